Background: an optimization exercise with open tools, aiming at small area. Do not read the settings as production practice.
The RTL was checked by simulation tests, not by an equivalence proof against the original design.
The runs stand in the order in which they began. Some may have run side by side, so a run need not build on the results above it, and the first need not be the original design.
Some runs may be left out. An edit can pass the tests and still lose a function that they never use.
In runs 4 to 11 the design's own scripts or RTL, not TritonCTS, make the clock network.
The clock input has no modelled driver; a real chip could not lean on it and would need a root buffer or a full tree.
Power figures rest on the tool's default switching activity, not on a simulated workload.

File: constraint.sdc
create_clock -name core_clock -period 30.0 [get_ports {CLK}]
set_input_delay 6.0000 -clock core_clock [delete_from_list [all_inputs] [get_ports {CLK}]]
set_output_delay 6.0000 -clock core_clock [all_outputs]
set_load 0.01 [all_outputs]
File: design.v
module SevenSegment(x, f);
	input [3:0]x;
	output reg [6:0]f;
	always @(x)
	begin
		case(x)
			4'b0000: f = ~(7'b1111110);
			4'b0001: f = ~(7'b0110000);
			4'b0010: f = ~(7'b1101101);
			4'b0011: f = ~(7'b1111001);
			4'b0100: f = ~(7'b0110011);
			4'b0101: f = ~(7'b1011011);
			4'b0110: f = ~(7'b1011111);
			4'b0111: f = ~(7'b1110000);
			4'b1000: f = ~(7'b1111111);
			4'b1001: f = ~(7'b1111011);
			4'b1010: f = ~(7'b1110111);
			4'b1011: f = ~(7'b0011111);
			4'b1100: f = ~(7'b1001110);
			4'b1101: f = ~(7'b0111101);
			4'b1110: f = ~(7'b1001111);
			4'b1111: f = ~(7'b1000111);
		endcase
	end
endmodule
module BCD_decoder(input [13:0]number,
						 output [6:0]HEXOUT_0, output [6:0]HEXOUT_1, output [6:0]HEXOUT_2, output [6:0]HEXOUT_3);
	reg [3:0]digit_0;
	reg [3:0]digit_1;
	reg [3:0]digit_2;
	reg [3:0]digit_3;
	always@(number)
	begin
		digit_3 = number / 1000;
		digit_2 = (number / 100) % 10;
		digit_1 = (number / 10) % 10;
		digit_0 = number % 10;
	end
	SevenSegment HEX0(digit_0[3:0],HEXOUT_0[6:0]);
	SevenSegment HEX1(digit_1[3:0],HEXOUT_1[6:0]);
	SevenSegment HEX2(digit_2[3:0],HEXOUT_2[6:0]);
	SevenSegment HEX3(digit_3[3:0],HEXOUT_3[6:0]);
endmodule
module BCD_counter(input clock, input rst, input tick, input start, input reset, output  reg [13:0]count);
	always@(posedge clock)
	begin
		if(rst == 1)
			count <= 0;
		else if(tick == 1)
		begin
			if(reset == 1)
				count <= 0;
			else if(start == 1)
				count <= (count + 1) % 9999;
		end
	end
endmodule
module Clock_divider(input CLK, input rst, output div_CLK, output tick);
	parameter n = 1000;
	integer clock_count;
	reg new_clock;
	always@(posedge CLK)
	begin
		if(rst)
		begin
			clock_count <= 0;
			new_clock <= 1'b0;
		end
		else if(clock_count < (n/2))
			clock_count <= clock_count + 1;
		else
		begin
			new_clock <= ~new_clock;
			clock_count <= 0;
		end
	end
	assign div_CLK = new_clock;
	assign tick = ~(clock_count < (n/2)) & ~new_clock;
endmodule
module LFSR(input CLK, input rst, input tick, output reg [7:0]number);
	parameter start_state = 8'b01101010;
	always@(posedge CLK)
	begin
		if(rst)
			number <= start_state;
		else if(tick)
		begin
			number <= {number[3] ^ number[5] ^ number[7] ^ number[0], number[7:1]};
		end
	end
endmodule
module go_buffs(input clock, input rst, input step,
					 output reg [7:0]HEX0, output reg [7:0]HEX1, output reg [7:0]HEX2, output reg [7:0]HEX3, output reg [7:0]HEX4, output reg [7:0]HEX5);
	parameter g_HEX = ~(8'b01011111);
	parameter O_HEX = ~(8'b01111110);
	parameter space_HEX = ~(8'b00000000);
	parameter b_HEX = ~(8'b00011111);
	parameter u_HEX = ~(8'b00011100);
	parameter f_HEX = ~(8'b01000111);
	parameter s_HEX = ~(8'b01011011);
	integer state;
	integer next_state;
	always@(*)
		next_state = (state + 1) % 9;
	always@(posedge clock)
	begin
		if(rst)
		begin
			HEX5 <= g_HEX;
			HEX4 <= O_HEX;
			HEX3 <= space_HEX;
			HEX2 <= b_HEX;
			HEX1 <= u_HEX;
			HEX0 <= f_HEX;
			state <= 0;
		end
		else if(step)
		begin
			state <= next_state;
			HEX5 <= HEX4;
			HEX4 <= HEX3;
			HEX3 <= HEX2;
			HEX2 <= HEX1;
			HEX1 <= HEX0;
			case(next_state)
				0: HEX0 <= f_HEX;
				1: HEX0 <= f_HEX;
				2: HEX0 <= s_HEX;
				3: HEX0 <= space_HEX;
				4: HEX0 <= g_HEX;
				5: HEX0 <= O_HEX;
				6: HEX0 <= space_HEX;
				7: HEX0 <= b_HEX;
				8: HEX0 <= u_HEX;
			endcase
		end
	end
endmodule
module MUX(input [4*n-1:0]x, input[1:0]s, output reg [n-1:0]f);
	parameter n = 4;
	always@(x,s)
	begin
		case(s)
			2'b00: f = x[n-1:0];
			2'b01: f = x[2*n-1:n];
			2'b10: f = x[3*n-1:2*n];
			2'b11: f = x[4*n-1:3*n];
		endcase
	end
endmodule
module Project_2( input [1:0]KEY,
						input [9:0]SW,input CLK,input RST,
						output [9:0]LED,
						output [7:0]HEXOUT_0, output [7:0]HEXOUT_1, output [7:0]HEXOUT_2, output [7:0]HEXOUT_3, output [7:0]HEXOUT_4, output [7:0]HEXOUT_5);
	reg [1:0]state;
	parameter ready_state = 2'b00;	 
	parameter delay_state = 2'b01;	 
	parameter timing_state = 2'b10;	 
	parameter finish_state = 2'b11;	 
	parameter ready_HEX0 = ~(8'b00111011);	 
	parameter ready_HEX1 = ~(8'b00111101);	 
	parameter ready_HEX2 = ~(8'b01110111);	 
	parameter ready_HEX3 = ~(8'b01001111);	 
	parameter ready_HEX4 = ~(8'b01000110);	 
	parameter ready_HEX5 = ~(8'b00000000);	 
	parameter ready_all = {ready_HEX5, ready_HEX4, ready_HEX3, ready_HEX2, ready_HEX1, ready_HEX0};
	parameter delay_HEX0 = ~(8'b00111011);	 
	parameter delay_HEX1 = ~(8'b01110111);	 
	parameter delay_HEX2 = ~(8'b00110000);	 
	parameter delay_HEX3 = ~(8'b01001111);	 
	parameter delay_HEX4 = ~(8'b00111101);	 
	parameter delay_HEX5 = ~(8'b00000000);	 
	parameter delay_all = {delay_HEX5, delay_HEX4, delay_HEX3, delay_HEX2, delay_HEX1, delay_HEX0};
	wire clock_1k;
	wire tick_1k;
	Clock_divider clock_division(CLK, RST, clock_1k, tick_1k);
	defparam clock_division.n = 8;	 
	wire clock_5;
	wire tick_5;
	Clock_divider clock_division2(CLK, RST, clock_5, tick_5);
	defparam clock_division2.n = 1998;	 
	wire [8:0]delay;
	reg [8:0]current_delay;
	assign delay[8] = 1'b0;
	LFSR random(CLK, RST, tick_1k, delay[7:0]);
	wire [7:0]react_HEX0;
	wire [7:0]react_HEX1;
	wire [7:0]react_HEX2;
	wire [7:0]react_HEX3;
	wire [47:0]react_all;
	assign react_all[47:0] = {8'b11111111, 8'b11111111, react_HEX3[7:0], react_HEX2[7:0], react_HEX1[7:0], react_HEX0[7:0]};
	assign react_HEX0[7] = 1;
	assign react_HEX1[7] = 1;
	assign react_HEX2[7] = 1;
	assign react_HEX3[7] = 0;
	wire go;
	wire reset;
	assign go = state[1] & ~state[0];
	assign reset = ~state[1] & ~state[0];
	wire [13:0]reaction_count;
	BCD_counter reaction_counter(CLK, RST, tick_1k, go, reset, reaction_count[13:0]);
	BCD_decoder reaction_HEX_block(reaction_count[13:0], react_HEX0[6:0], react_HEX1[6:0], react_HEX2[6:0], react_HEX3[6:0]);
	wire [7:0]high_HEX0;
	wire [7:0]high_HEX1;
	wire [7:0]high_HEX2;
	wire [7:0]high_HEX3;
	assign high_HEX0[7] = 1;
	assign high_HEX1[7] = 1;
	assign high_HEX2[7] = 1;
	assign high_HEX3[7] = 0;
	wire [47:0]high_all;
	assign high_all[47:0] = {8'b11111111, 8'b11111111, high_HEX3[7:0], high_HEX2[7:0], high_HEX1[7:0], high_HEX0[7:0]};
	reg [13:0]high_score_count;
	BCD_decoder high_score_HEX_block(high_score_count[13:0], high_HEX0[6:0], high_HEX1[6:0], high_HEX2[6:0], high_HEX3[6:0]);
	always@(posedge CLK)
	begin
		if(RST)
			high_score_count[13:0] <= 14'b11111111111111;
		else if((state == finish_state) && (reaction_count < high_score_count))
		begin
			high_score_count[13:0] <= reaction_count[13:0];
		end
	end
	reg [1:0]button_state;
	reg key0_last;
	always@(posedge CLK)
	begin
		if(RST)
		begin
			button_state <= 2'b00;
			key0_last <= 1'b1;
		end
		else
		begin
			key0_last <= KEY[0];
			if(~KEY[1])
			begin
				button_state <= 2'b00;
			end
			else if(key0_last & ~KEY[0])
			begin
				button_state <= (button_state + 1) % 3;
			end
		end
	end
	integer delay_count;
	reg delay_flag;
	always@(posedge CLK)
	begin
		if(RST)
		begin
			state <= ready_state;
			delay_count <= 0;
			delay_flag <= 1'b0;
		end
		else if(tick_1k)
		case(button_state)
			2'b00: state <= ready_state;
			2'b01:
			begin
				if((delay_count < ((delay << 1) + 500)) && (delay_flag == 0))
				begin
					state <= delay_state;
					delay_count <= delay_count + 1;
				end
				else
				begin
					state <= timing_state;
					delay_flag <= 1;
					delay_count <= 0;
				end
			end
			2'b10:
			begin
				state <= finish_state;
				delay_flag <= 0;
			end
		endcase
	end
	genvar i;
	generate
		for(i=0; i<10; i=i+1) begin: LED_assignment
			assign LED[i] = state[1];
		end
	endgenerate
	wire [7:0]buff_HEX0;
	wire [7:0]buff_HEX1;
	wire [7:0]buff_HEX2;
	wire [7:0]buff_HEX3;
	wire [7:0]buff_HEX4;
	wire [7:0]buff_HEX5;
	wire [47:0]buff_all;
	assign buff_all[47:0] = {buff_HEX5[7:0],buff_HEX4[7:0],buff_HEX3[7:0],buff_HEX2[7:0],buff_HEX1[7:0],buff_HEX0[7:0]};
	reg buff_gate_last;
	always@(posedge CLK)
	begin
		if(RST)
			buff_gate_last <= 1'b0;
		else
			buff_gate_last <= clock_5 & state[1];
	end
	go_buffs buff_block(CLK, RST, clock_5 & state[1] & ~buff_gate_last, buff_HEX0[7:0], buff_HEX1[7:0], buff_HEX2[7:0], buff_HEX3[7:0], buff_HEX4[7:0], buff_HEX5[7:0]);
	wire [47:0]reaction_total;
	MUX react_HEX_MUX({react_all[47:0],buff_all[47:0],buff_all[47:0],ready_all[47:0]}, state[1:0], reaction_total[47:0]);
	defparam react_HEX_MUX.n = 48;
	MUX final_HEX_MUX({reaction_total[47:0], high_all[47:0], reaction_total[47:0], reaction_total[47:0]}, {SW[9:8] & ~state[1:0]},
		{HEXOUT_5[7:0], HEXOUT_4[7:0], HEXOUT_3[7:0], HEXOUT_2[7:0], HEXOUT_1[7:0], HEXOUT_0[7:0]});
	defparam final_HEX_MUX.n = 48;
endmodule
File: config.mk
export PLATFORM = sky130hd
export DESIGN_NAME = Project_2
export DESIGN_NICKNAME = Project_2
export VERILOG_FILES = /design/flow/design.v
export SDC_FILE = /design/flow/constraint.sdc
export NUM_CORES = 4
export LEC_CHECK = 0
export CAP_MARGIN = 20
export CORE_MARGIN = 2
export CORE_UTILIZATION = 40
export SLEW_MARGIN = 20
File: run.sh
#!/bin/bash
# synth_recipe.tcl (not shown) runs the flow's synth.tcl, then flattens the netlist and writes it again
# the make line also repeats each setting of config.mk as NAME=value (left out here)
make -C /OpenROAD-flow-scripts/flow DESIGN_CONFIG=/design/flow/config.mk WORK_HOME=/design/flow/orfs CLKGATE_MAP_FILE= SYNTH_SCRIPT=/design/flow/synth_recipe.tcl finish
==> notes.md, run 1 <==
----------------------------------------------------
[Finish]
  Antenna diode instance count ... 0
  Count of filler cells inserted in the layout ... 7,323
  Most frequent standard cell in the layout excluding fill and tap cells ... sky130_fd_sc_hd__nor2_1
  Post-route design area ... 30,120 um2
  Final Net Count ... ~4,100
  Area delta synth->final ... 7.411%
  Commonest non-fill, non-tap cells in the layout ... sky130_fd_sc_hd__nor2_1, sky130_fd_sc_hd__nand2_1, sky130_fd_sc_hd__a21oi_1, sky130_fd_sc_hd__o21ai_0, sky130_fd_sc_hd__xnor2_1
  Fraction of final layout cells sized beyond drive strength 1 ... about 6.3%

[Die]
  Total number of placement rows ... 97
  Die area ... 72,240 um2
  X dimension of the die ... around 270 um
  Chip Height ... approximately 270 um
  Starting utilization of the core area ... roughly two fifths
  Area of the core ... 69,660 um2
  I/O pin count ... between 70 and 80

[Clocking]
  Deepest clock path buffer count ... 3
  Clock tree root driver cell ... sky130_fd_sc_hd__clkbuf_16
  Htree depth ... 1
  Total number of clock tree sinks ... between 200 and 250
  Hold-fix buffers at CTS ... 0
  Clock-pin slew reported for the worst setup and hold paths after clock tree synthesis ... ~0.060 ns
  Post-CTS Setup Repair Bufs ... 0
  Clock buffers created by TritonCTS ... 26
  CTS tree ... done
  Resized Gates After CTS ... 0
  Worst skew pair latency ... 0.54 ns

[Worst setup path]
  Critical register-to-register path startpoint ... buff_block.state[0]
  Critical Path Most Common Cell ... sky130_fd_sc_hd__nor2_1
  Element type at the critical path end ... primary output
  Required time of the critical path ... 24.00 ns
  Type of element launching the critical path ... flop
  Critical-path top delay cell ... sky130_fd_sc_hd__dfxtp_1
  Peak fanout along the critical path ... 19
  Critical Setup Path Class ... reg -> out
  Crit. Startpoint ... reaction_counter.count[12]
  Crit-path max cell delay ... roughly 0.75 ns
  Worst EP arrival ... 17.19 ns

[Timing]
  Final TNS setup ... 0 ns
  Worst Max-Slew Pin Slew ... 1.141 ns
  RSZ-0062 raised after global routing ... false
  Final hold viol count ... 0
  Final Setup Violations ... 0
  Fmax achieved ... between 0.04 and 0.05 GHz
  Relative slew slack ... 23.94%
  Final period demand of the worst path ... around 23 ns
  Max-slew violation total from the final report ... 0
  Largest clock skew in the final design ... 0.01046 ns
  Period utilization ... between 70 and 80%

[Hold path]
  Hold crit path type ... reg -> reg
  Critical hold path startpoint ... clock_division2.clock_count[0]

[Logic synthesis]
  Sequential cell area fraction in the yosys report ... between 10% and 20%
  Top area cells in the synthesized netlist ... sky130_fd_sc_hd__dfxtp_1, sky130_fd_sc_hd__xnor2_1, sky130_fd_sc_hd__nor2_1, sky130_fd_sc_hd__nand2_1, sky130_fd_sc_hd__ha_1
  Post-synth EDFFs ... 0
  Area share of the largest cell type after synthesis ... ~15%
  Cell Area, Synth ... 28,040 um2
  Distinct cell type count after synthesis ... about 140
  Cells after Synth ... 4,096
  Flip-flop cell with the highest count after synthesis ... sky130_fd_sc_hd__dfxtp_1
  Count of synthesis-stage warnings from yosys ... 9
  Average instance area after synthesis ... a little under 7 um2
  Area leader, netlist ... sky130_fd_sc_hd__dfxtp_1
  Register bit count reported by yosys ... about 210
  Async S/R FF share, synth ... 0%

[Drt]
  Remaining DRCs ... 0
  Number of detailed-route iterations in the first pass ... 7
  Post-Route WL ... about 80,000 um
  Number of routed nets with antenna violations ... 0
  Post-DR vias/cell ... between 5 and 6
  DR vias ... 29,040
  Detail-routed net length per standard cell ... around 16 um
  Violation count after the first detailed-route iteration ... around 2,100

[Place]
  Routability congestion estimate from global placement ... around 0.9
  Number of buffers inserted by port buffering ... 58
  Post-detailed-placement half-perimeter wirelength ... slightly below 60,000 um
  Cell Area, Placed ... between 20,000 and 30,000 um2

[Run]
  Max_cap viols ... 0

[Global routing]
  First-pass GRT wire length ... 129,800 um
  Total congestion overflow after global routing ... 0
  Maximum number of pins on one net before global-route repair ... 55
  Number of antenna violations at the first check in global routing ... 0
  Number of global-route vias before repair ... 25,500
  GRT Resource Usage Total ... between 20% and 30%

[Outcome]
  Result of the run ... no timing/DRC/antenna violations

----------------------------------------------------
cells by family after synthesis:
| group | share of synthesized area [%] |
|---|---|
| buffers and inverters | 5.577 |
| adders and majority gates | 6.229 |
| xor gates and xnor gates | 10.94 |
| other | 0.01337 |
| DFF | 14.92 |
| AOI/OAI and AO/OA | 30.16 |
| muxes | 3.507 |
| and+or+nand+nor | 28.66 |
flip-flops by register name, indices dropped and copies added, names as in the netlist, 8 cells and up:
name                         count
clock_division2.clock_count     32
high_score_count                14
random.number                    8
buff_block.state                32
delay_count                     32
reaction_counter.count          14
clock_division.clock_count      32
metal layers:
metal | vias to the layer above | wire [um] | global-route usage, %
met2 | 666 | 35690 | 34.44
met4 | 0 | 1834 | 5.210
met3 | 94 | 3686 | 2.155
met5 | - | 0 | 0
met1 | 13560 | 38860 | 29.66
li1 | 14720 | - | -
synth_stat cells, types with 22 or more instances:
cell                       count
sky130_fd_sc_hd__nor2_1      516
sky130_fd_sc_hd__nand2_1     489
sky130_fd_sc_hd__a21oi_1     302
sky130_fd_sc_hd__o21ai_0     250
sky130_fd_sc_hd__xnor2_1     228
sky130_fd_sc_hd__dfxtp_1     209
sky130_fd_sc_hd__clkbuf_1    173
sky130_fd_sc_hd__nand3_1     151
sky130_fd_sc_hd__inv_1       132
sky130_fd_sc_hd__ha_1        126
sky130_fd_sc_hd__xor2_1      114
sky130_fd_sc_hd__nor3_1      102
sky130_fd_sc_hd__a31oi_1      64
sky130_fd_sc_hd__a211oi_1     59
sky130_fd_sc_hd__mux2i_1      59
sky130_fd_sc_hd__and3_1       54
sky130_fd_sc_hd__o211ai_1     54
sky130_fd_sc_hd__nand4_1      51
sky130_fd_sc_hd__o22ai_1      51
sky130_fd_sc_hd__a22oi_1      45
sky130_fd_sc_hd__and2_1       43
sky130_fd_sc_hd__nand2b_1     43
sky130_fd_sc_hd__nor4_1       40
sky130_fd_sc_hd__nor2b_1      38
sky130_fd_sc_hd__a21o_1       36
sky130_fd_sc_hd__o21ai_1      31
sky130_fd_sc_hd__or3_1        31
sky130_fd_sc_hd__o31ai_1      26
sky130_fd_sc_hd__buf_4        24
sky130_fd_sc_hd__o21a_1       24
sky130_fd_sc_hd__or2_2        22
final timing paths:
kind	end	slack (ns)	depth (start not counted)
worst min register to register	clock_division2.clock_count[0]	0.44	1
worst max register to register	buff_block.HEX0[5]	8.00	76
worst min-delay path	clock_division2.clock_count[0]	0.44	1
worst max-delay path	HEXOUT_1[6]	6.81	68
area by class of cell:
| cell class | count | area (um2) | area share, % |
|---|---|---|---|
| sequential | 209 | 4184 | 13.89 |
| timing repair buffer | 103 | 920.9 | 3.057 |
| clock inverter | 14 | 192.7 | 0.6397 |
| clock buffer | 34 | 721.9 | 2.397 |
| inverter | 147 | 551.8 | 1.832 |
| tap | 940 | 1176 | 3.905 |
| multi-input combinational | 3511 | 22370 | 74.28 |
critical path, delay by kind of cell (launching register included):
| family | cells | cell delay (ns) |
|---|---|---|
| DFF | 1 | 0.75 |
| muxes | 2 | 0.37 |
| AOI/OAI and AO/OA | 24 | 5.69 |
| and+or+nand+nor | 25 | 5.50 |
| adders and majority gates | 3 | 0.85 |
| buffers and inverters | 10 | 2.22 |
| xor gates and xnor gates | 4 | 1.25 |
metrics by stage:
step                      utilization (%)  std cells  setup slack, ns  hold WS [ns]
after detailed placement            41.86       4909            7.137        0.4402
after floorplan                         -       4100            9.606        0.4176
after global routing                43.24       4958            5.044        0.4614
after global placement              41.85       4908            7.274        0.4345
final                               43.24       4958            6.812        0.4448
after CTS                           43.17       4957            6.502        0.4484
Power of run 1 is not shown: the default activity estimate is doubtful for this run.
==> inputs of run 2 (changes only) <==
==> design.v (replaced) <==
module Project_2( input [1:0]KEY,
						input [9:0]SW,input CLK,input RST,
						output [9:0]LED,
						output [7:0]HEXOUT_0, output [7:0]HEXOUT_1, output [7:0]HEXOUT_2, output [7:0]HEXOUT_3, output [7:0]HEXOUT_4, output [7:0]HEXOUT_5);
	function [3:0] bcd_inc(input [3:0] d, input ci);
		bcd_inc = {d[3] ^ (ci & (d[3] ? d[0] : d[2] & d[1] & d[0])),
		           d[2] ^ (ci & d[1] & d[0]),
		           d[1] ^ (ci & d[0] & ~d[3]),
		           d[0] ^ ci};
	endfunction
	reg [3:0] c1;
	wire tick = c1[2] & ~c1[1] & ~c1[0];
	wire wrap = c1[3] & c1[0];
	always @(posedge CLK)
		c1 <= RST ? 4'd0 : bcd_inc(c1, 1'b1);
	reg [6:0] m;
	reg clock_5;
	wire m_end = m[6] & m[5] & m[1] & m[0];	 
	wire [7:0] mc;	 
	assign mc[0] = wrap & ~m_end;
	genvar gi;
	generate for (gi = 0; gi < 7; gi = gi + 1) begin : mcarry
		assign mc[gi+1] = mc[gi] & m[gi];
	end endgenerate
	always @(posedge CLK) begin
		m <= (RST | (wrap & m_end)) ? 7'd0 : m ^ mc[6:0];
		clock_5 <= ~RST & (clock_5 ^ (wrap & m_end));
	end
	reg [7:0] lfsr;
	always @(posedge CLK)
		if (RST) lfsr <= 8'b01101010;
		else if (tick) lfsr <= {lfsr[3] ^ lfsr[5] ^ lfsr[7] ^ lfsr[0], lfsr[7:1]};
	reg [1:0] button_state;
	reg key0_last;
	wire press = key0_last & ~KEY[0];
	always @(posedge CLK) begin
		key0_last <= RST | KEY[0];
		if (RST | ~KEY[1])
			button_state <= 2'b00;
		else if (press)
			button_state <= {button_state[0], ~button_state[1] & ~button_state[0]};
	end
	reg [1:0] state;
	reg [9:0] dcnt;		 
	reg delay_flag;
	wire [8:0] lt;
	assign lt[0] = 1'b0;
	generate for (gi = 0; gi < 8; gi = gi + 1) begin : cmp
		assign lt[gi+1] = (~dcnt[gi+1] & lfsr[gi]) | (~(dcnt[gi+1] ^ lfsr[gi]) & lt[gi]);
	end endgenerate
	wire in_delay = (~dcnt[9] | lt[8]) & ~delay_flag;
	wire [10:0] dc;
	assign dc[0] = 1'b1;
	generate for (gi = 0; gi < 10; gi = gi + 1) begin : dcarry
		assign dc[gi+1] = dc[gi] & dcnt[gi];
	end endgenerate
	always @(posedge CLK)
		if (RST) begin
			state <= 2'b00;
			dcnt <= 10'd12;
			delay_flag <= 1'b0;
		end else if (tick)
			case (button_state)
				2'b00: state <= 2'b00;
				2'b01:
					if (in_delay) begin
						state <= 2'b01;
						dcnt <= dcnt ^ dc[9:0];
					end else begin
						state <= 2'b10;
						delay_flag <= 1'b1;
						dcnt <= 10'd12;
					end
				default: begin	 
					state <= 2'b11;
					delay_flag <= 1'b0;
				end
			endcase
	reg [3:0] r3, r2, r1, r0;
	wire r_last = r3[3] & r3[0] & r2[3] & r2[0] & r1[3] & r1[0] & r0[3] & ~r0[0];	 
	wire r_go = tick & state[1] & ~state[0];
	wire r_clr = tick & ((~state[1] & ~state[0]) | (state[1] & ~state[0] & r_last));
	wire rc1 = r_go & r0[3] & r0[0];
	wire rc2 = rc1 & r1[3] & r1[0];
	wire rc3 = rc2 & r2[3] & r2[0];
	always @(posedge CLK)
		if (r_clr) begin
			r3 <= 4'd0; r2 <= 4'd0; r1 <= 4'd0; r0 <= 4'd0;
		end else begin
			r0 <= bcd_inc(r0, r_go);
			r1 <= bcd_inc(r1, rc1);
			r2 <= bcd_inc(r2, rc2);
			r3 <= bcd_inc(r3, rc3);
		end
	reg h_max;
	reg [3:0] h3, h2, h1, h0;
	wire [15:0] rv = {r3, r2, r1, r0};
	wire [15:0] hv = {h3, h2, h1, h0};
	wire [16:0] hlt;	 
	assign hlt[0] = 1'b0;
	generate for (gi = 0; gi < 16; gi = gi + 1) begin : hcmp
		assign hlt[gi+1] = (~rv[gi] & hv[gi]) | (~(rv[gi] ^ hv[gi]) & hlt[gi]);
	end endgenerate
	always @(posedge CLK)
		if (RST) begin
			h_max <= 1'b1;
			h3 <= 4'd0; h2 <= 4'd3; h1 <= 4'd8; h0 <= 4'd3;	 
		end else if (state[1] & state[0] & (h_max | hlt[16])) begin
			h_max <= 1'b0;
			h3 <= r3; h2 <= r2; h1 <= r1; h0 <= r0;
		end
	reg buff_gate_last;
	wire buff_gate = clock_5 & state[1];
	always @(posedge CLK)
		buff_gate_last <= buff_gate;
	reg [3:0] bpos;		 
	wire bstep = buff_gate & ~buff_gate_last;
	always @(posedge CLK)
		if (RST | (bstep & bpos[3])) bpos <= 4'd0;
		else if (bstep) bpos <= {bpos[2] & bpos[1] & bpos[0], bpos[2] ^ (bpos[1] & bpos[0]), bpos[1] ^ bpos[0], ~bpos[0]};
	assign LED = {10{state[1]}};
	function [6:0] buff_lit(input [3:0] p);
		reg [8:0] o;
		begin
			o = 9'd1 << p;
			buff_lit = {o[0] | o[1] | o[5] | o[6] | o[7],		 
			            o[1],					 
			            o[0] | o[1] | o[3] | o[4] | o[7],		 
			            o[0] | o[1] | o[3] | o[4] | o[7],		 
			            o[0] | o[1] | o[3] | o[4] | o[5] | o[6],	 
			            o[0] | o[1] | o[3] | o[5] | o[6] | o[7],	 
			            o[0] | o[3] | o[5] | o[6] | o[7]};		 
		end
	endfunction
	function [3:0] add9(input [3:0] a, input [3:0] k);	 
		add9 = (a + k >= 9) ? a + k - 4'd9 : a + k;
	endfunction
	function [6:0] seg_lit(input [3:0] x);
		reg A, B, C, D;
		begin
			{A, B, C, D} = x;
			seg_lit = {A | C | (B & D) | (~B & ~D),
			           ~B | (~C & ~D) | (C & D),
			           B | ~C | D,
			           A | (~B & ~D) | (C & ~D) | (B & ~C & D) | (~B & C),
			           (~B & ~D) | (C & ~D),
			           A | (~C & ~D) | (B & ~C) | (B & ~D),
			           A | (B & ~C) | (~B & C) | (C & ~D)};
		end
	endfunction
	wire show_high = ~state[1] & SW[9] & (~SW[8] | state[0]);
	wire show_num = show_high | (state[1] & state[0]);
	wire ready = ~state[1] & ~state[0];
	wire [15:0] digits = show_high ? hv : rv;
	wire [27:0] num_lit = {seg_lit(digits[15:12]), seg_lit(digits[11:8]), seg_lit(digits[7:4]), seg_lit(digits[3:0])};
	wire [41:0] buff_l = {buff_lit(bpos), buff_lit(add9(bpos, 4'd1)), buff_lit(add9(bpos, 4'd2)),
	                      buff_lit(add9(bpos, 4'd3)), buff_lit(add9(bpos, 4'd4)), buff_lit(add9(bpos, 4'd5))};
	wire [41:0] ready_l = {7'b0000000, 7'b1000110, 7'b1001111, 7'b1110111, 7'b0111101, 7'b0111011};
	wire [41:0] lit = show_num ? {14'd0, num_lit} : ready ? ready_l : buff_l;
	assign HEXOUT_5 = {1'b1, ~lit[41:35]};
	assign HEXOUT_4 = {1'b1, ~lit[34:28]};
	assign HEXOUT_3 = {~show_num, ~lit[27:21]};
	assign HEXOUT_2 = {1'b1, ~lit[20:14]};
	assign HEXOUT_1 = {1'b1, ~lit[13:7]};
	assign HEXOUT_0 = {1'b1, ~lit[6:0]};
endmodule
==> run 2 against run 1 <==
Still clean on timing, DRC and antenna. Synthesized cell count fell by 80%. Register-to-register slack improved by 19 ns. Wire length fell by 79%. Clock skew barely moved. Largest cell class unchanged.
==> notes.md, run 2 <==
----------------------------------------------------
[Clocking]
  Clock-pin slew reported for the worst setup and hold paths after clock tree synthesis ... roughly 0.06 ns
  Post-CTS Setup Repair Bufs ... 0
  Clock tree root driver cell ... sky130_fd_sc_hd__clkbuf_16
  Clock buffers created by TritonCTS ... 9
  Htree depth ... 3
  Deepest clock path buffer count ... 2
  Worst skew pair latency ... ~0.34 ns
  Resized Gates After CTS ... 0
  Hold-fix buffers at CTS ... 0
  CTS tree ... done
  Total number of clock tree sinks ... between 70 and 80

[Power]
  Maximum vdd drop ... 28.08 uV
  Tot Pwr ... 0.2743 mW
  Lkg Pwr ... 2.932 nW
  Power per Cell Area ... between 30 and 40 nW/um2

[Place]
  Routability congestion estimate from global placement ... 0.8628
  Number of buffers inserted by port buffering ... 58
  Cell Area, Placed ... about 7000 um2
  Post-detailed-placement half-perimeter wirelength ... roughly 12,000 um
  Dpl cells ... about 1,100

[Logic synthesis]
  Top area cells in the synthesized netlist ... sky130_fd_sc_hd__dfxtp_1, sky130_fd_sc_hd__ha_1, sky130_fd_sc_hd__mux2i_1, sky130_fd_sc_hd__nor2_1, sky130_fd_sc_hd__xnor2_1
  Count of synthesis-stage warnings from yosys ... 1
  Register bit count reported by yosys ... between 70 and 80
  Cells after Synth ... 830
  Average instance area after synthesis ... between 7 and 8 um2
  Area leader, netlist ... sky130_fd_sc_hd__dfxtp_1
  Distinct cell type count after synthesis ... 80
  Post-synth EDFFs ... 0
  Async S/R FF share, synth ... 0%
  Flip-flop cell with the highest count after synthesis ... sky130_fd_sc_hd__dfxtp_1
  Most used standard cell by instance count after synthesis ... sky130_fd_sc_hd__nor2_1
  Commonest cells in the synthesized netlist ... sky130_fd_sc_hd__nor2_1, sky130_fd_sc_hd__dfxtp_1, sky130_fd_sc_hd__nand2_1
  Area share of the largest cell type after synthesis ... approximately 23%
  Sequential cell area fraction in the yosys report ... 23.11%
  Cell Area, Synth ... 6411 um2

[Worst setup path]
  Peak fanout along the critical path ... 21
  Element type at the critical path end ... primary output
  R2R Setup Slk ... approximately 27 ns
  Critical register-to-register path startpoint ... r0[1]
  Critical Setup Path Class ... in -> out
  Required time of the critical path ... ~24 ns
  Worst R2R Path Depth ... 10
  Type of element launching the critical path ... primary input
  Worst EP arrival ... ~10 ns
  Crit Reg-Reg Endpoint ... h1[1]

[Finish]
  Largest registers ... dcnt x10, lfsr x8, m x7
  Fraction of final layout cells sized beyond drive strength 1 ... under 10%
  Max FFs per register ... 10
  Commonest non-fill, non-tap cells in the layout ... sky130_fd_sc_hd__nor2_1, sky130_fd_sc_hd__dfxtp_1, sky130_fd_sc_hd__nand2_1, sky130_fd_sc_hd__ha_1, sky130_fd_sc_hd__clkdlybuf4s50_1
  Non-filler cells in the finished layout ... ~1,100
  Post-route design area ... approximately 7300 um2
  Largest reg by FF count ... dcnt
  Most frequent standard cell in the layout excluding fill and tap cells ... sky130_fd_sc_hd__nor2_1
  Final Net Count ... between 900 and 1,000
  Antenna diode instance count ... 0
  Post-layout util ... ~46%
  Area delta synth->final ... 14.09%

[Timing]
  Period utilization ... between 50% and 60%
  Final hold viol count ... 0
  Final TNS setup ... 0 ns
  Max-slew violation total from the final report ... 0
  Worst Max-Slew Pin Slew ... just over 1 ns
  Fmax achieved ... ~0.063 GHz
  Largest clock skew in the final design ... between 0.01 and 0.015 ns
  RSZ-0062 raised after global routing ... false
  Final Setup Violations ... 0
  Final period demand of the worst path ... ~16 ns
  Relative slew slack ... around 31%

[Drt]
  Violation count after the first detailed-route iteration ... 461
  Remaining DRCs ... 0
  Post-DR vias/cell ... ~5.4
  Max Used Layer ... met4
  Number of routed nets with antenna violations ... 0
  Number of detailed-route iterations in the first pass ... 5
  Post-Route WL ... ~16,000 um
  Met3 wire len ... between 700 and 800 um
  M1 WL ... approximately 8100 um
  Detail-routed net length per standard cell ... roughly 15 um
  Met2 Wirelength ... about 7300 um
  DR vias ... between 5,000 and 6,000

[Hold path]
  Hold crit path type ... reg -> reg
  Hold Path Sink ... h_max
  Critical hold path startpoint ... h_max
  Worst hold stages ... 1

[Global routing]
  Number of antenna violations at the first check in global routing ... 0
  Number of global-route vias before repair ... ~5,300
  Total congestion overflow after global routing ... 0
  Maximum number of pins on one net before global-route repair ... 66
  GRT Resource Usage Total ... between 15 and 20%
  First-pass GRT wire length ... ~27,000 um

[Die]
  Chip Height ... around 130 um
  Die area ... 17,060 um2
  Area of the core ... roughly 16,000 um2
  Starting utilization of the core area ... 40.65%
  X dimension of the die ... 130.6 um
  I/O pin count ... roughly 70
  Total number of placement rows ... 46

[Run]
  Max_cap viols ... 0

[Outcome]
  Result of the run ... no timing/DRC/antenna violations

----------------------------------------------------
==> run 2: kinds of logic (layout without fill, tap and decap cells) <==
logic type	after synthesis	count (layout)	share of synthesized area, %
buffers and inverters	97	120	7.143
and+or+nand+nor	298	298	22.93
AOI/OAI and AO/OA	220	220	22.76
adders and majority gates	59	59	11.44
other	1	5	0.05849
DFF	74	74	23.11
muxes	38	38	6.069
xor gates and xnor gates	43	43	6.499
==> run 2: final cells by class <==
class                   count  area (um2)
clock buffers              10       229.0
clock inverters             6       65.06
fillers                  1647        8456
inverters                  39       146.4
multi-input cells         663        4494
flip-flops and latches     74        1481
well taps                 216       270.3
repair buffers             65       628.1
==> run 2: how the worst max path moves through the flow <==
stage,slack [ns],endpoint,cells past startpoint,from
after CTS,14.01,HEXOUT_1[3],9,SW[8]
after floorplan,16.57,HEXOUT_2[2],8,SW[8]
after detailed placement,14.03,HEXOUT_1[3],9,SW[8]
after global placement,14.03,HEXOUT_1[3],9,SW[8]
final,14.02,HEXOUT_1[3],9,SW[8]
after global routing,13.75,HEXOUT_1[3],9,SW[8]
==> run 2: metrics by stage <==
| step | setup slack [ns] | hold slack, ns |
|---|---|---|
| final | 14.02 | 0.4605 |
| after global routing | 13.75 | 0.4920 |
| after CTS | 14.01 | 0.4616 |
| after detailed placement | 14.03 | 0.4477 |
| after global placement | 14.03 | 0.4425 |
| after floorplan | 16.57 | 0.4279 |
==> run 2: where the power goes <==
| part | internal [mW] | leakage, nW | switching (mW) | total (mW) |
|---|---|---|---|---|
| clock network | 0.0645 | 0.143 | 0.0428 | 0.107 |
| logic | 0.0278 | 2.19 | 0.0314 | 0.0592 |
| registers | 0.103 | 0.599 | 0.00525 | 0.108 |
| total | 0.195 | 2.93 | 0.0795 | 0.274 |
==> run 2: layer usage <==
| metal | GRT usage, % | up-vias |
|---|---|---|
| met1 | 27.01 | 2693 |
| li1 | - | 2994 |
| met2 | 30.58 | 127 |
| met5 | 0 | - |
| met3 | 3.705 | 18 |
| met4 | 6.258 | 0 |
==> run 2: worst max-delay path, stage by stage <==
cell                              delay, ns
sky130_fd_sc_hd__clkdlybuf4s50_1       0.40
sky130_fd_sc_hd__nand2b_1              0.08
sky130_fd_sc_hd__nand3b_2              0.51
sky130_fd_sc_hd__nand2_1               0.73
sky130_fd_sc_hd__clkinv_1              0.55
sky130_fd_sc_hd__nand2_1               0.71
sky130_fd_sc_hd__a21oi_1               0.14
sky130_fd_sc_hd__or2_2                 0.36
sky130_fd_sc_hd__clkdlybuf4s50_1       0.48
==> inputs of run 3 (changes only) <==
==> flow/run.sh (new file) <==
#!/bin/bash
# Own layout flow: the standard layout with
#  - the standard flow's synthesis script, except that abc maps with flow/abc.script and
#    the full-adder extraction is skipped (ADDER_MAP_FILE empty),
#  - port buffers of the smallest buffer cell.
# Each tool's output goes to the logs ORFS writes under orfs/logs; make's own
# output goes to flow_make.log here.
set -euo pipefail
W=$(pwd)
# flow/abc_proc.tcl is sourced right after synth_recipe.tcl's first line
{ head -n 1 synth_recipe.tcl; echo "source $W/flow/abc_proc.tcl"; tail -n +2 synth_recipe.tcl; } > own_synth.tcl
bash standard.sh "SYNTH_SCRIPT=$W/own_synth.tcl" "ADDER_MAP_FILE=" \
  "BUFFER_PORTS_ARGS=-buffer_cell sky130_fd_sc_hd__buf_1" \
  finish > flow_make.log 2>&1
==> flow/abc.script (new file) <==
strash
dc2
strash
&get -n
&dch -f
&nf -R 1000
&put
topo
==> flow/abc_proc.tcl (new file) <==
# abc runs flow/abc.script instead of the script ORFS picks
set ::own_abc_script [file join [file dirname [file normalize [info script]]] abc.script]
proc abc {args} {
  set i [lsearch -exact $args -script]
  if {$i >= 0} { lset args [expr {$i + 1}] $::own_abc_script }
  yosys abc {*}$args
}
==> standard.sh (new file) <==
#!/bin/bash
# synth_recipe.tcl (not shown) runs the flow's synth.tcl, then flattens the netlist and writes it again
# the make line also repeats each setting of config.mk as NAME=value (left out here)
make -C /OpenROAD-flow-scripts/flow DESIGN_CONFIG=/design/flow/config.mk WORK_HOME=/design/flow/orfs CLKGATE_MAP_FILE= SYNTH_SCRIPT=/design/flow/synth_recipe.tcl "${@:-finish}"
removed: run.sh
==> run 3 against run 2 <==
Core utilization decreased by 0.60 points. Non-clock buffer count shrank 3. Combinational power is 79% lower. Wire length is 35% lower. Clock skew decreased by 0.0027 ns. Die area decreased by 35%. Final area is 37% lower. Sequential share of layout area up 12 points. Cell count decreased by 29%. Sequential cell count unchanged. Largest cell class unchanged. Largest power group unchanged.
==> notes.md, run 3 <==
----------------------------------------------------
[Outcome]
  Result of the run ... no timing/DRC/antenna violations

[Finish]
  Antenna diode instance count ... 0
  Max FFs per register ... 10
  Largest registers ... dcnt x10, lfsr x8, m x7
  Commonest non-fill, non-tap cells in the layout ... sky130_fd_sc_hd__nor2_1, sky130_fd_sc_hd__dfxtp_1, sky130_fd_sc_hd__buf_1, sky130_fd_sc_hd__nand2_1, sky130_fd_sc_hd__a21oi_1
  Area delta synth->final ... 12.66%
  Most frequent standard cell in the layout excluding fill and tap cells ... sky130_fd_sc_hd__nor2_1
  Count of filler cells inserted in the layout ... 1,073
  Final Net Count ... around 640
  Post-route design area ... approximately 4600 um2
  Fraction of final layout cells sized beyond drive strength 1 ... 3.349%
  Largest reg by FF count ... dcnt

[Logic synthesis]
  Most used standard cell by instance count after synthesis ... sky130_fd_sc_hd__nor2_1
  Commonest cells in the synthesized netlist ... sky130_fd_sc_hd__nor2_1, sky130_fd_sc_hd__dfxtp_1, sky130_fd_sc_hd__a21oi_1, sky130_fd_sc_hd__nand2_1, sky130_fd_sc_hd__o21ai_0
  Sequential cell area fraction in the yosys report ... between 30 and 40%
  Async S/R FF share, synth ... 0%
  Area leader, netlist ... sky130_fd_sc_hd__dfxtp_1
  Cells after Synth ... roughly 560
  Register bit count reported by yosys ... 74
  Flip-flop cell with the highest count after synthesis ... sky130_fd_sc_hd__dfxtp_1
  Top area cells in the synthesized netlist ... sky130_fd_sc_hd__dfxtp_1, sky130_fd_sc_hd__nor2_1, sky130_fd_sc_hd__a21oi_1, sky130_fd_sc_hd__o21ai_0, sky130_fd_sc_hd__nand2_1
  Distinct cell type count after synthesis ... 44
  Cell Area, Synth ... just over 4000 um2
  Count of synthesis-stage warnings from yosys ... 1
  Average instance area after synthesis ... 7.331 um2
  Post-synth EDFFs ... 0
  Area share of the largest cell type after synthesis ... around 36%

[Drt]
  Number of routed nets with antenna violations ... 0
  Detail-routed net length per standard cell ... ~14 um
  Number of detailed-route iterations in the first pass ... 6
  Post-DR vias/cell ... approximately 5.5
  Violation count after the first detailed-route iteration ... approximately 210
  Post-Route WL ... ~11,000 um
  DR vias ... roughly 4,200
  Remaining DRCs ... 0

[Worst setup path]
  Critical Path Most Common Cell ... sky130_fd_sc_hd__buf_1
  Type of element launching the critical path ... primary input
  Element type at the critical path end ... primary output
  Worst path depth ... 11
  Critical Setup Path Class ... in -> out
  Crit. Startpoint ... SW[8]
  Sequence of cells on the critical path ... buf_1, nand2b_1, nand3b_1, buf_4, nand2_1, clkinv_1, o21ai_0, nor2_1, nand4_1, nand3_1, buf_1
  Required time of the critical path ... approximately 24 ns
  Number of buffers and inverters on the critical path ... 4
  Critical register-to-register path startpoint ... r0[0]
  R2R Setup Slk ... ~26 ns
  Largest delay share family, worst path ... simple AND/OR/NAND/NOR gates
  Crit Reg-Reg Endpoint ... h1[1]
  Endpoint of the worst setup timing path ... HEXOUT_0[0]
  Peak fanout along the critical path ... 33
  Worst EP arrival ... about 8.4 ns
  Critical-path top delay cell ... sky130_fd_sc_hd__nand2_1
  Worst R2R Path Depth ... 19
  Crit-path max cell delay ... roughly 0.49 ns

[Timing]
  RSZ-0062 raised after global routing ... false
  Relative slew slack ... between 50 and 60%
  Final TNS setup ... 0 ns
  Worst Max-Slew Pin Slew ... about 0.73 ns
  Largest clock skew in the final design ... roughly 0.0075 ns
  Final Setup Violations ... 0
  Period utilization ... 47.99%
  Final period demand of the worst path ... 14.40 ns
  Max-slew violation total from the final report ... 0
  Final hold viol count ... 0
  Fmax achieved ... 0.06946 GHz
  Smallest hold slack ... approximately 0.44 ns

[Clocking]
  Hold-fix buffers at CTS ... 0
  Total number of clock tree sinks ... 74
  Clock-pin slew reported for the worst setup and hold paths after clock tree synthesis ... ~0.09 ns
  Worst skew pair latency ... between 0.3 and 0.4 ns
  Clock buffers created by TritonCTS ... 9
  Resized Gates After CTS ... 0
  Post-CTS Setup Repair Bufs ... 0
  Deepest clock path buffer count ... 2
  CTS tree ... done
  Clock tree root driver cell ... sky130_fd_sc_hd__clkbuf_8
  Htree depth ... 3

[Die]
  Area of the core ... 10,140 um2
  Chip Height ... 105.5 um
  Starting utilization of the core area ... just over 40%
  I/O pin count ... ~70
  X dimension of the die ... approximately 110 um
  Total number of placement rows ... 37
  Die area ... about 11,000 um2

[Place]
  Cell Area, Placed ... approximately 4400 um2
  Routability congestion estimate from global placement ... between 0.9 and 1
  Number of buffers inserted by port buffering ... between 50 and 60
  Post-detailed-placement half-perimeter wirelength ... just under 8000 um

[Global routing]
  First-pass GRT wire length ... approximately 18,000 um
  GRT Resource Usage Total ... between 10% and 20%
  Number of global-route vias before repair ... around 3,800
  Total congestion overflow after global routing ... 0
  Maximum number of pins on one net before global-route repair ... 34
  Number of antenna violations at the first check in global routing ... 0

[Power]
  Switching power of the nets ... ~0.052 mW
  Lkg Pwr ... about 1.6 nW
  Power per Cell Area ... about 42 nW/um2
  Maximum vdd drop ... between 20 and 30 uV
  Cell internal pwr ... 0.1432 mW
  Gate power share ... roughly 6.4%
  Sequential group share of total power ... 51.4%
  Tot Pwr ... roughly 0.19 mW
  Proportion of power drawn by the clock network ... between 40 and 50%
  Fraction of power spent switching nets ... between 20% and 30%

[Run]
  Max_cap viols ... 0

[Hold path]
  Hold crit path type ... reg -> reg

----------------------------------------------------
[run 3: cell types whose count changed after synthesis, sizes merged, moves of 17 or more]
cell | before | now
clkinv | 3 | 28
clkbuf | 27 | 0
inv | 36 | 0
mux2i | 34 | 10
xnor2 | 37 | 6
ha | 57 | 0
nand2 | 70 | 53
nand2b | 33 | 8
[run 3: per-stage QoR]
| stage | util [%] | std cells | setup WS [ns] |
|---|---|---|---|
| after floorplan | - | 566 | 15.42 |
| after global placement | 43.60 | 746 | 15.63 |
| after detailed placement | 43.60 | 746 | 15.63 |
| after CTS | 45.66 | 762 | 15.62 |
| after global routing | 45.79 | 763 | 15.33 |
| final | 45.79 | 763 | 15.60 |
[run 3: worst reg2reg max path, delay by kind of cell, from the launching register on]
family	cells	cell delay, ns
muxes	1	0.26
DFF	1	0.37
AOI/OAI and AO/OA	11	1.37
adders and majority gates	3	1.07
and+or+nand+nor	4	0.93
[run 3: final cells by class]
type                            instances  area [um2]  area share, %
Multi-Input combinational cell        447        2429          52.32
Inverter                               28       105.1          2.264
Clock inverter                          7       85.08          1.833
Tap cell                              136       170.2          3.666
Sequential cell                        74        1481          31.91
Timing Repair Buffer                   62       247.7          5.337
Clock buffer                            9       123.9          2.668
[run 3: cell families after synthesis]
kind of cell,Yosys count,share of synthesized area (%)
AND/OR/NAND/NOR,248,27.73
AO/OA/AOI/OAI,168,24.57
flip-flops,74,35.96
buffers and inverters,45,5.648
XOR/XNOR,10,2.126
multiplexers,10,2.429
adder cells (fa/ha/maj),6,1.458
other,1,0.09101
[run 3: routing by layer]
metal  GRT usage (%)  vias up  part of all wire, %  wire length [um]
met4           6.203        0                  1.6               173
met5               0        -                    0                 0
met1           23.93     1938                   46              4903
met2           33.09      113                   47              5060
li1                -     2133                    -                 -
met3           4.020       15                  5.4               577
[run 3: how the worst min path moves through the flow]
| stage | startpoint | cells after the start | end | slack (ns) |
|---|---|---|---|---|
| after CTS | h_max | 2 | h_max | 0.45 |
| after floorplan | h_max | 2 | h_max | 0.42 |
| after global routing | h_max | 2 | h_max | 0.46 |
| final | h_max | 2 | h_max | 0.44 |
| after global placement | h_max | 2 | h_max | 0.43 |
| after detailed placement | h_max | 2 | h_max | 0.43 |
[run 3: power groups by stage]
stage	combinational (mW)	sequential, mW	clock (mW)
2_1_floorplan	0.00871	0.102	0
6_report	0.0125	0.100	0.0823
4_1_cts	0.0125	0.100	0.0847
3_5_place_dp	0.0124	0.102	0
5_1_grt	0.0140	0.100	0.0891
3_3_place_gp	0.0122	0.102	0
==> inputs of run 4 (changes only) <==
==> flow/run.sh (replaced) <==
#!/bin/bash
# Own layout flow: the standard layout (standard.sh), with
#  - the standard flow's synthesis script, except that abc maps with flow/abc.script and
#    the full-adder extraction is skipped (ADDER_MAP_FILE empty),
#  - port buffers of the smallest buffer cell,
#  - a clock tree built by flow/cts.tcl in place of the CTS step: a root
#    buffer and four leaf buffers, each for a group of nearby flip-flops.
# Logs: make's output in flow_place.log and flow_finish.log, the clock tree
# step's in flow_cts.log, and each ORFS step's in orfs/logs.
set -euo pipefail
W=$(pwd)
# flow/abc_proc.tcl is sourced right after synth_recipe.tcl's first line
{ head -n 1 synth_recipe.tcl; echo "source $W/flow/abc_proc.tcl"; tail -n +2 synth_recipe.tcl; } > own_synth.tcl
VARS=("SYNTH_SCRIPT=$W/own_synth.tcl" "ADDER_MAP_FILE="
  "BUFFER_PORTS_ARGS=-buffer_cell sky130_fd_sc_hd__buf_1"
  "CORE_UTILIZATION=70" "PLACE_DENSITY=0.8")
bash standard.sh "${VARS[@]}" place > flow_place.log 2>&1
R=$W/orfs/results/$FLOW_PLATFORM/Project_2/base
LIB=$FLOW_HOME/platforms/$FLOW_PLATFORM/lib/sky130_fd_sc_hd__tt_025C_1v80.lib \
PLATFORM_DIR=$FLOW_HOME/platforms/$FLOW_PLATFORM \
CTS_IN=$R/3_place.odb CTS_SDC_IN=$R/3_place.sdc CTS_OUT=$R/4_1_cts.odb \
CTS_GROUPS=4 CTS_LEAF_BUF=sky130_fd_sc_hd__clkbuf_8 CTS_ROOT_BUF=sky130_fd_sc_hd__clkbuf_4 \
  openroad -no_init -exit $W/flow/cts.tcl > flow_cts.log 2>&1
sleep 1
cp $R/4_1_cts.odb $R/4_cts.odb
sleep 1
cp $R/3_place.sdc $R/4_cts.sdc
bash standard.sh "${VARS[@]}" finish > flow_finish.log 2>&1
==> flow/cts.tcl (new file) <==
# Clock tree for a small design: CLK drives a root clock buffer, which drives a
# few leaf buffers, each for one group of nearby flip-flops, placed at the middle
# of its group; then the placement is legalised.
# Reads $::env(CTS_IN) (odb) and $::env(CTS_SDC_IN); writes $::env(CTS_OUT).
read_liberty $::env(LIB)
read_db $::env(CTS_IN)
read_sdc $::env(CTS_SDC_IN)
source $::env(PLATFORM_DIR)/setRC.tcl
set db [ord::get_db]
set block [ord::get_db_block]
set clk_net [$block findNet CLK]
set leaf_master [$db findMaster $::env(CTS_LEAF_BUF)]
set ngroups $::env(CTS_GROUPS)

# clock sinks and their positions
set sinks {}
foreach it [$clk_net getITerms] {
  set inst [$it getInst]
  lassign [$inst getLocation] x y
  lappend sinks [list $it $x $y]
}
puts "clock sinks: [llength $sinks]"

# split the sinks into ngroups groups: k-means on their positions, started from
# strips sorted by x
set sorted [lsort -real -index 1 $sinks]
set n [llength $sorted]
set cents {}
for {set g 0} {$g < $ngroups} {incr g} {
  set lo [expr {$g * $n / $ngroups}]
  set hi [expr {($g + 1) * $n / $ngroups - 1}]
  set sx 0; set sy 0
  foreach s [lrange $sorted $lo $hi] { set sx [expr {$sx + [lindex $s 1]}]; set sy [expr {$sy + [lindex $s 2]}] }
  set k [expr {$hi - $lo + 1}]
  lappend cents [list [expr {$sx / $k}] [expr {$sy / $k}]]
}
# k-means with groups of at most cap sinks: each round, sinks pick their
# nearest centroid that still has room, the closest sink-centroid pairs first
set cap [expr {($n + $ngroups - 1) / $ngroups}]
for {set iter 0} {$iter < 30} {incr iter} {
  set pairs {}
  set si 0
  foreach s $sinks {
    for {set g 0} {$g < $ngroups} {incr g} {
      lassign [lindex $cents $g] cx cy
      lappend pairs [list [expr {abs([lindex $s 1] - $cx) + abs([lindex $s 2] - $cy)}] $si $g]
    }
    incr si
  }
  set pairs [lsort -real -index 0 $pairs]
  set groups {}
  set room {}
  for {set g 0} {$g < $ngroups} {incr g} { lappend groups {}; lappend room $cap }
  set done {}
  foreach p $pairs {
    lassign $p d si g
    if {[dict exists $done $si] || [lindex $room $g] <= 0} continue
    dict set done $si 1
    lset room $g [expr {[lindex $room $g] - 1}]
    lset groups $g [concat [lindex $groups $g] [list [lindex $sinks $si]]]
  }
  set cents {}
  foreach grp $groups {
    set sx 0; set sy 0
    foreach s $grp { set sx [expr {$sx + [lindex $s 1]}]; set sy [expr {$sy + [lindex $s 2]}] }
    set k [expr {max(1, [llength $grp])}]
    lappend cents [list [expr {$sx / $k}] [expr {$sy / $k}]]
  }
}
set groups [lsearch -all -inline -not -exact $groups {}]
foreach grp $groups { puts "group of [llength $grp]" }

proc centroid {items} {
  set sx 0; set sy 0
  foreach s $items { set sx [expr {$sx + [lindex $s 1]}]; set sy [expr {$sy + [lindex $s 2]}] }
  set k [llength $items]
  return [list [expr {int($sx / $k)}] [expr {int($sy / $k)}]]
}

proc add_buf {block master name in_net out_name x y} {
  set inst [odb::dbInst_create $block $master $name]
  set out [odb::dbNet_create $block $out_name]
  $out setSigType CLOCK
  [$inst findITerm A] connect $in_net
  [$inst findITerm X] connect $out
  $inst setLocation $x $y
  $inst setPlacementStatus PLACED
  return $out
}

if {$ngroups == 1} {
  lassign [centroid $sinks] cx cy
  foreach s $sinks { [lindex $s 0] disconnect }
  set out [add_buf $block $leaf_master clkbuf_leaf_0 $clk_net clknet_leaf_0 $cx $cy]
  foreach s $sinks { [lindex $s 0] connect $out }
} else {
  set root_master [$db findMaster $::env(CTS_ROOT_BUF)]
  lassign [centroid $sinks] cx cy
  foreach s $sinks { [lindex $s 0] disconnect }
  set root [add_buf $block $root_master clkbuf_root $clk_net clknet_root $cx $cy]
  set g 0
  foreach grp $groups {
    lassign [centroid $grp] gx gy
    set out [add_buf $block $leaf_master clkbuf_leaf_$g $root clknet_leaf_$g $gx $gy]
    foreach s $grp { [lindex $s 0] connect $out }
    incr g
  }
}
detailed_placement
check_placement
set_propagated_clock [all_clocks]
estimate_parasitics -placement
report_clock_skew
set w 0
foreach p [get_pins -hierarchical */CLK] { set s [get_property $p slew_max]; if {$s > $w} {set w $s} }
puts "max clock pin slew $w"
report_worst_slack -min
report_worst_slack -max
write_db $::env(CTS_OUT)
==> run 4 against run 3 <==
Critical endpoint is now HEXOUT_3[6]. Worst hold slack improved by 0.016 ns. Via count increased by 2.2%. Sequential power about the same. Largest cell class unchanged. Total power decreased by 21%.
==> notes.md, run 4 <==
----------------------------------------------------
[Timing]
  Final period demand of the worst path ... between 10 and 15 ns
  Largest clock skew in the final design ... around 0.012 ns
  Relative slew slack ... 26.66%
  Period utilization ... 49.66%
  Final hold viol count ... 0
  Smallest hold slack ... around 0.46 ns
  Fmax achieved ... 0.06712 GHz
  RSZ-0062 raised after global routing ... false
  Final Setup Violations ... 0
  Worst Max-Slew Pin Slew ... approximately 1.1 ns
  Final Worst Setup Slack ... between 15 and 20 ns
  Final TNS setup ... 0 ns
  Max-slew violation total from the final report ... 0

[Finish]
  Largest registers ... dcnt x10, lfsr x8, m x7
  Largest reg by FF count ... dcnt
  Antenna diode instance count ... 0
  Count of filler cells inserted in the layout ... around 420
  Commonest non-fill, non-tap cells in the layout ... sky130_fd_sc_hd__nor2_1, sky130_fd_sc_hd__dfxtp_1, sky130_fd_sc_hd__buf_1, sky130_fd_sc_hd__nand2_1, sky130_fd_sc_hd__a21oi_1
  Area delta synth->final ... 6.802%
  Max FFs per register ... 10
  Fraction of final layout cells sized beyond drive strength 1 ... under 10%
  Final Net Count ... ~630
  Most frequent standard cell in the layout excluding fill and tap cells ... sky130_fd_sc_hd__nor2_1
  Non-filler cells in the finished layout ... 687

[Run]
  Max_cap viols ... 0

[Drt]
  DR vias ... 4,290
  Number of detailed-route iterations in the first pass ... 5
  Violation count after the first detailed-route iteration ... 364
  Detail-routed net length per standard cell ... ~15 um
  Post-Route WL ... between 10,000 and 15,000 um
  Post-DR vias/cell ... 6.245
  Number of routed nets with antenna violations ... 0
  Remaining DRCs ... 0

[Worst setup path]
  Number of buffers and inverters on the critical path ... 3
  Required time of the critical path ... roughly 24 ns
  Critical Path Most Common Cell ... sky130_fd_sc_hd__nand2_1
  Worst path depth ... 12
  Critical-path top delay cell ... sky130_fd_sc_hd__nor2_1
  Crit-path max cell delay ... 0.79 ns
  Critical Setup Path Class ... in -> out
  Peak fanout along the critical path ... 33
  R2R Setup Slk ... roughly 26 ns
  Worst EP arrival ... a little under 9 ns
  Sequence of cells on the critical path ... buf_1, nand2b_1, nand3b_1, buf_4, nand2_1, nor2_1, nand2_1, or3_1, a21oi_1, nand2_1, o31ai_1, buf_1
  Critical register-to-register path startpoint ... r0[0]
  Type of element launching the critical path ... primary input
  Worst R2R Path Depth ... 20
  Crit Reg-Reg Endpoint ... h1[2]
  Element type at the critical path end ... primary output
  Largest delay share family, worst path ... simple AND/OR/NAND/NOR gates

[Die]
  Die area ... 6516 um2
  Total number of placement rows ... 27
  Area of the core ... 5608 um2
  Starting utilization of the core area ... approximately 73%
  I/O pin count ... just over 70
  Chip Height ... roughly 81 um
  X dimension of the die ... a little over 80 um

[Power]
  Lkg Pwr ... 1.562 nW
  Maximum vdd drop ... 47.25 uV
  Power per Cell Area ... about 35 nW/um2

[Logic synthesis]
  Area leader, netlist ... sky130_fd_sc_hd__dfxtp_1
  Post-synth EDFFs ... 0
  Async S/R FF share, synth ... 0%
  Most used standard cell by instance count after synthesis ... sky130_fd_sc_hd__nor2_1
  Distinct cell type count after synthesis ... 44
  Flip-flop cell with the highest count after synthesis ... sky130_fd_sc_hd__dfxtp_1
  Average instance area after synthesis ... roughly 7.3 um2
  Sequential cell area fraction in the yosys report ... between 30% and 40%
  Register bit count reported by yosys ... 74
  Top area cells in the synthesized netlist ... sky130_fd_sc_hd__dfxtp_1, sky130_fd_sc_hd__nor2_1, sky130_fd_sc_hd__a21oi_1, sky130_fd_sc_hd__o21ai_0, sky130_fd_sc_hd__nand2_1
  Commonest cells in the synthesized netlist ... sky130_fd_sc_hd__nor2_1, sky130_fd_sc_hd__dfxtp_1, sky130_fd_sc_hd__a21oi_1, sky130_fd_sc_hd__nand2_1, sky130_fd_sc_hd__o21ai_0
  Count of synthesis-stage warnings from yosys ... 1
  Cell Area, Synth ... just over 4000 um2
  Area share of the largest cell type after synthesis ... between 30% and 40%
  Cells after Synth ... around 560

[Clocking]
  Worst skew pair latency ... between 0.3 and 0.4 ns
  Clock-pin slew reported for the worst setup and hold paths after clock tree synthesis ... 0.10 ns

[Hold path]
  Worst hold stages ... 2
  Critical hold path startpoint ... h_max
  Hold Path Sink ... h_max
  Hold crit path type ... reg -> reg

[Global routing]
  Total congestion overflow after global routing ... 0
  Maximum number of pins on one net before global-route repair ... 34
  Number of global-route vias before repair ... roughly 3,900
  GRT Resource Usage Total ... around a third
  First-pass GRT wire length ... ~17,000 um
  Number of antenna violations at the first check in global routing ... 0

[Place]
  Number of buffers inserted by port buffering ... between 50 and 60
  Setup slack after placement ... 15.21 ns
  Dpl cells ... 682
  Routability congestion estimate from global placement ... 0.9741
  Post-detailed-placement half-perimeter wirelength ... between 7000 and 8000 um

[Outcome]
  Result of the run ... no timing/DRC/antenna violations

----------------------------------------------------
[run 4: cell counts after synthesis]
No cell type changed its count.
[run 4: through the flow]
step / util, % / area, um2 / power, mW
floorplan: - / 4135 / 0.1109
global placement: 77.35 / 4338 / 0.1142
detailed placement: 77.35 / 4338 / 0.1147
global route: 78.47 / 4400 / 0.1595
finish: 78.47 / 4400 / 0.1543
[run 4: cells by family (layout without fill, tap and decap cells)]
group	count (synthesis)	count (layout)	synth area share, %
xor gates and xnor gates	10	10	2.126
and+or+nand+nor	248	248	27.73
AOI/OAI and AO/OA	168	168	24.57
muxes	10	10	2.429
other	1	5	0.09101
adders and majority gates	6	6	1.458
buffers and inverters	45	94	5.648
DFF	74	74	35.96
[run 4: worst reg2reg max path, delay by kind of cell (launching register included)]
kind / cells / cell delay [ns]
compound gates: 11 / 1.35
fa+ha+maj: 3 / 1.09
buf+inv: 1 / 0.35
flops: 1 / 0.37
mux: 1 / 0.23
simple gates: 4 / 0.99
[run 4: final cells by class]
cell class	count	area, um2	area share [%]
multi-input cells	447	2421	55.02
flip-flops and latches	74	1481	33.67
repair buffers	61	240.2	5.459
inverters	28	105.1	2.388
well taps	72	90.09	2.047
plain buffers	5	62.56	1.422
[run 4: where the power goes]
part	internal, mW	switching [mW]
combinational	0.00387	0.00869
sequential	0.0992	0.00106
clock	0.0137	0.0277
total	0.117	0.0375
[run 4: layer usage]
| layer | vias up | wire length, um | track usage (%) |
|---|---|---|---|
| li1 | 2109 | - | - |
| met1 | 2014 | 4267 | 37.54 |
| met2 | 159 | 5415 | 62.58 |
| met3 | 8 | 711 | 2.921 |
| met4 | 0 | 111 | 5.932 |
| met5 | - | 0 | 0 |
[run 4: worst max path at each step]
stage / start / end
finish: SW[8] / HEXOUT_3[6]
global route: SW[8] / HEXOUT_3[6]
detailed placement: SW[8] / HEXOUT_3[2]
global placement: SW[8] / HEXOUT_3[2]
floorplan: SW[8] / HEXOUT_3[2]
==> inputs of run 5 (changes only) <==
--- a/design.v
+++ b/design.v
@@ -92,7 +92,6 @@
 			r2 <= bcd_inc(r2, rc2);
 			r3 <= bcd_inc(r3, rc3);
 		end
-	reg h_max;
 	reg [3:0] h3, h2, h1, h0;
 	wire [15:0] rv = {r3, r2, r1, r0};
 	wire [15:0] hv = {h3, h2, h1, h0};
@@ -103,10 +102,8 @@
 	end endgenerate
 	always @(posedge CLK)
 		if (RST) begin
-			h_max <= 1'b1;
-			h3 <= 4'd0; h2 <= 4'd3; h1 <= 4'd8; h0 <= 4'd3;	 
-		end else if (state[1] & state[0] & (h_max | hlt[16])) begin
-			h_max <= 1'b0;
+			h3 <= 4'd12; h2 <= 4'd3; h1 <= 4'd8; h0 <= 4'd3;
+		end else if (state[1] & state[0] & hlt[16]) begin
 			h3 <= r3; h2 <= r2; h1 <= r1; h0 <= r0;
 		end
 	reg buff_gate_last;
@@ -116,36 +113,18 @@
 	reg [3:0] bpos;		 
 	wire bstep = buff_gate & ~buff_gate_last;
 	always @(posedge CLK)
-		if (RST | (bstep & bpos[3])) bpos <= 4'd0;
+		if (RST | (bstep & bpos[3])) bpos <= 4'd0;	 
 		else if (bstep) bpos <= {bpos[2] & bpos[1] & bpos[0], bpos[2] ^ (bpos[1] & bpos[0]), bpos[1] ^ bpos[0], ~bpos[0]};
 	assign LED = {10{state[1]}};
-	function [6:0] buff_lit(input [3:0] p);
-		reg [8:0] o;
+	localparam [335:0] BUFF_M = 336'he3029b9b7bebe971014d4d3d7574b800a6a69ebabadc80d3d3cfdd5d6e406969676e2e3720b4b4b3b797;
+	localparam [41:0] BUFF_8 = 42'b000000010111111111110000000000111110011100;
+	localparam [55:0] SEG_M = 56'hed9ffb6d45717c;
+	localparam [6:0] SEG_0 = 7'h7E, SEG_8 = 7'h7F, SEG_9 = 7'h7B;
+	function [6:0] seg_lit(input [3:0] x);
+		integer k;
 		begin
-			o = 9'd1 << p;
-			buff_lit = {o[0] | o[1] | o[5] | o[6] | o[7],		 
-			            o[1],					 
-			            o[0] | o[1] | o[3] | o[4] | o[7],		 
-			            o[0] | o[1] | o[3] | o[4] | o[7],		 
-			            o[0] | o[1] | o[3] | o[4] | o[5] | o[6],	 
-			            o[0] | o[1] | o[3] | o[5] | o[6] | o[7],	 
-			            o[0] | o[3] | o[5] | o[6] | o[7]};		 
-		end
-	endfunction
-	function [3:0] add9(input [3:0] a, input [3:0] k);	 
-		add9 = (a + k >= 9) ? a + k - 4'd9 : a + k;
-	endfunction
-	function [6:0] seg_lit(input [3:0] x);
-		reg A, B, C, D;
-		begin
-			{A, B, C, D} = x;
-			seg_lit = {A | C | (B & D) | (~B & ~D),
-			           ~B | (~C & ~D) | (C & D),
-			           B | ~C | D,
-			           A | (~B & ~D) | (C & ~D) | (B & ~C & D) | (~B & C),
-			           (~B & ~D) | (C & ~D),
-			           A | (~C & ~D) | (B & ~C) | (B & ~D),
-			           A | (B & ~C) | (~B & C) | (C & ~D)};
+			for (k = 0; k < 7; k = k + 1)
+				seg_lit[k] = x[3] ? (x[2] ? SEG_0[k] : x[0] ? SEG_9[k] : SEG_8[k]) : SEG_M[k*8 + x[2:0]];
 		end
 	endfunction
 	wire show_high = ~state[1] & SW[9] & (~SW[8] | state[0]);
@@ -153,8 +132,10 @@
 	wire ready = ~state[1] & ~state[0];
 	wire [15:0] digits = show_high ? hv : rv;
 	wire [27:0] num_lit = {seg_lit(digits[15:12]), seg_lit(digits[11:8]), seg_lit(digits[7:4]), seg_lit(digits[3:0])};
-	wire [41:0] buff_l = {buff_lit(bpos), buff_lit(add9(bpos, 4'd1)), buff_lit(add9(bpos, 4'd2)),
-	                      buff_lit(add9(bpos, 4'd3)), buff_lit(add9(bpos, 4'd4)), buff_lit(add9(bpos, 4'd5))};
+	wire [41:0] buff_l;
+	generate for (gi = 0; gi < 42; gi = gi + 1) begin : buffdec
+		assign buff_l[gi] = bpos[3] ? BUFF_8[gi] : BUFF_M[gi*8 + bpos[2:0]];
+	end endgenerate
 	wire [41:0] ready_l = {7'b0000000, 7'b1000110, 7'b1001111, 7'b1110111, 7'b0111101, 7'b0111011};
 	wire [41:0] lit = show_num ? {14'd0, num_lit} : ready ? ready_l : buff_l;
 	assign HEXOUT_5 = {1'b1, ~lit[41:35]};
--- a/flow/run.sh
+++ b/flow/run.sh
@@ -1,10 +1,10 @@
 #!/bin/bash
 # Own layout flow: the standard layout (standard.sh), with
-#  - the standard flow's synthesis script, except that abc maps with flow/abc.script and
+#  - the standard flow's synthesis script, except that abc maps with flow/abc.script (deepsyn, then dch and nf) and
 #    the full-adder extraction is skipped (ADDER_MAP_FILE empty),
 #  - port buffers of the smallest buffer cell,
 #  - a clock tree built by flow/cts.tcl in place of the CTS step: a root
-#    buffer and four leaf buffers, each for a group of nearby flip-flops.
+#    buffer and eight leaf buffers, each for a group of nearby flip-flops.
 # Logs: make's output in flow_place.log and flow_finish.log, the clock tree
 # step's in flow_cts.log, and each ORFS step's in orfs/logs.
 set -euo pipefail
@@ -19,7 +19,7 @@
 LIB=$FLOW_HOME/platforms/$FLOW_PLATFORM/lib/sky130_fd_sc_hd__tt_025C_1v80.lib \
 PLATFORM_DIR=$FLOW_HOME/platforms/$FLOW_PLATFORM \
 CTS_IN=$R/3_place.odb CTS_SDC_IN=$R/3_place.sdc CTS_OUT=$R/4_1_cts.odb \
-CTS_GROUPS=4 CTS_LEAF_BUF=sky130_fd_sc_hd__clkbuf_8 CTS_ROOT_BUF=sky130_fd_sc_hd__clkbuf_4 \
+CTS_GROUPS=8 CTS_LEAF_BUF=sky130_fd_sc_hd__clkbuf_4 CTS_ROOT_BUF=sky130_fd_sc_hd__clkbuf_2 \
   openroad -no_init -exit $W/flow/cts.tcl > flow_cts.log 2>&1
 sleep 1
 cp $R/4_1_cts.odb $R/4_cts.odb
==> flow/abc.script (replaced) <==
strash
&get -n
&deepsyn -T 60
&put
dc2
strash
&get -n
&dch -f
&nf -R 1000
&put
topo
==> run 5 against run 4 <==
Combinational power grew 130%. Synthesized area shrank 7.3%. Global-route usage down 3.9 points. Sequential cell count down 1. Sequential share of layout area rose by 1.9 points. First-iteration DRC count fell by 19%. Critical path type unchanged. Cell count shrank 8.4%.
==> notes.md, run 5 <==
----------------------------------------------------
[Global routing]
  First-pass GRT wire length ... 14,480 um
  Maximum number of pins on one net before global-route repair ... 31
  Number of global-route vias before repair ... between 3,000 and 4,000
  Number of antenna violations at the first check in global routing ... 0
  GRT Resource Usage Total ... about 28%
  Total congestion overflow after global routing ... 0

[Finish]
  Area delta synth->final ... 7.735%
  Commonest non-fill, non-tap cells in the layout ... sky130_fd_sc_hd__dfxtp_1, sky130_fd_sc_hd__buf_1, sky130_fd_sc_hd__a21oi_1, sky130_fd_sc_hd__nor2_1, sky130_fd_sc_hd__nand2_1
  Largest registers ... dcnt x10, lfsr x8, m x7
  Fraction of final layout cells sized beyond drive strength 1 ... 2.326%
  Antenna diode instance count ... 0
  Post-layout util ... between 70% and 80%
  Count of filler cells inserted in the layout ... ~390
  Final Net Count ... 575
  Largest reg by FF count ... dcnt
  Max FFs per register ... 10
  Most frequent standard cell in the layout excluding fill and tap cells ... sky130_fd_sc_hd__dfxtp_1

[Power]
  Switching power of the nets ... ~0.050 mW
  Fraction of power spent switching nets ... 28.72%
  Power per Cell Area ... roughly 42 nW/um2
  Cell internal pwr ... between 0.1 and 0.15 mW
  Lkg Pwr ... between 1.5 and 2 nW
  Proportion of power drawn by the clock network ... between 20 and 25%
  Gate power share ... between 10% and 20%
  Maximum vdd drop ... 38.73 uV
  Sequential group share of total power ... approximately three fifths

[Timing]
  Max-slew violation total from the final report ... 0
  Period utilization ... roughly 52%
  Final Setup Violations ... 0
  Final period demand of the worst path ... 15.52 ns
  Final Worst Setup Slack ... ~14 ns
  Final hold viol count ... 0
  Final TNS setup ... 0 ns
  RSZ-0062 raised after global routing ... false
  Fmax achieved ... between 0.06 and 0.07 GHz
  Worst Max-Slew Pin Slew ... 1.086 ns
  Largest clock skew in the final design ... between 0.02 and 0.025 ns
  Relative slew slack ... a little over a quarter

[Place]
  Number of buffers inserted by port buffering ... 58
  Post-detailed-placement half-perimeter wirelength ... around 6400 um
  Routability congestion estimate from global placement ... approximately 0.96
  Setup slack after placement ... ~14 ns

[Clocking]
  Worst skew pair latency ... approximately 0.48 ns
  Clock-pin slew reported for the worst setup and hold paths after clock tree synthesis ... approximately 0.09 ns

[Drt]
  Post-Route WL ... roughly 8600 um
  Violation count after the first detailed-route iteration ... around 300
  Number of routed nets with antenna violations ... 0
  Remaining DRCs ... 0
  Post-DR vias/cell ... 5.882
  Number of detailed-route iterations in the first pass ... 7
  Detail-routed net length per standard cell ... between 10 and 15 um
  DR vias ... 3,700

[Die]
  Area of the core ... slightly above 5000 um2
  X dimension of the die ... ~78 um
  I/O pin count ... 72
  Total number of placement rows ... 26
  Chip Height ... between 70 and 80 um
  Die area ... a little over 6000 um2
  Starting utilization of the core area ... ~74%

[Logic synthesis]
  Register bit count reported by yosys ... 73
  Flip-flop cell with the highest count after synthesis ... sky130_fd_sc_hd__dfxtp_1
  Async S/R FF share, synth ... 0%
  Top area cells in the synthesized netlist ... sky130_fd_sc_hd__dfxtp_1, sky130_fd_sc_hd__a21oi_1, sky130_fd_sc_hd__nor2_1, sky130_fd_sc_hd__nand2_1, sky130_fd_sc_hd__clkinv_1
  Average instance area after synthesis ... 7.620 um2
  Area share of the largest cell type after synthesis ... 38.28%
  Count of synthesis-stage warnings from yosys ... 1
  Cells after Synth ... approximately 500
  Post-synth EDFFs ... 0
  Sequential cell area fraction in the yosys report ... approximately two fifths
  Cell Area, Synth ... 3817 um2
  Most used standard cell by instance count after synthesis ... sky130_fd_sc_hd__dfxtp_1
  Area leader, netlist ... sky130_fd_sc_hd__dfxtp_1
  Distinct cell type count after synthesis ... 45
  Commonest cells in the synthesized netlist ... sky130_fd_sc_hd__dfxtp_1, sky130_fd_sc_hd__a21oi_1, sky130_fd_sc_hd__nor2_1

[Hold path]
  Hold crit path type ... reg -> reg

[Worst setup path]
  Type of element launching the critical path ... primary input
  Required time of the critical path ... about 24 ns
  Element type at the critical path end ... primary output
  Critical Setup Path Class ... in -> out
  Peak fanout along the critical path ... 13
  Worst EP arrival ... ~9.5 ns

[Outcome]
  Result of the run ... no timing/DRC/antenna violations

[Run]
  Max_cap viols ... 0

----------------------------------------------------
==> run 5: cell types whose count changed after synthesis, sizes merged, moves of 9 or more <==
cell    previous run  this run
clkinv            28        42
o21ai             48        25
a22o               1        10
nor2              90        52
==> run 5: through the flow <==
| step | cells | area, um2 | hold slack, ns | power [mW] |
|---|---|---|---|---|
| final | 629 | 4113 | 0.4724 | 0.1745 |
| after global routing | 629 | 4113 | 0.4756 | 0.1842 |
| after detailed placement | 618 | 4025 | 0.4523 | 0.1361 |
| after global placement | 618 | 4025 | 0.4446 | 0.1351 |
| after floorplan | 505 | 3832 | 0.4304 | 0.1280 |
==> run 5: power groups by stage <==
stage	Combinational (mW)	Clock [mW]	Sequential [mW]
5_1_grt	0.0335	0.0448	0.106
6_report	0.0294	0.0399	0.105
3_5_place_dp	0.0288	0	0.107
3_3_place_gp	0.0281	0	0.107
2_1_floorplan	0.0222	0	0.106
==> run 5: layer usage <==
metal  GRT usage (%)  part of all wire [%]  up-vias
li1                -                     -     1899
met1           36.89                    45     1649
met2           50.43                    48      136
met3           1.977                   5.9       16
met4           4.821                   1.9        0
met5               0                     0        -
==> run 5: final timing paths <==
kind | cells past startpoint | end | from | slack [ns]
min | 2 | h0[0] | h0[0] | 0.47
min reg2reg | 2 | h0[0] | h0[0] | 0.47
max reg2reg | 18 | h2[0] | r0[0] | 25.79
max | 19 | HEXOUT_2[0] | SW[9] | 14.48
==> run 5: kinds of logic after synthesis <==
logic type | share of synthesized area (%)
AOI/OAI and AO/OA | 24.91
buffers and inverters | 7.473
and+or+nand+nor | 25.07
other | 0.09823
xor gates and xnor gates | 2.065
muxes | 0.7867
adders and majority gates | 1.311
DFF | 38.28
==> run 5: area by class of cell <==
type	count	area, um2	area share (%)
multi-input cells	373	2086	50.71
flip-flops and latches	73	1461	35.53
repair buffers	62	255.2	6.206
inverters	42	157.7	3.833
well taps	70	87.58	2.130
plain buffers	9	65.06	1.582
==> run 5: worst max-delay path: stages <==
cell,delay (ns)
sky130_fd_sc_hd__buf_1,0.11
sky130_fd_sc_hd__clkinv_1,0.05
sky130_fd_sc_hd__o21ai_0,0.10
sky130_fd_sc_hd__nand3b_1,0.42
sky130_fd_sc_hd__nand2_1,0.38
sky130_fd_sc_hd__clkinv_1,0.18
sky130_fd_sc_hd__o21ai_0,0.15
sky130_fd_sc_hd__nor2_1,0.37
sky130_fd_sc_hd__nand2_1,0.17
sky130_fd_sc_hd__a21oi_1,0.29
sky130_fd_sc_hd__nor2_1,0.13
sky130_fd_sc_hd__nand2_1,0.11
sky130_fd_sc_hd__nand2_1,0.11
sky130_fd_sc_hd__nand2b_1,0.17
sky130_fd_sc_hd__nand2_1,0.09
sky130_fd_sc_hd__o21ai_0,0.25
sky130_fd_sc_hd__o21ai_0,0.18
sky130_fd_sc_hd__nand2_1,0.11
sky130_fd_sc_hd__buf_1,0.15
==> inputs of run 6 (changes only) <==
--- a/design.v
+++ b/design.v
@@ -79,7 +79,7 @@
 	reg [3:0] r3, r2, r1, r0;
 	wire r_last = r3[3] & r3[0] & r2[3] & r2[0] & r1[3] & r1[0] & r0[3] & ~r0[0];	 
 	wire r_go = tick & state[1] & ~state[0];
-	wire r_clr = tick & ((~state[1] & ~state[0]) | (state[1] & ~state[0] & r_last));
+	wire r_clr = (~state[1] & ~state[0]) | (r_go & r_last);
 	wire rc1 = r_go & r0[3] & r0[0];
 	wire rc2 = rc1 & r1[3] & r1[0];
 	wire rc3 = rc2 & r2[3] & r2[0];
@@ -130,7 +130,7 @@
 	wire show_high = ~state[1] & SW[9] & (~SW[8] | state[0]);
 	wire show_num = show_high | (state[1] & state[0]);
 	wire ready = ~state[1] & ~state[0];
-	wire [15:0] digits = show_high ? hv : rv;
+	wire [15:0] digits = state[1] ? rv : hv;
 	wire [27:0] num_lit = {seg_lit(digits[15:12]), seg_lit(digits[11:8]), seg_lit(digits[7:4]), seg_lit(digits[3:0])};
 	wire [41:0] buff_l;
 	generate for (gi = 0; gi < 42; gi = gi + 1) begin : buffdec
--- a/flow/run.sh
+++ b/flow/run.sh
@@ -1,6 +1,6 @@
 #!/bin/bash
 # Own layout flow: the standard layout (standard.sh), with
-#  - the standard flow's synthesis script, except that abc maps with flow/abc.script (deepsyn, then dch and nf) and
+#  - the standard flow's synthesis script, except that abc maps with flow/abc.script (deepsyn, then dch and amap) and
 #    the full-adder extraction is skipped (ADDER_MAP_FILE empty),
 #  - port buffers of the smallest buffer cell,
 #  - a clock tree built by flow/cts.tcl in place of the CTS step: a root
==> flow/abc.script (replaced) <==
strash
&get -n
&deepsyn -T 90
&put
strash
dch -f
amap
topo
==> run 6 against run 5 <==
Still clean on timing, DRC and antenna. Total power fell by 7.1%. Die area down 1.4%. Via count grew 5.8%. Worst setup slack worse by 0.24 ns. Core utilization shrank 1.0 points. Critical endpoint is now HEXOUT_2[5]. Largest power group unchanged.
==> notes.md, run 6 <==
----------------------------------------------------
[Drt]
  Post-Route WL ... 9133 um
  Number of detailed-route iterations in the first pass ... 6
  Number of routed nets with antenna violations ... 0
  Post-DR vias/cell ... 6.051
  Detail-routed net length per standard cell ... between 10 and 15 um
  Violation count after the first detailed-route iteration ... roughly 290
  DR vias ... 3,915
  Remaining DRCs ... 0

[Worst setup path]
  Critical Setup Path Class ... in -> out
  Element type at the critical path end ... primary output
  Crit. Startpoint ... SW[8]
  Required time of the critical path ... 24.00 ns
  Worst R2R Path Depth ... 23
  Type of element launching the critical path ... primary input
  Critical register-to-register path startpoint ... r0[3]
  Worst EP arrival ... 9.76 ns
  Peak fanout along the critical path ... 10

[Timing]
  Worst Max-Slew Pin Slew ... about 1 ns
  Max-slew violation total from the final report ... 0
  RSZ-0062 raised after global routing ... false
  Largest clock skew in the final design ... between 0.02 and 0.03 ns
  Fmax achieved ... about 0.063 GHz
  Final TNS setup ... 0 ns
  Final hold viol count ... 0
  Relative slew slack ... about a third
  Period utilization ... a little over half
  Final Setup Violations ... 0
  Final period demand of the worst path ... between 15 and 20 ns

[Global routing]
  Number of antenna violations at the first check in global routing ... 0
  Total congestion overflow after global routing ... 0
  Maximum number of pins on one net before global-route repair ... 32
  First-pass GRT wire length ... between 15,000 and 20,000 um
  Number of global-route vias before repair ... 3,573
  GRT Resource Usage Total ... roughly 30%

[Die]
  Starting utilization of the core area ... 73.20%
  Chip Height ... 77.32 um
  Total number of placement rows ... 26
  X dimension of the die ... slightly below 80 um
  Area of the core ... around 5100 um2
  Die area ... between 5000 and 6000 um2
  I/O pin count ... between 70 and 80

[Run]
  Max_cap viols ... 0

[Logic synthesis]
  Async S/R FF share, synth ... 0%
  Sequential cell area fraction in the yosys report ... 38.84%
  Flip-flop cell with the highest count after synthesis ... sky130_fd_sc_hd__dfxtp_1
  Cell Area, Synth ... between 3000 and 4000 um2
  Area leader, netlist ... sky130_fd_sc_hd__dfxtp_1
  Post-synth EDFFs ... 0
  Count of synthesis-stage warnings from yosys ... 1
  Commonest cells in the synthesized netlist ... sky130_fd_sc_hd__nor2_1, sky130_fd_sc_hd__clkinv_1, sky130_fd_sc_hd__dfxtp_1
  Distinct cell type count after synthesis ... 38
  Average instance area after synthesis ... a little over 7 um2
  Cells after Synth ... between 500 and 600
  Most used standard cell by instance count after synthesis ... sky130_fd_sc_hd__nor2_1
  Register bit count reported by yosys ... 73
  Top area cells in the synthesized netlist ... sky130_fd_sc_hd__dfxtp_1, sky130_fd_sc_hd__nor2_1, sky130_fd_sc_hd__clkinv_1, sky130_fd_sc_hd__o22ai_1, sky130_fd_sc_hd__o21ai_0
  Area share of the largest cell type after synthesis ... just under 40%

[Outcome]
  Result of the run ... no timing/DRC/antenna violations

[Power]
  Maximum vdd drop ... roughly 36 uV
  Lkg Pwr ... approximately 1.3 nW
  Power per Cell Area ... 40.20 nW/um2
  Switching power of the nets ... roughly 0.044 mW
  Sequential group share of total power ... approximately three fifths
  Gate power share ... a little over an eighth
  Fraction of power spent switching nets ... roughly 27%
  Proportion of power drawn by the clock network ... 25.3%
  Cell internal pwr ... 0.1178 mW

[Finish]
  Antenna diode instance count ... 0
  Max FFs per register ... 10
  Largest reg by FF count ... dcnt
  Fraction of final layout cells sized beyond drive strength 1 ... ~1.9%
  Largest registers ... dcnt x10, lfsr x8, m x7
  Most frequent standard cell in the layout excluding fill and tap cells ... sky130_fd_sc_hd__nor2_1
  Area delta synth->final ... 7.250%
  Final Net Count ... 593
  Non-filler cells in the finished layout ... 647
  Commonest non-fill, non-tap cells in the layout ... sky130_fd_sc_hd__nor2_1, sky130_fd_sc_hd__clkinv_1, sky130_fd_sc_hd__dfxtp_1, sky130_fd_sc_hd__buf_1, sky130_fd_sc_hd__o21ai_0

[Place]
  Routability congestion estimate from global placement ... 0.9514
  Dpl cells ... between 600 and 700
  Post-detailed-placement half-perimeter wirelength ... just under 7000 um
  Number of buffers inserted by port buffering ... 58

[Clocking]
  Clock-pin slew reported for the worst setup and hold paths after clock tree synthesis ... roughly 0.1 ns
  Worst skew pair latency ... just under 0.5 ns

[Hold path]
  Critical hold path startpoint ... clock_5
  Hold crit path type ... reg -> reg
  Worst hold stages ... 2

----------------------------------------------------
run 6: cell count changes after synthesis, moves of 10 or more:
cell and delta:
sky130_fd_sc_hd__a21oi_1 -35, sky130_fd_sc_hd__nand2b_1 -10, sky130_fd_sc_hd__o21ai_0 +12, sky130_fd_sc_hd__and3_1 -16
sky130_fd_sc_hd__nor2_1 +51, sky130_fd_sc_hd__o22ai_1 +27, sky130_fd_sc_hd__clkinv_1 +37, sky130_fd_sc_hd__a22o_1 -10
sky130_fd_sc_hd__nand2_1 -21
run 6: cell families after synthesis:
| group | after synthesis | share of synthesized area (%) |
|---|---|---|
| simple gates | 202 | 23.88 |
| compound gates | 149 | 25.91 |
| buf+inv | 96 | 11.27 |
| flops | 73 | 38.84 |
| other cells | 1 | 0.09967 |
run 6: path summary, 6_finish.rpt:
check | end | slack [ns]
setup / recovery | HEXOUT_2[5] | 14.24
hold / removal | buff_gate_last | 0.47
setup reg to reg | h1[1] | 25.90
hold reg to reg | buff_gate_last | 0.47
run 6: final cells by class:
cell class / instances / area (um2)
well taps: 70 / 87.58
repair buffers: 60 / 232.7
fillers: 412 / 1105
flip-flops and latches: 73 / 1461
plain buffers: 9 / 65.06
inverters: 79 / 296.5
multi-input cells: 356 / 1892
run 6: worst max-delay path, stage by stage:
cell and delay (ns):
sky130_fd_sc_hd__buf_1 0.08, sky130_fd_sc_hd__o21ai_0 0.07, sky130_fd_sc_hd__o21ai_0 0.07, sky130_fd_sc_hd__buf_4 0.19, sky130_fd_sc_hd__clkinv_1 0.25, sky130_fd_sc_hd__nor2_1 0.25, sky130_fd_sc_hd__nand2_1 0.25, sky130_fd_sc_hd__clkinv_1 0.14
sky130_fd_sc_hd__o21ai_0 0.30, sky130_fd_sc_hd__nor2_1 0.19, sky130_fd_sc_hd__nor2_1 0.07, sky130_fd_sc_hd__o21ai_0 0.43, sky130_fd_sc_hd__nor2_1 0.07, sky130_fd_sc_hd__o21ai_0 0.22, sky130_fd_sc_hd__nor2b_1 0.42, sky130_fd_sc_hd__nor2_1 0.08
sky130_fd_sc_hd__nor2_1 0.26, sky130_fd_sc_hd__o311ai_0 0.21, sky130_fd_sc_hd__buf_1 0.20
run 6: layer usage:
metal  track usage, %  part of all wire (%)  up-vias
met4            11.79                   2.6        0
li1                 -                     -     1940
met3            2.824                   6.4       21
met5                0                     0        -
met1            37.67                    42     1795
met2            53.22                    49      159
run 6: power groups by stage:
stage | Sequential (mW) | Clock [mW] | Combinational (mW)
finish | 0.0997 | 0.0411 | 0.0214
global route | 0.100 | 0.0456 | 0.0233
detailed placement | 0.102 | 0 | 0.0208
global placement | 0.102 | 0 | 0.0203
floorplan | 0.102 | 0 | 0.0146
run 6: through the flow:
stage / hold WS, ns / power (mW) / worst slack [ns] / instance area (um2) / util, %
6_report: 0.4682 / 0.1622 / 14.24 / 4035 / 78.51
3_5_place_dp: 0.4506 / 0.1228 / 14.40 / 3970 / 77.24
2_1_floorplan: 0.4268 / 0.1162 / 14.61 / 3777 / -
5_1_grt: 0.4855 / 0.1689 / 13.82 / 4035 / 78.51
3_3_place_gp: 0.4385 / 0.1222 / 14.51 / 3970 / 77.24
==> inputs of run 7 (changes only) <==
--- a/flow/run.sh
+++ b/flow/run.sh
@@ -1,6 +1,6 @@
 #!/bin/bash
 # Own layout flow: the standard layout (standard.sh), with
-#  - the standard flow's synthesis script, except that abc maps with flow/abc.script (deepsyn, then dch and amap) and
+#  - the standard flow's synthesis script, except that abc maps with flow/abc.script (deepsyn, then dch and amap), keeping the best of four seeds, and
 #    the full-adder extraction is skipped (ADDER_MAP_FILE empty),
 #  - port buffers of the smallest buffer cell,
 #  - a clock tree built by flow/cts.tcl in place of the CTS step: a root
==> flow/abc.script (replaced) <==
strash
&get -n
&deepsyn -T 45 -S @SEED@
&put
strash
dch -f
amap
topo
==> flow/abc_proc.tcl (replaced) <==
# abc maps with flow/abc.script instead of the script ORFS picks. The script is
# run once per seed in ::own_abc_seeds (its @SEED@ replaced by the seed), each
# time from the same design, and the run with the smallest cell area is kept.
set ::own_flow_dir [file dirname [file normalize [info script]]]
set ::own_abc_seeds {0 1 2 3}
proc own_area {} {
  set lib [lindex $::env(LIB_FILES) 0]
  set s [tee -q -s result.string stat -liberty $lib]
  if {[regexp {Chip area for module[^:]*:\s*([0-9.]+)} $s -> a]} { return $a }
  return 1e30
}
proc abc {args} {
  set i [lsearch -exact $args -script]
  if {$i < 0} { yosys abc {*}$args; return }
  set tmpl [read [open [file join $::own_flow_dir abc.script]]]
  yosys design -save own_abc_pre
  set best 1e30
  set best_seed -1
  foreach seed $::own_abc_seeds {
    yosys design -load own_abc_pre
    set f [file join $::env(OBJECTS_DIR) own_abc_$seed.script]
    set fh [open $f w]
    puts $fh [string map [list @SEED@ $seed] $tmpl]
    close $fh
    lset args [expr {$i + 1}] $f
    yosys abc {*}$args
    set a [own_area]
    puts "own abc seed $seed: area $a"
    if {$a < $best} { set best $a; set best_seed $seed; yosys design -save own_abc_best }
  }
  puts "own abc: kept seed $best_seed, area $best"
  yosys design -load own_abc_best
}
==> run 7 against run 6 <==
Fmax decreased by 0.75%. Critical path depth rose by 2. Sequential cell count is the same. First-iteration DRC count rose by 3.1%. Synthesized cell count fell by 1.7%. Register-to-register slack improved by 0.46 ns. Wire length is 3.6% lower. Sequential share of layout area grew 0.43 points. Worst hold slack got worse by 0.026 ns. Synthesized area decreased by 1.3%. Combinational power decreased by 13%.
==> notes.md, run 7 <==
----------------------------------------------------
[Finish]
  Count of filler cells inserted in the layout ... 411
  Max FFs per register ... 10
  Fraction of final layout cells sized beyond drive strength 1 ... 1.937%
  Post-route design area ... 3988 um2
  Largest registers ... dcnt x10, lfsr x8, m x7
  Area delta synth->final ... 7.342%
  Final Net Count ... about 600
  Antenna diode instance count ... 0
  Largest reg by FF count ... dcnt
  Most frequent standard cell in the layout excluding fill and tap cells ... sky130_fd_sc_hd__nor2_1
  Commonest non-fill, non-tap cells in the layout ... sky130_fd_sc_hd__nor2_1, sky130_fd_sc_hd__clkinv_1, sky130_fd_sc_hd__dfxtp_1, sky130_fd_sc_hd__buf_1, sky130_fd_sc_hd__o21ai_0

[Global routing]
  First-pass GRT wire length ... ~15,000 um
  Total congestion overflow after global routing ... 0
  GRT busiest layer ... met2
  Met1 Track Usage GR ... 37.34%
  Number of global-route vias before repair ... roughly 3,500
  Global-route track usage on met3 ... under 10%
  Met2 track demand over resource in global routing ... 52.37%
  Maximum number of pins on one net before global-route repair ... 35
  GRT Resource Usage Total ... just under 30%
  Number of antenna violations at the first check in global routing ... 0

[Hold path]
  Hold crit path type ... reg -> reg

[Drt]
  Remaining DRCs ... 0
  Violation count after the first detailed-route iteration ... 303
  Number of detailed-route iterations in the first pass ... 6
  Number of routed nets with antenna violations ... 0
  Post-Route WL ... between 8000 and 9000 um
  DR vias ... just under 4,000
  Post-DR vias/cell ... 6.052
  Detail-routed net length per standard cell ... approximately 14 um

[Place]
  Cell Area, Placed ... around 3900 um2
  Number of buffers inserted by port buffering ... 58
  Post-detailed-placement half-perimeter wirelength ... about 6800 um
  Routability congestion estimate from global placement ... approximately 1

[Logic synthesis]
  Flip-flop cell with the highest count after synthesis ... sky130_fd_sc_hd__dfxtp_1
  Area leader, netlist ... sky130_fd_sc_hd__dfxtp_1
  Distinct cell type count after synthesis ... 38
  Register bit count reported by yosys ... 73
  Area share of the largest cell type after synthesis ... 39.34%
  Sequential cell area fraction in the yosys report ... roughly two fifths
  Commonest cells in the synthesized netlist ... sky130_fd_sc_hd__nor2_1, sky130_fd_sc_hd__clkinv_1, sky130_fd_sc_hd__dfxtp_1
  Most used standard cell by instance count after synthesis ... sky130_fd_sc_hd__nor2_1
  Top area cells in the synthesized netlist ... sky130_fd_sc_hd__dfxtp_1, sky130_fd_sc_hd__nor2_1, sky130_fd_sc_hd__clkinv_1, sky130_fd_sc_hd__o22ai_1, sky130_fd_sc_hd__o21ai_0
  Async S/R FF share, synth ... 0%
  Cells after Synth ... between 500 and 600
  Post-synth EDFFs ... 0
  Cell Area, Synth ... 3715 um2
  Count of synthesis-stage warnings from yosys ... 1
  Average instance area after synthesis ... 7.255 um2

[Worst setup path]
  Peak fanout along the critical path ... 14
  Element type at the critical path end ... primary output
  Worst EP arrival ... between 9 and 10 ns
  Required time of the critical path ... 24.00 ns
  Critical Setup Path Class ... in -> out
  Type of element launching the critical path ... primary input

[Timing]
  Fmax achieved ... between 0.06 and 0.07 GHz
  Period utilization ... a little over half
  Final period demand of the worst path ... roughly 16 ns
  Worst Max-Slew Pin Slew ... between 1 and 1.5 ns
  RSZ-0062 raised after global routing ... false
  Final Setup Violations ... 0
  Largest clock skew in the final design ... 0.02711 ns
  Relative slew slack ... a little under a third
  Max-slew violation total from the final report ... 0
  Final hold viol count ... 0
  Final TNS setup ... 0 ns

[Clocking]
  Clock-pin slew reported for the worst setup and hold paths after clock tree synthesis ... about 0.090 ns
  Worst skew pair latency ... about 0.46 ns

[Die]
  Total number of placement rows ... 26
  Chip Height ... between 70 and 80 um
  Die area ... between 5000 and 6000 um2
  X dimension of the die ... ~77 um
  Area of the core ... 5107 um2
  I/O pin count ... 72
  Starting utilization of the core area ... 72.73%

[Power]
  Tot Pwr ... between 0.15 and 0.2 mW
  Lkg Pwr ... around 1.3 nW
  Maximum vdd drop ... ~39 uV
  Power per Cell Area ... roughly 40 nW/um2

[Run]
  Max_cap viols ... 0

[Outcome]
  Result of the run ... no timing/DRC/antenna violations

----------------------------------------------------
==> run 7: stage by stage <==
stage               setup WS (ns)  cells  utilization, %  hold slack, ns
finish                      14.12    638           78.07          0.4417
global route                13.60    638           78.07          0.4622
detailed placement          14.27    629           76.80          0.4506
global placement            14.32    629           76.80          0.4363
floorplan                   14.01    516               -          0.4268
==> run 7: path summary, 6_finish.rpt <==
check | startpoint | end | slack (ns) | cells past startpoint
worst min-delay path | clock_5 | buff_gate_last | 0.44 | 2
worst max register to register | r0[3] | h2[2] | 26.36 | 16
worst max-delay path | SW[8] | HEXOUT_1[0] | 14.12 | 21
worst min register to register | clock_5 | buff_gate_last | 0.44 | 2
==> run 7: metal layers <==
| layer | wire [um] | vias to the layer above |
|---|---|---|
| li1 | - | 1916 |
| met1 | 3812 | 1782 |
| met2 | 4292 | 153 |
| met3 | 600 | 10 |
| met4 | 101 | 0 |
| met5 | 0 | - |
==> run 7: cell type report <==
type / count / area [um2] / area share, %
repair buffers: 60 / 232.7 / 5.836
flip-flops and latches: 73 / 1461 / 36.65
plain buffers: 9 / 65.06 / 1.632
multi-input cells: 347 / 1844 / 46.25
inverters: 79 / 296.5 / 7.436
well taps: 70 / 87.58 / 2.196
==> run 7: worst max-delay path: stages <==
cell	delay (ns)
sky130_fd_sc_hd__buf_1	0.07
sky130_fd_sc_hd__o21ai_0	0.06
sky130_fd_sc_hd__o21ai_0	0.07
sky130_fd_sc_hd__buf_4	0.23
sky130_fd_sc_hd__o21ai_0	0.28
sky130_fd_sc_hd__nor2_1	0.23
sky130_fd_sc_hd__clkinv_1	0.11
sky130_fd_sc_hd__nor2_1	0.37
sky130_fd_sc_hd__nor2_1	0.13
sky130_fd_sc_hd__nor3_1	0.48
sky130_fd_sc_hd__nor2_1	0.17
sky130_fd_sc_hd__nor2_1	0.28
sky130_fd_sc_hd__a21oi_1	0.15
sky130_fd_sc_hd__nor2_1	0.20
sky130_fd_sc_hd__nor2_1	0.08
sky130_fd_sc_hd__nor3_1	0.30
sky130_fd_sc_hd__clkinv_1	0.13
sky130_fd_sc_hd__nand2_1	0.09
sky130_fd_sc_hd__nor3_1	0.07
sky130_fd_sc_hd__a211oi_1	0.19
sky130_fd_sc_hd__buf_1	0.18
==> run 7: power breakdown <==
part	leakage (nW)	internal [mW]	switching [mW]
clock network	0.0410	0.0131	0.0273
registers	0.590	0.0981	0.00137
logic	0.675	0.00575	0.0129
total	1.31	0.117	0.0416
==> run 7: kinds of logic after synthesis <==
kind of cell / synth area share, %
AND/OR/NAND/NOR: 21.99
flip-flops: 39.34
buffers and inverters: 11.42
AO/OA/AOI/OAI: 27.15
other: 0.1009
==> inputs of run 8 (changes only) <==
--- a/design.v
+++ b/design.v
@@ -79,7 +79,7 @@
 	reg [3:0] r3, r2, r1, r0;
 	wire r_last = r3[3] & r3[0] & r2[3] & r2[0] & r1[3] & r1[0] & r0[3] & ~r0[0];	 
 	wire r_go = tick & state[1] & ~state[0];
-	wire r_clr = (~state[1] & ~state[0]) | (r_go & r_last);
+	wire r_clr = RST | (~state[1] & ~state[0]) | (r_go & r_last);
 	wire rc1 = r_go & r0[3] & r0[0];
 	wire rc2 = rc1 & r1[3] & r1[0];
 	wire rc3 = rc2 & r2[3] & r2[0];
@@ -109,7 +109,7 @@
 	reg buff_gate_last;
 	wire buff_gate = clock_5 & state[1];
 	always @(posedge CLK)
-		buff_gate_last <= buff_gate;
+		buff_gate_last <= ~RST & buff_gate;
 	reg [3:0] bpos;		 
 	wire bstep = buff_gate & ~buff_gate_last;
 	always @(posedge CLK)
@@ -124,20 +124,29 @@
 		integer k;
 		begin
 			for (k = 0; k < 7; k = k + 1)
-				seg_lit[k] = x[3] ? (x[2] ? SEG_0[k] : x[0] ? SEG_9[k] : SEG_8[k]) : SEG_M[k*8 + x[2:0]];
+				seg_lit[k] = x[3] ? (x[0] ? SEG_9[k] : SEG_8[k]) : SEG_M[k*8 + x[2:0]];
+		end
+	endfunction
+	function [6:0] seg_lit3(input [3:0] x);
+		integer k;
+		begin
+			for (k = 0; k < 7; k = k + 1)
+				seg_lit3[k] = x[3] ? (x[2] ? SEG_0[k] : x[0] ? SEG_9[k] : SEG_8[k]) : SEG_M[k*8 + x[2:0]];
 		end
 	endfunction
 	wire show_high = ~state[1] & SW[9] & (~SW[8] | state[0]);
 	wire show_num = show_high | (state[1] & state[0]);
 	wire ready = ~state[1] & ~state[0];
 	wire [15:0] digits = state[1] ? rv : hv;
-	wire [27:0] num_lit = {seg_lit(digits[15:12]), seg_lit(digits[11:8]), seg_lit(digits[7:4]), seg_lit(digits[3:0])};
-	wire [41:0] buff_l;
-	generate for (gi = 0; gi < 42; gi = gi + 1) begin : buffdec
-		assign buff_l[gi] = bpos[3] ? BUFF_8[gi] : BUFF_M[gi*8 + bpos[2:0]];
+	wire [27:0] num_lit = {seg_lit3(digits[15:12]), seg_lit(digits[11:8]), seg_lit(digits[7:4]), seg_lit(digits[3:0])};
+	localparam [41:0] READY_L = {7'b0000000, 7'b1000110, 7'b1001111, 7'b1110111, 7'b0111101, 7'b0111011};
+	wire tp3 = bpos[3] | ready;
+	wire tp0 = bpos[0] | ready;
+	wire [41:0] text_l;
+	generate for (gi = 0; gi < 42; gi = gi + 1) begin : textdec
+		assign text_l[gi] = tp3 ? (tp0 ? READY_L[gi] : BUFF_8[gi]) : BUFF_M[gi*8 + bpos[2:0]];
 	end endgenerate
-	wire [41:0] ready_l = {7'b0000000, 7'b1000110, 7'b1001111, 7'b1110111, 7'b0111101, 7'b0111011};
-	wire [41:0] lit = show_num ? {14'd0, num_lit} : ready ? ready_l : buff_l;
+	wire [41:0] lit = show_num ? {14'd0, num_lit} : text_l;
 	assign HEXOUT_5 = {1'b1, ~lit[41:35]};
 	assign HEXOUT_4 = {1'b1, ~lit[34:28]};
 	assign HEXOUT_3 = {~show_num, ~lit[27:21]};
--- a/flow/run.sh
+++ b/flow/run.sh
@@ -1,6 +1,6 @@
 #!/bin/bash
 # Own layout flow: the standard layout (standard.sh), with
-#  - the standard flow's synthesis script, except that abc maps with flow/abc.script (deepsyn, then dch and amap), keeping the best of four seeds, and
+#  - the standard flow's synthesis script, except that abc maps with flow/abc.script (deepsyn, then dch and amap), keeping the best of eight seeds, and
 #    the full-adder extraction is skipped (ADDER_MAP_FILE empty),
 #  - port buffers of the smallest buffer cell,
 #  - a clock tree built by flow/cts.tcl in place of the CTS step: a root
--- a/flow/abc_proc.tcl
+++ b/flow/abc_proc.tcl
@@ -2,7 +2,7 @@
 # run once per seed in ::own_abc_seeds (its @SEED@ replaced by the seed), each
 # time from the same design, and the run with the smallest cell area is kept.
 set ::own_flow_dir [file dirname [file normalize [info script]]]
-set ::own_abc_seeds {0 1 2 3}
+set ::own_abc_seeds {0 1 2 3 4 5 6 7}
 proc own_area {} {
   set lib [lindex $::env(LIB_FILES) 0]
   set s [tee -q -s result.string stat -liberty $lib]
==> run 8 against run 7 <==
Die area shrank 0.26%. First-iteration DRC count is 26% higher. Cell count decreased by 0.16%. Global-route usage rose by 0.087 points. Final area is 0.25% lower. Clock power increased by 3%. Synthesized cell count is 0.20% lower. Sequential cell count stayed put.
==> notes.md, run 8 <==
----------------------------------------------------
[Clocking]
  Worst skew pair latency ... between 0.4 and 0.5 ns
  Clock-pin slew reported for the worst setup and hold paths after clock tree synthesis ... approximately 0.10 ns

[Logic synthesis]
  Register bit count reported by yosys ... 73
  Flip-flop cell with the highest count after synthesis ... sky130_fd_sc_hd__dfxtp_1
  Area share of the largest cell type after synthesis ... about 40%
  Top area cells in the synthesized netlist ... sky130_fd_sc_hd__dfxtp_1, sky130_fd_sc_hd__nor2_1, sky130_fd_sc_hd__clkinv_1, sky130_fd_sc_hd__o22ai_1, sky130_fd_sc_hd__nor3_1
  Post-synth EDFFs ... 0
  Most used standard cell by instance count after synthesis ... sky130_fd_sc_hd__nor2_1
  Cells after Synth ... 511
  Cell Area, Synth ... 3705 um2
  Distinct cell type count after synthesis ... 35
  Async S/R FF share, synth ... 0%
  Count of synthesis-stage warnings from yosys ... 1
  Sequential cell area fraction in the yosys report ... between 30% and 40%
  Commonest cells in the synthesized netlist ... sky130_fd_sc_hd__nor2_1, sky130_fd_sc_hd__clkinv_1, sky130_fd_sc_hd__dfxtp_1
  Average instance area after synthesis ... 7.250 um2
  Area leader, netlist ... sky130_fd_sc_hd__dfxtp_1

[Finish]
  Most frequent standard cell in the layout excluding fill and tap cells ... sky130_fd_sc_hd__nor2_1
  Count of filler cells inserted in the layout ... 410
  Largest registers ... dcnt x10, lfsr x8, m x7
  Commonest non-fill, non-tap cells in the layout ... sky130_fd_sc_hd__nor2_1, sky130_fd_sc_hd__clkinv_1, sky130_fd_sc_hd__dfxtp_1, sky130_fd_sc_hd__buf_1
  Post-route design area ... between 3000 and 4000 um2
  Area delta synth->final ... 7.362%
  Antenna diode instance count ... 0
  Final Net Count ... 583
  Largest reg by FF count ... dcnt
  Fraction of final layout cells sized beyond drive strength 1 ... just under 2%
  Max FFs per register ... 10

[Die]
  Area of the core ... 5107 um2
  Chip Height ... 76.75 um
  Die area ... 5891 um2
  Starting utilization of the core area ... 72.54%
  I/O pin count ... 72
  X dimension of the die ... between 70 and 80 um
  Total number of placement rows ... 26

[Timing]
  Final period demand of the worst path ... ~15 ns
  Relative slew slack ... about a third
  Largest clock skew in the final design ... ~0.030 ns
  Period utilization ... between 40% and 50%
  RSZ-0062 raised after global routing ... false
  Smallest hold slack ... around 0.47 ns
  Fmax achieved ... 0.06788 GHz
  Final hold viol count ... 0
  Final Worst Setup Slack ... between 15 and 20 ns
  Max-slew violation total from the final report ... 0
  Final TNS setup ... 0 ns
  Worst Max-Slew Pin Slew ... just under 1 ns
  Final Setup Violations ... 0

[Worst setup path]
  Type of element launching the critical path ... primary input
  Critical register-to-register path startpoint ... r0[2]
  Worst R2R Path Depth ... 19
  R2R Setup Slk ... 26.32 ns
  Required time of the critical path ... 24.00 ns
  Element type at the critical path end ... primary output
  Worst EP arrival ... between 8 and 9 ns
  Crit Reg-Reg Endpoint ... h0[0]
  Peak fanout along the critical path ... 13
  Critical Setup Path Class ... in -> out

[Drt]
  Number of detailed-route iterations in the first pass ... 7
  Post-DR vias/cell ... a little under 6
  DR vias ... approximately 3,800
  Remaining DRCs ... 0
  Post-Route WL ... roughly 8600 um
  Detail-routed net length per standard cell ... roughly 14 um
  Violation count after the first detailed-route iteration ... roughly 380
  Number of routed nets with antenna violations ... 0

[Hold path]
  Hold crit path type ... reg -> reg
  Worst hold stages ... 2
  Hold Path Sink ... buff_gate_last
  Critical hold path startpoint ... clock_5

[Power]
  Tot Pwr ... roughly 0.15 mW
  Power per Cell Area ... 38.79 nW/um2
  Maximum vdd drop ... between 30 and 40 uV
  Lkg Pwr ... roughly 1.3 nW

[Run]
  Max_cap viols ... 0

[Global routing]
  Total congestion overflow after global routing ... 0
  Number of global-route vias before repair ... between 3,000 and 4,000
  Number of antenna violations at the first check in global routing ... 0
  GRT Resource Usage Total ... 29.02%
  First-pass GRT wire length ... 14,810 um
  Maximum number of pins on one net before global-route repair ... 31

[Place]
  Routability congestion estimate from global placement ... 1.003
  Number of buffers inserted by port buffering ... between 50 and 60
  Setup slack after placement ... between 15 and 20 ns
  Cell Area, Placed ... around 4000 um2
  Post-detailed-placement half-perimeter wirelength ... 6467 um

[Outcome]
  Result of the run ... no timing/DRC/antenna violations

----------------------------------------------------
## run 8: changes by cell type in the layout (fill, tap and decap cells not counted), sizes merged, moves of 3 or more
cell    previous run  this run
and3               4         7
nor3              33        36
o32ai              0         3
or3                1         6
nand2             29        36
a22oi              1         4
o221ai            10         1
nor2             104        85
## run 8: final cells by class
cell class	count	area (um2)	area share, %
repair buffers	60	232.7	5.851
multi-input cells	344	1827	45.93
plain buffers	9	65.06	1.636
inverters	81	304.0	7.644
well taps	70	87.58	2.202
flip-flops and latches	73	1461	36.74
## run 8: worst max-delay path by stage
stage               startpoint          end  slack (ns)  depth (start not counted)
floorplan                SW[9]  HEXOUT_0[6]       15.13                          9
detailed placement       SW[8]  HEXOUT_0[1]       15.36                         14
global route             SW[8]  HEXOUT_0[1]       14.94                         14
finish                   SW[8]  HEXOUT_0[1]       15.27                         14
global placement         SW[8]  HEXOUT_0[6]       15.42                         13
## run 8: critical path: stages
cell and delay, ns:
sky130_fd_sc_hd__buf_1 0.08, sky130_fd_sc_hd__o21ai_0 0.06, sky130_fd_sc_hd__o21ai_0 0.11, sky130_fd_sc_hd__buf_4 0.23
sky130_fd_sc_hd__o21ai_0 0.14, sky130_fd_sc_hd__nor2_1 0.34, sky130_fd_sc_hd__clkinv_1 0.18, sky130_fd_sc_hd__nor3_1 0.43
sky130_fd_sc_hd__nor3_1 0.19, sky130_fd_sc_hd__o22ai_1 0.31, sky130_fd_sc_hd__o31ai_1 0.17, sky130_fd_sc_hd__nor2_1 0.16
sky130_fd_sc_hd__or2_0 0.16, sky130_fd_sc_hd__buf_1 0.16
## run 8: cell families (layout without fill, tap and decap cells)
| kind of cell | Yosys count | after routing | share of synthesized area [%] |
|---|---|---|---|
| other | 1 | 5 | 0.1012 |
| buffers and inverters | 98 | 150 | 11.65 |
| and+or+nand+nor | 192 | 192 | 22.86 |
| DFF | 73 | 73 | 39.45 |
| AOI/OAI and AO/OA | 147 | 147 | 25.94 |
## run 8: power breakdown
group	internal [mW]	leakage, nW	switching, mW
Clock	0.0131	0.0410	0.0285
Combinational	0.00463	0.666	0.00959
Sequential	0.0977	0.590	0.000742
## run 8: per-layer routing
metal	global-route usage, %	wire length [um]
met3	2.235	597
met1	38.23	3750
met4	6.727	189
met2	51.75	4090
met5	0	0
## run 8: metrics by stage
stage          cells  util, %
3_5_place_dp     628    76.60
6_report         637    77.88
2_1_floorplan    515        -
3_3_place_gp     628    76.60
5_1_grt          637    77.88
==> inputs of run 9 (changes only) <==
--- a/flow/run.sh
+++ b/flow/run.sh
@@ -1,6 +1,6 @@
 #!/bin/bash
 # Own layout flow: the standard layout (standard.sh), with
-#  - the standard flow's synthesis script, except that abc maps with flow/abc.script (deepsyn, then dch and amap), keeping the best of eight seeds, and
+#  - the standard flow's synthesis script, except that abc maps with flow/abc.script (deepsyn, then dch and amap), keeping the best of sixteen seeds, and
 #    the full-adder extraction is skipped (ADDER_MAP_FILE empty),
 #  - port buffers of the smallest buffer cell,
 #  - a clock tree built by flow/cts.tcl in place of the CTS step: a root
==> flow/abc.script (replaced) <==
strash
&get -n
&deepsyn -T 40 -S @SEED@
&put
strash
dch -f
amap
topo
--- a/flow/abc_proc.tcl
+++ b/flow/abc_proc.tcl
@@ -2,7 +2,7 @@
 # run once per seed in ::own_abc_seeds (its @SEED@ replaced by the seed), each
 # time from the same design, and the run with the smallest cell area is kept.
 set ::own_flow_dir [file dirname [file normalize [info script]]]
-set ::own_abc_seeds {0 1 2 3 4 5 6 7}
+set ::own_abc_seeds {0 1 2 3 4 5 6 7 8 9 10 11 12 13 14 15}
 proc own_area {} {
   set lib [lindex $::env(LIB_FILES) 0]
   set s [tee -q -s result.string stat -liberty $lib]
==> run 9 against run 8 <==
Clock power is essentially flat. Total power grew 0.62%. Die area shrank 0.20%. Via count grew 1.9%. Largest cell class unchanged. Worst hold slack gained 0.0044 ns. Wire length grew 9.2%. Synthesized cell count shrank 0.78%. Fmax shrank 4.6%. Worst setup slack lost 0.71 ns. Still clean on timing, DRC and antenna. Critical endpoint is now HEXOUT_0[2]. Register-to-register slack lost 0.72 ns. Final area is the same.
==> notes.md, run 9 <==
----------------------------------------------------
[Logic synthesis]
  Count of synthesis-stage warnings from yosys ... 1
  Cell Area, Synth ... 3697 um2
  Distinct cell type count after synthesis ... 40
  Area share of the largest cell type after synthesis ... between 30% and 40%
  Average instance area after synthesis ... 7.292 um2
  Post-synth EDFFs ... 0
  Sequential cell area fraction in the yosys report ... 39.53%
  Area leader, netlist ... sky130_fd_sc_hd__dfxtp_1
  Most used standard cell by instance count after synthesis ... sky130_fd_sc_hd__nor2_1
  Cells after Synth ... slightly above 500
  Flip-flop cell with the highest count after synthesis ... sky130_fd_sc_hd__dfxtp_1
  Top area cells in the synthesized netlist ... sky130_fd_sc_hd__dfxtp_1, sky130_fd_sc_hd__nor2_1, sky130_fd_sc_hd__clkinv_1, sky130_fd_sc_hd__o22ai_1, sky130_fd_sc_hd__o21ai_0
  Commonest cells in the synthesized netlist ... sky130_fd_sc_hd__nor2_1, sky130_fd_sc_hd__clkinv_1, sky130_fd_sc_hd__dfxtp_1
  Async S/R FF share, synth ... 0%
  Register bit count reported by yosys ... 73

[Global routing]
  Total congestion overflow after global routing ... 0
  Number of global-route vias before repair ... around 3,600
  First-pass GRT wire length ... about 16,000 um
  GRT Resource Usage Total ... 31.66%
  Number of antenna violations at the first check in global routing ... 0
  Maximum number of pins on one net before global-route repair ... 20

[Drt]
  Post-DR vias/cell ... between 6 and 7
  Violation count after the first detailed-route iteration ... 235
  Number of detailed-route iterations in the first pass ... 5
  DR vias ... about 3,800
  Number of routed nets with antenna violations ... 0
  Post-Route WL ... 9421 um
  Remaining DRCs ... 0
  Detail-routed net length per standard cell ... around 15 um

[Timing]
  Worst Max-Slew Pin Slew ... 0.9702 ns
  Period utilization ... around 51%
  Max-slew violation total from the final report ... 0
  Final TNS setup ... 0 ns
  Fmax achieved ... between 0.06 and 0.07 GHz
  Final Setup Violations ... 0
  Final hold viol count ... 0
  Final period demand of the worst path ... 15.44 ns
  RSZ-0062 raised after global routing ... false
  Relative slew slack ... between 30% and 40%
  Largest clock skew in the final design ... around 0.018 ns

[Die]
  Chip Height ... ~77 um
  X dimension of the die ... 76.68 um
  I/O pin count ... between 70 and 80
  Die area ... just under 6000 um2
  Area of the core ... roughly 5000 um2
  Starting utilization of the core area ... roughly 72%
  Total number of placement rows ... 26

[Finish]
  Area delta synth->final ... 7.580%
  Commonest non-fill, non-tap cells in the layout ... sky130_fd_sc_hd__nor2_1, sky130_fd_sc_hd__clkinv_1, sky130_fd_sc_hd__dfxtp_1, sky130_fd_sc_hd__buf_1, sky130_fd_sc_hd__o21ai_0
  Post-layout util ... between 70 and 80%
  Area of the multi-input gates ... around 1800 um2
  Sequential Area ... about 1500 um2
  Fraction of final layout cells sized beyond drive strength 1 ... between 2 and 2.5%
  Largest reg by FF count ... dcnt
  Count of filler cells inserted in the layout ... between 300 and 400
  Largest registers ... dcnt x10, lfsr x8, m x7
  Final Net Count ... slightly below 600
  Max FFs per register ... 10
  Most frequent standard cell in the layout excluding fill and tap cells ... sky130_fd_sc_hd__nor2_1
  Antenna diode instance count ... 0

[Worst setup path]
  Element type at the critical path end ... primary output
  Required time of the critical path ... between 20 and 25 ns
  Type of element launching the critical path ... primary input
  Critical Setup Path Class ... in -> out
  Worst EP arrival ... between 9 and 10 ns
  Peak fanout along the critical path ... 10

[Power]
  Power per Cell Area ... 39.03 nW/um2
  Lkg Pwr ... 1.299 nW
  Maximum vdd drop ... ~33 uV

[Run]
  Max_cap viols ... 0

[Outcome]
  Result of the run ... no timing/DRC/antenna violations

[Clocking]
  Worst skew pair latency ... 0.49 ns
  Clock-pin slew reported for the worst setup and hold paths after clock tree synthesis ... ~0.10 ns

[Place]
  Number of buffers inserted by port buffering ... 58
  Post-detailed-placement half-perimeter wirelength ... 7310 um
  Routability congestion estimate from global placement ... around 1

[Hold path]
  Hold crit path type ... reg -> reg

----------------------------------------------------
run 9: cell types whose count changed in the layout (fill, tap and decap cells not counted), moves of 3 or more:
cell	before	now
sky130_fd_sc_hd__o221ai_1	1	8
sky130_fd_sc_hd__nand3_1	5	2
sky130_fd_sc_hd__o22a_1	11	8
sky130_fd_sc_hd__nor2_1	85	96
sky130_fd_sc_hd__clkinv_1	81	73
sky130_fd_sc_hd__a21oi_1	19	27
sky130_fd_sc_hd__o22ai_1	35	32
sky130_fd_sc_hd__o32ai_1	3	0
sky130_fd_sc_hd__nor2b_1	2	7
sky130_fd_sc_hd__nor3_1	36	29
sky130_fd_sc_hd__nand2_1	36	28
run 9: metal layers:
layer	GRT usage, %	wire [um]	vias up
met3	3.529	562	31
li1	-	-	1891
met1	38.56	3933	1741
met5	0	0	-
met4	9.273	277	0
met2	58.51	4647	162
run 9: final timing paths:
check / end / depth (start not counted) / slack [ns] / start
setup reg to reg: h1[1] / 25 / 25.60 / r0[0]
hold / removal: buff_gate_last / 2 / 0.47 / clock_5
setup / recovery: HEXOUT_0[2] / 17 / 14.56 / SW[8]
hold reg to reg: buff_gate_last / 2 / 0.47 / clock_5
run 9: critical path, cell delays in order:
cell	delay, ns
sky130_fd_sc_hd__buf_1	0.06
sky130_fd_sc_hd__o21ai_0	0.12
sky130_fd_sc_hd__o21ai_0	0.09
sky130_fd_sc_hd__buf_4	0.20
sky130_fd_sc_hd__o21ai_0	0.13
sky130_fd_sc_hd__nor2_1	0.14
sky130_fd_sc_hd__o21ai_0	0.32
sky130_fd_sc_hd__nor2_1	0.27
sky130_fd_sc_hd__nor2_1	0.20
sky130_fd_sc_hd__o21ai_0	0.14
sky130_fd_sc_hd__nor3_1	0.51
sky130_fd_sc_hd__or2_0	0.31
sky130_fd_sc_hd__nor2_1	0.12
sky130_fd_sc_hd__nor3_1	0.30
sky130_fd_sc_hd__or2_0	0.20
sky130_fd_sc_hd__a211o_1	0.15
sky130_fd_sc_hd__buf_1	0.16
run 9: cell families (layout without fill, tap and decap cells):
| family | after synthesis | count (layout) | synth area share [%] |
|---|---|---|---|
| AOI/OAI and AO/OA | 150 | 150 | 26.19 |
| buffers and inverters | 90 | 143 | 10.86 |
| DFF | 73 | 73 | 39.53 |
| other | 1 | 5 | 0.1014 |
| and+or+nand+nor | 193 | 193 | 23.32 |
run 9: area by class of cell:
cell class                      count  share of cell area (%)
Multi-Input combinational cell    348                   46.49
Buffer                              9                   1.636
Tap cell                           70                   2.202
Timing Repair Buffer               61                   6.040
Sequential cell                    73                   36.74
Inverter                           73                   6.889
run 9: through the flow:
stage	area, um2	hold slack (ns)	power (mW)	worst slack (ns)	instances
after detailed placement	3913	0.4640	0.1157	14.66	625
after floorplan	3712	0.4337	0.1109	14.95	511
after global placement	3913	0.4474	0.1154	14.65	625
after global routing	3978	0.5054	0.1614	14.34	634
final	3978	0.4743	0.1552	14.56	634
run 9: power by group:
group	switching (mW)	leakage, nW	internal [mW]
Sequential	0.000792	0.590	0.0977
Combinational	0.0105	0.669	0.00482
Clock	0.0283	0.0410	0.0131
==> inputs of run 10 (changes only) <==
--- a/design.v
+++ b/design.v
@@ -8,6 +8,43 @@
 		           d[1] ^ (ci & d[0] & ~d[3]),
 		           d[0] ^ ci};
 	endfunction
+	function [6:0] seg_lit(input [3:0] x);
+		begin
+			seg_lit[6] = (~x[1]) | (x[3]);
+			seg_lit[5] = (~x[3]) | (x[1]) | (x[2]);
+			seg_lit[4] = (x[0]) | (x[3]);
+			seg_lit[3] = (~x[1]);
+			seg_lit[2] = (~x[0] & x[2]) | (x[0] & ~x[1] & ~x[2]);
+			seg_lit[1] = ~((x[1] & ~x[2]) | (~x[1] & x[2] & ~x[3]));
+			seg_lit[0] = (x[2]) | (~x[1] & x[3]);
+		end
+	endfunction
+	function [6:0] seg_lit3(input [3:0] x);
+		begin
+			seg_lit3[6] = (~x[1]) | (x[3]);
+			seg_lit3[5] = (~x[3]) | (x[1]) | (x[2]);
+			seg_lit3[4] = (x[0]) | (x[3]);
+			seg_lit3[3] = (~x[1]) | (x[2] & x[3]);
+			seg_lit3[2] = (x[0] & ~x[1] & ~x[2]) | (~x[0] & x[2]) | (x[1] & x[2] & x[3]);
+			seg_lit3[1] = ~((x[1] & ~x[2]) | (~x[1] & x[2] & ~x[3]));
+			seg_lit3[0] = (x[2] & ~x[3]) | (~x[1] & x[3]);
+		end
+	endfunction
+	function [3:0] code_next(input [3:0] x);
+		begin
+			code_next[0] = (~x[1]);
+			code_next[1] = ~((x[1]) | (~x[0]) | (x[2] & x[3]));
+			code_next[2] = (x[1] & ~x[2]) | (~x[1] & x[2] & ~x[3]) | (~x[0] & x[2]);
+			code_next[3] = (x[1] & x[2]) | (~x[2] & x[3]) | (~x[0] & x[3]);
+		end
+	endfunction
+	function is8(input [3:0] x);
+		is8 = (~x[0] & x[2] & x[3]);
+	endfunction
+	function is9(input [3:0] x);
+		is9 = (x[0] & x[2] & x[3]);
+	endfunction
+	localparam [3:0] CODE_0 = 4'd1, CODE_3 = 4'd5, CODE_8 = 4'd12, CODE_HMAX = 4'd15;
 	reg [3:0] c1;
 	wire tick = c1[2] & ~c1[1] & ~c1[0];
 	wire wrap = c1[3] & c1[0];
@@ -77,20 +114,20 @@
 				end
 			endcase
 	reg [3:0] r3, r2, r1, r0;
-	wire r_last = r3[3] & r3[0] & r2[3] & r2[0] & r1[3] & r1[0] & r0[3] & ~r0[0];	 
+	wire r_last = is9(r3) & is9(r2) & is9(r1) & is8(r0);	 
 	wire r_go = tick & state[1] & ~state[0];
 	wire r_clr = RST | (~state[1] & ~state[0]) | (r_go & r_last);
-	wire rc1 = r_go & r0[3] & r0[0];
-	wire rc2 = rc1 & r1[3] & r1[0];
-	wire rc3 = rc2 & r2[3] & r2[0];
+	wire rc1 = r_go & is9(r0);
+	wire rc2 = rc1 & is9(r1);
+	wire rc3 = rc2 & is9(r2);
 	always @(posedge CLK)
 		if (r_clr) begin
-			r3 <= 4'd0; r2 <= 4'd0; r1 <= 4'd0; r0 <= 4'd0;
+			r3 <= CODE_0; r2 <= CODE_0; r1 <= CODE_0; r0 <= CODE_0;
 		end else begin
-			r0 <= bcd_inc(r0, r_go);
-			r1 <= bcd_inc(r1, rc1);
-			r2 <= bcd_inc(r2, rc2);
-			r3 <= bcd_inc(r3, rc3);
+			if (r_go) r0 <= code_next(r0);
+			if (rc1) r1 <= code_next(r1);
+			if (rc2) r2 <= code_next(r2);
+			if (rc3) r3 <= code_next(r3);
 		end
 	reg [3:0] h3, h2, h1, h0;
 	wire [15:0] rv = {r3, r2, r1, r0};
@@ -102,7 +139,7 @@
 	end endgenerate
 	always @(posedge CLK)
 		if (RST) begin
-			h3 <= 4'd12; h2 <= 4'd3; h1 <= 4'd8; h0 <= 4'd3;
+			h3 <= CODE_HMAX; h2 <= CODE_3; h1 <= CODE_8; h0 <= CODE_3;
 		end else if (state[1] & state[0] & hlt[16]) begin
 			h3 <= r3; h2 <= r2; h1 <= r1; h0 <= r0;
 		end
@@ -118,22 +155,6 @@
 	assign LED = {10{state[1]}};
 	localparam [335:0] BUFF_M = 336'he3029b9b7bebe971014d4d3d7574b800a6a69ebabadc80d3d3cfdd5d6e406969676e2e3720b4b4b3b797;
 	localparam [41:0] BUFF_8 = 42'b000000010111111111110000000000111110011100;
-	localparam [55:0] SEG_M = 56'hed9ffb6d45717c;
-	localparam [6:0] SEG_0 = 7'h7E, SEG_8 = 7'h7F, SEG_9 = 7'h7B;
-	function [6:0] seg_lit(input [3:0] x);
-		integer k;
-		begin
-			for (k = 0; k < 7; k = k + 1)
-				seg_lit[k] = x[3] ? (x[0] ? SEG_9[k] : SEG_8[k]) : SEG_M[k*8 + x[2:0]];
-		end
-	endfunction
-	function [6:0] seg_lit3(input [3:0] x);
-		integer k;
-		begin
-			for (k = 0; k < 7; k = k + 1)
-				seg_lit3[k] = x[3] ? (x[2] ? SEG_0[k] : x[0] ? SEG_9[k] : SEG_8[k]) : SEG_M[k*8 + x[2:0]];
-		end
-	endfunction
 	wire show_high = ~state[1] & SW[9] & (~SW[8] | state[0]);
 	wire show_num = show_high | (state[1] & state[0]);
 	wire ready = ~state[1] & ~state[0];
--- a/flow/run.sh
+++ b/flow/run.sh
@@ -1,6 +1,6 @@
 #!/bin/bash
 # Own layout flow: the standard layout (standard.sh), with
-#  - the standard flow's synthesis script, except that abc maps with flow/abc.script (deepsyn, then dch and amap), keeping the best of sixteen seeds, and
+#  - the standard flow's synthesis script, except that abc maps with flow/abc.script (deepsyn, then dch and amap), keeping the best of eight seeds, and
 #    the full-adder extraction is skipped (ADDER_MAP_FILE empty),
 #  - port buffers of the smallest buffer cell,
 #  - a clock tree built by flow/cts.tcl in place of the CTS step: a root
==> flow/abc.script (replaced) <==
strash
&get -n
&deepsyn -T 45 -S @SEED@
&put
strash
dch -f
amap
topo
--- a/flow/abc_proc.tcl
+++ b/flow/abc_proc.tcl
@@ -2,7 +2,7 @@
 # run once per seed in ::own_abc_seeds (its @SEED@ replaced by the seed), each
 # time from the same design, and the run with the smallest cell area is kept.
 set ::own_flow_dir [file dirname [file normalize [info script]]]
-set ::own_abc_seeds {0 1 2 3 4 5 6 7 8 9 10 11 12 13 14 15}
+set ::own_abc_seeds {0 1 2 3 4 5 6 7}
 proc own_area {} {
   set lib [lindex $::env(LIB_FILES) 0]
   set s [tee -q -s result.string stat -liberty $lib]
==> run 10 against run 9 <==
Highest routed layer unchanged. Combinational power shrank 12%. Global-route usage shrank 0.95 points. Clock skew grew 0.015 ns.
==> notes.md, run 10 <==
----------------------------------------------------
[Timing]
  Worst Max-Slew Pin Slew ... just under 1 ns
  Period utilization ... between 50% and 60%
  Final hold viol count ... 0
  Largest clock skew in the final design ... approximately 0.033 ns
  Smallest hold slack ... ~0.46 ns
  Relative slew slack ... a little over a third
  RSZ-0062 raised after global routing ... false
  Final TNS setup ... 0 ns
  Max-slew violation total from the final report ... 0
  Final Worst Setup Slack ... 13.40 ns
  Fmax achieved ... ~0.060 GHz
  Final Setup Violations ... 0
  Final period demand of the worst path ... around 17 ns

[Hold path]
  Hold crit path type ... reg -> reg

[Worst setup path]
  Critical-path top delay cell ... sky130_fd_sc_hd__nor3_1
  Worst R2R Path Depth ... 25
  Endpoint of the worst setup timing path ... HEXOUT_0[1]
  R2R Setup Slk ... around 26 ns
  Element type at the critical path end ... primary output
  Crit. Startpoint ... SW[9]
  Critical Setup Path Class ... in -> out
  Peak fanout along the critical path ... 13
  Sequence of cells on the critical path ... buf_1, o21ai_0, buf_4, clkinv_1, nor3_1, clkinv_1, nor2_1, clkinv_1, nor2_1, nor2_1, o21ai_0, nor2_1, o21ai_0, nor2_1, nor2_1, nor2_1, o21ai_0, clkinv_1, nand2_1, nor3_1, buf_1
  Worst EP arrival ... 10.60 ns
  Critical Path Most Common Cell ... sky130_fd_sc_hd__nor2_1
  Crit Reg-Reg Endpoint ... h2[2]
  Critical register-to-register path startpoint ... r0[0]
  Required time of the critical path ... about 24 ns
  Crit-path max cell delay ... about 0.43 ns
  Type of element launching the critical path ... primary input

[Logic synthesis]
  Cells after Synth ... ~500
  Count of synthesis-stage warnings from yosys ... 1
  Commonest cells in the synthesized netlist ... sky130_fd_sc_hd__nor2_1, sky130_fd_sc_hd__clkinv_1, sky130_fd_sc_hd__dfxtp_1
  Cell Area, Synth ... roughly 3700 um2
  Average instance area after synthesis ... approximately 7.4 um2
  Sequential cell area fraction in the yosys report ... between 30% and 40%
  Area leader, netlist ... sky130_fd_sc_hd__dfxtp_1
  Area share of the largest cell type after synthesis ... approximately two fifths
  Top area cells in the synthesized netlist ... sky130_fd_sc_hd__dfxtp_1, sky130_fd_sc_hd__nor2_1, sky130_fd_sc_hd__clkinv_1, sky130_fd_sc_hd__o22ai_1, sky130_fd_sc_hd__o21ai_0
  Distinct cell type count after synthesis ... 38
  Async S/R FF share, synth ... 0%
  Flip-flop cell with the highest count after synthesis ... sky130_fd_sc_hd__dfxtp_1
  Register bit count reported by yosys ... 73
  Post-synth EDFFs ... 0
  Most used standard cell by instance count after synthesis ... sky130_fd_sc_hd__nor2_1

[Drt]
  Number of routed nets with antenna violations ... 0
  Post-DR vias/cell ... around 6
  Violation count after the first detailed-route iteration ... 220
  Remaining DRCs ... 0
  Post-Route WL ... approximately 9300 um
  Number of detailed-route iterations in the first pass ... 4
  Detail-routed net length per standard cell ... 14.78 um
  DR vias ... roughly 3,800

[Die]
  X dimension of the die ... 76.46 um
  Total number of placement rows ... 26
  Starting utilization of the core area ... 72.41%
  Die area ... 5845 um2
  Area of the core ... a little over 5000 um2
  I/O pin count ... about 70
  Chip Height ... between 70 and 80 um

[Global routing]
  First-pass GRT wire length ... 15,240 um
  Global-route track usage on met3 ... 3.199%
  Met2 track demand over resource in global routing ... 53.54%
  GRT Resource Usage Total ... a little under a third
  Total congestion overflow after global routing ... 0
  Number of antenna violations at the first check in global routing ... 0
  Met1 Track Usage GR ... 41.79%
  Number of global-route vias before repair ... between 3,000 and 4,000
  GRT busiest layer ... met2
  Maximum number of pins on one net before global-route repair ... 33

[Finish]
  Antenna diode instance count ... 0
  Commonest non-fill, non-tap cells in the layout ... sky130_fd_sc_hd__nor2_1, sky130_fd_sc_hd__clkinv_1, sky130_fd_sc_hd__dfxtp_1, sky130_fd_sc_hd__buf_1, sky130_fd_sc_hd__nand2_1
  Non-filler cells in the finished layout ... roughly 630
  Largest registers ... dcnt x10, lfsr x8, m x7
  Final Net Count ... around 570
  Area delta synth->final ... 7.831%
  Max FFs per register ... 10
  Largest reg by FF count ... dcnt
  Most frequent standard cell in the layout excluding fill and tap cells ... sky130_fd_sc_hd__nor2_1
  Fraction of final layout cells sized beyond drive strength 1 ... around 2.3%

[Clocking]
  Clock-pin slew reported for the worst setup and hold paths after clock tree synthesis ... approximately 0.10 ns
  Worst skew pair latency ... between 0.5 and 0.6 ns

[Power]
  Lkg Pwr ... 1.289 nW
  Tot Pwr ... 0.1548 mW
  Maximum vdd drop ... around 40 uV
  Power per Cell Area ... between 30 and 40 nW/um2

[Run]
  Max_cap viols ... 0

[Place]
  Number of buffers inserted by port buffering ... 58
  Setup slack after placement ... 13.50 ns
  Dpl cells ... approximately 620
  Routability congestion estimate from global placement ... ~0.96
  Post-detailed-placement half-perimeter wirelength ... between 7000 and 8000 um

[Outcome]
  Result of the run ... no timing/DRC/antenna violations

----------------------------------------------------
==> run 10: cell types whose count changed after synthesis, moves of 3 or more <==
cell / previous run / this run
sky130_fd_sc_hd__a21oi_1: 27 / 12
sky130_fd_sc_hd__a311oi_1: 3 / 0
sky130_fd_sc_hd__o221ai_1: 8 / 4
sky130_fd_sc_hd__o22a_1: 8 / 13
sky130_fd_sc_hd__o221a_1: 0 / 4
sky130_fd_sc_hd__nor2_1: 96 / 92
sky130_fd_sc_hd__clkinv_1: 73 / 77
sky130_fd_sc_hd__nand2_1: 28 / 37
sky130_fd_sc_hd__o31ai_1: 0 / 3
sky130_fd_sc_hd__nor2b_1: 7 / 3
sky130_fd_sc_hd__or2_0: 9 / 6
==> run 10: layout make-up <==
type,count,area [um2]
Tap cell,70,87.58
Buffer,9,65.06
Multi-Input combinational cell,336,1812
Inverter,77,289.0
Timing Repair Buffer,62,247.7
Fill cell,383,1112
Sequential cell,73,1461
==> run 10: worst min-delay path by stage <==
stage	from	endpoint	slack, ns	depth (start not counted)
final	clock_5	buff_gate_last	0.46	2
after floorplan	clock_5	buff_gate_last	0.43	2
after global placement	clock_5	buff_gate_last	0.44	2
after detailed placement	clock_5	buff_gate_last	0.44	2
after global routing	clock_5	buff_gate_last	0.50	2
==> run 10: metrics by stage <==
stage          utilization (%)  cell area (um2)
3_3_place_gp             76.80             3897
6_report                 78.08             3963
5_1_grt                  78.08             3963
2_1_floorplan                -             3690
3_5_place_dp             76.80             3897
==> run 10: kinds of logic after synthesis <==
family	share of synthesized area [%]
flops	39.77
other cells	0.1020
simple gates	21.83
buf+inv	11.34
compound gates	26.97
==> run 10: where the power goes <==
group          total [mW]  switching [mW]  internal, mW  leakage, nW
Combinational      0.0135         0.00933       0.00418        0.658
Clock              0.0427          0.0297        0.0130       0.0410
Sequential         0.0987        0.000844        0.0978        0.590
Total               0.155          0.0398         0.115         1.29
==> run 10: per-layer routing <==
| layer | wire length, um | vias up |
|---|---|---|
| met4 | 86 | 0 |
| met1 | 4072 | 1734 |
| met5 | 0 | - |
| met2 | 4424 | 155 |
| met3 | 683 | 11 |
| li1 | - | 1872 |
==> run 10: worst max-delay path: cells and delay by family <==
family,cells,cell delay (ns)
AND/OR/NAND/NOR,10,2.06
buffers and inverters,7,1.40
AO/OA/AOI/OAI,4,1.12
==> inputs of run 11 (changes only) <==
--- a/flow/run.sh
+++ b/flow/run.sh
@@ -4,7 +4,8 @@
 #    the full-adder extraction is skipped (ADDER_MAP_FILE empty),
 #  - port buffers of the smallest buffer cell,
 #  - a clock tree built by flow/cts.tcl in place of the CTS step: a root
-#    buffer and eight leaf buffers, each for a group of nearby flip-flops.
+#    buffer and eight or more leaf buffers, each for a group of nearby
+#    flip-flops: more groups while the estimated clock-pin slew is over 100 ps.
 # Logs: make's output in flow_place.log and flow_finish.log, the clock tree
 # step's in flow_cts.log, and each ORFS step's in orfs/logs.
 set -euo pipefail
@@ -19,7 +20,8 @@
 LIB=$FLOW_HOME/platforms/$FLOW_PLATFORM/lib/sky130_fd_sc_hd__tt_025C_1v80.lib \
 PLATFORM_DIR=$FLOW_HOME/platforms/$FLOW_PLATFORM \
 CTS_IN=$R/3_place.odb CTS_SDC_IN=$R/3_place.sdc CTS_OUT=$R/4_1_cts.odb \
-CTS_GROUPS=8 CTS_LEAF_BUF=sky130_fd_sc_hd__clkbuf_4 CTS_ROOT_BUF=sky130_fd_sc_hd__clkbuf_2 \
+CTS_GROUPS=8 CTS_GROUPS_MAX=12 CTS_MAX_SLEW=0.100 \
+CTS_LEAF_BUF=sky130_fd_sc_hd__clkbuf_4 CTS_ROOT_BUF=sky130_fd_sc_hd__clkbuf_2 \
   openroad -no_init -exit $W/flow/cts.tcl > flow_cts.log 2>&1
 sleep 1
 cp $R/4_1_cts.odb $R/4_cts.odb
==> flow/cts.tcl (replaced) <==
# Clock tree for a small design: CLK drives a root clock buffer, which drives a
# few leaf buffers, each for one group of nearby flip-flops, placed at the middle
# of its group; then the placement is legalised. If the estimated slew at a
# flip-flop clock pin is above CTS_MAX_SLEW (ns), the tree is taken out again
# and rebuilt with one more group, up to CTS_GROUPS_MAX groups.
# Reads $::env(CTS_IN) (odb) and $::env(CTS_SDC_IN); writes $::env(CTS_OUT).
read_liberty $::env(LIB)
read_db $::env(CTS_IN)
read_sdc $::env(CTS_SDC_IN)
source $::env(PLATFORM_DIR)/setRC.tcl
set db [ord::get_db]
set block [ord::get_db_block]
set clk_net [$block findNet CLK]
set leaf_master [$db findMaster $::env(CTS_LEAF_BUF)]

# clock sinks and their positions
set sinks {}
foreach it [$clk_net getITerms] {
  set inst [$it getInst]
  lassign [$inst getLocation] x y
  lappend sinks [list $it $x $y]
}
puts "clock sinks: [llength $sinks]"

proc centroid {items} {
  set sx 0; set sy 0
  foreach s $items { set sx [expr {$sx + [lindex $s 1]}]; set sy [expr {$sy + [lindex $s 2]}] }
  set k [llength $items]
  return [list [expr {int($sx / $k)}] [expr {int($sy / $k)}]]
}

proc add_buf {block master name in_net out_name x y} {
  set inst [odb::dbInst_create $block $master $name]
  set out [odb::dbNet_create $block $out_name]
  $out setSigType CLOCK
  [$inst findITerm A] connect $in_net
  [$inst findITerm X] connect $out
  $inst setLocation $x $y
  $inst setPlacementStatus PLACED
  return $out
}

proc make_groups {sinks ngroups} {
  # split the sinks into ngroups groups: k-means on their positions, started from
  # strips sorted by x
  set sorted [lsort -real -index 1 $sinks]
  set n [llength $sorted]
  set cents {}
  for {set g 0} {$g < $ngroups} {incr g} {
    set lo [expr {$g * $n / $ngroups}]
    set hi [expr {($g + 1) * $n / $ngroups - 1}]
    set sx 0; set sy 0
    foreach s [lrange $sorted $lo $hi] { set sx [expr {$sx + [lindex $s 1]}]; set sy [expr {$sy + [lindex $s 2]}] }
    set k [expr {$hi - $lo + 1}]
    lappend cents [list [expr {$sx / $k}] [expr {$sy / $k}]]
  }
  # k-means with groups of at most cap sinks: each round, sinks pick their
  # nearest centroid that still has room, the closest sink-centroid pairs first
  set cap [expr {($n + $ngroups - 1) / $ngroups}]
  for {set iter 0} {$iter < 30} {incr iter} {
    set pairs {}
    set si 0
    foreach s $sinks {
      for {set g 0} {$g < $ngroups} {incr g} {
        lassign [lindex $cents $g] cx cy
        lappend pairs [list [expr {abs([lindex $s 1] - $cx) + abs([lindex $s 2] - $cy)}] $si $g]
      }
      incr si
    }
    set pairs [lsort -real -index 0 $pairs]
    set groups {}
    set room {}
    for {set g 0} {$g < $ngroups} {incr g} { lappend groups {}; lappend room $cap }
    set done {}
    foreach p $pairs {
      lassign $p d si g
      if {[dict exists $done $si] || [lindex $room $g] <= 0} continue
      dict set done $si 1
      lset room $g [expr {[lindex $room $g] - 1}]
      lset groups $g [concat [lindex $groups $g] [list [lindex $sinks $si]]]
    }
    set cents {}
    foreach grp $groups {
      set sx 0; set sy 0
      foreach s $grp { set sx [expr {$sx + [lindex $s 1]}]; set sy [expr {$sy + [lindex $s 2]}] }
      set k [expr {max(1, [llength $grp])}]
      lappend cents [list [expr {$sx / $k}] [expr {$sy / $k}]]
    }
  }
  set groups [lsearch -all -inline -not -exact $groups {}]


  return $groups
}

proc build_tree {block db clk_net sinks groups} {
  set leaf_master [$db findMaster $::env(CTS_LEAF_BUF)]
  set ngroups [llength $groups]
  if {$ngroups == 1} {
    lassign [centroid $sinks] cx cy
    foreach s $sinks { [lindex $s 0] disconnect }
    set out [add_buf $block $leaf_master clkbuf_leaf_0 $clk_net clknet_leaf_0 $cx $cy]
    foreach s $sinks { [lindex $s 0] connect $out }
  } else {
    set root_master [$db findMaster $::env(CTS_ROOT_BUF)]
    lassign [centroid $sinks] cx cy
    foreach s $sinks { [lindex $s 0] disconnect }
    set root [add_buf $block $root_master clkbuf_root $clk_net clknet_root $cx $cy]
    set g 0
    foreach grp $groups {
      lassign [centroid $grp] gx gy
      set out [add_buf $block $leaf_master clkbuf_leaf_$g $root clknet_leaf_$g $gx $gy]
      foreach s $grp { [lindex $s 0] connect $out }
      incr g
    }
  }

}

proc undo_tree {block clk_net sinks} {
  foreach s $sinks { [lindex $s 0] disconnect; [lindex $s 0] connect $clk_net }
  foreach inst [$block getInsts] {
    if {[string match clkbuf_leaf_* [$inst getName]] || [$inst getName] eq "clkbuf_root"} { odb::dbInst_destroy $inst }
  }
  foreach net [$block getNets] {
    if {[string match clknet_leaf_* [$net getName]] || [$net getName] eq "clknet_root"} { odb::dbNet_destroy $net }
  }
}

proc max_clk_slew {} {
  estimate_parasitics -placement
  set w 0
  foreach p [get_pins -hierarchical */CLK] { set s [get_property $p slew_max]; if {$s > $w} {set w $s} }
  return $w
}

set_propagated_clock [all_clocks]
set ngroups $::env(CTS_GROUPS)
while 1 {
  set groups [make_groups $sinks $ngroups]
  foreach grp $groups { puts "group of [llength $grp]" }
  build_tree $block $db $clk_net $sinks $groups
  detailed_placement
  set w [max_clk_slew]
  puts "groups $ngroups: max clock pin slew $w"
  if {$w <= $::env(CTS_MAX_SLEW) || $ngroups >= $::env(CTS_GROUPS_MAX)} break
  undo_tree $block $clk_net $sinks
  incr ngroups
}
check_placement
set_propagated_clock [all_clocks]
estimate_parasitics -placement
report_clock_skew
set w 0
foreach p [get_pins -hierarchical */CLK] { set s [get_property $p slew_max]; if {$s > $w} {set w $s} }
puts "max clock pin slew $w"
report_worst_slack -min
report_worst_slack -max
write_db $::env(CTS_OUT)
==> run 11 against run 10 <==
Clock skew down 0.0097 ns. Largest power group unchanged. Global-route usage down 0.23 points. Fmax about the same. Register-to-register slack better by 0.04 ns. Clock power down 1%. Final area up 0.19%.
==> notes.md, run 11 <==
----------------------------------------------------
[Global routing]
  Number of global-route vias before repair ... around 3,400
  GRT Resource Usage Total ... 30.48%
  First-pass GRT wire length ... between 15,000 and 20,000 um
  Number of antenna violations at the first check in global routing ... 0
  Maximum number of pins on one net before global-route repair ... 33
  Total congestion overflow after global routing ... 0

[Power]
  Power per Cell Area ... between 30 and 40 nW/um2
  Tot Pwr ... roughly 0.15 mW
  Lkg Pwr ... about 1.3 nW
  Maximum vdd drop ... ~38 uV

[Hold path]
  Worst hold stages ... 2
  Hold Path Sink ... buff_gate_last
  Critical hold path startpoint ... clock_5
  Hold crit path type ... reg -> reg

[Logic synthesis]
  Mux cell area share after synthesis ... 0%
  Distinct cell type count after synthesis ... 38
  Compound-Gate Fraction of Synth Area ... between 20% and 30%
  Cells after Synth ... roughly 500
  Synth Area in Simple Gates ... between 20 and 25%
  Average instance area after synthesis ... 7.364 um2
  Post-Synth Adder-Cell Area ... 0%
  Register bit count reported by yosys ... 73
  Cell Area, Synth ... ~3700 um2
  Sequential cell area fraction in the yosys report ... about 40%
  Top area cells in the synthesized netlist ... sky130_fd_sc_hd__dfxtp_1, sky130_fd_sc_hd__nor2_1, sky130_fd_sc_hd__clkinv_1, sky130_fd_sc_hd__o22ai_1, sky130_fd_sc_hd__o21ai_0
  Area share of the largest cell type after synthesis ... about 40%
  Post-synth EDFFs ... 0
  Async S/R FF share, synth ... 0%
  Dominant combinational cell family by area after synthesis ... compound AO/OA/AOI/OAI gates
  Commonest cells in the synthesized netlist ... sky130_fd_sc_hd__nor2_1, sky130_fd_sc_hd__clkinv_1, sky130_fd_sc_hd__dfxtp_1
  Xor and xnor area share after synthesis ... 0%
  Flip-flop cell with the highest count after synthesis ... sky130_fd_sc_hd__dfxtp_1
  Area leader, netlist ... sky130_fd_sc_hd__dfxtp_1
  Count of synthesis-stage warnings from yosys ... 1
  Most used standard cell by instance count after synthesis ... sky130_fd_sc_hd__nor2_1

[Outcome]
  Result of the run ... no timing/DRC/antenna violations

[Timing]
  Fmax achieved ... about 0.06 GHz
  RSZ-0062 raised after global routing ... false
  Period utilization ... around 55%
  Worst Max-Slew Pin Slew ... between 0.9 and 1 ns
  Largest clock skew in the final design ... roughly 0.024 ns
  Final hold viol count ... 0
  Final Setup Violations ... 0
  Relative slew slack ... between 30% and 40%
  Final period demand of the worst path ... approximately 17 ns
  Smallest hold slack ... about 0.46 ns
  Final TNS setup ... 0 ns
  Max-slew violation total from the final report ... 0

[Finish]
  Antenna diode instance count ... 0
  Largest registers ... dcnt x10, lfsr x8, m x7
  Fraction of final layout cells sized beyond drive strength 1 ... around 2.5%
  Post-route design area ... 3970 um2
  Largest reg by FF count ... dcnt
  Post-layout util ... between 70% and 80%
  Most frequent standard cell in the layout excluding fill and tap cells ... sky130_fd_sc_hd__nor2_1
  Final Net Count ... 574
  Max FFs per register ... 10
  Area delta synth->final ... 8.035%
  Commonest non-fill, non-tap cells in the layout ... sky130_fd_sc_hd__nor2_1, sky130_fd_sc_hd__clkinv_1, sky130_fd_sc_hd__dfxtp_1, sky130_fd_sc_hd__buf_1, sky130_fd_sc_hd__nand2_1
  Count of filler cells inserted in the layout ... between 300 and 400

[Worst setup path]
  Worst R2R Path Depth ... 25
  Crit Reg-Reg Endpoint ... h3[2]
  Worst EP arrival ... about 11 ns
  Element type at the critical path end ... primary output
  Peak fanout along the critical path ... 13
  Required time of the critical path ... roughly 24 ns
  Type of element launching the critical path ... primary input
  R2R Setup Slk ... between 20 and 30 ns
  Critical register-to-register path startpoint ... r0[0]
  Critical Setup Path Class ... in -> out

[Place]
  Routability congestion estimate from global placement ... ~0.96
  Number of buffers inserted by port buffering ... 58
  Post-detailed-placement half-perimeter wirelength ... about 7100 um
  Cell Area, Placed ... ~3900 um2

[Die]
  Die area ... 5845 um2
  Area of the core ... between 5000 and 6000 um2
  Chip Height ... around 76 um
  X dimension of the die ... between 70 and 80 um
  Total number of placement rows ... 26
  I/O pin count ... around 70
  Starting utilization of the core area ... approximately 72%

[Drt]
  DR vias ... 3,789
  Remaining DRCs ... 0
  Post-DR vias/cell ... between 6 and 7
  Detail-routed net length per standard cell ... ~15 um
  Number of detailed-route iterations in the first pass ... 5
  Violation count after the first detailed-route iteration ... about 220
  Number of routed nets with antenna violations ... 0
  Post-Route WL ... 9151 um

[Clocking]
  Clock-pin slew reported for the worst setup and hold paths after clock tree synthesis ... around 0.090 ns
  Worst skew pair latency ... ~0.48 ns

[Run]
  Max_cap viols ... 0

----------------------------------------------------
==> run 11: changes by cell type in the layout (fill, tap and decap cells not counted) <==
cell	change
sky130_fd_sc_hd__clkbuf_4	+1
==> run 11: worst max path at each step <==
stage / startpoint / to / slack, ns / cells past startpoint
finish: SW[9] / HEXOUT_0[1] / 13.41 / 21
global route: SW[8] / HEXOUT_0[1] / 12.90 / 22
detailed placement: SW[9] / HEXOUT_0[1] / 13.50 / 21
global placement: SW[8] / HEXOUT_0[1] / 13.43 / 22
floorplan: SW[9] / HEXOUT_2[2] / 13.56 / 17
==> run 11: routing by layer <==
layer	vias up	track usage (%)	part of all wire, %
met1	1746	40.88	44
met3	12	3.081	7.2
met2	152	54.07	48
li1	1879	-	-
met5	-	0	0
met4	0	5.273	1.1
==> run 11: kinds of logic (layout without fill, tap and decap cells) <==
kind of cell,Yosys count,in the layout
DFF,73,73
buffers and inverters,94,149
and+or+nand+nor,186,186
AOI/OAI and AO/OA,145,145
other,1,5
==> run 11: worst max-delay path, cell delays in order <==
cell and delay [ns]:
sky130_fd_sc_hd__buf_1 0.07, sky130_fd_sc_hd__o21ai_0 0.15, sky130_fd_sc_hd__buf_4 0.22, sky130_fd_sc_hd__clkinv_1 0.36, sky130_fd_sc_hd__nor3_1 0.43, sky130_fd_sc_hd__clkinv_1 0.27
sky130_fd_sc_hd__nor2_1 0.39, sky130_fd_sc_hd__clkinv_1 0.15, sky130_fd_sc_hd__nor2_1 0.30, sky130_fd_sc_hd__nor2_1 0.17, sky130_fd_sc_hd__o21ai_0 0.37, sky130_fd_sc_hd__nor2_1 0.14
sky130_fd_sc_hd__o21ai_0 0.36, sky130_fd_sc_hd__nor2_1 0.14, sky130_fd_sc_hd__nor2_1 0.24, sky130_fd_sc_hd__nor2_1 0.10, sky130_fd_sc_hd__o21ai_0 0.23, sky130_fd_sc_hd__clkinv_1 0.18
sky130_fd_sc_hd__nand2_1 0.12, sky130_fd_sc_hd__nor3_1 0.06, sky130_fd_sc_hd__buf_1 0.15
==> run 11: layout make-up <==
cell class | count | area (um2) | share of cell area, %
buffer | 10 | 72.57 | 1.828
inverter | 77 | 289.0 | 7.280
multi-input combinational | 336 | 1812 | 45.64
sequential | 73 | 1461 | 36.81
tap | 70 | 87.58 | 2.206
timing repair buffer | 62 | 247.7 | 6.240
==> run 11: metrics by stage <==
stage | worst slack (ns) | cells
6_report | 13.41 | 628
5_1_grt | 12.90 | 628
3_5_place_dp | 13.50 | 618
3_3_place_gp | 13.43 | 618
2_1_floorplan | 13.56 | 503
==> run 11: power by group <==
group | total [mW] | leakage [nW] | internal [mW] | switching, mW
clock | 0.0421 | 0.0456 | 0.0145 | 0.0275
combinational | 0.0135 | 0.658 | 0.00417 | 0.00933
sequential | 0.0986 | 0.590 | 0.0978 | 0.000838
total | 0.154 | 1.29 | 0.116 | 0.0377

port drivers added, routing unchanged:
In the flow no input, the clock included, has a driving cell. The finished layouts below were timed again as built, in two steps.
Step 1: set_driving_cell puts a clkbuf_16 on CLK and a buf_2 on each other input, an assumption about the parent block.
Step 2, shift: input delay + t, output delay - t, t = (earliest + latest rising clock arrival at the registers) / 2. This alone moves slack from input paths to output paths.
Three values: ideal ports, drivers, drivers and shift; two values: the first two.
run	t (ns)	setup slack, ns	hold slack, ns	slew at the worst register clock pin (ns)	cell pins on the clock port's net
run 1	0.596	6.812 / 6.756 / 7.352	0.445 / 0.445 / 0.445	0.06 / 0.06	1
run 2	0.370	14.021 / 13.997 / 13.997	0.460 / 0.460 / 0.460	0.06 / 0.06	1
run 3	0.376	15.603 / 15.580 / 15.580	0.444 / 0.444 / 0.444	0.09 / 0.09	1
run 4	0.402	15.102 / 15.074 / 15.074	0.460 / 0.460 / 0.460	0.11 / 0.11	1
run 5	0.490	14.477 / 14.456 / 14.456	0.472 / 0.472 / 0.472	0.11 / 0.11	1
run 6	0.499	14.235 / 14.214 / 14.214	0.468 / 0.468 / 0.468	0.11 / 0.11	1
run 7	0.471	14.117 / 14.090 / 14.090	0.442 / 0.442 / 0.442	0.11 / 0.11	1
run 8	0.495	15.268 / 15.246 / 15.246	0.470 / 0.470 / 0.470	0.11 / 0.11	1
run 9	0.500	14.555 / 14.534 / 14.534	0.474 / 0.474 / 0.474	0.10 / 0.10	1
run 10	0.530	13.398 / 13.370 / 13.370	0.457 / 0.457 / 0.457	0.12 / 0.12	1
run 11	0.491	13.410 / 13.382 / 13.382	0.462 / 0.462 / 0.462	0.10 / 0.10	1
After both steps setup and hold are still met in every run listed.
